From an optimization exercise on the open Yosys and OpenROAD flow, aimed at small area and a short achievable clock period; shortcuts taken in it are not production practice.
RTL that was checked went through simulation tests only; none was proved equivalent to the original.
The runs stand in the order in which they began. Some may have run side by side, so a run need not build on the results above it, and the first need not be the original design.
Some runs may be left out. An edit can pass the tests and still lose a function that they never use.
No functional check of the RTL was part of runs 1 to 10, 14, 16 and 18 to 21.
Power figures rest on the tool's default switching activity, not on a simulated workload.

$ cat flow/config.mk
export PLATFORM = sky130hd
export DESIGN_NAME = b16_core
export DESIGN_NICKNAME = b16_core
export VERILOG_FILES = /design/flow/design.v
export SDC_FILE = /design/flow/constraint.sdc
export NUM_CORES = 4
export LEC_CHECK = 0
export CAP_MARGIN = 20
export CORE_MARGIN = 2
export CORE_UTILIZATION = 40
export SLEW_MARGIN = 20
$ cat flow/constraint.sdc
create_clock -name core_clock -period 14.0 [get_ports {clk}]
set_input_delay 2.8000 -clock core_clock [delete_from_list [all_inputs] [get_ports {clk}]]
set_output_delay 2.8000 -clock core_clock [all_outputs]
set_load 0.01 [all_outputs]
$ cat flow/design.v
module alu(res, carry, zero, T, N, c, inst);
   parameter l=16;
   input [l-1:0] T, N;
   input c;
   input [2:0] inst;
   output [l-1:0] res;
   output carry, zero;
   wire prop, andor, selr;
   assign { prop, selr, andor } = inst;
   wire        [l-1:0] r1, r2;
   wire [l:0]  carries;
   assign r1 = T ^ N ^ carries;
   assign r2 = (T & N) | 
               (T & carries[l-1:0]) | 
               (N & carries[l-1:0]);
   assign carries = 
        prop ? { r2[l-1:0], (c | selr) & andor } 
             : { c, {(l){andor}}};
   assign res = (selr & ~prop) ? r2 : r1;
   assign carry = carries[l];
   assign zero = ~|T;
endmodule  
module stack(clk, sp, spdec, push, gwrite, in, out);
   parameter dep=2, l=16;
   input clk, push, gwrite;
   input [dep-1:0] sp, spdec;
   input [l-1:0] in;
   output [l-1:0] out;
   reg [l-1:0] stackmem[0:(1<<dep)-1];
   always @(posedge clk)
      if(push)
         stackmem[spdec] <= in;
  assign out = stackmem[sp];
endmodule  
module cpu(clk, latclk, run, nreset, addr, rd, wr, data, 
           dataout, gwrite
 ,
           dr, dw, daddr, din, dout, bp);
   parameter rstaddr=16'h3FFE, show=0,
             l=16, sdep=4, rdep=4;
   input clk, latclk, run, nreset, gwrite;
   output [l-1:0] addr;
   output rd;
   output [1:0] wr;
   input  [l-1:0] data;
   output [l-1:0] dataout;
      input [2:0] daddr;
      input dr, dw;
      input [l-1:0] din, bp;
      output [l-1:0] dout;
   reg [sdep-1:0] sp;
   reg [rdep-1:0] rp;
   reg [l-1:0] T, I, P, R;
   reg [1:0] state;
   reg c;
   wire [4:0] inst, rwinst;
   reg [l-1:0] jmp;
   assign inst = { 4'b0000, data[15], I[14:0] }
                 >> (5*(3-state[1:0]));
   assign rwinst = { 5'b00000, I[14:0] }
                   >> (5*(3-state[1:0]));
   always @(state or I or P or T or data)
      case(state[1:0])
        2'b00: jmp = { data[14:0], 1'b0 };
        2'b01: jmp = { P[15:11], I[9:0], 1'b0 };
        2'b10: jmp = { P[15:6], I[4:0], 1'b0 };
        2'b11: jmp = { T[15:1], 1'b0 };
      endcase  
   wire [l-1:0] res, toN, toR, N;
   wire carry, zero;
   alu #(l) alu16(.res(res), .carry(carry),
                  .zero(zero),
                  .T(T), .N(N), .c(c),
                  .inst(inst[2:0]));
   wire [l-1:0] incaddr, dataw, datas;
   wire tos2n;
   wire incby, bswap, addrsel, access, rd;
   wire [1:0] wr;
   assign incby = (rwinst[4:2] != 3'b101);
   assign access = (rwinst[4:3]==2'b10);
   assign addrsel = rd ? 
         (access & (rwinst[1:0] != 2'b11)) : |wr;
   assign rd = (state==2'b00) || 
               (access && (rwinst[1:0]!=2'b00));
   assign wr = (access && (rwinst[1:0]==2'b00)) ?
               { ~rwinst[2] | ~T[0], 
                 ~rwinst[2] | T[0] } : 2'b00;
   assign addr = addrsel ? T : P;
   assign incaddr = addr + incby + 1;
   assign tos2n = (!rd | (rwinst[1:0] == 2'b11));
   assign toN = tos2n ? T : dataw;
   assign bswap = ~incby ^ addr[0];
   assign datas = bswap ? { data[7:0], data[l-1:8] }
                        : data;
   assign dataw = incby ? datas
                        : { 8'h00, datas[7:0] }; 
   assign dataout = bswap ? { N[7:0], N[l-1:8] }
                          : N; 
   reg dpush, rpush;
   always @(state or inst or rd or run  
                                       or run or dw or daddr
                                       )
     begin
        rpush = 1'b0;
        dpush = (|state[1:0] & rd) |
                (inst[4] && inst[3] && inst[1]);
        case(inst)
           5'b00001: rpush = |state[1:0] | run;
           5'b11100: rpush = 1'b1;
           default ;
        endcase  
        if(!run && dw) case(daddr)
           3'h0: dpush = 1;
           3'h1: rpush = 1;
           default ;
        endcase
     end
   wire [sdep-1:0] spdec, spinc;
   wire [rdep-1:0] rpdec, rpinc;
   stack #(sdep,l) dstack(.clk(latclk),
                          .sp(sp),
                          .spdec(spdec),
                          .push(dpush),
                          .in(toN),
                          .out(N),
                          .gwrite(gwrite));
   stack #(rdep,l) rstack(.clk(latclk),
                          .sp(rp),
                          .spdec(rpdec),
                          .push(rpush),
                          .in(R),
                          .out(toR),
                          .gwrite(gwrite));
   assign spdec = sp-{{(sdep-1){1'b0}}, 1'b1};
   assign spinc = sp+{{(sdep-1){1'b0}}, 1'b1};
   assign rpdec = rp-{{(rdep-1){1'b0}}, 1'b1};
   assign rpinc = rp+{{(rdep-1){1'b0}}, 1'b1};
   wire [1:0] nextstate;
   assign nextstate = ((~|inst) || (|inst[4:3])) ?
                      state[1:0] + 2'b01 : 2'b00;
   reg [l-1:0] dout;
   always @(daddr or dr or run or P or T or R or I or
            state or sp or rp or c or N or toR or bp)
   if(!dr || run) dout = 'h0;
   else case(daddr)
      3'h0: dout = N;
      3'h1: dout = toR;
      3'h2: dout = bp;
      3'h3: dout = { run, 4'h0, c, state,
                     {4-sdep{1'b0}}, sp,
                     {4-rdep{1'b0}}, rp };
      3'h4: dout = P;
      3'h5: dout = T;
      3'h6: dout = R;
      3'h7: dout = I;
   endcase
   always @(posedge clk or negedge nreset)
      if(!nreset) begin
         state <= 2'b11;
         P <= rstaddr;
         T <= 16'h0000;
         I <= 16'h0000;
         R <= 16'h0000;
         c <= 1'b0;
         sp <= 0;
         rp <= 0;
      end else if(run) begin
         if(~|state || 
            ({ inst[4:3], inst[1:0] } == 4'b1011))
            P <= incaddr;
         if(|state[1:0]) begin 
            if(rd && { inst[4:3], inst[1:0] } != 4'b1010)
               sp <= spdec;
            if(|wr) sp <= spinc;
         end else begin 
            I <= data; 
            if(!data[15]) state[1:0] <= 2'b01;
         end
         state <= nextstate;
         case(inst)
            5'b00001: begin  
               rp <= rpdec;
               R <= { ~|state ? incaddr[15:1] : P[15:1], c };
               P <= jmp;
               c <= 1'b0;
               if(state == 2'b11) { sp, T } <= { spinc, N };
            end  
            5'b00010: begin  
               P <= jmp;
               if(state == 2'b11) { sp, T } <= { spinc, N };
            end
            5'b00011:  
                      { rp, c, P, R } <= 
                      { rpinc, R[0], R[l-1:1], 1'b0, toR };
            5'b00100, 5'b00101, 5'b00110, 5'b00111:
            begin  
               if((inst[1] ? c : zero) ^ inst[0]) 
                  P <= jmp;
               { sp, T } <= { spinc, N };
            end
            5'b01001:  
               { c, T } <= { 1'b1, ~T };
            5'b01110:  
               { T, R, c } <=
               { c ? { carry, res } : { 1'b0, T }, R };
            5'b01111:  
               { c, T, R } <=
               { (c | carry) ? res : T, R, (c | carry) };
            5'b01000, 5'b01010, 5'b01011, 5'b01100, 5'b01101:
               { sp, c, T } <= { spinc, carry, res };
            5'b10000, 5'b10001, 5'b10100, 5'b10101:
            begin         
               if(nextstate != 2'b10) T <= incaddr;
               sp <= rd ? spdec : spinc;
            end
            5'b10010, 5'b10011, 5'b10110, 5'b10111:
               T <= dataw;   
            5'b11000: sp <= spinc;                
            5'b11001: { sp, T } <= { spinc, N };                      
            5'b11010: { sp, T } <= { spdec, N };  
            5'b11011: sp <= spdec;                
            5'b11100: begin                       
               R <= T; rp <= rpdec; { sp, T } <= { spinc, N };
            end  
            5'b11110: begin                       
               { sp, T, R } <= { spdec, R, toR };
               rp <= rpinc;
            end  
            default ;                             
         endcase  
      end else begin  
         if(dw) case(daddr)
            3'h0: { sp, T } <= { spdec, din };
            3'h1: { rp, R } <= { rpdec, din };
            3'h3: { c, state, sp, rp } <= 
                    { din[10:8],
                      din[sdep+3:4], din[rdep-1:0] };
            3'h4: P <= din;
            3'h5: T <= din;
            3'h6: R <= din;
            3'h7: I <= din;
            default ;
         endcase
         if(dr) case(daddr)
            3'h0: sp <= spinc;
            3'h1: rp <= rpinc;
            default ;
         endcase
      end  
endmodule  
module b16_core(clk, nreset, run, addr, rd, wr, data, dataout,
                dr, dw, daddr, din, bp, dout);
   input         clk, nreset, run;
   output [15:0] addr;
   output        rd;
   output [1:0]  wr;
   input  [15:0] data;
   output [15:0] dataout;
   input         dr, dw;
   input  [2:0]  daddr;
   input  [15:0] din, bp;
   output [15:0] dout;
   cpu b16(.clk(clk), .latclk(clk), .run(run), .nreset(nreset),
           .addr(addr), .rd(rd), .wr(wr), .data(data),
           .dataout(dataout), .gwrite(1'b0),
           .dr(dr), .dw(dw), .daddr(daddr), .din(din), .dout(dout),
           .bp(bp));
endmodule
$ cat flow/run.sh
#!/bin/bash
# synth_recipe.tcl (not shown) runs the flow's synth.tcl, then flattens the netlist and writes it again
# the make line also repeats each setting of config.mk as NAME=value (left out here)
make -C /OpenROAD-flow-scripts/flow DESIGN_CONFIG=/design/flow/config.mk WORK_HOME=/design/flow/orfs CLKGATE_MAP_FILE= SYNTH_SCRIPT=/design/flow/synth_recipe.tcl finish
==> flow_summary.ini, run 1 <==
[drt]
drt_pre_antenna_iters = 8
dr_total_vias = 23600
avgRoutedWirePerCell_um = 34.0
detail_route.vias_per_cell = 6.59
count_of_unresolved_drc_violations_after_routing = 0
first_iter_violations = 3257
route.antenna.remaining_nets = 0
postRouteWirelength_mm = 122

[global_route]
wire_length_of_the_first_global_routing_pass_mm = 172
grt_pass1_vias = 22700
pin_count_of_the_biggest_net_entering_global_routing = 78
antenna_violations_before_repair = 2
grt.overflow.total = 0
grt.total_usage_pct = 30.8

[yosys]
synth_top_area_share_pct = 50.4
post_synth_edffs = 512
synth_cell_types = 88
synth_area_leader_cell = sky130_fd_sc_hd__edfxtp_1
synth_top_cells_by_count = sky130_fd_sc_hd__edfxtp_1 (512), sky130_fd_sc_hd__nand2_1 (240), sky130_fd_sc_hd__o21ai_0 (178), sky130_fd_sc_hd__nor2_1 (165), sky130_fd_sc_hd__mux2i_1 (158)
async_flop_share_pct = 12.8
prevailing_post_synth_register_cell = sky130_fd_sc_hd__edfxtp_1
synth.area.top_cells = sky130_fd_sc_hd__edfxtp_1 (50%), sky130_fd_sc_hd__mux4_2 (8.6%), sky130_fd_sc_hd__mux2i_1 (5.2%)
postSynthAreaPerCell_um2 = 12.5
ys_seq_area_share_pct = 56.6
synth.cell_area_mm2 = 0.0305
ys.warnings.count = 2
gate_count_post_synth = 2434
postSynthRegisterBits = 587
yosys.cell_count.top_type = sky130_fd_sc_hd__edfxtp_1

[timing]
slew_headroom_pct = 20.4
hold_viol_final = 0
finalSetupViolCount = 0
worst_slew_pin_slew_ns = 1.19
report.final.slew_viol_count = 0
rsz_0062_raised_after_global_routing = no
fmaxAchievable_ghz = 0.0748
timing.clock.skew_ns = 0.0435
final.setup.worst_slack_ns = 0.628
min_period_over_period_pct = 95.5
fin_crit_ns = 13.37

[layout]
nets = 2640
layout.core_utilization_pct = 46.8
post_route_cells_drive_above_1_share_pct = 18.2
multi_input_area_mm2 = 0.0123
num-fill-cells = 6694
ff_latch_area_mm2 = 0.0173
syn_to_final_growth_pct = 16.1

[critical_path]
required_ns = 14.48
reg2reg_slack_ns = 1.34
cp_num_buf_inv = 2
worstRegToRegCells = 43
cell_seen_most_often_among_critical_path_stages = sky130_fd_sc_hd__fa_2
critical_path_cell_count = 41
crit_path_max_incr_delay_ns = 0.56
cp-end-kind = register
critPathTopFamily = adder cells
worstSetupStartpoint = data[15]
worst-endpoint-arrival_ns = 13.85
setup.worst_path.class = primary input to register
critical_path.reg2reg.startpoint = b16.sp[1]
path_max_fanout = 16
crit_path_end = b16.T[3]
r2r_end = b16.T[3]
startpoint_type = primary input
crit_slowest_cell = sky130_fd_sc_hd__or4bb_4

[place]
number_of_buffer_cells_added_on_primary_ports = 106
post-dp-hpwl_mm = 81.8
routabilityCongestion = 1.03
dpl_worst_slack_ns = -0.664

[outcome]
status = no timing/DRC/antenna violations

[floorplanning]
num_io_pins = 107
floorplan.die.width_um = 280
die-height_um = 280
die_area_mm2 = 0.0785
floorplan.initialDensity_pct = 40.3
core.rowCount = 101
floorplan.core_area_mm2 = 0.0757

[clock_tree]
clk_root_buffer_cell = sky130_fd_sc_hd__clkbuf_16
cts_max_path_buffers = 3
cts_hold_buffers = 0
tritoncts_num_sinks = 587
cts_made_buffers = 68
h-tree-depth = 3
cts_tree = yes
clk-insertion-delay-late_ns = 0.63
clock_pin_slew_on_the_worst_setup_and_hold_paths_ns = 0.07

[flow_run]
max_cap_violations = 0

[hold_path]
holdCritPathClass = register to register
-- through the flow --
step / instance area [µm²] / setup TNS, ns / hold WS, ns / instances
after floorplan: 30600 / 0 / 0.445 / 2434
after global placement: 33100 / -6.91 / 0.527 / 3456
after detailed placement: 33200 / -8.08 / 0.537 / 3458
after CTS: 35300 / 0 / 0.552 / 3578
after global routing: 35400 / 0 / 0.569 / 3579
final: 35400 / 0 / 0.559 / 3580
-- per-layer routing --
layer / global-route usage [%] / routed length [µm] / up-vias
met3: 6.79 / 12700 / 342
li1: - / - / 9715
met1: 43.0 / 49500 / 11900
met4: 15.6 / 7180 / 2
met2: 45.2 / 52200 / 1615
met5: 0 / 13 / -
-- cells in the final DEF, fill, tap and decap left out, drive strengths merged, types with 12 or more instances in the layout --
master / n
o221ai: 19
mux2: 13
xnor2: 26
nand4: 12
a22oi: 41
o21ai: 189
clkbuf: 82
nor4: 17
nand3: 48
clkinv: 35
a221oi: 61
clkdlybuf4s50: 102
o21a: 19
edfxtp: 512
a222oi: 12
nor2: 165
nor3: 30
o211ai: 15
nor2b: 17
nand2: 240
a21oi: 111
inv: 61
o22ai: 34
o31ai: 17
dfrtp: 60
dfstp: 15
mux2i: 158
a31oi: 37
ha: 17
fa: 16
mux4: 116
a211oi: 24
buf: 145
-- timing repair --
item                       in CTS  in global routing
pin swaps                       0                  2
gates cloned                    0                  0
resized for setup               1                 10
setup buffers                   0                  1
setup endpoints to repair       2                 17
-- cells by family after synthesis --
| logic type | Yosys count | share of synthesized area (%) |
|---|---|---|
| multiplexers | 287 | 14.3 |
| AND/OR/NAND/NOR | 574 | 8.32 |
| XOR/XNOR | 34 | 0.977 |
| adder cells (fa/ha/maj) | 33 | 1.75 |
| flip-flops | 587 | 56.6 |
| buffers and inverters | 265 | 3.69 |
| AO/OA/AOI/OAI | 654 | 14.4 |
-- layout make-up --
cell class                      instances  area share [%]
Antenna cell                            1         0.00707
Clock inverter                         38            1.17
Tap cell                              978            3.46
Inverter                               64           0.679
Multi-Input combinational cell       1582            34.9
Sequential cell                       587            48.8
Clock buffer                           82            4.95
Timing Repair Buffer                  248            6.05
-- registers in the layout, indices dropped and copies added (netlist names) --
| register | cells |
|---|---|
| b16.sp | 4 |
| b16.c | 1 |
| b16.P | 16 |
| b16.rp | 4 |
| b16.T | 16 |
| b16.I | 16 |
| b16.rstack.stackmem | 256 |
| b16.R | 16 |
| b16.state | 2 |
| b16.dstack.stackmem | 256 |
-- worst register-to-register path, delay by kind of cell, from the launching register on --
kind	cells	cell delay, ns
compound gates	20	3.92
simple gates	4	1.38
fa+ha+maj	16	5.87
flops	1	0.72
buf+inv	2	0.45
mux	1	0.22
-- worst min-delay path by stage --
stage / startpoint / to / slack [ns] / depth (start not counted)
after floorplan: b16.I[15] / b16.I[15] / 0.44 / 2
after global placement: b16.I[14] / b16.I[14] / 0.53 / 2
after detailed placement: b16.I[14] / b16.I[14] / 0.54 / 2
after CTS: b16.I[14] / b16.I[14] / 0.55 / 2
after global routing: b16.I[14] / b16.I[14] / 0.57 / 2
final: b16.I[14] / b16.I[14] / 0.56 / 2
Power of run 1 is not shown: the default activity estimate is doubtful for this run.
==> run 2, diff against run 1 <==
--- a/flow/design.v
+++ b/flow/design.v
@@ -7,30 +7,35 @@
    output carry, zero;
    wire prop, andor, selr;
    assign { prop, selr, andor } = inst;
-   wire        [l-1:0] r1, r2;
-   wire [l:0]  carries;
-   assign r1 = T ^ N ^ carries;
-   assign r2 = (T & N) | 
-               (T & carries[l-1:0]) | 
-               (N & carries[l-1:0]);
-   assign carries = 
-        prop ? { r2[l-1:0], (c | selr) & andor } 
-             : { c, {(l){andor}}};
-   assign res = (selr & ~prop) ? r2 : r1;
-   assign carry = carries[l];
+   wire cin = andor & (c | selr);
+   wire [l+1:0] s = { 1'b0, T, 1'b1 } + { 1'b0, N, cin };
+   wire [l-1:0] lg = selr ? (andor ? (T | N) : (T & N))
+                     : (andor ? ~(T ^ N) : (T ^ N));
+   assign res = prop ? s[l:1] : lg;
+   assign carry = prop ? s[l+1] : c;
    assign zero = ~|T;
 endmodule  
-module stack(clk, sp, spdec, push, gwrite, in, out);
-   parameter dep=2, l=16;
-   input clk, push, gwrite;
-   input [dep-1:0] sp, spdec;
+module stack(clk, sp, push, in, out);
+   parameter dep=4, l=16;
+   input clk, push;
+   input [dep-1:0] sp;
    input [l-1:0] in;
    output [l-1:0] out;
-   reg [l-1:0] stackmem[0:(1<<dep)-1];
-   always @(posedge clk)
-      if(push)
-         stackmem[spdec] <= in;
-  assign out = stackmem[sp];
+   localparam n = 1 << dep;
+   wire [n-1:0] sel;
+   wire [n-1:0] we;
+   wire [l-1:0] rd [0:n];
+   assign rd[0] = {l{1'b0}};
+   genvar k;
+   generate for(k=0; k<n; k=k+1) begin : e
+      reg [l-1:0] m;
+      assign sel[k] = (sp == k);
+      assign we[k] = push & sel[(k+1) % n];
+      always @(posedge clk)
+         m <= (in & {l{we[k]}}) | (m & {l{~we[k]}});
+      assign rd[k+1] = rd[k] | (m & {l{sel[k]}});
+   end endgenerate
+   assign out = rd[n];
 endmodule  
 module cpu(clk, latclk, run, nreset, addr, rd, wr, data, 
            dataout, gwrite
@@ -119,18 +124,14 @@
    wire [rdep-1:0] rpdec, rpinc;
    stack #(sdep,l) dstack(.clk(latclk),
                           .sp(sp),
-                          .spdec(spdec),
                           .push(dpush),
                           .in(toN),
-                          .out(N),
-                          .gwrite(gwrite));
+                          .out(N));
    stack #(rdep,l) rstack(.clk(latclk),
                           .sp(rp),
-                          .spdec(rpdec),
                           .push(rpush),
                           .in(R),
-                          .out(toR),
-                          .gwrite(gwrite));
+                          .out(toR));
    assign spdec = sp-{{(sdep-1){1'b0}}, 1'b1};
    assign spinc = sp+{{(sdep-1){1'b0}}, 1'b1};
    assign rpdec = rp-{{(rdep-1){1'b0}}, 1'b1};
--- a/flow/config.mk
+++ b/flow/config.mk
@@ -5,6 +5,7 @@
 export SDC_FILE = /design/flow/constraint.sdc
 export NUM_CORES = 4
 export LEC_CHECK = 0
+export ABC_AREA = 1
 export CAP_MARGIN = 20
 export CORE_MARGIN = 2
 export CORE_UTILIZATION = 40
==> flow_summary.ini, run 2 <==
[timing]
slew_headroom_pct = 17.5
worst_slew_pin_slew_ns = 1.23
finalSetupViolCount = 0
min_period_over_period_pct = 61.8
hold_viol_final = 0
total_negative_slack_ns = 0
timing.clock.skew_ns = 0.0697
fmaxAchievable_ghz = 0.116
rsz_0062_raised_after_global_routing = no
fin_crit_ns = 8.65
report.final.slew_viol_count = 0

[global_route]
pin_count_of_the_biggest_net_entering_global_routing = 58
grt_pass1_vias = 24100
grt.total_usage_pct = 31.2
wire_length_of_the_first_global_routing_pass_mm = 175
grt.overflow.total = 0
antenna_violations_before_repair = 6

[place]
post-dp-hpwl_mm = 84.9
cell_area_after_placement_mm2 = 0.0328
placed_cells_incl_taps = 4178
number_of_buffer_cells_added_on_primary_ports = 106
routabilityCongestion = 1.06

[clock_tree]
cts_max_path_buffers = 3
clk_root_buffer_cell = sky130_fd_sc_hd__clkbuf_16
clock_pin_slew_on_the_worst_setup_and_hold_paths_ns = 0.06
tritoncts_num_sinks = 587
cts_setup_buffers = 0
cts_made_buffers = 68
cts_repair_resize_count = 0
cts_tree = yes
h-tree-depth = 3
cts_hold_buffers = 0
clk-insertion-delay-late_ns = 0.65

[floorplanning]
core.rowCount = 100
floorplan.core_area_mm2 = 0.0746
floorplan.die.width_um = 279
die_area_mm2 = 0.0778
die-height_um = 279
num_io_pins = 107
floorplan.initialDensity_pct = 40.5

[layout]
post_route_cells_drive_above_1_share_pct = 10.6
layout.core_utilization_pct = 47.1
mostFrequentLayoutCells = sky130_fd_sc_hd__nand2_1 (704), sky130_fd_sc_hd__edfxtp_1 (512), sky130_fd_sc_hd__inv_1 (267), sky130_fd_sc_hd__nor2_1 (243), sky130_fd_sc_hd__o21ai_0 (208)
post-route-cell-area_mm2 = 0.0351
count_of_placed_standard_cells_in_the_final_layout_fillers_left_out = 4303
nets = 3385
commonest_non_fill_non_tap_cell_in_the_layout = sky130_fd_sc_hd__nand2_1
syn_to_final_growth_pct = 16.1
num-fill-cells = 7033

[drt]
detail_route.vias_per_cell = 6.08
route.antenna.remaining_nets = 0
dr_total_vias = 26200
drt_pre_antenna_iters = 9
avgRoutedWirePerCell_um = 28.6
first_iter_violations = 3974
count_of_unresolved_drc_violations_after_routing = 0
postRouteWirelength_mm = 123

[yosys]
synth.area.top_cells = sky130_fd_sc_hd__edfxtp_1 (51%), sky130_fd_sc_hd__nand2_1 (8.7%), sky130_fd_sc_hd__dfrtp_1 (5.0%)
synth_top_area_share_pct = 50.9
postSynthAreaPerCell_um2 = 9.68
postSynthRegisterBits = 587
yosys.cell_count.top_type = sky130_fd_sc_hd__nand2_1
prevailing_post_synth_register_cell = sky130_fd_sc_hd__edfxtp_1
synth_cell_types = 72
synth_top_cells_by_count = sky130_fd_sc_hd__nand2_1 (704), sky130_fd_sc_hd__edfxtp_1 (512), sky130_fd_sc_hd__inv_1 (267), sky130_fd_sc_hd__nor2_1 (252), sky130_fd_sc_hd__o21ai_0 (213)
synth.cell_area_mm2 = 0.0302
post_synth_edffs = 512
synth_area_leader_cell = sky130_fd_sc_hd__edfxtp_1
async_flop_share_pct = 12.8
ys_seq_area_share_pct = 57.1
ys.warnings.count = 2
gate_count_post_synth = 3122

[critical_path]
required_ns = 11.20
setup.worst_path.class = primary input to output pin
startpoint_type = primary input
cp-end-kind = output pin
worst-endpoint-arrival_ns = 5.85
path_max_fanout = 9

[hold_path]
holdCritPathClass = register to register

[outcome]
status = no timing/DRC/antenna violations

[flow_run]
max_cap_violations = 0
run 2: changes by cell type after synthesis, sizes merged, moves of 42 or more:
cell and delta:
mux2i -158, inv +231, mux4 -116, nor2 +101, nand2 +493, a21oi +65, nand3 +65, a22o +59
o21ai +61, nand4 +71, clkbuf -42
run 2: cell type report:
class                   instances  area (µm²)  share of cell area (%)
clock inverters                40         458                    1.31
flip-flops and latches        587       17300                    49.2
clock buffers                  83        1780                    5.07
repair buffers                214        1860                    5.31
inverters                     305        1160                    3.31
well taps                     969        1210                    3.46
multi-input cells            2103       11300                    32.3
diodes                          2        5.00                  0.0143
run 2: logic make-up (layout without fill, tap and decap cells):
family          count (synthesis)  count (layout)  synth area share (%)
xor+xnor                       14              14                 0.406
compound gates                771             771                  16.3
other cells                     0               2                     0
mux                             1               1                0.0372
buf+inv                       432             642                  5.83
flops                         587             587                  57.1
fa+ha+maj                      50              50                  2.09
simple gates                 1267            1267                  18.2
run 2: critical path, stage by stage:
cell                              delay, ns
sky130_fd_sc_hd__clkdlybuf4s50_1       0.56
sky130_fd_sc_hd__inv_1                 0.12
sky130_fd_sc_hd__nor2_1                0.54
sky130_fd_sc_hd__clkinv_1              0.45
sky130_fd_sc_hd__o221ai_1              0.30
sky130_fd_sc_hd__a211oi_1              0.07
sky130_fd_sc_hd__a221oi_1              0.39
sky130_fd_sc_hd__clkdlybuf4s50_1       0.61
run 2: path summary, 6_finish.rpt:
path	start	endpoint	slack, ns	cells after the start
worst max-delay path	daddr[2]	dout[2]	5.35	8
worst min-delay path	b16.P[3]	b16.P[3]	0.49	2
worst max register to register	b16.sp[0]	b16.T[10]	7.99	27
worst min register to register	b16.P[3]	b16.P[3]	0.49	2
max in group asynchronous	nreset	b16.T[2]	10.70	2
min in group asynchronous	nreset	b16.P[15]	2.02	1
run 2: per-stage QoR:
stage	hold slack (ns)	worst slack (ns)
final	0.492	5.35
after global routing	0.510	5.07
after CTS	0.491	5.37
after detailed placement	0.482	5.38
after global placement	0.478	5.39
after floorplan	0.463	6.96
run 2: metal layers:
| metal | part of all wire [%] | global-route usage [%] | vias to the layer above |
|---|---|---|---|
| li1 | - | - | 11500 |
| met1 | 40 | 42.8 | 12600 |
| met2 | 42 | 45.6 | 1680 |
| met3 | 12 | 8.12 | 369 |
| met4 | 5.9 | 15.7 | 2 |
| met5 | 0.015 | 0 | - |
Power of run 2 is not shown: the default activity estimate is doubtful for this run.
==> run 3, diff against run 2 <==
--- a/flow/config.mk
+++ b/flow/config.mk
@@ -5,7 +5,6 @@
 export SDC_FILE = /design/flow/constraint.sdc
 export NUM_CORES = 4
 export LEC_CHECK = 0
-export ABC_AREA = 1
 export CAP_MARGIN = 20
 export CORE_MARGIN = 2
 export CORE_UTILIZATION = 40
==> flow_summary.ini, run 3 <==
[clock_tree]
cts_setup_buffers = 0
cts_tree = yes
clk-insertion-delay-late_ns = 0.65
cts_max_path_buffers = 3
cts_repair_resize_count = 0
cts_hold_buffers = 0
clock_pin_slew_on_the_worst_setup_and_hold_paths_ns = 0.07
tritoncts_num_sinks = 587
clk_root_buffer_cell = sky130_fd_sc_hd__clkbuf_16
h-tree-depth = 3
cts_made_buffers = 67

[critical_path]
startpoint_type = primary input
worst-endpoint-arrival_ns = 6.63
path_max_fanout = 47
cp-end-kind = output pin
setup.worst_path.class = primary input to output pin
required_ns = 11.20

[drt]
drt_pre_antenna_iters = 7
avgRoutedWirePerCell_um = 36.5
postRouteWirelength_mm = 138
route.antenna.remaining_nets = 0
first_iter_violations = 3839
count_of_unresolved_drc_violations_after_routing = 0
detail_route.vias_per_cell = 6.81
dr_total_vias = 25700

[floorplanning]
core.rowCount = 101
floorplan.die.width_um = 281
floorplan.core_area_mm2 = 0.0758
floorplan.initialDensity_pct = 40.4
die-height_um = 281
die_area_mm2 = 0.0787
num_io_pins = 107

[yosys]
ys.warnings.count = 2
synth_fa_ha_area_share_pct = 2.07
synth_top_cells_by_count = sky130_fd_sc_hd__edfxtp_1 (512), sky130_fd_sc_hd__nand2_1 (255), sky130_fd_sc_hd__o21ai_0 (189), sky130_fd_sc_hd__clkbuf_1 (172), sky130_fd_sc_hd__a22oi_1 (150)
synth_top_area_share_pct = 50.2
synth_cell_types = 101
post_synth_and_or_nand_nor_area_fraction_pct = 10.6
synth_top_family_by_area = compound AO/OA/AOI/OAI gates
async_flop_share_pct = 12.8
ys_seq_area_share_pct = 56.4
post_synth_edffs = 512
synth.cell_area_mm2 = 0.0306
yosys.cell_count.top_type = sky130_fd_sc_hd__edfxtp_1
synth.area.mux_share_pct = 5.37
postSynthRegisterBits = 587
synth_area_leader_cell = sky130_fd_sc_hd__edfxtp_1
synth_xor_area_share_pct = 1.09
synth.area.top_cells = sky130_fd_sc_hd__edfxtp_1 (50%), sky130_fd_sc_hd__dfrtp_1 (4.9%), sky130_fd_sc_hd__a22oi_1 (3.7%)
postSynthAreaPerCell_um2 = 11.4
synth-compound-area-share_pct = 20.5
gate_count_post_synth = 2673
prevailing_post_synth_register_cell = sky130_fd_sc_hd__edfxtp_1

[layout]
syn_to_final_growth_pct = 15.2
num-fill-cells = 6887
commonest_non_fill_non_tap_cell_in_the_layout = sky130_fd_sc_hd__edfxtp_1
mostFrequentLayoutCells = sky130_fd_sc_hd__edfxtp_1 (512), sky130_fd_sc_hd__nand2_1 (254), sky130_fd_sc_hd__o21ai_0 (187), sky130_fd_sc_hd__a22oi_1 (150), sky130_fd_sc_hd__a21oi_1 (138)
nets = 2853
post_route_cells_drive_above_1_share_pct = 13.0
post-route-cell-area_mm2 = 0.0353
layout.core_utilization_pct = 46.5

[place]
cell_area_after_placement_mm2 = 0.0331
number_of_buffer_cells_added_on_primary_ports = 106
dpl_worst_slack_ns = 4.62
post-dp-hpwl_mm = 93.9
routabilityCongestion = 1.02

[timing]
worst_slew_pin_slew_ns = 1.23
fin_crit_ns = 9.43
hold_viol_final = 0
min_period_over_period_pct = 67.4
final.setup.worst_slack_ns = 4.57
slew_headroom_pct = 17.9
fmaxAchievable_ghz = 0.106
rsz_0062_raised_after_global_routing = no
timing.clock.skew_ns = 0.0477
finalSetupViolCount = 0
total_negative_slack_ns = 0
report.final.slew_viol_count = 0

[hold_path]
holdCritPathClass = register to register

[outcome]
status = no timing/DRC/antenna violations

[global_route]
pin_count_of_the_biggest_net_entering_global_routing = 61
grt.total_usage_pct = 34.5
wire_length_of_the_first_global_routing_pass_mm = 191
grt.overflow.total = 0
grt_pass1_vias = 24300
antenna_violations_before_repair = 9

[flow_run]
max_cap_violations = 0
## run 3: cell count changes in the layout (fill, tap and decap cells not counted), sizes merged, moves of 29 or more
cell,before,now
nand2,733,256
o22ai,53,24
mux2i,0,111
nor2b,0,53
inv,293,67
a21oi,176,142
nand3,113,61
a22oi,52,151
a221oi,31,79
o21ai,250,201
nor2,266,128
nand4,83,40
## run 3: per-layer routing
layer  vias up  share of wire [%]  global-route usage [%]
met3       396                 11                    9.09
li1      10600                  -                       -
met2      1760                 43                    51.2
met4         4                5.4                    16.4
met1     13000                 40                    46.9
met5         -              0.020                       0
## run 3: logic make-up after synthesis
kind of cell,after synthesis
AO/OA/AOI/OAI,889
XOR/XNOR,38
adder cells (fa/ha/maj),50
buffers and inverters,291
flip-flops,587
multiplexers,147
AND/OR/NAND/NOR,671
## run 3: final timing paths
kind                            from          end  slack [ns]  cells past startpoint
max                         data[15]  dataout[13]        4.57                     11
min                        b16.I[15]    b16.I[15]        0.59                      2
max reg2reg                b16.sp[0]    b16.T[15]        7.01                     17
min reg2reg                b16.I[15]    b16.I[15]        0.59                      2
max in group asynchronous     nreset    b16.rp[1]       10.69                      2
min in group asynchronous     nreset     b16.I[8]        2.02                      1
## run 3: final cells by class
type / instances / area [µm²] / share of cell area, %
multi-input combinational: 1795 / 12400 / 35.1
inverter: 64 / 240 / 0.681
timing repair buffer: 232 / 2000 / 5.67
tap: 978 / 1220 / 3.47
sequential: 587 / 17300 / 49.0
clock inverter: 32 / 363 / 1.03
antenna: 6 / 15.0 / 0.0426
clock buffer: 84 / 1770 / 5.03
## run 3: worst max-delay path: stages
cell,delay [ns]
sky130_fd_sc_hd__clkdlybuf4s50_1,0.48
sky130_fd_sc_hd__mux2_2,0.32
sky130_fd_sc_hd__mux2i_4,0.13
sky130_fd_sc_hd__buf_4,0.42
sky130_fd_sc_hd__o211ai_4,0.12
sky130_fd_sc_hd__buf_4,0.30
sky130_fd_sc_hd__o21a_1,0.25
sky130_fd_sc_hd__ha_2,0.31
sky130_fd_sc_hd__buf_4,0.58
sky130_fd_sc_hd__mux2i_1,0.27
sky130_fd_sc_hd__clkdlybuf4s50_1,0.57
## run 3: through the flow
stage	hold WS [ns]	std cells
after floorplan	0.445	2673
after global placement	0.575	3655
after detailed placement	0.579	3656
after CTS	0.594	3772
after global routing	0.608	3774
final	0.595	3778
Power of run 3 is not shown: the default activity estimate is doubtful for this run.
==> run 4, diff against run 3 <==
--- a/flow/config.mk
+++ b/flow/config.mk
@@ -8,4 +8,6 @@
 export CAP_MARGIN = 20
 export CORE_MARGIN = 2
 export CORE_UTILIZATION = 40
+export SETUP_SLACK_MARGIN = 5
 export SLEW_MARGIN = 20
+export TNS_END_PERCENT = 100
==> flow_summary.ini, run 4 <==
[yosys]
synth.area.top_cells = sky130_fd_sc_hd__edfxtp_1 (50%), sky130_fd_sc_hd__dfrtp_1 (4.9%), sky130_fd_sc_hd__a22oi_1 (3.7%)
ys_seq_area_share_pct = 56.4
postSynthAreaPerCell_um2 = 11.4
synth_top_area_share_pct = 50.2
postSynthRegisterBits = 587
synth_cell_types = 101
ys.warnings.count = 2
synth.cell_area_mm2 = 0.0306
synth_area_leader_cell = sky130_fd_sc_hd__edfxtp_1
yosys.cell_count.top_type = sky130_fd_sc_hd__edfxtp_1
post_synth_edffs = 512
synth_top_cells_by_count = sky130_fd_sc_hd__edfxtp_1 (512), sky130_fd_sc_hd__nand2_1 (255), sky130_fd_sc_hd__o21ai_0 (189), sky130_fd_sc_hd__clkbuf_1 (172), sky130_fd_sc_hd__a22oi_1 (150)
prevailing_post_synth_register_cell = sky130_fd_sc_hd__edfxtp_1
async_flop_share_pct = 12.8
gate_count_post_synth = 2673

[critical_path]
path_max_fanout = 46
reg2reg_slack_ns = 7.03
worst-endpoint-arrival_ns = 6.03
cp-end-kind = output pin
crit_slowest_cell = sky130_fd_sc_hd__clkdlybuf4s50_1
required_ns = 11.20
crit_path_max_incr_delay_ns = 0.57
critical_path.cell_chain = clkdlybuf4s50_1 -> mux2_2 -> mux2i_4 -> buf_12 -> o211ai_4 -> buf_8 -> o21a_1 -> ha_2 -> buf_12 -> mux2i_1 -> clkdlybuf4s50_1
worstRegToRegCells = 17
setup.worst_path.class = primary input to output pin
startpoint_type = primary input

[layout]
nets = 2854
syn_to_final_growth_pct = 15.4
post_route_cells_drive_above_1_share_pct = 13.0
mostFrequentLayoutCells = sky130_fd_sc_hd__edfxtp_1 (512), sky130_fd_sc_hd__nand2_1 (254), sky130_fd_sc_hd__o21ai_0 (187), sky130_fd_sc_hd__a22oi_1 (150), sky130_fd_sc_hd__a21oi_1 (138)
commonest_non_fill_non_tap_cell_in_the_layout = sky130_fd_sc_hd__edfxtp_1

[place]
routabilityCongestion = 1.02
number_of_buffer_cells_added_on_primary_ports = 106
post-dp-hpwl_mm = 93.9

[timing]
min_period_over_period_pct = 63.1
finalSetupViolCount = 0
worst_hold_slack_after_final_layout_ns = 0.599
fin_crit_ns = 8.83
worst_slew_pin_slew_ns = 1.21
slew_headroom_pct = 18.9
hold_viol_final = 0
rsz_0062_raised_after_global_routing = no
report.final.slew_viol_count = 0
fmaxAchievable_ghz = 0.113
timing.clock.skew_ns = 0.0524
total_negative_slack_ns = 0

[hold_path]
holdCritPathClass = register to register
worst_hold_path.num_cells = 2

[drt]
drt_pre_antenna_iters = 8
avgRoutedWirePerCell_um = 36.6
count_of_unresolved_drc_violations_after_routing = 0
postRouteWirelength_mm = 138
route.antenna.remaining_nets = 0
detail_route.vias_per_cell = 6.83
first_iter_violations = 3912
dr_total_vias = 25800

[floorplanning]
die_area_mm2 = 0.0787
floorplan.die.width_um = 281
core.rowCount = 101
num_io_pins = 107
floorplan.initialDensity_pct = 40.4
floorplan.core_area_mm2 = 0.0758
die-height_um = 281

[clock_tree]
tritoncts_num_sinks = 587
clock_pin_slew_on_the_worst_setup_and_hold_paths_ns = 0.07
cts_tree = yes
cts_made_buffers = 67
clk_root_buffer_cell = sky130_fd_sc_hd__clkbuf_16
cts_hold_buffers = 0
clk-insertion-delay-late_ns = 0.65
cts_max_path_buffers = 3
cts_setup_buffers = 0
h-tree-depth = 3

[global_route]
grt_pass1_vias = 24200
wire_length_of_the_first_global_routing_pass_mm = 191
grt.total_usage_pct = 34.5
pin_count_of_the_biggest_net_entering_global_routing = 61
antenna_violations_before_repair = 7
grt.overflow.total = 0

[outcome]
status = no timing/DRC/antenna violations

[flow_run]
max_cap_violations = 0
[run 4: cell counts after synthesis]
No cell type changed its count.
[run 4: cell type report]
cell class | count | area, µm²
fillers | 6883 | 40500
flip-flops and latches | 587 | 17300
multi-input cells | 1795 | 12400
repair buffers | 233 | 2060
clock buffers | 84 | 1770
well taps | 978 | 1220
clock inverters | 32 | 363
inverters | 64 | 240
diodes | 3 | 7.51
[run 4: cell families (layout without fill, tap and decap cells)]
| kind of cell | count (synthesis) | count (layout) | share of synthesized area (%) |
|---|---|---|---|
| AO/OA/AOI/OAI | 889 | 889 | 20.5 |
| other | 0 | 3 | 0 |
| adder cells (fa/ha/maj) | 50 | 50 | 2.07 |
| AND/OR/NAND/NOR | 671 | 671 | 10.6 |
| XOR/XNOR | 38 | 38 | 1.09 |
| flip-flops | 587 | 587 | 56.4 |
| multiplexers | 147 | 147 | 5.37 |
| buffers and inverters | 291 | 413 | 3.92 |
[run 4: stage by stage]
| stage | setup WS (ns) | cells | util [%] | instance area [µm²] |
|---|---|---|---|---|
| 2_1_floorplan | 5.61 | 2673 | - | 30600 |
| 3_3_place_gp | 4.66 | 3655 | 43.6 | 33000 |
| 3_5_place_dp | 4.62 | 3656 | 43.6 | 33100 |
| 4_1_cts | 5.02 | 3772 | 46.5 | 35200 |
| 5_1_grt | 5.03 | 3774 | 46.6 | 35300 |
| 6_report | 5.17 | 3776 | 46.6 | 35300 |
[run 4: path summary, 6_finish.rpt]
path                                start     endpoint
worst max-delay path             data[15]  dataout[13]
worst min-delay path            b16.I[15]    b16.I[15]
worst max register to register  b16.sp[0]    b16.T[15]
worst min register to register  b16.I[15]    b16.I[15]
max in group asynchronous          nreset    b16.rp[2]
min in group asynchronous          nreset     b16.I[8]
[run 4: per-layer routing]
layer | track usage (%) | up-vias | part of all wire (%)
li1 | - | 10600 | -
met1 | 46.9 | 13000 | 40
met2 | 51.4 | 1819 | 43
met3 | 9.18 | 382 | 12
met4 | 15.9 | 8 | 5.1
met5 | 0 | - | 0.040
[run 4: critical path: cells and delay by family]
kind,cells,cell delay [ns]
mux,3,0.71
compound gates,2,0.33
buf+inv,5,1.75
fa+ha+maj,1,0.40
[run 4: timing repair]
item	4_1_cts	5_1_grt
endpoints found under the setup margin	16	16
cloned	0	1
gates resized for setup	5	4
Power of run 4 is not shown: the default activity estimate is doubtful for this run.
==> run 5, diff against run 4 <==
==> flow/design.v (replaced) <==
module alu(sum, cout, T, N, cin);
   parameter l=16;
   input [l-1:0] T, N;
   input cin;
   output [l-1:0] sum;
   output cout;
   wire [l+1:0] s = { 1'b0, T, 1'b1 } + { 1'b0, N, cin };
   assign sum = s[l:1];
   assign cout = s[l+1];
endmodule  
module stack(clk, sp, push, in, out);
   parameter dep=4, l=16;
   input clk, push;
   input [dep-1:0] sp;
   input [l-1:0] in;
   output [l-1:0] out;
   localparam n = 1 << dep;
   wire [n*l-1:0] all;
   wire [dep-1:0] spdec = sp - 1'b1;
   genvar k;
   generate for(k=0; k<n; k=k+1) begin : e
      reg [l-1:0] m;
      always @(posedge clk)
         if(push && spdec == k) m <= in;
      assign all[k*l +: l] = m;
   end endgenerate
   assign out = all[sp*l +: l];
endmodule  
module cpu(clk, run, nreset, addr, rd, wr, data, dataout,
           dr, dw, daddr, din, dout, bp);
   parameter rstaddr=16'h3FFE, l=16, sdep=4, rdep=4;
   input clk, run, nreset;
   output [l-1:0] addr;
   output rd;
   output [1:0] wr;
   input  [l-1:0] data;
   output [l-1:0] dataout;
   input [2:0] daddr;
   input dr, dw;
   input [l-1:0] din, bp;
   output [l-1:0] dout;
   reg [sdep-1:0] sp;
   reg [rdep-1:0] rp;
   reg [l-1:0] T, I, P, R;
   reg [1:0] state;
   reg c;
   wire s0 = (state == 2'b00);
   wire s1 = (state == 2'b01);
   wire s3 = (state == 2'b11);
   reg [4:0] slot;                       
   always @(state or I)
      case(state)
        2'b00: slot = 5'b00000;
        2'b01: slot = I[14:10];
        2'b10: slot = I[9:5];
        2'b11: slot = I[4:0];
      endcase
   wire fcall = s0 & data[15];           
   wire op_exec = (slot == 5'b00001);
   wire op_call = fcall | op_exec;
   wire op_jmp  = (slot == 5'b00010);
   wire op_ret  = (slot == 5'b00011);
   wire op_cond = (slot[4:2] == 3'b001);
   wire op_com  = (slot == 5'b01001);
   wire op_mul  = (slot == 5'b01110);
   wire op_div  = (slot == 5'b01111);
   wire op_alu  = (slot[4:3] == 2'b01) & ~slot[0] & ~(slot[2] & slot[1])
                | (slot == 5'b01011) | (slot == 5'b01101);
   wire access  = (slot[4:3] == 2'b10);
   wire op_minc = access & ~slot[1];     
   wire op_ld   = access & slot[1];      
   wire op_lit  = access & slot[1] & slot[0];
   wire op_st   = access & ~slot[1] & ~slot[0];
   wire op_nip  = (slot == 5'b11000);
   wire op_drop = (slot == 5'b11001);
   wire op_over = (slot == 5'b11010);
   wire op_dup  = (slot == 5'b11011);
   wire op_tor  = (slot == 5'b11100);
   wire op_rfrom= (slot == 5'b11110);
   wire bop = (slot[4:2] == 3'b101);    
   assign rd = s0 | (access & (slot[1:0] != 2'b00));
   assign wr = op_st ? { ~slot[2] | ~T[0], ~slot[2] | T[0] } : 2'b00;
   wire addrsel = access & (slot[1:0] != 2'b11);
   assign addr = addrsel ? T : P;
   wire bswap = bop ^ addr[0];
   wire [l-1:0] incaddr = addr + { bop ? 2'b01 : 2'b10 };
   wire [l-1:0] dataw = { bop ? 8'h00 : (bswap ? data[7:0] : data[15:8]),
                     bswap ? data[15:8] : data[7:0] };
   wire [l-1:0] N, toR;
   assign dataout = bswap ? { N[7:0], N[l-1:8] } : N;
   wire dbg = ~run;
   wire dw0 = dbg & dw & (daddr == 3'h0);
   wire dw1 = dbg & dw & (daddr == 3'h1);
   wire tos2n = ~rd | (slot[1:0] == 2'b11);
   wire [l-1:0] toN = tos2n ? T : dataw;
   wire dpush = (access & (slot[1:0] != 2'b00)) |
                (slot[4] & slot[3] & slot[1]) | dw0;
   wire rpush = (fcall & run) | op_exec | op_tor | dw1;
   stack #(sdep,l) dstack(.clk(clk), .sp(sp), .push(dpush),
                          .in(toN), .out(N));
   stack #(rdep,l) rstack(.clk(clk), .sp(rp), .push(rpush),
                          .in(R), .out(toR));
   wire [sdep-1:0] spdec = sp - 1'b1;
   wire [sdep-1:0] spinc = sp + 1'b1;
   wire [rdep-1:0] rpdec = rp - 1'b1;
   wire [rdep-1:0] rpinc = rp + 1'b1;
   wire cin = slot[0] & (c | slot[1]);
   wire [l-1:0] sum;
   wire cout;
   alu #(l) alu16(.sum(sum), .cout(cout), .T(T), .N(N), .cin(cin));
   wire [l-1:0] lres = slot[1] ? (slot[0] ? (T | N) : (T & N)) : (T ^ N);
   wire [l-1:0] res = slot[2] ? sum : lres;        
   wire acarry = slot[2] ? cout : c;
   wire zero = ~|T;
   wire cond = (slot[1] ? c : zero) ^ slot[0];
   wire [l:0] msel = c ? { cout, sum } : { 1'b0, T };
   wire dc = c | cout;
   wire [l-1:0] dsel = dc ? sum : T;
   reg [l-1:0] jmp;
   always @(state or I or P or T or data)
      case(state)
        2'b00: jmp = { data[14:0], 1'b0 };
        2'b01: jmp = { P[15:11], I[9:0], 1'b0 };
        2'b10: jmp = { P[15:6], I[4:0], 1'b0 };
        2'b11: jmp = { T[15:1], 1'b0 };
      endcase
   wire [1:0] nextstate = (op_call | op_jmp | op_ret | op_cond) ?
                          2'b00 : state + 2'b01;
   wire drop3 = (op_call | op_jmp) & s3;
   wire dwa = dbg & dw;
   wire dra = dbg & dr;
   wire p_inc = run & ((s0 & ~fcall) | op_lit);
   wire p_jmp = run & (op_call | op_jmp | (op_cond & cond));
   wire p_ret = run & op_ret;
   wire p_din = dwa & (daddr == 3'h4);
   wire p_hold = ~(p_inc | p_jmp | p_ret | p_din);
   wire [l-1:0] P_n = ({l{p_inc}} & incaddr) | ({l{p_jmp}} & jmp) |
                 ({l{p_ret}} & { R[l-1:1], 1'b0 }) |
                 ({l{p_din}} & din) | ({l{p_hold}} & P);
   wire i_data = run & s0;
   wire i_din = dwa & (daddr == 3'h7);
   wire [l-1:0] I_n = i_data ? data : i_din ? din : I;
   wire t_n    = run & (drop3 | op_cond | op_drop | op_over | op_tor);
   wire t_com  = run & op_com;
   wire t_mul  = run & op_mul;
   wire t_div  = run & op_div;
   wire t_res  = run & op_alu;
   wire t_inc  = run & op_minc & ~s1;
   wire t_ld   = run & op_ld;
   wire t_r    = run & op_rfrom;
   wire t_din  = dwa & ((daddr == 3'h0) | (daddr == 3'h5));
   wire t_hold = ~(t_n | t_com | t_mul | t_div | t_res | t_inc | t_ld |
                   t_r | t_din);
   wire [l-1:0] T_n = ({l{t_n}} & N) | ({l{t_com}} & ~T) |
                 ({l{t_mul}} & msel[l:1]) |
                 ({l{t_div}} & { dsel[l-2:0], R[l-1] }) |
                 ({l{t_res}} & res) | ({l{t_inc}} & incaddr) |
                 ({l{t_ld}} & dataw) | ({l{t_r}} & R) |
                 ({l{t_din}} & din) | ({l{t_hold}} & T);
   wire r_call = run & op_call;
   wire r_pop  = run & (op_ret | op_rfrom);
   wire r_mul  = run & op_mul;
   wire r_div  = run & op_div;
   wire r_t    = run & op_tor;
   wire r_din  = dwa & ((daddr == 3'h1) | (daddr == 3'h6));
   wire r_hold = ~(r_call | r_pop | r_mul | r_div | r_t | r_din);
   wire [l-1:0] R_n = ({l{r_call}} & { s0 ? incaddr[l-1:1] : P[l-1:1], c }) |
                 ({l{r_pop}} & toR) |
                 ({l{r_mul}} & { msel[0], R[l-1:1] }) |
                 ({l{r_div}} & { R[l-2:0], dc }) |
                 ({l{r_t}} & T) | ({l{r_din}} & din) |
                 ({l{r_hold}} & R);
   reg c_n;
   always @(*) begin
      c_n = c;
      if(run) begin
         if(op_call) c_n = 1'b0;
         if(op_ret | op_mul) c_n = R[0];
         if(op_com) c_n = 1'b1;
         if(op_div) c_n = dsel[l-1];
         if(op_alu) c_n = acarry;
      end else if(dw && daddr == 3'h3)
         c_n = din[10];
   end
   wire sp_dec = run ? ((access & slot[0]) | op_over | op_dup | op_rfrom)
                     : (dw & (daddr == 3'h0) & ~(dr & (daddr == 3'h0)));
   wire sp_inc = run ? (op_st | drop3 | op_cond | op_alu | op_nip |
                        op_drop | op_tor)
                     : (dr & (daddr == 3'h0));
   wire sp_din = dwa & (daddr == 3'h3);
   reg [sdep-1:0] sp_n;
   always @(*)
      if(sp_din) sp_n = din[sdep+3:4];
      else if(sp_dec) sp_n = spdec;
      else if(sp_inc) sp_n = spinc;
      else sp_n = sp;
   wire rp_dec = run ? (op_call | op_tor)
                     : (dw & (daddr == 3'h1) & ~(dr & (daddr == 3'h1)));
   wire rp_inc = run ? (op_ret | op_rfrom) : (dr & (daddr == 3'h1));
   reg [rdep-1:0] rp_n;
   always @(*)
      if(sp_din) rp_n = din[rdep-1:0];
      else if(rp_dec) rp_n = rpdec;
      else if(rp_inc) rp_n = rpinc;
      else rp_n = rp;
   wire [1:0] state_n = run ? nextstate :
                        (dwa & (daddr == 3'h3)) ? din[9:8] : state;
   wire dsel_en = dr & ~run;
   wire [7:0] da = { 7'b0, dsel_en } << daddr;
   assign dout = ({l{da[0]}} & N) | ({l{da[1]}} & toR) |
                 ({l{da[2]}} & bp) |
                 ({l{da[3]}} & { run, 4'h0, c, state,
                                 {4-sdep{1'b0}}, sp,
                                 {4-rdep{1'b0}}, rp }) |
                 ({l{da[4]}} & P) | ({l{da[5]}} & T) |
                 ({l{da[6]}} & R) | ({l{da[7]}} & I);
   always @(posedge clk or negedge nreset)
      if(!nreset) begin
         state <= 2'b11;
         P <= rstaddr;
         T <= 16'h0000;
         I <= 16'h0000;
         R <= 16'h0000;
         c <= 1'b0;
         sp <= 0;
         rp <= 0;
      end else begin
         state <= state_n;
         P <= P_n;
         T <= T_n;
         I <= I_n;
         R <= R_n;
         c <= c_n;
         sp <= sp_n;
         rp <= rp_n;
      end
endmodule  
module b16_core(clk, nreset, run, addr, rd, wr, data, dataout,
                dr, dw, daddr, din, bp, dout);
   input         clk, nreset, run;
   output [15:0] addr;
   output        rd;
   output [1:0]  wr;
   input  [15:0] data;
   output [15:0] dataout;
   input         dr, dw;
   input  [2:0]  daddr;
   input  [15:0] din, bp;
   output [15:0] dout;
   cpu b16(.clk(clk), .run(run), .nreset(nreset),
           .addr(addr), .rd(rd), .wr(wr), .data(data),
           .dataout(dataout),
           .dr(dr), .dw(dw), .daddr(daddr), .din(din), .dout(dout),
           .bp(bp));
endmodule
--- a/flow/config.mk
+++ b/flow/config.mk
@@ -8,6 +8,4 @@
 export CAP_MARGIN = 20
 export CORE_MARGIN = 2
 export CORE_UTILIZATION = 40
-export SETUP_SLACK_MARGIN = 5
 export SLEW_MARGIN = 20
-export TNS_END_PERCENT = 100
==> flow_summary.ini, run 5 <==
[critical_path]
critPathTopFamily = simple AND/OR/NAND/NOR gates
setup.worst_path.class = register to output pin
cp_num_buf_inv = 3
required_ns = 11.20
startpoint_type = register
cp-end-kind = output pin
worst-endpoint-arrival_ns = 6.20
critical_path.cell_chain = inv_1 -> ha_1 -> a222oi_1 -> buf_4 -> nor3b_2 -> nand2_1 -> o21ai_0 -> ha_2 -> nand2_1 -> o21ai_0 -> clkdlybuf4s50_1
crit_path_max_incr_delay_ns = 0.98
path_max_fanout = 51
crit_slowest_cell = sky130_fd_sc_hd__ha_2

[global_route]
grt.total_usage_pct = 29.5
grt_pass1_vias = 21300
pin_count_of_the_biggest_net_entering_global_routing = 52
use_met1_pct = 41.2
wire_length_of_the_first_global_routing_pass_mm = 161
antenna_violations_before_repair = 4
gr_util_met2_pct = 43.7
top_usage_layer = met2
grtUsageMet3_pct = 8.31
grt.overflow.total = 0

[floorplanning]
core.rowCount = 99
die-height_um = 276
num_io_pins = 107
floorplan.core_area_mm2 = 0.0732
die_area_mm2 = 0.0764
floorplan.die.width_um = 276
floorplan.initialDensity_pct = 40.5

[timing]
fin_crit_ns = 9.00
hold_viol_final = 0
fmaxAchievable_ghz = 0.111
min_period_over_period_pct = 64.3
timing.clock.skew_ns = 0.0440
total_negative_slack_ns = 0
worst_slew_pin_slew_ns = 1.26
report.final.slew_viol_count = 0
rsz_0062_raised_after_global_routing = no
finalSetupViolCount = 0
slew_headroom_pct = 15.6

[yosys]
async_flop_share_pct = 12.8
postSynthAreaPerCell_um2 = 13.1
synth_cell_types = 83
synth.area.top_cells = sky130_fd_sc_hd__edfxtp_1 (52%), sky130_fd_sc_hd__mux4_2 (8.6%), sky130_fd_sc_hd__mux2i_1 (5.2%)
synth.cell_area_mm2 = 0.0297
synth_area_leader_cell = sky130_fd_sc_hd__edfxtp_1
synth_top_cells_by_count = sky130_fd_sc_hd__edfxtp_1 (512), sky130_fd_sc_hd__nand2_1 (199), sky130_fd_sc_hd__o21ai_0 (156), sky130_fd_sc_hd__mux2i_1 (153), sky130_fd_sc_hd__nor2_1 (143)
prevailing_post_synth_register_cell = sky130_fd_sc_hd__edfxtp_1
postSynthRegisterBits = 587
synth_top_area_share_pct = 51.8
post_synth_edffs = 512
gate_count_post_synth = 2266
ys.warnings.count = 2
yosys.cell_count.top_type = sky130_fd_sc_hd__edfxtp_1
ys_seq_area_share_pct = 58.2

[drt]
first_iter_violations = 3533
route.antenna.remaining_nets = 0
count_of_unresolved_drc_violations_after_routing = 0
dr_total_vias = 22200
avgRoutedWirePerCell_um = 33.8
postRouteWirelength_mm = 115
drt_pre_antenna_iters = 7
detail_route.vias_per_cell = 6.54

[layout]
post_route_cells_drive_above_1_share_pct = 17.2
top_regs = b16.dstack.e.m: 256 flops, b16.rstack.e.m: 256 flops
mostFrequentLayoutCells = sky130_fd_sc_hd__edfxtp_1 (512), sky130_fd_sc_hd__nand2_1 (199), sky130_fd_sc_hd__mux2i_1 (153), sky130_fd_sc_hd__o21ai_0 (152), sky130_fd_sc_hd__buf_4 (119)
num-fill-cells = 6489
post-route-cell-area_mm2 = 0.0344
nets = 2495
commonest_non_fill_non_tap_cell_in_the_layout = sky130_fd_sc_hd__edfxtp_1
syn_to_final_growth_pct = 15.8

[flow_run]
max_cap_violations = 0

[clock_tree]
cts_repair_resize_count = 0
cts_made_buffers = 66
cts_hold_buffers = 0
cts_tree = yes
clk-insertion-delay-late_ns = 0.65
clk_root_buffer_cell = sky130_fd_sc_hd__clkbuf_16
clock_pin_slew_on_the_worst_setup_and_hold_paths_ns = 0.06
cts_setup_buffers = 0
tritoncts_num_sinks = 587
h-tree-depth = 3
cts_max_path_buffers = 3

[place]
post-dp-hpwl_mm = 80.0
number_of_buffer_cells_added_on_primary_ports = 106
cell_area_after_placement_mm2 = 0.0323
routabilityCongestion = 1.02

[hold_path]
holdCritPathClass = register to register

[outcome]
status = no timing/DRC/antenna violations
-- run 5: final timing paths --
check	endpoint	startpoint	slack, ns	depth (start not counted)
max	dataout[4]	b16.state[1]	5.00	11
min	b16.state[1]	b16.state[1]	0.53	2
max reg2reg	b16.T[12]	b16.state[1]	7.20	14
min reg2reg	b16.state[1]	b16.state[1]	0.53	2
max in group asynchronous	b16.rp[0]	nreset	10.66	2
min in group asynchronous	b16.I[4]	nreset	2.15	1
-- run 5: layer usage --
layer	part of all wire [%]	wire [µm]
met1	41	47100
met2	43	49900
met3	11	12900
met4	4.2	4800
met5	0.027	31
-- run 5: tightest hold or removal path: stages, from the launching register on --
cell	delay (ns)
sky130_fd_sc_hd__dfstp_2	0.39
sky130_fd_sc_hd__nand2_1	0.05
sky130_fd_sc_hd__o21ai_0	0.07
-- run 5: metrics by stage --
stage / cells / utilization [%] / hold WS (ns) / worst slack (ns)
after floorplan: 2266 / - / 0.484 / 6.48
after global placement: 3277 / 44.1 / 0.506 / 5.03
after detailed placement: 3277 / 44.1 / 0.513 / 4.99
after CTS: 3391 / 46.9 / 0.522 / 4.99
after global routing: 3391 / 46.9 / 0.569 / 4.46
final: 3392 / 46.9 / 0.530 / 5.00
-- run 5: logic make-up (layout without fill, tap and decap cells) --
family | after synthesis | in the layout | share of synthesized area, %
AO/OA/AOI/OAI | 562 | 562 | 13.3
XOR/XNOR | 35 | 35 | 1.03
adder cells (fa/ha/maj) | 53 | 53 | 2.28
buffers and inverters | 246 | 412 | 3.21
flip-flops | 587 | 587 | 58.2
multiplexers | 274 | 274 | 14.0
other | 0 | 1 | 0
AND/OR/NAND/NOR | 509 | 509 | 7.93
-- run 5: final cells by class --
type                            instances  area, µm²  share of cell area, %
Tap cell                              959       1200                   3.49
Antenna cell                            1       2.50                0.00728
Inverter                               74        278                  0.808
Clock inverter                         42        364                   1.06
Clock buffer                           72       1700                   4.93
Multi-Input combinational cell       1433      11600                   33.8
Sequential cell                       587      17300                   50.3
Timing Repair Buffer                  224       1940                   5.64
Power of run 5 is not shown: the default activity estimate is doubtful for this run.
==> run 6, diff against run 5 <==
==> flow/flow/run.sh (new file) <==
#!/bin/bash
cp standard.sh standard_sh.txt
export SETUP_SLACK_MARGIN=7.2
bash standard.sh > standard.log 2>&1
==> flow/standard.sh (new file) <==
#!/bin/bash
# synth_recipe.tcl (not shown) runs the flow's synth.tcl, then flattens the netlist and writes it again
# the make line also repeats each setting of config.mk as NAME=value (left out here)
make -C /OpenROAD-flow-scripts/flow DESIGN_CONFIG=/design/flow/config.mk WORK_HOME=/design/flow/orfs CLKGATE_MAP_FILE= SYNTH_SCRIPT=/design/flow/synth_recipe.tcl "${@:-finish}"
removed: flow/run.sh
==> flow_summary.ini, run 6 <==
[yosys]
async_flop_share_pct = 12.8
synth_top_area_share_pct = 51.8
postSynthRegisterBits = 587
prevailing_post_synth_register_cell = sky130_fd_sc_hd__edfxtp_1
synth_area_leader_cell = sky130_fd_sc_hd__edfxtp_1
post_synth_edffs = 512
postSynthAreaPerCell_um2 = 13.1
synth.area.top_cells = sky130_fd_sc_hd__edfxtp_1 (52%), sky130_fd_sc_hd__mux4_2 (8.6%), sky130_fd_sc_hd__mux2i_1 (5.2%)
ys.warnings.count = 2
yosys.cell_count.top_type = sky130_fd_sc_hd__edfxtp_1
gate_count_post_synth = 2266
synth.cell_area_mm2 = 0.0297
ys_seq_area_share_pct = 58.2
synth_top_cells_by_count = sky130_fd_sc_hd__edfxtp_1 (512), sky130_fd_sc_hd__nand2_1 (199), sky130_fd_sc_hd__o21ai_0 (156), sky130_fd_sc_hd__mux2i_1 (153), sky130_fd_sc_hd__nor2_1 (143)
synth_cell_types = 83

[pwr]
power.leakage_nw = 12.6
power_density_mw_per_mm2 = 250
worst_ir_drop_vdd_mv = 0.140

[floorplanning]
floorplan.core_area_mm2 = 0.0732
floorplan.die.width_um = 276
die_area_mm2 = 0.0764
core.rowCount = 99
floorplan.initialDensity_pct = 40.5
die-height_um = 276
num_io_pins = 107

[global_route]
grt.overflow.total = 0
grt_pass1_vias = 22100
pin_count_of_the_biggest_net_entering_global_routing = 53
antenna_violations_before_repair = 3
grt.total_usage_pct = 29.1
wire_length_of_the_first_global_routing_pass_mm = 161

[hold_path]
hp-start = b16.P[13]
whs_endpoint = b16.P[13]
holdCritPathClass = register to register
worst_hold_path.num_cells = 2

[timing]
slew_headroom_pct = 23.9
min_period_over_period_pct = 50.5
final.setup.worst_slack_ns = 6.93
worst_slew_pin_slew_ns = 1.14
fin_crit_ns = 7.07
timing.clock.skew_ns = 0.0455
hold_viol_final = 0
finalSetupViolCount = 0
rsz_0062_raised_after_global_routing = yes
report.final.slew_viol_count = 0
fmaxAchievable_ghz = 0.141
total_negative_slack_ns = 0

[critical_path]
setup.worst_path.class = primary input to output pin
worst-endpoint-arrival_ns = 4.27
reg2reg_slack_ns = 8.12
path_max_fanout = 5
startpoint_type = primary input
cp-end-kind = output pin
critical_path.reg2reg.startpoint = b16.sp[0]
r2r_end = b16.T[14]
worstRegToRegCells = 12
required_ns = 11.20

[layout]
multi_input_area_mm2 = 0.0123
nets = 2542
ff_latch_area_mm2 = 0.0173
syn_to_final_growth_pct = 20.1
top_regs = b16.dstack.e.m: 256 flops, b16.rstack.e.m: 256 flops
mostFrequentLayoutCells = sky130_fd_sc_hd__edfxtp_1 (512), sky130_fd_sc_hd__nand2_1 (194), sky130_fd_sc_hd__mux2i_1 (147), sky130_fd_sc_hd__buf_4 (137), sky130_fd_sc_hd__o21ai_0 (117)
post_route_cells_drive_above_1_share_pct = 22.3
num-fill-cells = 6282
commonest_non_fill_non_tap_cell_in_the_layout = sky130_fd_sc_hd__edfxtp_1

[place]
number_of_buffer_cells_added_on_primary_ports = 106
post-dp-hpwl_mm = 76.4
dpl_worst_slack_ns = 5.41
routabilityCongestion = 0.977

[clock_tree]
cts_made_buffers = 61
tritoncts_num_sinks = 587
clk-insertion-delay-late_ns = 0.67
cts_max_path_buffers = 3
clk_root_buffer_cell = sky130_fd_sc_hd__clkbuf_16
h-tree-depth = 2
cts_tree = yes
clock_pin_slew_on_the_worst_setup_and_hold_paths_ns = 0.06

[flow_run]
max_cap_violations = 0

[drt]
first_iter_violations = 3350
avgRoutedWirePerCell_um = 32.9
detail_route.vias_per_cell = 6.59
postRouteWirelength_mm = 113
route.antenna.remaining_nets = 0
count_of_unresolved_drc_violations_after_routing = 0
dr_total_vias = 22600
drt_pre_antenna_iters = 9

[outcome]
status = no timing/DRC/antenna violations
[run 6: repair_timing]
item	CTS	global route
cloned	10	0
endpoints found under the setup margin	50	30
setup buffers	48	5
resized for setup	238	36
pin swaps	31	14
hold buffers	0	0
[run 6: cell type report]
class | instances | share of cell area, %
clock buffer | 72 | 4.40
timing repair buffer | 273 | 7.30
tap | 959 | 3.37
antenna | 1 | 0.00702
multi-input combinational | 1436 | 34.5
sequential | 587 | 48.5
clock inverter | 34 | 1.09
inverter | 74 | 0.832
[run 6: how the worst max path moves through the flow]
| stage | from | endpoint | cells past startpoint |
|---|---|---|---|
| finish | daddr[0] | dout[3] | 11 |
| global route | daddr[0] | dout[3] | 11 |
| CTS | daddr[0] | dout[3] | 11 |
| detailed placement | run | dout[0] | 10 |
| global placement | run | dout[0] | 10 |
| floorplan | run | dout[4] | 9 |
[run 6: logic make-up (layout without fill, tap and decap cells)]
kind of cell,Yosys count,in the layout,share of synthesized area [%]
other,0,1,0
AOI/OAI and AO/OA,562,562,13.3
adders and majority gates,53,53,2.28
muxes,274,274,14.0
DFF,587,587,58.2
and+or+nand+nor,509,512,7.93
xor gates and xnor gates,35,35,1.03
buffers and inverters,246,453,3.21
[run 6: critical path, stage by stage]
cell                       delay [ns]
sky130_fd_sc_hd__buf_12          0.10
sky130_fd_sc_hd__buf_12          0.14
sky130_fd_sc_hd__nand2_8         0.06
sky130_fd_sc_hd__nor2_4          0.05
sky130_fd_sc_hd__and3_4          0.23
sky130_fd_sc_hd__buf_6           0.12
sky130_fd_sc_hd__a22oi_2         0.14
sky130_fd_sc_hd__o21ai_2         0.08
sky130_fd_sc_hd__a221oi_2        0.22
sky130_fd_sc_hd__o21ai_2         0.15
sky130_fd_sc_hd__buf_2           0.17
[run 6: report_power, final]
part / internal (mW) / total (mW) / switching, mW
Sequential: 2.37 / 2.75 / 0.373
Clock: 0.897 / 1.61 / 0.710
Combinational: 1.59 / 4.56 / 2.97
[run 6: metrics by stage]
stage | std cells | utilization [%] | instance area, µm² | total power [mW] | hold WS (ns)
after detailed placement | 3266 | 44.2 | 32400 | 7.05 | 0.551
after global placement | 3265 | 44.2 | 32400 | 7.00 | 0.526
after floorplan | 2266 | - | 30000 | 5.22 | 0.484
after global routing | 3435 | 48.7 | 35600 | 9.24 | 0.639
after CTS | 3430 | 48.4 | 35500 | 8.77 | 0.580
final | 3436 | 48.7 | 35700 | 8.91 | 0.593
[run 6: per-layer routing]
layer  global-route usage (%)  vias to the layer above  routed length, µm
li1                         -                     9311                  -
met1                     38.9                    11500              44600
met2                     43.1                     1473              48900
met3                     8.26                      372              12700
met4                     14.9                        4               6740
met5                        0                        -                 26
==> run 7, diff against run 6 <==
--- a/flow/design.v
+++ b/flow/design.v
@@ -47,14 +47,7 @@
    wire s0 = (state == 2'b00);
    wire s1 = (state == 2'b01);
    wire s3 = (state == 2'b11);
-   reg [4:0] slot;                       
-   always @(state or I)
-      case(state)
-        2'b00: slot = 5'b00000;
-        2'b01: slot = I[14:10];
-        2'b10: slot = I[9:5];
-        2'b11: slot = I[4:0];
-      endcase
+   reg [4:0] slot;
    wire fcall = s0 & data[15];           
    wire op_exec = (slot == 5'b00001);
    wire op_call = fcall | op_exec;
@@ -205,6 +198,14 @@
       else rp_n = rp;
    wire [1:0] state_n = run ? nextstate :
                         (dwa & (daddr == 3'h3)) ? din[9:8] : state;
+   reg [4:0] slot_n;
+   always @(state_n or I_n)
+      case(state_n)
+        2'b00: slot_n = 5'b00000;
+        2'b01: slot_n = I_n[14:10];
+        2'b10: slot_n = I_n[9:5];
+        2'b11: slot_n = I_n[4:0];
+      endcase
    wire dsel_en = dr & ~run;
    wire [7:0] da = { 7'b0, dsel_en } << daddr;
    assign dout = ({l{da[0]}} & N) | ({l{da[1]}} & toR) |
@@ -224,6 +225,7 @@
          c <= 1'b0;
          sp <= 0;
          rp <= 0;
+         slot <= 5'b00000;
       end else begin
          state <= state_n;
          P <= P_n;
@@ -233,6 +235,7 @@
          c <= c_n;
          sp <= sp_n;
          rp <= rp_n;
+         slot <= slot_n;
       end
 endmodule  
 module b16_core(clk, nreset, run, addr, rd, wr, data, dataout,
==> flow_summary.ini, run 7 <==
[clock_tree]
cts_max_path_buffers = 3
cts_hold_buffers = 0
h-tree-depth = 2
cts_tree = yes
cts_made_buffers = 61
tritoncts_num_sinks = 592
clock_pin_slew_on_the_worst_setup_and_hold_paths_ns = 0.05
clk-insertion-delay-late_ns = 0.66
clk_root_buffer_cell = sky130_fd_sc_hd__clkbuf_16

[drt]
wl_met3_mm = 10.4
detail_route.vias_per_cell = 6.40
dr.max_layer_used = met5
avgRoutedWirePerCell_um = 32.2
drt_pre_antenna_iters = 10
met2RoutedLength_mm = 48.9
route.antenna.remaining_nets = 0
first_iter_violations = 2562
postRouteWirelength_mm = 112
drt-met1-wl_mm = 46.3
dr_total_vias = 22200
count_of_unresolved_drc_violations_after_routing = 0

[pwr]
switching_power_mw = 3.94
switching_share_pct = 44.7
power.leakage_nw = 12.5
logic_gate_share_of_total_power_pct = 50.1
power_density_mw_per_mm2 = 252
pwr-share-seq_pct = 31.4
worst_ir_drop_vdd_mv = 0.169
p_int_mw = 4.88
clkPwrFrac_pct = 18.5

[layout]
count_of_placed_standard_cells_in_the_final_layout_fillers_left_out = 3467
post_route_cells_drive_above_1_share_pct = 18.7
mostFrequentLayoutCells = sky130_fd_sc_hd__edfxtp_1 (512), sky130_fd_sc_hd__mux2i_1 (231), sky130_fd_sc_hd__nand2_1 (161), sky130_fd_sc_hd__o21ai_0 (130), sky130_fd_sc_hd__nor2_1 (129)
syn_to_final_growth_pct = 17.7
commonest_non_fill_non_tap_cell_in_the_layout = sky130_fd_sc_hd__edfxtp_1
nets = 2552
layout.core_utilization_pct = 47.3
num-fill-cells = 6640
top_regs = b16.dstack.e.m: 256 flops, b16.rstack.e.m: 256 flops

[critical_path]
required_ns = 11.20
crit_slowest_cell = sky130_fd_sc_hd__or3_4
critPathTopFamily = buffers and inverters
path_max_fanout = 11
worstRegToRegCells = 17
critical_path_cell_count = 9
startpoint_type = primary input
cell_seen_most_often_among_critical_path_stages = sky130_fd_sc_hd__buf_6
critical_path.cell_chain = buf_4 -> buf_12 -> or3_4 -> buf_6 -> buf_6 -> o22ai_2 -> a221oi_2 -> o21ai_2 -> buf_2
worst-endpoint-arrival_ns = 4.33
cp_num_buf_inv = 5
crit_path_max_incr_delay_ns = 0.42
cp-end-kind = output pin
setup.worst_path.class = primary input to output pin

[timing]
worst_slew_pin_slew_ns = 1.14
timing.clock.skew_ns = 0.0415
fmaxAchievable_ghz = 0.140
worst_hold_slack_after_final_layout_ns = 0.596
rsz_0062_raised_after_global_routing = yes
fin_crit_ns = 7.13
total_negative_slack_ns = 0
finalSetupViolCount = 0
slew_headroom_pct = 23.0
hold_viol_final = 0
min_period_over_period_pct = 50.9
report.final.slew_viol_count = 0
final.setup.worst_slack_ns = 6.87

[yosys]
synth_top_area_share_pct = 51.6
ys.warnings.count = 2
ys_seq_area_share_pct = 58.4
async_flop_share_pct = 13.5
post_synth_edffs = 512
synth_cell_types = 84
synth.cell_area_mm2 = 0.0298
yosys.cell_count.top_type = sky130_fd_sc_hd__edfxtp_1
synth_top_cells_by_count = sky130_fd_sc_hd__edfxtp_1 (512), sky130_fd_sc_hd__mux2i_1 (231), sky130_fd_sc_hd__nand2_1 (168), sky130_fd_sc_hd__nor2_1 (152), sky130_fd_sc_hd__o21ai_0 (151)
prevailing_post_synth_register_cell = sky130_fd_sc_hd__edfxtp_1
postSynthAreaPerCell_um2 = 13.0
synth_area_leader_cell = sky130_fd_sc_hd__edfxtp_1
synth.area.top_cells = sky130_fd_sc_hd__edfxtp_1 (52%), sky130_fd_sc_hd__mux2i_1 (7.8%), sky130_fd_sc_hd__mux4_2 (5.6%)
postSynthRegisterBits = 592
gate_count_post_synth = 2297

[global_route]
grt_pass1_vias = 21400
pin_count_of_the_biggest_net_entering_global_routing = 55
grt.total_usage_pct = 28.4
wire_length_of_the_first_global_routing_pass_mm = 158
grt.overflow.total = 0
antenna_violations_before_repair = 6

[flow_run]
max_cap_violations = 0

[floorplanning]
floorplan.die.width_um = 277
die_area_mm2 = 0.0767
floorplan.core_area_mm2 = 0.0741
num_io_pins = 107
floorplan.initialDensity_pct = 40.2
die-height_um = 277
core.rowCount = 100

[place]
number_of_buffer_cells_added_on_primary_ports = 106
placed_cells_incl_taps = 3309
routabilityCongestion = 0.961
post-dp-hpwl_mm = 74.9
dpl_worst_slack_ns = 5.31

[outcome]
status = no timing/DRC/antenna violations

[hold_path]
worst_hold_path.num_cells = 2
holdCritPathClass = register to register
==> run 7: changes by cell type after synthesis, moves of 13 or more <==
cell | previous run | this run
sky130_fd_sc_hd__mux4_2 | 113 | 74
sky130_fd_sc_hd__buf_2 | 17 | 37
sky130_fd_sc_hd__nand2_1 | 199 | 168
sky130_fd_sc_hd__mux2i_1 | 153 | 231
sky130_fd_sc_hd__clkbuf_1 | 132 | 104
sky130_fd_sc_hd__nand4_1 | 22 | 6
sky130_fd_sc_hd__o22ai_1 | 5 | 18
sky130_fd_sc_hd__a221oi_1 | 74 | 93
sky130_fd_sc_hd__o211ai_1 | 33 | 15
==> run 7: path summary, 6_finish.rpt <==
| check | from | to | slack [ns] |
|---|---|---|---|
| max | daddr[0] | dout[6] | 6.87 |
| min | b16.P[11] | b16.P[11] | 0.60 |
| max reg2reg | b16.sp[2] | b16.T[8] | 8.31 |
| min reg2reg | b16.P[11] | b16.P[11] | 0.60 |
| max in group asynchronous | nreset | b16.sp[0] | 10.54 |
| min in group asynchronous | nreset | b16.R[12] | 2.10 |
==> run 7: final cells by class <==
| cell class | instances | area, µm² | share of cell area [%] |
|---|---|---|---|
| well taps | 969 | 1210 | 3.46 |
| multi-input cells | 1460 | 11800 | 33.6 |
| repair buffers | 251 | 2360 | 6.73 |
| clock buffers | 78 | 1600 | 4.56 |
| clock inverters | 37 | 400 | 1.14 |
| inverters | 77 | 289 | 0.824 |
| diodes | 3 | 7.51 | 0.0214 |
| flip-flops and latches | 592 | 17400 | 49.7 |
==> run 7: metrics by stage <==
step,area [µm²],total power [mW]
2_1_floorplan,29800,5.25
4_1_cts,34800,8.71
3_5_place_dp,32200,7.03
3_3_place_gp,32200,6.97
6_report,35100,8.82
5_1_grt,35100,9.18
==> run 7: worst min-delay path, stage by stage (launching register included) <==
cell and delay, ns:
sky130_fd_sc_hd__dfstp_2 0.40, sky130_fd_sc_hd__inv_1 0.06, sky130_fd_sc_hd__o221ai_1 0.11
==> run 7: logic make-up after synthesis <==
logic type	share of synthesized area, %
xor gates and xnor gates	1.03
adders and majority gates	2.28
AOI/OAI and AO/OA	13.8
DFF	58.4
muxes	13.8
buffers and inverters	3.49
and+or+nand+nor	7.19
==> run 7: power by group through the flow <==
stage | registers, mW | clock network (mW) | logic, mW
after detailed placement | 2.79 | 0 | 4.24
final | 2.77 | 1.63 | 4.42
after global routing | 2.78 | 1.72 | 4.67
after floorplan | 2.58 | 0 | 2.67
after global placement | 2.79 | 0 | 4.19
after CTS | 2.75 | 1.65 | 4.31
==> run 7: timing repair <==
item / 4_1_cts / 5_1_grt
pin swaps: 19 / 5
resized for setup: 176 / 38
buffers inserted: 24 / 9
cloned: 3 / 3
hold endpoints to repair: 0 / 0
endpoints found under the setup margin: 32 / 32
==> run 7: layer usage <==
metal	vias up	global-route usage, %
met2	1170	42.8
met5	-	0
met4	6	13.2
li1	9338	-
met1	11400	39.1
met3	299	6.51
==> run 8, diff against run 7 <==
==> flow/flow/run.sh (replaced) <==
#!/bin/bash
cp standard.sh standard_sh.txt
export SETUP_SLACK_MARGIN=7.3
export CTS_ARGS="-sink_clustering_enable -repair_clock_nets -dont_use_dummy_load -sink_clustering_size 30 -buf_list {sky130_fd_sc_hd__clkbuf_4 sky130_fd_sc_hd__clkbuf_8}"
bash standard.sh > standard.log 2>&1
==> flow_summary.ini, run 8 <==
[hold_path]
hp-start = b16.P[1]
holdCritPathClass = register to register

[drt]
detail_route.vias_per_cell = 6.48
dr_total_vias = 22300
count_of_unresolved_drc_violations_after_routing = 0
avgRoutedWirePerCell_um = 32.1
postRouteWirelength_mm = 111
route.antenna.remaining_nets = 0
first_iter_violations = 3175
drt_pre_antenna_iters = 9

[pwr]
power.leakage_nw = 12.2
worst_ir_drop_vdd_mv = 0.167
power_density_mw_per_mm2 = 245
p_total_mw = 8.46

[yosys]
synth_area_leader_cell = sky130_fd_sc_hd__edfxtp_1
post_synth_edffs = 512
ys.warnings.count = 2
ys_seq_area_share_pct = 58.4
postSynthRegisterBits = 592
synth_top_cells_by_count = sky130_fd_sc_hd__edfxtp_1 (512), sky130_fd_sc_hd__mux2i_1 (231), sky130_fd_sc_hd__nand2_1 (168), sky130_fd_sc_hd__nor2_1 (152), sky130_fd_sc_hd__o21ai_0 (151)
synth.cell_area_mm2 = 0.0298
prevailing_post_synth_register_cell = sky130_fd_sc_hd__edfxtp_1
yosys.cell_count.top_type = sky130_fd_sc_hd__edfxtp_1
synth_cell_types = 84
postSynthAreaPerCell_um2 = 13.0
async_flop_share_pct = 13.5
synth_top_area_share_pct = 51.6
gate_count_post_synth = 2297
synth.area.top_cells = sky130_fd_sc_hd__edfxtp_1 (52%), sky130_fd_sc_hd__mux2i_1 (7.8%), sky130_fd_sc_hd__mux4_2 (5.6%)

[clock_tree]
tritoncts_num_sinks = 592
cts_max_path_buffers = 3
cts_tree = yes
h-tree-depth = 3
clock_pin_slew_on_the_worst_setup_and_hold_paths_ns = 0.06
cts_made_buffers = 99
clk-insertion-delay-late_ns = 0.71
clk_root_buffer_cell = sky130_fd_sc_hd__clkbuf_8
cts_hold_buffers = 0

[flow_run]
max_cap_violations = 0

[critical_path]
critical_path.cell_chain = buf_12 -> buf_12 -> nand2b_4 -> or3_4 -> buf_6 -> o22ai_4 -> a221oi_2 -> o21ai_1 -> buf_2
reg2reg_slack_ns = 8.71
cell_seen_most_often_among_critical_path_stages = sky130_fd_sc_hd__buf_12
worst-endpoint-arrival_ns = 4.33
cp-end-kind = output pin
worstSetupStartpoint = run
crit_slowest_cell = sky130_fd_sc_hd__or3_4
critical_path.reg2reg.startpoint = b16.sp[1]
cp_num_buf_inv = 4
path_max_fanout = 5
critPathTopFamily = simple AND/OR/NAND/NOR gates
required_ns = 11.20
setup.worst_path.class = primary input to output pin
startpoint_type = primary input
crit_path_max_incr_delay_ns = 0.45

[layout]
syn_to_final_growth_pct = 15.9
mostFrequentLayoutCells = sky130_fd_sc_hd__edfxtp_1 (512), sky130_fd_sc_hd__mux2i_1 (224), sky130_fd_sc_hd__nand2_1 (159), sky130_fd_sc_hd__o21ai_0 (128), sky130_fd_sc_hd__nor2_1 (126)
top_regs = b16.dstack.e.m: 256 flops, b16.rstack.e.m: 256 flops
ff_latch_area_mm2 = 0.0174
post_route_cells_drive_above_1_share_pct = 19.8
nets = 2587
commonest_non_fill_non_tap_cell_in_the_layout = sky130_fd_sc_hd__edfxtp_1
multi_input_area_mm2 = 0.0119
num-fill-cells = 6644

[timing]
slew_headroom_pct = 26.0
fin_crit_ns = 7.13
report.final.slew_viol_count = 0
finalSetupViolCount = 0
timing.clock.skew_ns = 0.0718
total_negative_slack_ns = 0
worst_slew_pin_slew_ns = 1.11
rsz_0062_raised_after_global_routing = yes
hold_viol_final = 0
min_period_over_period_pct = 50.9
fmaxAchievable_ghz = 0.140

[global_route]
antenna_violations_before_repair = 7
grt.overflow.total = 0
grt_pass1_vias = 21600
pin_count_of_the_biggest_net_entering_global_routing = 51
wire_length_of_the_first_global_routing_pass_mm = 158
grt.total_usage_pct = 28.4

[floorplanning]
floorplan.die.width_um = 277
die-height_um = 277
core.rowCount = 100
num_io_pins = 107
floorplan.core_area_mm2 = 0.0741
floorplan.initialDensity_pct = 40.2
die_area_mm2 = 0.0767

[place]
number_of_buffer_cells_added_on_primary_ports = 106
post-dp-hpwl_mm = 74.3
routabilityCongestion = 0.991

[outcome]
status = no timing/DRC/antenna violations
-- run 8: cell types whose count changed in the layout (fill, tap and decap cells not counted), sizes merged, moves of 2 or more --
cell	change
clkinv	-25
clkbuf	+16
bufinv	-6
clkinvlp	-3
inv	-3
diode	+2
dlygate4sd2	+2
-- run 8: final cells by class --
type	instances	share of cell area (%)
Multi-Input combinational cell	1462	34.5
Sequential cell	592	50.4
Timing Repair Buffer	246	6.78
Inverter	77	0.859
Tap cell	969	3.51
Antenna cell	5	0.0362
Clock buffer	99	3.95
-- run 8: routing by layer --
metal | vias to the layer above | GRT usage [%] | wire [µm]
met5 | - | 0 | 35
met4 | 6 | 13.2 | 5870
met3 | 318 | 7.27 | 12400
met2 | 1369 | 41.6 | 47100
met1 | 11300 | 39.6 | 45100
li1 | 9357 | - | -
-- run 8: path summary, 6_finish.rpt --
path,end,cells past startpoint
max,dout[9],9
min,b16.P[1],2
max reg2reg,b16.T[8],17
min reg2reg,b16.P[1],2
max in group asynchronous,b16.rp[0],2
min in group asynchronous,b16.R[11],1
-- run 8: power by group --
group | switching, mW | internal [mW] | total [mW]
combinational | 2.88 | 1.58 | 4.46
clock | 0.629 | 0.619 | 1.25
sequential | 0.343 | 2.40 | 2.75
-- run 8: cells by family after synthesis --
logic type | Yosys count | share of synthesized area, %
xor gates and xnor gates | 35 | 1.03
AOI/OAI and AO/OA | 590 | 13.8
DFF | 592 | 58.4
buffers and inverters | 245 | 3.49
and+or+nand+nor | 465 | 7.19
adders and majority gates | 53 | 2.28
muxes | 317 | 13.8
-- run 8: worst reg2reg max path: stages, from the launching register on --
cell                       delay (ns)
sky130_fd_sc_hd__dfrtp_2         0.37
sky130_fd_sc_hd__buf_12          0.28
sky130_fd_sc_hd__nor2_4          0.20
sky130_fd_sc_hd__buf_4           0.26
sky130_fd_sc_hd__a221oi_1        0.39
sky130_fd_sc_hd__o21ai_0         0.13
sky130_fd_sc_hd__nand2_1         0.56
sky130_fd_sc_hd__inv_1           0.11
sky130_fd_sc_hd__ha_1            0.47
sky130_fd_sc_hd__nand3_1         0.16
sky130_fd_sc_hd__nor4_1          0.48
sky130_fd_sc_hd__a21oi_1         0.16
sky130_fd_sc_hd__a21oi_2         0.48
sky130_fd_sc_hd__nor2_2          0.05
sky130_fd_sc_hd__buf_4           0.25
sky130_fd_sc_hd__mux2i_1         0.19
sky130_fd_sc_hd__nor2_1          0.05
sky130_fd_sc_hd__or4_1           0.53
-- run 8: timing repair --
item                       CTS  global route
pin swaps                   14             4
buffers inserted            22             7
setup endpoints to repair   32            32
gates cloned                 6             0
resized for setup          196            38
-- run 8: stage by stage --
stage / area, µm² / worst slack, ns / utilization [%] / hold WS (ns) / instances
after floorplan: 29800 / 7.21 / - / 0.526 / 2297
after global placement: 32200 / 5.43 / 43.5 / 0.568 / 3311
final: 34500 / 6.87 / 46.6 / 0.598 / 3450
after CTS: 34300 / 6.86 / 46.3 / 0.583 / 3438
after detailed placement: 32200 / 5.34 / 43.5 / 0.574 / 3311
after global routing: 34500 / 6.84 / 46.6 / 0.610 / 3446
==> run 9, diff against run 8 <==
==> flow/flow/run.sh (replaced) <==
#!/bin/bash
cp standard.sh standard_sh.txt
export SETUP_SLACK_MARGIN=7.3
export CTS_ARGS="-sink_clustering_enable -repair_clock_nets -dont_use_dummy_load -sink_clustering_size 30 -buf_list {sky130_fd_sc_hd__clkbuf_4 sky130_fd_sc_hd__clkbuf_8}"
export BUFFER_PORTS_ARGS="-buffer_cell sky130_fd_sc_hd__buf_1"
bash standard.sh > standard.log 2>&1
==> flow_summary.ini, run 9 <==
[critical_path]
cell_seen_most_often_among_critical_path_stages = sky130_fd_sc_hd__buf_12
required_ns = 11.20
crit_slowest_cell = sky130_fd_sc_hd__or3_4
cp-end-kind = output pin
path_max_fanout = 8
startpoint_type = primary input
worst-endpoint-arrival_ns = 4.30
worstSetupStartpoint = run
critical_path.reg2reg.startpoint = b16.sp[2]
setup.worst_path.class = primary input to output pin
critical_path.cell_chain = buf_12 -> buf_12 -> nand2b_4 -> or3_4 -> o22ai_2 -> a221oi_2 -> o21ai_2 -> buf_2
crit_path_max_incr_delay_ns = 0.50

[hold_path]
hp-start = b16.P[12]
holdCritPathClass = register to register

[drt]
route.antenna.remaining_nets = 0
avgRoutedWirePerCell_um = 32.3
drt_pre_antenna_iters = 7
first_iter_violations = 3115
detail_route.vias_per_cell = 6.48
count_of_unresolved_drc_violations_after_routing = 0
postRouteWirelength_mm = 111
dr_total_vias = 22200

[yosys]
postSynthRegisterBits = 592
synth_area_leader_cell = sky130_fd_sc_hd__edfxtp_1
synth_top_area_share_pct = 51.6
gate_count_post_synth = 2297
postSynthAreaPerCell_um2 = 13.0
ys.warnings.count = 2
post_synth_edffs = 512
synth.area.top_cells = sky130_fd_sc_hd__edfxtp_1 (52%), sky130_fd_sc_hd__mux2i_1 (7.8%), sky130_fd_sc_hd__mux4_2 (5.6%)
synth.cell_area_mm2 = 0.0298
prevailing_post_synth_register_cell = sky130_fd_sc_hd__edfxtp_1
ys_seq_area_share_pct = 58.4
yosys.cell_count.top_type = sky130_fd_sc_hd__edfxtp_1
synth_top_cells_by_count = sky130_fd_sc_hd__edfxtp_1 (512), sky130_fd_sc_hd__mux2i_1 (231), sky130_fd_sc_hd__nand2_1 (168), sky130_fd_sc_hd__nor2_1 (152), sky130_fd_sc_hd__o21ai_0 (151)
synth_cell_types = 84
async_flop_share_pct = 13.5

[layout]
num-fill-cells = 6729
top_regs = b16.dstack.e.m: 256 flops, b16.rstack.e.m: 256 flops
mostFrequentLayoutCells = sky130_fd_sc_hd__edfxtp_1 (512), sky130_fd_sc_hd__mux2i_1 (231), sky130_fd_sc_hd__nand2_1 (164), sky130_fd_sc_hd__nor2_1 (132), sky130_fd_sc_hd__o21ai_0 (131)
post_route_cells_drive_above_1_share_pct = 17.9
syn_to_final_growth_pct = 12.5
commonest_non_fill_non_tap_cell_in_the_layout = sky130_fd_sc_hd__edfxtp_1
nets = 2564

[timing]
worst_slew_pin_slew_ns = 1.20
slew_headroom_pct = 19.2
finalSetupViolCount = 0
total_negative_slack_ns = 0
rsz_0062_raised_after_global_routing = yes
hold_viol_final = 0
report.final.slew_viol_count = 0
min_period_over_period_pct = 50.7
fmaxAchievable_ghz = 0.141
timing.clock.skew_ns = 0.0752
fin_crit_ns = 7.10

[place]
routabilityCongestion = 0.999
number_of_buffer_cells_added_on_primary_ports = 106
post-dp-hpwl_mm = 75.4

[clock_tree]
clk_root_buffer_cell = sky130_fd_sc_hd__clkbuf_8
cts_tree = yes
clk-insertion-delay-late_ns = 0.70
tritoncts_num_sinks = 592
cts_max_path_buffers = 3
h-tree-depth = 3
clock_pin_slew_on_the_worst_setup_and_hold_paths_ns = 0.05
cts_hold_buffers = 0
cts_made_buffers = 97

[global_route]
grt_pass1_vias = 21600
wire_length_of_the_first_global_routing_pass_mm = 157
pin_count_of_the_biggest_net_entering_global_routing = 59
grt.overflow.total = 0
antenna_violations_before_repair = 4
grt.total_usage_pct = 28.3

[floorplanning]
floorplan.die.width_um = 277
die-height_um = 277
floorplan.initialDensity_pct = 40.2
die_area_mm2 = 0.0767
num_io_pins = 107
floorplan.core_area_mm2 = 0.0741
core.rowCount = 100

[outcome]
status = no timing/DRC/antenna violations

[flow_run]
max_cap_violations = 0
[run 9: cell counts after synthesis]
No cell type changed its count.
[run 9: worst paths after layout]
check / to / slack [ns] / cells past startpoint
setup / recovery: dout[5] / 6.90 / 8
hold / removal: b16.P[12] / 0.60 / 2
setup reg to reg: b16.T[8] / 8.10 / 17
hold reg to reg: b16.P[12] / 0.60 / 2
max in group asynchronous: b16.sp[0] / 10.52 / 2
min in group asynchronous: b16.R[13] / 2.06 / 1
[run 9: timing repair]
action | 4_1_cts | 5_1_grt
pin swaps | 13 | 11
gates resized for setup | 88 | 22
gates cloned | 4 | 0
setup buffers | 10 | 7
endpoints found under the setup margin | 32 | 25
[run 9: stage by stage]
step,hold slack (ns),setup slack (ns),utilization [%],instances,instance area [µm²]
2_1_floorplan,0.526,7.21,-,2297,29800
3_3_place_gp,0.592,5.89,42.5,3302,31500
3_5_place_dp,0.589,6.14,42.6,3303,31500
4_1_cts,0.597,6.92,45.0,3414,33400
5_1_grt,0.629,6.90,45.2,3423,33500
6_report,0.597,6.90,45.2,3423,33500
[run 9: logic make-up after synthesis]
family / after synthesis / share of synthesized area (%)
AO/OA/AOI/OAI: 590 / 13.8
buffers and inverters: 245 / 3.49
AND/OR/NAND/NOR: 465 / 7.19
XOR/XNOR: 35 / 1.03
multiplexers: 317 / 13.8
adder cells (fa/ha/maj): 53 / 2.28
flip-flops: 592 / 58.4
[run 9: layout make-up]
cell class | count | area (µm²) | share of cell area, %
diodes | 1 | 2.50 | 0.00747
inverters | 77 | 293 | 0.874
clock buffers | 97 | 1340 | 3.98
well taps | 969 | 1210 | 3.62
repair buffers | 226 | 1550 | 4.63
multi-input cells | 1461 | 11700 | 34.9
flip-flops and latches | 592 | 17400 | 51.9
[run 9: worst max-delay path: cells and delay by family]
kind | cells | cell delay [ns]
and+or+nand+nor | 2 | 0.68
buffers and inverters | 3 | 0.41
AOI/OAI and AO/OA | 3 | 0.39
[run 9: routing by layer]
layer  share of wire (%)  wire [µm]  GRT usage [%]  vias up
met2                  43      47800           41.9     1389
met4                 4.6       5120           12.0        6
li1                    -          -              -     9303
met1                  41      45600           39.4    11200
met3                  11      12000           7.28      281
met5               0.032         35              0        -
Power of run 9 is not shown: the default activity estimate is doubtful for this run.
==> run 10, diff against run 9 <==
--- a/flow/design.v
+++ b/flow/design.v
@@ -4,9 +4,25 @@
    input cin;
    output [l-1:0] sum;
    output cout;
-   wire [l+1:0] s = { 1'b0, T, 1'b1 } + { 1'b0, N, cin };
-   assign sum = s[l:1];
-   assign cout = s[l+1];
+   wire [l:0] g0 = { T & N, cin };
+   wire [l:0] p0 = { T ^ N, 1'b0 };
+   reg [l:0] g, p;
+   integer i, d;
+   always @(g0 or p0) begin
+      g = g0; p = p0;
+      for(d = 1; d < l+1; d = d * 2)
+         for(i = 2*d-1; i < l+1; i = i + 2*d) begin
+            g[i] = g[i] | (p[i] & g[i-d]);
+            p[i] = p[i] & p[i-d];
+         end
+      for(d = 8; d >= 1; d = d / 2)
+         for(i = 3*d-1; i < l+1; i = i + 2*d) begin
+            g[i] = g[i] | (p[i] & g[i-d]);
+            p[i] = p[i] & p[i-d];
+         end
+   end
+   assign sum = p0[l:1] ^ g[l-1:0];
+   assign cout = g[l];
 endmodule  
 module stack(clk, sp, push, in, out);
    parameter dep=4, l=16;
@@ -101,14 +117,10 @@
    wire [l-1:0] sum;
    wire cout;
    alu #(l) alu16(.sum(sum), .cout(cout), .T(T), .N(N), .cin(cin));
-   wire [l-1:0] lres = slot[1] ? (slot[0] ? (T | N) : (T & N)) : (T ^ N);
-   wire [l-1:0] res = slot[2] ? sum : lres;        
-   wire acarry = slot[2] ? cout : c;
    wire zero = ~|T;
    wire cond = (slot[1] ? c : zero) ^ slot[0];
-   wire [l:0] msel = c ? { cout, sum } : { 1'b0, T };
-   wire dc = c | cout;
-   wire [l-1:0] dsel = dc ? sum : T;
+   wire k = c | (slot[0] & cout);
+   wire [l-1:0] u = k ? sum : T;
    reg [l-1:0] jmp;
    always @(state or I or P or T or data)
       case(state)
@@ -135,21 +147,34 @@
    wire [l-1:0] I_n = i_data ? data : i_din ? din : I;
    wire t_n    = run & (drop3 | op_cond | op_drop | op_over | op_tor);
    wire t_com  = run & op_com;
+   wire t_xor  = run & (slot == 5'b01000);
+   wire t_and  = run & (slot == 5'b01010);
+   wire t_or   = run & (slot == 5'b01011);
+   wire t_add  = run & (slot[4:1] == 4'b0110);
    wire t_mul  = run & op_mul;
    wire t_div  = run & op_div;
-   wire t_res  = run & op_alu;
    wire t_inc  = run & op_minc & ~s1;
    wire t_ld   = run & op_ld;
    wire t_r    = run & op_rfrom;
    wire t_din  = dwa & ((daddr == 3'h0) | (daddr == 3'h5));
-   wire t_hold = ~(t_n | t_com | t_mul | t_div | t_res | t_inc | t_ld |
-                   t_r | t_din);
-   wire [l-1:0] T_n = ({l{t_n}} & N) | ({l{t_com}} & ~T) |
-                 ({l{t_mul}} & msel[l:1]) |
-                 ({l{t_div}} & { dsel[l-2:0], R[l-1] }) |
-                 ({l{t_res}} & res) | ({l{t_inc}} & incaddr) |
+   wire t_hold = ~(t_n | t_com | t_xor | t_and | t_or | t_add | t_mul |
+                   t_div | t_inc | t_ld | t_r | t_din);
+   wire [3:0] lut = { t_hold | t_n | t_and | t_or,
+                      t_hold | t_xor | t_or,
+                      t_com | t_n | t_xor | t_or,
+                      t_com };
+   reg [l-1:0] tl;
+   integer i;
+   always @(lut or T or N)
+      for(i=0; i<l; i=i+1)
+         tl[i] = T[i] ? (N[i] ? lut[3] : lut[2])
+                      : (N[i] ? lut[1] : lut[0]);
+   wire [l-1:0] T_n = tl | ({l{t_add}} & sum) |
+                 ({l{t_mul}} & { k & cout, u[l-1:1] }) |
+                 ({l{t_div}} & { u[l-2:0], R[l-1] }) |
+                 ({l{t_inc}} & incaddr) |
                  ({l{t_ld}} & dataw) | ({l{t_r}} & R) |
-                 ({l{t_din}} & din) | ({l{t_hold}} & T);
+                 ({l{t_din}} & din);
    wire r_call = run & op_call;
    wire r_pop  = run & (op_ret | op_rfrom);
    wire r_mul  = run & op_mul;
@@ -159,8 +184,8 @@
    wire r_hold = ~(r_call | r_pop | r_mul | r_div | r_t | r_din);
    wire [l-1:0] R_n = ({l{r_call}} & { s0 ? incaddr[l-1:1] : P[l-1:1], c }) |
                  ({l{r_pop}} & toR) |
-                 ({l{r_mul}} & { msel[0], R[l-1:1] }) |
-                 ({l{r_div}} & { R[l-2:0], dc }) |
+                 ({l{r_mul}} & { u[0], R[l-1:1] }) |
+                 ({l{r_div}} & { R[l-2:0], k }) |
                  ({l{r_t}} & T) | ({l{r_din}} & din) |
                  ({l{r_hold}} & R);
    reg c_n;
@@ -170,8 +195,8 @@
          if(op_call) c_n = 1'b0;
          if(op_ret | op_mul) c_n = R[0];
          if(op_com) c_n = 1'b1;
-         if(op_div) c_n = dsel[l-1];
-         if(op_alu) c_n = acarry;
+         if(op_div) c_n = u[l-1];
+         if(op_alu & slot[2]) c_n = cout;
       end else if(dw && daddr == 3'h3)
          c_n = din[10];
    end
==> flow/flow/run.sh (replaced) <==
#!/bin/bash
cp standard.sh standard_sh.txt
export SETUP_SLACK_MARGIN=7.3
export CTS_ARGS="-sink_clustering_enable -repair_clock_nets -dont_use_dummy_load -sink_clustering_size 30 -sink_clustering_max_diameter 120 -buf_list {sky130_fd_sc_hd__clkbuf_8 sky130_fd_sc_hd__clkbuf_16}"
bash standard.sh > standard.log 2>&1
--- a/flow/config.mk
+++ b/flow/config.mk
@@ -7,5 +7,6 @@
 export LEC_CHECK = 0
 export CAP_MARGIN = 20
 export CORE_MARGIN = 2
-export CORE_UTILIZATION = 40
+export CORE_UTILIZATION = 60
+export PLACE_DENSITY = 0.72
 export SLEW_MARGIN = 20
==> flow_summary.ini, run 10 <==
[outcome]
status = no timing/DRC/antenna violations

[global_route]
top_usage_layer = met2
pin_count_of_the_biggest_net_entering_global_routing = 49
grt.overflow.total = 0
gr_util_met2_pct = 57.4
grtUsageMet3_pct = 7.55
antenna_violations_before_repair = 0
grt.total_usage_pct = 38.7
grt_pass1_vias = 19600
use_met1_pct = 54.0
wire_length_of_the_first_global_routing_pass_mm = 137

[layout]
top_regs = b16.dstack.e.m: 256 flops, b16.rstack.e.m: 256 flops
num-fill-cells = 3262
count_of_placed_standard_cells_in_the_final_layout_fillers_left_out = 2738
post_route_cells_drive_above_1_share_pct = 20.5
layout.core_utilization_pct = 67.4
syn_to_final_growth_pct = 11.1
ff_latch_area_mm2 = 0.0174
multi_input_area_mm2 = 0.0111
nets = 2223
mostFrequentLayoutCells = sky130_fd_sc_hd__edfxtp_1 (512), sky130_fd_sc_hd__nand2_1 (191), sky130_fd_sc_hd__mux4_2 (125), sky130_fd_sc_hd__mux2i_1 (120), sky130_fd_sc_hd__buf_4 (94)
post-route-cell-area_mm2 = 0.0320
commonest_non_fill_non_tap_cell_in_the_layout = sky130_fd_sc_hd__edfxtp_1

[yosys]
ys.warnings.count = 3
postSynthAreaPerCell_um2 = 14.2
ys_seq_area_share_pct = 60.4
async_flop_share_pct = 13.5
yosys.cell_count.top_type = sky130_fd_sc_hd__edfxtp_1
postSynthRegisterBits = 592
synth_area_leader_cell = sky130_fd_sc_hd__edfxtp_1
post_synth_edffs = 512
synth_cell_types = 80
synth.area.top_cells = sky130_fd_sc_hd__edfxtp_1 (53%), sky130_fd_sc_hd__mux4_2 (9.8%), sky130_fd_sc_hd__dfrtp_1 (5.6%)
prevailing_post_synth_register_cell = sky130_fd_sc_hd__edfxtp_1
synth_top_area_share_pct = 53.4
gate_count_post_synth = 2029
synth_top_cells_by_count = sky130_fd_sc_hd__edfxtp_1 (512), sky130_fd_sc_hd__nand2_1 (207), sky130_fd_sc_hd__mux4_2 (125), sky130_fd_sc_hd__mux2i_1 (120), sky130_fd_sc_hd__a22oi_1 (103)
synth.cell_area_mm2 = 0.0288

[drt]
detail_route.vias_per_cell = 7.47
first_iter_violations = 3131
postRouteWirelength_mm = 96.3
dr_total_vias = 20400
avgRoutedWirePerCell_um = 35.2
route.antenna.remaining_nets = 0
drt_pre_antenna_iters = 12
count_of_unresolved_drc_violations_after_routing = 0

[floorplanning]
die_area_mm2 = 0.0498
floorplan.die.width_um = 223
floorplan.core_area_mm2 = 0.0475
floorplan.initialDensity_pct = 60.6
die-height_um = 223
num_io_pins = 107
core.rowCount = 80

[critical_path]
critical_path_cell_count = 9
startpoint_type = primary input
path_max_fanout = 7
setup.worst_path.class = primary input to output pin
critical_path.reg2reg.startpoint = b16.sp[2]
crit_slowest_cell = sky130_fd_sc_hd__or3_4
cp_num_buf_inv = 5
reg2reg_slack_ns = 7.69
r2r_end = b16.T[12]
critical_path.cell_chain = buf_12 -> inv_4 -> or3_4 -> buf_6 -> nor2_4 -> clkbuf_16 -> a22oi_2 -> nand4_1 -> buf_2
worstRegToRegCells = 22
critPathTopFamily = simple AND/OR/NAND/NOR gates
crit_path_end = dout[5]
required_ns = 11.20
worstSetupStartpoint = dr
crit_path_max_incr_delay_ns = 0.38
worst-endpoint-arrival_ns = 4.21
cp-end-kind = output pin

[flow_run]
max_cap_violations = 0

[timing]
hold_viol_final = 0
fin_crit_ns = 7.01
min_period_over_period_pct = 50.1
timing.clock.skew_ns = 0.0426
worst_hold_slack_after_final_layout_ns = 0.527
finalSetupViolCount = 0
final.setup.worst_slack_ns = 6.99
report.final.slew_viol_count = 0
worst_slew_pin_slew_ns = 1.16
total_negative_slack_ns = 0
slew_headroom_pct = 22.5
rsz_0062_raised_after_global_routing = yes
fmaxAchievable_ghz = 0.143

[pwr]
switching_share_pct = 44.1
p_int_mw = 4.09
p_total_mw = 7.33
power.leakage_nw = 11.1
power_density_mw_per_mm2 = 229
clkPwrFrac_pct = 11.2
logic_gate_share_of_total_power_pct = 50.3
switching_power_mw = 3.23
worst_ir_drop_vdd_mv = 0.164
pwr-share-seq_pct = 38.5

[clock_tree]
h-tree-depth = 1
clk_root_buffer_cell = sky130_fd_sc_hd__clkbuf_16
clock_pin_slew_on_the_worst_setup_and_hold_paths_ns = 0.07
cts_made_buffers = 24
clk-insertion-delay-late_ns = 0.61
cts_max_path_buffers = 3
cts_tree = yes
tritoncts_num_sinks = 592

[place]
dpl_worst_slack_ns = 5.71
placed_cells_incl_taps = 2671
number_of_buffer_cells_added_on_primary_ports = 106
cell_area_after_placement_mm2 = 0.0307
post-dp-hpwl_mm = 64.9
routabilityCongestion = 1.05

[hold_path]
holdCritPathClass = register to register
[run 10: changes by cell type after synthesis, sizes merged, moves of 25 or more]
cell | previous run | this run
mux4 | 74 | 125
mux2i | 231 | 120
a22oi | 57 | 103
o21ai | 163 | 102
inv | 76 | 26
nand3 | 17 | 42
nor2 | 153 | 95
a21oi | 92 | 42
a221oi | 95 | 57
nand2 | 168 | 207
[run 10: cells by family (layout without fill, tap and decap cells)]
| kind of cell | after synthesis | in the layout | synth area share, % |
|---|---|---|---|
| flops | 592 | 592 | 60.4 |
| simple gates | 467 | 467 | 7.60 |
| compound gates | 460 | 460 | 11.7 |
| mux | 258 | 258 | 14.4 |
| buf+inv | 179 | 272 | 2.83 |
| fa+ha+maj | 43 | 43 | 2.13 |
| xor+xnor | 30 | 30 | 0.938 |
| other cells | 0 | 1 | 0 |
[run 10: layout make-up]
class	count	share of cell area, %
sequential	592	54.4
multi-input combinational	1258	34.6
timing repair buffer	219	6.39
tap	615	2.40
clock buffer	24	1.88
inverter	28	0.352
timing repair inverter	1	0.0234
antenna	1	0.00781
[run 10: worst min-delay path by stage]
stage / start / end / cells past startpoint
6_report: b16.P[1] / b16.P[1] / 2
5_1_grt: b16.P[1] / b16.P[1] / 2
4_1_cts: b16.P[4] / b16.P[4] / 2
3_5_place_dp: b16.P[4] / b16.P[4] / 2
3_3_place_gp: b16.P[4] / b16.P[4] / 2
2_1_floorplan: b16.P[1] / b16.P[1] / 2
[run 10: power by group through the flow]
| stage | combinational, mW | clock [mW] | sequential [mW] |
|---|---|---|---|
| finish | 3.69 | 0.823 | 2.82 |
| global route | 3.86 | 0.875 | 2.83 |
| CTS | 3.54 | 0.827 | 2.79 |
| detailed placement | 3.46 | 0 | 2.84 |
| global placement | 3.40 | 0 | 2.83 |
| floorplan | 2.26 | 0 | 2.57 |
[run 10: timing repair]
action / in CTS / in global routing
setup buffers: 34 / 5
hold buffers: 0 / 0
gates cloned: 1 / 2
resized for setup: 155 / 45
setup endpoints to repair: 52 / 39
pin swaps: 24 / 23
[run 10: routing by layer]
metal | share of wire [%] | up-vias
li1 | - | 8300
met1 | 37 | 10300
met2 | 44 | 1498
met3 | 11 | 359
met4 | 7.3 | 0
met5 | 0 | -
[run 10: worst reg2reg max path, cell delays in order (launching register included)]
cell                       delay (ns)
sky130_fd_sc_hd__dfrtp_1         0.35
sky130_fd_sc_hd__buf_4           0.55
sky130_fd_sc_hd__and2_1          0.24
sky130_fd_sc_hd__buf_6           0.33
sky130_fd_sc_hd__a221oi_1        0.16
sky130_fd_sc_hd__o21ai_0         0.41
sky130_fd_sc_hd__nand2_2         0.29
sky130_fd_sc_hd__fa_1            0.49
sky130_fd_sc_hd__a21o_1          0.18
sky130_fd_sc_hd__a21o_1          0.20
sky130_fd_sc_hd__a21o_1          0.20
sky130_fd_sc_hd__o311a_1         0.31
sky130_fd_sc_hd__a221o_1         0.36
sky130_fd_sc_hd__nand4_1         0.14
sky130_fd_sc_hd__a31o_2          0.19
sky130_fd_sc_hd__fa_1            0.21
sky130_fd_sc_hd__inv_1           0.06
sky130_fd_sc_hd__a21oi_1         0.47
sky130_fd_sc_hd__mux2_2          0.44
sky130_fd_sc_hd__a22oi_1         0.15
sky130_fd_sc_hd__nand3_1         0.12
sky130_fd_sc_hd__a221oi_1        0.21
sky130_fd_sc_hd__o21ai_1         0.11
==> run 11, diff against run 10 <==
--- a/flow/design.v
+++ b/flow/design.v
@@ -31,17 +31,52 @@
    input [l-1:0] in;
    output [l-1:0] out;
    localparam n = 1 << dep;
+   wire [n-1:0] sel = { {n-1{1'b0}}, 1'b1 } << sp;
    wire [n*l-1:0] all;
-   wire [dep-1:0] spdec = sp - 1'b1;
-   genvar k;
+   genvar k, b;
    generate for(k=0; k<n; k=k+1) begin : e
       reg [l-1:0] m;
       always @(posedge clk)
-         if(push && spdec == k) m <= in;
-      assign all[k*l +: l] = m;
+         if(push && sel[(k+1) % n]) m <= in;
+      for(b=0; b<l; b=b+1) begin : t
+         assign all[b*n+k] = m[b];
+      end
+   end endgenerate
+   generate for(b=0; b<l; b=b+1) begin : r
+      mux16oh rm(.d(all[b*n +: n]), .s(sel), .y(out[b]));
    end endgenerate
-   assign out = all[sp*l +: l];
 endmodule  
+module mux16oh(d, s, y);
+   input [15:0] d, s;
+   output y;
+   wire [5:0] t;
+   aoi222 a0(.a1(d[0]), .a2(s[0]), .b1(d[1]), .b2(s[1]), .c1(d[2]), .c2(s[2]), .y(t[0]));
+   aoi222 a1(.a1(d[3]), .a2(s[3]), .b1(d[4]), .b2(s[4]), .c1(d[5]), .c2(s[5]), .y(t[1]));
+   aoi222 a2(.a1(d[6]), .a2(s[6]), .b1(d[7]), .b2(s[7]), .c1(d[8]), .c2(s[8]), .y(t[2]));
+   aoi222 a3(.a1(d[9]), .a2(s[9]), .b1(d[10]), .b2(s[10]), .c1(d[11]), .c2(s[11]), .y(t[3]));
+   aoi222 a4(.a1(d[12]), .a2(s[12]), .b1(d[13]), .b2(s[13]), .c1(d[14]), .c2(s[14]), .y(t[4]));
+   assign t[5] = ~(d[15] & s[15]);
+   nand6 o(.a(t), .y(y));
+endmodule
+module aoi222(a1, a2, b1, b2, c1, c2, y);
+   input a1, a2, b1, b2, c1, c2;
+   output y;
+   assign y = ~(a1 & a2 | b1 & b2 | c1 & c2);
+endmodule
+module nand6(a, y);
+   input [5:0] a;
+   output y;
+   assign y = ~&a;
+endmodule
+module mux8oh(d, s, y);
+   input [7:0] d, s;
+   output y;
+   wire [2:0] t;
+   aoi222 a0(.a1(d[0]), .a2(s[0]), .b1(d[1]), .b2(s[1]), .c1(d[2]), .c2(s[2]), .y(t[0]));
+   aoi222 a1(.a1(d[3]), .a2(s[3]), .b1(d[4]), .b2(s[4]), .c1(d[5]), .c2(s[5]), .y(t[1]));
+   assign t[2] = ~(d[6] & s[6] | d[7] & s[7]);
+   assign y = ~&t;
+endmodule
 module cpu(clk, run, nreset, addr, rd, wr, data, dataout,
            dr, dw, daddr, din, dout, bp);
    parameter rstaddr=16'h3FFE, l=16, sdep=4, rdep=4;
@@ -233,13 +268,13 @@
       endcase
    wire dsel_en = dr & ~run;
    wire [7:0] da = { 7'b0, dsel_en } << daddr;
-   assign dout = ({l{da[0]}} & N) | ({l{da[1]}} & toR) |
-                 ({l{da[2]}} & bp) |
-                 ({l{da[3]}} & { run, 4'h0, c, state,
-                                 {4-sdep{1'b0}}, sp,
-                                 {4-rdep{1'b0}}, rp }) |
-                 ({l{da[4]}} & P) | ({l{da[5]}} & T) |
-                 ({l{da[6]}} & R) | ({l{da[7]}} & I);
+   wire [l-1:0] st = { run, 4'h0, c, state, {4-sdep{1'b0}}, sp,
+                  {4-rdep{1'b0}}, rp };
+   genvar b;
+   generate for(b=0; b<l; b=b+1) begin : dbg_rd
+      mux8oh dm(.d({ I[b], R[b], T[b], P[b], st[b], bp[b], toR[b], N[b] }),
+                .s(da), .y(dout[b]));
+   end endgenerate
    always @(posedge clk or negedge nreset)
       if(!nreset) begin
          state <= 2'b11;
==> flow/flow/run.sh (replaced) <==
#!/bin/bash
cp standard.sh standard_sh.txt
export SETUP_SLACK_MARGIN=7.3
export CTS_ARGS="-sink_clustering_enable -repair_clock_nets -dont_use_dummy_load -sink_clustering_size 30 -sink_clustering_max_diameter 120 -buf_list {sky130_fd_sc_hd__clkbuf_8 sky130_fd_sc_hd__clkbuf_16}"
export BUFFER_PORTS_ARGS="-buffer_cell sky130_fd_sc_hd__buf_1"
bash standard.sh > standard.log 2>&1
--- a/flow/config.mk
+++ b/flow/config.mk
@@ -7,6 +7,6 @@
 export LEC_CHECK = 0
 export CAP_MARGIN = 20
 export CORE_MARGIN = 2
-export CORE_UTILIZATION = 60
-export PLACE_DENSITY = 0.72
+export CORE_UTILIZATION = 40
 export SLEW_MARGIN = 20
+export SYNTH_HIERARCHICAL = 1
==> flow_summary.ini, run 11 <==
[floorplanning]
floorplan.initialDensity_pct = 40.6
core.rowCount = 95
floorplan.core_area_mm2 = 0.0674
num_io_pins = 107
die_area_mm2 = 0.0704
floorplan.die.width_um = 265
die-height_um = 265

[yosys]
prevailing_post_synth_register_cell = sky130_fd_sc_hd__edfxtp_1
yosys.cell_count.top_type = sky130_fd_sc_hd__edfxtp_1
synth_top_cells_by_count = sky130_fd_sc_hd__edfxtp_1 (512), sky130_fd_sc_hd__a222oi_1 (229), sky130_fd_sc_hd__nand2_1 (153), sky130_fd_sc_hd__nor2_1 (110), sky130_fd_sc_hd__nand3_1 (76)
ys_seq_area_share_pct = 63.6
ys.warnings.count = 9
synth.cell_area_mm2 = 0.0273
synth_area_leader_cell = sky130_fd_sc_hd__edfxtp_1
postSynthAreaPerCell_um2 = 13.5
postSynthRegisterBits = 592
async_flop_share_pct = 13.5
synth_cell_types = 88
synth.area.top_cells = sky130_fd_sc_hd__edfxtp_1 (56%), sky130_fd_sc_hd__a222oi_1 (8.4%), sky130_fd_sc_hd__dfrtp_1 (6.0%)
synth_top_area_share_pct = 56.3
post_synth_edffs = 512
gate_count_post_synth = 2023

[timing]
total_negative_slack_ns = 0
worst_slew_pin_slew_ns = 1.16
finalSetupViolCount = 0
fmaxAchievable_ghz = 0.139
report.final.slew_viol_count = 0
rsz_0062_raised_after_global_routing = yes
slew_headroom_pct = 22.2
hold_viol_final = 0
fin_crit_ns = 7.20
min_period_over_period_pct = 51.4
timing.clock.skew_ns = 0.0466

[place]
post-dp-hpwl_mm = 71.2
placed_cells_incl_taps = 3015
number_of_buffer_cells_added_on_primary_ports = 106
routabilityCongestion = 0.994

[critical_path]
setup.worst_path.class = primary input to output pin
startpoint_type = primary input
reg2reg_slack_ns = 7.68
path_max_fanout = 5
cp-end-kind = output pin
worst-endpoint-arrival_ns = 4.40
required_ns = 11.20

[flow_run]
max_cap_violations = 0

[global_route]
pin_count_of_the_biggest_net_entering_global_routing = 51
grt.overflow.total = 0
antenna_violations_before_repair = 1
grt.total_usage_pct = 29.2
grt_pass1_vias = 20200
wire_length_of_the_first_global_routing_pass_mm = 149

[layout]
num-fill-cells = 6011
count_of_placed_standard_cells_in_the_final_layout_fillers_left_out = 3080
nets = 2300
commonest_non_fill_non_tap_cell_in_the_layout = sky130_fd_sc_hd__edfxtp_1
multi_input_area_mm2 = 0.00957
top_regs = b16.dstack.e.m: 256 flops, b16.rstack.e.m: 256 flops
ff_latch_area_mm2 = 0.0174
syn_to_final_growth_pct = 12.3
post_route_cells_drive_above_1_share_pct = 14.0
mostFrequentLayoutCells = sky130_fd_sc_hd__edfxtp_1 (512), sky130_fd_sc_hd__a222oi_1 (229), sky130_fd_sc_hd__nand2_1 (152), sky130_fd_sc_hd__buf_4 (127), sky130_fd_sc_hd__nor2_1 (98)

[drt]
route.antenna.remaining_nets = 0
dr_total_vias = 21200
count_of_unresolved_drc_violations_after_routing = 0
detail_route.vias_per_cell = 6.89
avgRoutedWirePerCell_um = 34.3
drt_pre_antenna_iters = 10
postRouteWirelength_mm = 106
first_iter_violations = 3870

[pwr]
worst_ir_drop_vdd_mv = 0.175
power.leakage_nw = 10.2
power_density_mw_per_mm2 = 235

[outcome]
status = no timing/DRC/antenna violations

[clock_tree]
clk_root_buffer_cell = sky130_fd_sc_hd__clkbuf_16
clk-insertion-delay-late_ns = 0.62
clock_pin_slew_on_the_worst_setup_and_hold_paths_ns = 0.07
cts_made_buffers = 25
cts_max_path_buffers = 3
tritoncts_num_sinks = 592
cts_tree = yes
h-tree-depth = 1

[hold_path]
holdCritPathClass = register to register
==> run 11: cell types whose count changed in the layout (fill, tap and decap cells not counted), moves of 38 or more <==
cell | before | now
sky130_fd_sc_hd__mux4_2 | 125 | 0
sky130_fd_sc_hd__nand2_1 | 191 | 152
sky130_fd_sc_hd__a221oi_1 | 53 | 4
sky130_fd_sc_hd__a222oi_1 | 42 | 229
sky130_fd_sc_hd__clkdlybuf4s50_1 | 84 | 0
sky130_fd_sc_hd__buf_1 | 0 | 85
sky130_fd_sc_hd__inv_1 | 24 | 62
sky130_fd_sc_hd__mux2i_1 | 120 | 65
==> run 11: per-module statistics from Yosys, one instance, submodules excluded, a selection <==
| module | cell area [µm²] | flip-flops and latches |
|---|---|---|
| mux8oh | 12.5 | 0 |
| nand6 | 13.8 | 0 |
| mux16oh | 3.75 | 0 |
| aoi222 | 10.0 | 0 |
| cpu | 8100 | 80 |
==> run 11: layer usage <==
metal	vias to the layer above	global-route usage, %	routed length, µm	share of wire, %
met5	-	0	0	0
met4	0	12.4	5470	5.2
met3	265	7.21	12500	12
met2	1458	43.3	45700	43
met1	10700	40.9	42100	40
li1	8789	-	-	-
==> run 11: worst max-delay path, stage by stage <==
cell,delay [ns]
sky130_fd_sc_hd__buf_8,0.10
sky130_fd_sc_hd__buf_12,0.12
sky130_fd_sc_hd__or3b_4,0.42
sky130_fd_sc_hd__buf_12,0.15
sky130_fd_sc_hd__nor2_4,0.12
sky130_fd_sc_hd__buf_4,0.15
sky130_fd_sc_hd__buf_6,0.12
sky130_fd_sc_hd__a222oi_1,0.06
sky130_fd_sc_hd__nand3_1,0.18
sky130_fd_sc_hd__buf_2,0.16
==> run 11: path summary, 6_finish.rpt <==
| check | startpoint | endpoint | depth (start not counted) |
|---|---|---|---|
| max | run | dout[2] | 10 |
| min | b16.P[1] | b16.P[1] | 2 |
| max reg2reg | b16.sp[2] | b16.T[8] | 20 |
| min reg2reg | b16.P[1] | b16.P[1] | 2 |
| max in group asynchronous | nreset | b16.I[7] | 2 |
| min in group asynchronous | nreset | b16.R[8] | 1 |
==> run 11: kinds of logic after synthesis <==
| family | after synthesis | share of synthesized area [%] |
|---|---|---|
| AOI/OAI and AO/OA | 592 | 17.9 |
| DFF | 592 | 63.6 |
| and+or+nand+nor | 520 | 9.69 |
| buffers and inverters | 165 | 2.51 |
| muxes | 89 | 3.37 |
| adders and majority gates | 37 | 2.02 |
| xor gates and xnor gates | 27 | 0.865 |
| other | 1 | 0.0137 |
==> run 11: where the power goes <==
group / leakage [nW] / internal [mW] / switching (mW)
Sequential: 5.62 / 2.41 / 0.298
Clock: 0.308 / 0.321 / 0.522
Combinational: 4.23 / 1.06 / 2.61
Total: 10.2 / 3.79 / 3.43
==> run 11: metrics by stage <==
stage / hold slack [ns] / utilization, % / area [µm²] / worst slack [ns] / total power [mW]
finish: 0.563 / 45.6 / 30700 / 6.80 / 7.22
global route: 0.577 / 45.5 / 30700 / 6.83 / 7.47
CTS: 0.559 / 45.3 / 30500 / 6.87 / 7.06
detailed placement: 0.547 / 43.6 / 29400 / 5.88 / 6.21
global placement: 0.547 / 43.6 / 29400 / 6.01 / 6.17
floorplan: 0.506 / - / 27400 / 6.94 / 4.60
==> run 11: what timing repair did <==
action                     4_1_cts  5_1_grt
pin swaps                       19       15
gates cloned                     2        1
setup endpoints to repair       32       33
resized for setup               49       21
hold buffers                     0        0
setup buffers                   30        5
hold endpoints to repair         0        0
==> run 11: area by class of cell <==
class	instances	area share, %
Sequential cell	592	56.7
Multi-Input combinational cell	1269	31.2
Timing Repair Buffer	255	5.75
Tap cell	873	3.56
Clock buffer	25	2.04
Inverter	64	0.795
Antenna cell	2	0.0163
==> run 12, diff against run 11 <==
==> flow/flow/run.sh (replaced) <==
#!/bin/bash
cp standard.sh standard_sh.txt
export SETUP_SLACK_MARGIN=7.3
export CTS_ARGS="-sink_clustering_enable -repair_clock_nets -dont_use_dummy_load -sink_clustering_size 20 -sink_clustering_max_diameter 100 -buf_list {sky130_fd_sc_hd__clkbuf_8 sky130_fd_sc_hd__clkbuf_16}"
export BUFFER_PORTS_ARGS="-buffer_cell sky130_fd_sc_hd__buf_1"
bash standard.sh > standard.log 2>&1
--- a/flow/config.mk
+++ b/flow/config.mk
@@ -7,6 +7,7 @@
 export LEC_CHECK = 0
 export CAP_MARGIN = 20
 export CORE_MARGIN = 2
-export CORE_UTILIZATION = 40
+export CORE_UTILIZATION = 60
+export PLACE_DENSITY = 0.72
 export SLEW_MARGIN = 20
 export SYNTH_HIERARCHICAL = 1
==> flow_summary.ini, run 12 <==
[outcome]
status = no timing/DRC/antenna violations

[clock_tree]
clk-insertion-delay-late_ns = 0.60
tritoncts_num_sinks = 592
clk_root_buffer_cell = sky130_fd_sc_hd__clkbuf_16
cts_tree = yes
h-tree-depth = 2
clock_pin_slew_on_the_worst_setup_and_hold_paths_ns = 0.10
cts_made_buffers = 36
cts_max_path_buffers = 3

[drt]
detail_route.vias_per_cell = 7.78
count_of_unresolved_drc_violations_after_routing = 0
avgRoutedWirePerCell_um = 35.8
dr_total_vias = 21800
first_iter_violations = 4802
postRouteWirelength_mm = 100
route.antenna.remaining_nets = 0
drt_pre_antenna_iters = 14

[yosys]
synth.cell_area_mm2 = 0.0273
ys_seq_area_share_pct = 63.6
ys.warnings.count = 9
postSynthRegisterBits = 592
prevailing_post_synth_register_cell = sky130_fd_sc_hd__edfxtp_1
gate_count_post_synth = 2023
post_synth_edffs = 512
postSynthAreaPerCell_um2 = 13.5
synth_cell_types = 88
synth_top_cells_by_count = sky130_fd_sc_hd__edfxtp_1 (512), sky130_fd_sc_hd__a222oi_1 (229), sky130_fd_sc_hd__nand2_1 (153), sky130_fd_sc_hd__nor2_1 (110), sky130_fd_sc_hd__nand3_1 (76)
synth_top_area_share_pct = 56.3
synth.area.top_cells = sky130_fd_sc_hd__edfxtp_1 (56%), sky130_fd_sc_hd__a222oi_1 (8.4%), sky130_fd_sc_hd__dfrtp_1 (6.0%)
synth_area_leader_cell = sky130_fd_sc_hd__edfxtp_1
yosys.cell_count.top_type = sky130_fd_sc_hd__edfxtp_1
async_flop_share_pct = 13.5

[global_route]
grt.total_usage_pct = 42.0
wire_length_of_the_first_global_routing_pass_mm = 142
pin_count_of_the_biggest_net_entering_global_routing = 53
grt_pass1_vias = 20500
grt.overflow.total = 0
antenna_violations_before_repair = 8

[floorplanning]
die-height_um = 217
floorplan.core_area_mm2 = 0.0452
num_io_pins = 107
floorplan.die.width_um = 217
core.rowCount = 78
die_area_mm2 = 0.0473
floorplan.initialDensity_pct = 60.5

[timing]
fin_crit_ns = 7.20
slew_headroom_pct = 22.2
worst_slew_pin_slew_ns = 1.15
hold_viol_final = 0
total_negative_slack_ns = 0
final.setup.worst_slack_ns = 6.80
finalSetupViolCount = 0
min_period_over_period_pct = 51.4
timing.clock.skew_ns = 0.0611
rsz_0062_raised_after_global_routing = yes
report.final.slew_viol_count = 0
fmaxAchievable_ghz = 0.139

[layout]
post_route_cells_drive_above_1_share_pct = 13.3
syn_to_final_growth_pct = 11.0
mostFrequentLayoutCells = sky130_fd_sc_hd__edfxtp_1 (512), sky130_fd_sc_hd__a222oi_1 (229), sky130_fd_sc_hd__nand2_1 (153), sky130_fd_sc_hd__buf_4 (111), sky130_fd_sc_hd__nor2_1 (95)
layout.core_utilization_pct = 67.1
top_regs = b16.dstack.e.m: 256 flops, b16.rstack.e.m: 256 flops
commonest_non_fill_non_tap_cell_in_the_layout = sky130_fd_sc_hd__edfxtp_1
nets = 2287
num-fill-cells = 3194

[flow_run]
max_cap_violations = 0

[critical_path]
reg2reg_slack_ns = 7.76
required_ns = 11.20
startpoint_type = primary input
cp-end-kind = output pin
r2r_end = b16.T[8]
path_max_fanout = 6
setup.worst_path.class = primary input to output pin
worst-endpoint-arrival_ns = 4.40
critical_path.reg2reg.startpoint = b16.sp[2]
critical_path.cell_chain = buf_8 -> buf_12 -> or3b_4 -> nor3_4 -> buf_6 -> buf_16 -> a222oi_1 -> nand3_1 -> buf_2
crit_path_max_incr_delay_ns = 0.39
crit_slowest_cell = sky130_fd_sc_hd__or3b_4
worstRegToRegCells = 20

[hold_path]
whs_endpoint = b16.P[1]
holdCritPathClass = register to register
worst_hold_path.num_cells = 2
hp-start = b16.P[1]

[pwr]
worst_ir_drop_vdd_mv = 0.189
power.leakage_nw = 10.1
power_density_mw_per_mm2 = 240

[place]
number_of_buffer_cells_added_on_primary_ports = 106
post-dp-hpwl_mm = 66.3
dpl_worst_slack_ns = 6.17
routabilityCongestion = 1.05
==> run 12: cell counts after synthesis <==
Identical to the previous run, type by type.
==> run 12: worst max-delay path by stage <==
stage,slack (ns),start,to,cells past startpoint
floorplan,6.94,run,dout[10],7
global placement,6.20,run,dout[2],7
detailed placement,6.17,run,dout[1],7
CTS,6.82,run,dout[5],9
global route,6.78,run,dout[8],9
finish,6.80,run,dout[8],9
==> run 12: metrics by stage <==
step	hold slack [ns]	total power, mW	instance area (µm²)	std cells
final	0.587	7.29	30300	2795
after global routing	0.599	7.51	30300	2795
after CTS	0.576	7.08	30300	2792
after detailed placement	0.564	6.08	29000	2731
after global placement	0.555	6.01	28900	2730
after floorplan	0.506	4.60	27400	2026
==> run 12: cell type report <==
type	instances	area [µm²]	share of cell area (%)
Tap cell	600	751	2.48
Antenna cell	3	7.51	0.0248
Clock buffer	36	901	2.97
Multi-Input combinational cell	1269	9500	31.3
Timing Repair Buffer	231	1520	5.03
Inverter	64	244	0.805
Sequential cell	592	17400	57.4
==> run 12: per-layer routing <==
metal	track usage (%)	vias to the layer above	wire length (µm)
met3	16.3	381	15800
met5	0.729	-	26
met1	56.5	10700	35500
li1	-	8786	-
met4	20.1	4	5720
met2	60.1	1882	43000
==> run 12: cell families (layout without fill, tap and decap cells) <==
kind of cell / after synthesis / count (layout) / synth area share [%]
adders and majority gates: 37 / 37 / 2.02
xor gates and xnor gates: 27 / 27 / 0.865
other: 1 / 7 / 0.0137
DFF: 592 / 592 / 63.6
and+or+nand+nor: 520 / 520 / 9.69
muxes: 89 / 89 / 3.37
buffers and inverters: 165 / 331 / 2.51
AOI/OAI and AO/OA: 592 / 592 / 17.9
==> run 12: power by group <==
group | internal [mW] | switching (mW)
Combinational | 1.02 | 2.42
Sequential | 2.41 | 0.423
Clock | 0.458 | 0.553
Total | 3.89 | 3.40
==> run 12: critical path: cells and delay by family <==
| family | cells | cell delay (ns) |
|---|---|---|
| and+or+nand+nor | 3 | 0.78 |
| AOI/OAI and AO/OA | 1 | 0.10 |
| buffers and inverters | 5 | 0.73 |
==> run 12: Yosys stat by module, one instance, submodules excluded, a selection <==
module	flops+latches	cells inside
nand6	0	2
mux16oh	0	1
cpu	80	1010
aoi222	0	1
mux8oh	0	2
==> run 12: what timing repair did <==
item | CTS | global route
hold buffers | 0 | 0
resized for setup | 39 | 6
endpoints found under the setup margin | 29 | 31
gates cloned | 2 | 0
setup buffers | 23 | 0
pin swaps | 25 | 8
==> run 13, diff against run 12 <==
--- a/flow/design.v
+++ b/flow/design.v
@@ -36,8 +36,14 @@
    genvar k, b;
    generate for(k=0; k<n; k=k+1) begin : e
       reg [l-1:0] m;
+      wire we = push & sel[(k+1) % n];
+      wire [l-1:0] d;
+      wire hw = ~we;
+      for(b=0; b<l; b=b+4) begin : h
+         keep4 h(.in(in[b +: 4]), .q(m[b +: 4]), .we(we), .hw(hw), .y(d[b +: 4]));
+      end
       always @(posedge clk)
-         if(push && sel[(k+1) % n]) m <= in;
+         m <= d;
       for(b=0; b<l; b=b+1) begin : t
          assign all[b*n+k] = m[b];
       end
@@ -46,6 +52,12 @@
       mux16oh rm(.d(all[b*n +: n]), .s(sel), .y(out[b]));
    end endgenerate
 endmodule  
+module keep4(in, q, we, hw, y);
+   input [3:0] in, q;
+   input we, hw;
+   output [3:0] y;
+   assign y = in & {4{we}} | q & {4{hw}};
+endmodule
 module mux16oh(d, s, y);
    input [15:0] d, s;
    output y;
@@ -68,7 +80,7 @@
    output y;
    assign y = ~&a;
 endmodule
-module mux8oh(d, s, y);
+module ao8(d, s, y);
    input [7:0] d, s;
    output y;
    wire [2:0] t;
@@ -77,6 +89,49 @@
    assign t[2] = ~(d[6] & s[6] | d[7] & s[7]);
    assign y = ~&t;
 endmodule
+module ao7(d, s, y);
+   input [6:0] d, s;
+   output y;
+   wire [2:0] t;
+   aoi222 a0(.a1(d[0]), .a2(s[0]), .b1(d[1]), .b2(s[1]), .c1(d[2]), .c2(s[2]), .y(t[0]));
+   aoi222 a1(.a1(d[3]), .a2(s[3]), .b1(d[4]), .b2(s[4]), .c1(d[5]), .c2(s[5]), .y(t[1]));
+   assign t[2] = ~(d[6] & s[6]);
+   assign y = ~&t;
+endmodule
+module ao7p1(d, s, xn, y);
+   input [6:0] d, s;
+   input xn;
+   output y;
+   wire [3:0] t;
+   aoi222 a0(.a1(d[0]), .a2(s[0]), .b1(d[1]), .b2(s[1]), .c1(d[2]), .c2(s[2]), .y(t[0]));
+   aoi222 a1(.a1(d[3]), .a2(s[3]), .b1(d[4]), .b2(s[4]), .c1(d[5]), .c2(s[5]), .y(t[1]));
+   assign t[2] = ~(d[6] & s[6]);
+   assign t[3] = xn;
+   assign y = ~&t;
+endmodule
+module ao3(d, s, y);
+   input [2:0] d, s;
+   output y;
+   wire t;
+   aoi222 a0(.a1(d[0]), .a2(s[0]), .b1(d[1]), .b2(s[1]), .c1(d[2]), .c2(s[2]), .y(t));
+   assign y = ~t;
+endmodule
+module ao8g(d, s, en_n, y);
+   input [7:0] d, s;
+   input en_n;
+   output y;
+   wire [2:0] t;
+   aoi222 a0(.a1(d[0]), .a2(s[0]), .b1(d[1]), .b2(s[1]), .c1(d[2]), .c2(s[2]), .y(t[0]));
+   aoi222 a1(.a1(d[3]), .a2(s[3]), .b1(d[4]), .b2(s[4]), .c1(d[5]), .c2(s[5]), .y(t[1]));
+   assign t[2] = ~(d[6] & s[6] | d[7] & s[7]);
+   assign y = ~(&t | en_n);
+endmodule
+module lut4(t, n, l, y);
+   input t, n;
+   input [3:0] l;
+   output y;
+   assign y = t ? (n ? l[3] : l[2]) : (n ? l[1] : l[0]);
+endmodule
 module cpu(clk, run, nreset, addr, rd, wr, data, dataout,
            dr, dw, daddr, din, dout, bp);
    parameter rstaddr=16'h3FFE, l=16, sdep=4, rdep=4;
@@ -174,12 +229,29 @@
    wire p_ret = run & op_ret;
    wire p_din = dwa & (daddr == 3'h4);
    wire p_hold = ~(p_inc | p_jmp | p_ret | p_din);
-   wire [l-1:0] P_n = ({l{p_inc}} & incaddr) | ({l{p_jmp}} & jmp) |
-                 ({l{p_ret}} & { R[l-1:1], 1'b0 }) |
-                 ({l{p_din}} & din) | ({l{p_hold}} & P);
+   wire pj0 = p_jmp & s0;
+   wire pj3 = p_jmp & s3;
+   wire [l-1:0] P_n;
+   genvar b;
+   generate for(b=0; b<l; b=b+1) begin : pn
+      if(b == 0) begin : z
+         ao3 g(.d({ din[0], P[0], incaddr[0] }),
+               .s({ p_din, p_hold, p_inc }), .y(P_n[0]));
+      end else begin : nz
+         wire selp = p_hold | (p_jmp & ((b >= 11) & s1 | (b >= 6) & ~s0 & ~s1 & ~s3));
+         wire seli = p_jmp & ((b <= 10) & s1 | (b <= 5) & ~s0 & ~s1 & ~s3);
+         ao7 g(.d({ din[b], R[b], I[b-1], P[b], T[b], data[b-1], incaddr[b] }),
+               .s({ p_din, p_ret, seli, selp, pj3, pj0, p_inc }), .y(P_n[b]));
+      end
+   end endgenerate
    wire i_data = run & s0;
    wire i_din = dwa & (daddr == 3'h7);
-   wire [l-1:0] I_n = i_data ? data : i_din ? din : I;
+   wire i_hold = ~(i_data | i_din);
+   wire [l-1:0] I_n;
+   generate for(b=0; b<l; b=b+1) begin : in_
+      ao3 g(.d({ I[b], din[b], data[b] }), .s({ i_hold, i_din, i_data }),
+            .y(I_n[b]));
+   end endgenerate
    wire t_n    = run & (drop3 | op_cond | op_drop | op_over | op_tor);
    wire t_com  = run & op_com;
    wire t_xor  = run & (slot == 5'b01000);
@@ -198,18 +270,16 @@
                       t_hold | t_xor | t_or,
                       t_com | t_n | t_xor | t_or,
                       t_com };
-   reg [l-1:0] tl;
-   integer i;
-   always @(lut or T or N)
-      for(i=0; i<l; i=i+1)
-         tl[i] = T[i] ? (N[i] ? lut[3] : lut[2])
-                      : (N[i] ? lut[1] : lut[0]);
-   wire [l-1:0] T_n = tl | ({l{t_add}} & sum) |
-                 ({l{t_mul}} & { k & cout, u[l-1:1] }) |
-                 ({l{t_div}} & { u[l-2:0], R[l-1] }) |
-                 ({l{t_inc}} & incaddr) |
-                 ({l{t_ld}} & dataw) | ({l{t_r}} & R) |
-                 ({l{t_din}} & din);
+   wire [l-1:0] T_n;
+   generate for(b=0; b<l; b=b+1) begin : tn
+      wire tln;
+      lut4 f(.t(T[b]), .n(N[b]), .l(~lut), .y(tln));
+      wire mu = (b == l-1) ? k & cout : u[(b+1) % l];
+      wire dv = (b == 0) ? R[l-1] : u[(b+l-1) % l];
+      ao7p1 g(.d({ din[b], R[b], dataw[b], incaddr[b], dv, mu, sum[b] }),
+              .s({ t_din, t_r, t_ld, t_inc, t_div, t_mul, t_add }),
+              .xn(tln), .y(T_n[b]));
+   end endgenerate
    wire r_call = run & op_call;
    wire r_pop  = run & (op_ret | op_rfrom);
    wire r_mul  = run & op_mul;
@@ -217,12 +287,21 @@
    wire r_t    = run & op_tor;
    wire r_din  = dwa & ((daddr == 3'h1) | (daddr == 3'h6));
    wire r_hold = ~(r_call | r_pop | r_mul | r_div | r_t | r_din);
-   wire [l-1:0] R_n = ({l{r_call}} & { s0 ? incaddr[l-1:1] : P[l-1:1], c }) |
-                 ({l{r_pop}} & toR) |
-                 ({l{r_mul}} & { u[0], R[l-1:1] }) |
-                 ({l{r_div}} & { R[l-2:0], k }) |
-                 ({l{r_t}} & T) | ({l{r_din}} & din) |
-                 ({l{r_hold}} & R);
+   wire rc0 = r_call & s0;
+   wire rc1 = r_call & ~s0;
+   wire [l-1:0] R_n;
+   generate for(b=0; b<l; b=b+1) begin : rn
+      if(b == 0) begin : z
+         ao7 g(.d({ R[0], din[0], T[0], k, R[1], toR[0], c }),
+               .s({ r_hold, r_din, r_t, r_div, r_mul, r_pop, r_call }),
+               .y(R_n[0]));
+      end else begin : nz
+         wire mr = (b == l-1) ? u[0] : R[(b+1) % l];
+         ao8 g(.d({ R[b], din[b], T[b], R[b-1], mr, toR[b], P[b], incaddr[b] }),
+               .s({ r_hold, r_din, r_t, r_div, r_mul, r_pop, rc1, rc0 }),
+               .y(R_n[b]));
+      end
+   end endgenerate
    reg c_n;
    always @(*) begin
       c_n = c;
@@ -266,14 +345,13 @@
         2'b10: slot_n = I_n[9:5];
         2'b11: slot_n = I_n[4:0];
       endcase
-   wire dsel_en = dr & ~run;
-   wire [7:0] da = { 7'b0, dsel_en } << daddr;
+   wire dsel_n = ~dr | run;
+   wire [7:0] da = 8'b1 << daddr;
    wire [l-1:0] st = { run, 4'h0, c, state, {4-sdep{1'b0}}, sp,
                   {4-rdep{1'b0}}, rp };
-   genvar b;
    generate for(b=0; b<l; b=b+1) begin : dbg_rd
-      mux8oh dm(.d({ I[b], R[b], T[b], P[b], st[b], bp[b], toR[b], N[b] }),
-                .s(da), .y(dout[b]));
+      ao8g dm(.d({ I[b], R[b], T[b], P[b], st[b], bp[b], toR[b], N[b] }),
+                .s(da), .en_n(dsel_n), .y(dout[b]));
    end endgenerate
    always @(posedge clk or negedge nreset)
       if(!nreset) begin
==> flow/flow/run.sh (replaced) <==
#!/bin/bash
cp standard.sh standard_sh.txt
export SETUP_SLACK_MARGIN=7.5
export CTS_ARGS="-sink_clustering_enable -repair_clock_nets -dont_use_dummy_load -sink_clustering_size 25 -sink_clustering_max_diameter 110 -buf_list {sky130_fd_sc_hd__clkbuf_8 sky130_fd_sc_hd__clkbuf_16}"
export BUFFER_PORTS_ARGS="-buffer_cell sky130_fd_sc_hd__buf_1"
bash standard.sh > standard.log 2>&1
--- a/flow/config.mk
+++ b/flow/config.mk
@@ -6,8 +6,8 @@
 export NUM_CORES = 4
 export LEC_CHECK = 0
 export CAP_MARGIN = 20
+export CELL_PAD_IN_SITES_DETAIL_PLACEMENT = 1
 export CORE_MARGIN = 2
-export CORE_UTILIZATION = 60
-export PLACE_DENSITY = 0.72
+export CORE_UTILIZATION = 45
 export SLEW_MARGIN = 20
 export SYNTH_HIERARCHICAL = 1
==> flow_summary.ini, run 13 <==
[hold_path]
hp-start = b16.dstack.e[14].m[7]
holdCritPathClass = register to register
worst_hold_path.num_cells = 1
whs_endpoint = b16.dstack.e[14].m[7]

[layout]
num-fill-cells = 6070
post-route-cell-area_mm2 = 0.0291
syn_to_final_growth_pct = 12.6
nets = 2631
commonest_non_fill_non_tap_cell_in_the_layout = sky130_fd_sc_hd__a22o_1
mostFrequentLayoutCells = sky130_fd_sc_hd__a22o_1 (514), sky130_fd_sc_hd__dfxtp_1 (512), sky130_fd_sc_hd__a222oi_1 (304), sky130_fd_sc_hd__nand2_1 (149), sky130_fd_sc_hd__buf_4 (102)
layout.core_utilization_pct = 51.4
top_regs = b16.dstack.e.m: 256 flops, b16.rstack.e.m: 256 flops
post_route_cells_drive_above_1_share_pct = 13.6

[drt]
dr_total_vias = 24900
postRouteWirelength_mm = 114
avgRoutedWirePerCell_um = 34.4
first_iter_violations = 4390
detail_route.vias_per_cell = 7.56
drt_pre_antenna_iters = 17
route.antenna.remaining_nets = 0
count_of_unresolved_drc_violations_after_routing = 0

[floorplanning]
floorplan.core_area_mm2 = 0.0566
floorplan.die.width_um = 244
die_area_mm2 = 0.0594
floorplan.initialDensity_pct = 45.7
die-height_um = 244
core.rowCount = 87
num_io_pins = 107

[timing]
min_period_over_period_pct = 48.5
worst_slew_pin_slew_ns = 1.23
slew_headroom_pct = 17.5
total_negative_slack_ns = 0
finalSetupViolCount = 0
hold_viol_final = 0
fmaxAchievable_ghz = 0.147
timing.clock.skew_ns = 0.0537
rsz_0062_raised_after_global_routing = yes
report.final.slew_viol_count = 0
fin_crit_ns = 6.79

[yosys]
ys.warnings.count = 9
synth_top_area_share_pct = 39.7
synth_area_leader_cell = sky130_fd_sc_hd__dfxtp_1
postSynthAreaPerCell_um2 = 11.1
async_flop_share_pct = 13.5
synth_cell_types = 74
post_synth_edffs = 0
postSynthRegisterBits = 592
synth_top_cells_by_count = sky130_fd_sc_hd__a22o_1 (514), sky130_fd_sc_hd__dfxtp_1 (512), sky130_fd_sc_hd__a222oi_1 (304), sky130_fd_sc_hd__nand2_1 (152), sky130_fd_sc_hd__nor2_1 (100)
prevailing_post_synth_register_cell = sky130_fd_sc_hd__dfxtp_1
gate_count_post_synth = 2322
synth.area.top_cells = sky130_fd_sc_hd__dfxtp_1 (40%), sky130_fd_sc_hd__a22o_1 (17%), sky130_fd_sc_hd__a222oi_1 (12%)
yosys.cell_count.top_type = sky130_fd_sc_hd__a22o_1
ys_seq_area_share_pct = 47.5
synth.cell_area_mm2 = 0.0258

[global_route]
grt_pass1_vias = 25000
antenna_violations_before_repair = 3
wire_length_of_the_first_global_routing_pass_mm = 169
pin_count_of_the_biggest_net_entering_global_routing = 49
grt.total_usage_pct = 37.0
grt.overflow.total = 0

[clock_tree]
clk_root_buffer_cell = sky130_fd_sc_hd__clkbuf_16
clk-insertion-delay-late_ns = 0.65
tritoncts_num_sinks = 592
cts_made_buffers = 28
h-tree-depth = 1
cts_tree = yes
cts_max_path_buffers = 3
clock_pin_slew_on_the_worst_setup_and_hold_paths_ns = 0.09

[critical_path]
cp-end-kind = output pin
critical_path.reg2reg.startpoint = b16.sp[2]
r2r_end = b16.T[2]
setup.worst_path.class = primary input to output pin
path_max_fanout = 17
reg2reg_slack_ns = 7.96
required_ns = 11.20
startpoint_type = primary input
worst-endpoint-arrival_ns = 3.99
worstRegToRegCells = 17

[pwr]
power_density_mw_per_mm2 = 239
worst_ir_drop_vdd_mv = 0.147
p_total_mw = 6.96
power.leakage_nw = 11.3

[place]
cell_area_after_placement_mm2 = 0.0278
number_of_buffer_cells_added_on_primary_ports = 106
post-dp-hpwl_mm = 77.2
routabilityCongestion = 1.01

[outcome]
status = no timing/DRC/antenna violations

[flow_run]
max_cap_violations = 0
run 13: changes by cell type in the layout (fill, tap and decap cells not counted), moves of 16 or more:
| cell | change |
|---|---|
| sky130_fd_sc_hd__a21oi_1 | -26 |
| sky130_fd_sc_hd__a222oi_1 | +75 |
| sky130_fd_sc_hd__a22o_1 | +507 |
| sky130_fd_sc_hd__a22oi_1 | -21 |
| sky130_fd_sc_hd__dfxtp_1 | +512 |
| sky130_fd_sc_hd__edfxtp_1 | -512 |
| sky130_fd_sc_hd__mux2_2 | +34 |
| sky130_fd_sc_hd__mux2i_1 | -42 |
| sky130_fd_sc_hd__mux4_2 | +16 |
| sky130_fd_sc_hd__o21ai_0 | -51 |
| sky130_fd_sc_hd__o311ai_0 | -17 |
run 13: area by class of cell:
class | instances | area (µm²) | area share, %
inverter | 58 | 218 | 0.748
antenna | 4 | 10.0 | 0.0344
multi-input combinational | 1643 | 13600 | 46.6
timing repair buffer | 216 | 1370 | 4.72
tap | 756 | 946 | 3.25
sequential | 592 | 12300 | 42.2
clock buffer | 28 | 701 | 2.41
run 13: how the worst max path moves through the flow:
| stage | startpoint | endpoint | slack, ns | depth (start not counted) |
|---|---|---|---|---|
| floorplan | daddr[1] | dout[0] | 7.42 | 4 |
| global placement | daddr[1] | dout[0] | 6.50 | 5 |
| detailed placement | daddr[1] | dout[14] | 6.42 | 5 |
| CTS | daddr[0] | dout[8] | 7.25 | 6 |
| global route | daddr[0] | dout[6] | 7.22 | 7 |
| finish | daddr[0] | dout[6] | 7.21 | 7 |
run 13: timing repair:
item,CTS,global route
gates cloned,4,0
hold buffers,0,0
setup endpoints to repair,45,32
buffers inserted,15,7
pin swaps,16,32
gates resized for setup,77,24
hold endpoints to repair,0,0
run 13: per-stage QoR:
step	std cells	worst slack, ns	hold slack, ns
6_report	3297	7.21	0.477
5_1_grt	3293	7.22	0.492
4_1_cts	3285	7.25	0.482
3_5_place_dp	3238	6.42	0.452
3_3_place_gp	3238	6.50	0.451
2_1_floorplan	2330	7.42	0.439
run 13: power by group:
part / leakage (nW) / internal [mW] / switching (mW) / total (mW)
sequential: 5.15 / 2.36 / 0.585 / 2.94
clock: 0.345 / 0.357 / 0.554 / 0.911
combinational: 5.77 / 1.09 / 2.01 / 3.10
total: 11.3 / 3.80 / 3.15 / 6.96
run 13: per-module statistics from Yosys (local to each module, per instance), a selection:
module / flip-flops and latches / cell area, µm² / cells inside / copies in the design
nand6: 0 / 13.8 / 2 / 32
cpu: 80 / 4950 / 511 / 1
ao8g: 0 / 13.8 / 2 / 16
keep4: 0 / 35.0 / 4 / 128
ao3: 0 / 3.75 / 1 / 17
lut4: 0 / 22.5 / 1 / 16
ao8: 0 / 12.5 / 2 / 15
ao7: 0 / 8.76 / 2 / 16
mux16oh: 0 / 3.75 / 1 / 32
aoi222: 0 / 10.0 / 1 / 303
ao7p1: 0 / 10.0 / 2 / 16
run 13: cells by family after synthesis:
family                   Yosys count  share of synthesized area (%)
AO/OA/AOI/OAI                    968                           33.2
XOR/XNOR                          24                          0.813
adder cells (fa/ha/maj)           36                           2.09
buffers and inverters             99                           1.68
flip-flops                       592                           47.5
multiplexers                      97                           4.81
other                              1                         0.0145
AND/OR/NAND/NOR                  505                           9.94
run 13: per-layer routing:
metal	GRT usage, %	up-vias	part of all wire, %
met5	0	-	0.022
met3	8.52	385	11
met2	54.2	1529	42
met4	18.4	2	6.2
met1	51.2	12700	41
li1	-	10300	-
run 13: critical path, cell delays in order:
cell                       delay, ns
sky130_fd_sc_hd__buf_12         0.11
sky130_fd_sc_hd__buf_12         0.13
sky130_fd_sc_hd__nor3_4         0.20
sky130_fd_sc_hd__buf_12         0.18
sky130_fd_sc_hd__a222oi_1       0.12
sky130_fd_sc_hd__a31oi_1        0.26
sky130_fd_sc_hd__buf_2          0.18
==> run 14, diff against run 13 <==
--- a/flow/design.v
+++ b/flow/design.v
@@ -120,10 +120,11 @@
    input [7:0] d, s;
    input en_n;
    output y;
-   wire [2:0] t;
-   aoi222 a0(.a1(d[0]), .a2(s[0]), .b1(d[1]), .b2(s[1]), .c1(d[2]), .c2(s[2]), .y(t[0]));
-   aoi222 a1(.a1(d[3]), .a2(s[3]), .b1(d[4]), .b2(s[4]), .c1(d[5]), .c2(s[5]), .y(t[1]));
-   assign t[2] = ~(d[6] & s[6] | d[7] & s[7]);
+   wire [3:0] t;
+   assign t[0] = ~(d[0] & s[0] | d[1] & s[1]);
+   assign t[1] = ~(d[2] & s[2] | d[3] & s[3]);
+   assign t[2] = ~(d[4] & s[4] | d[5] & s[5]);
+   assign t[3] = ~(d[6] & s[6] | d[7] & s[7]);
    assign y = ~(&t | en_n);
 endmodule
 module lut4(t, n, l, y);
@@ -176,10 +177,9 @@
    wire op_dup  = (slot == 5'b11011);
    wire op_tor  = (slot == 5'b11100);
    wire op_rfrom= (slot == 5'b11110);
-   wire bop = (slot[4:2] == 3'b101);    
    assign rd = s0 | (access & (slot[1:0] != 2'b00));
    assign wr = op_st ? { ~slot[2] | ~T[0], ~slot[2] | T[0] } : 2'b00;
-   wire addrsel = access & (slot[1:0] != 2'b11);
+   reg addrsel, bop;
    assign addr = addrsel ? T : P;
    wire bswap = bop ^ addr[0];
    wire [l-1:0] incaddr = addr + { bop ? 2'b01 : 2'b10 };
@@ -345,6 +345,8 @@
         2'b10: slot_n = I_n[9:5];
         2'b11: slot_n = I_n[4:0];
       endcase
+   wire addrsel_n = (slot_n[4:3] == 2'b10) & (slot_n[1:0] != 2'b11);
+   wire bop_n = (slot_n[4:2] == 3'b101);
    wire dsel_n = ~dr | run;
    wire [7:0] da = 8'b1 << daddr;
    wire [l-1:0] st = { run, 4'h0, c, state, {4-sdep{1'b0}}, sp,
@@ -364,6 +366,8 @@
          sp <= 0;
          rp <= 0;
          slot <= 5'b00000;
+         addrsel <= 1'b0;
+         bop <= 1'b0;
       end else begin
          state <= state_n;
          P <= P_n;
@@ -374,6 +378,8 @@
          sp <= sp_n;
          rp <= rp_n;
          slot <= slot_n;
+         addrsel <= addrsel_n;
+         bop <= bop_n;
       end
 endmodule  
 module b16_core(clk, nreset, run, addr, rd, wr, data, dataout,
==> flow_summary.ini, run 14 <==
[pwr]
worst_ir_drop_vdd_mv = 0.138
p_total_mw = 6.90
power_density_mw_per_mm2 = 234
power.leakage_nw = 11.4

[place]
post-dp-hpwl_mm = 76.9
number_of_buffer_cells_added_on_primary_ports = 106
placed_cells_incl_taps = 3252
routabilityCongestion = 0.983

[drt]
drt_pre_antenna_iters = 15
avgRoutedWirePerCell_um = 34.7
route.antenna.remaining_nets = 0
count_of_unresolved_drc_violations_after_routing = 0
detail_route.vias_per_cell = 7.53
dr_total_vias = 25000
postRouteWirelength_mm = 115
first_iter_violations = 4589

[floorplanning]
floorplan.die.width_um = 244
floorplan.core_area_mm2 = 0.0574
die_area_mm2 = 0.0596
die-height_um = 244
floorplan.initialDensity_pct = 45.2
num_io_pins = 107
core.rowCount = 88

[layout]
multi_input_area_mm2 = 0.0137
mostFrequentLayoutCells = sky130_fd_sc_hd__a22o_1 (512), sky130_fd_sc_hd__dfxtp_1 (512), sky130_fd_sc_hd__a222oi_1 (271), sky130_fd_sc_hd__nand2_1 (127), sky130_fd_sc_hd__buf_4 (113)
syn_to_final_growth_pct = 13.9
layout.core_utilization_pct = 51.5
nets = 2645
top_regs = b16.dstack.e.m: 256 flops, b16.rstack.e.m: 256 flops
post_route_cells_drive_above_1_share_pct = 14.8
ff_latch_area_mm2 = 0.0123
count_of_placed_standard_cells_in_the_final_layout_fillers_left_out = 3317
num-fill-cells = 6083

[global_route]
grt_pass1_vias = 25000
pin_count_of_the_biggest_net_entering_global_routing = 64
grt.total_usage_pct = 37.4
grt.overflow.total = 0
antenna_violations_before_repair = 4
wire_length_of_the_first_global_routing_pass_mm = 170

[timing]
fmaxAchievable_ghz = 0.143
hold_viol_final = 0
min_period_over_period_pct = 49.9
rsz_0062_raised_after_global_routing = yes
total_negative_slack_ns = 0
timing.clock.skew_ns = 0.0323
finalSetupViolCount = 0
report.final.slew_viol_count = 0
worst_slew_pin_slew_ns = 1.21
fin_crit_ns = 6.99
slew_headroom_pct = 19.6

[hold_path]
holdCritPathClass = register to register

[clock_tree]
cts_tree = yes
cts_hold_buffers = 0
clk_root_buffer_cell = sky130_fd_sc_hd__clkbuf_16
clock_pin_slew_on_the_worst_setup_and_hold_paths_ns = 0.10
cts_made_buffers = 28
h-tree-depth = 1
tritoncts_num_sinks = 594
cts_max_path_buffers = 3
clk-insertion-delay-late_ns = 0.63

[yosys]
synth_top_area_share_pct = 39.5
ys_seq_area_share_pct = 47.5
postSynthRegisterBits = 594
synth_top_cells_by_count = sky130_fd_sc_hd__a22o_1 (512), sky130_fd_sc_hd__dfxtp_1 (512), sky130_fd_sc_hd__a222oi_1 (271), sky130_fd_sc_hd__nand2_1 (129), sky130_fd_sc_hd__nor2_1 (100)
gate_count_post_synth = 2321
synth.area.top_cells = sky130_fd_sc_hd__dfxtp_1 (39%), sky130_fd_sc_hd__a22o_1 (17%), sky130_fd_sc_hd__a222oi_1 (10%)
synth_cell_types = 74
async_flop_share_pct = 13.8
prevailing_post_synth_register_cell = sky130_fd_sc_hd__dfxtp_1
post_synth_edffs = 0
ys.warnings.count = 9
synth.cell_area_mm2 = 0.0260
synth_area_leader_cell = sky130_fd_sc_hd__dfxtp_1
postSynthAreaPerCell_um2 = 11.2

[critical_path]
required_ns = 11.20
path_max_fanout = 6
worst-endpoint-arrival_ns = 4.19
setup.worst_path.class = primary input to output pin
cp-end-kind = output pin
startpoint_type = primary input

[outcome]
status = no timing/DRC/antenna violations

[flow_run]
max_cap_violations = 0
## run 14: cell types whose count changed after synthesis, moves of 6 or more
cell                       change
sky130_fd_sc_hd__a41oi_1      +15
sky130_fd_sc_hd__a22oi_1      +48
sky130_fd_sc_hd__a222oi_1     -33
sky130_fd_sc_hd__inv_1         +9
sky130_fd_sc_hd__nand2_1      -23
sky130_fd_sc_hd__mux2_2        +7
sky130_fd_sc_hd__a31oi_1      -14
sky130_fd_sc_hd__xnor2_1       +6
sky130_fd_sc_hd__nand3_1       -6
## run 14: routing by layer
layer  vias up  global-route usage (%)  part of all wire, %
li1      10300                       -                    -
met1     12700                    51.6                   40
met2      1716                    55.0                   42
met3       345                    9.28                   12
met4         2                    17.4                  5.5
met5         -                       0               0.0096
## run 14: stage by stage
step	worst slack (ns)	area (µm²)	hold WS (ns)
floorplan	7.28	26200	0.439
finish	7.01	29600	0.479
detailed placement	5.89	28100	0.454
global placement	6.04	28100	0.451
CTS	7.15	29400	0.481
global route	7.00	29600	0.491
## run 14: critical path, stage by stage
cell	delay, ns
sky130_fd_sc_hd__buf_12	0.10
sky130_fd_sc_hd__clkinvlp_4	0.16
sky130_fd_sc_hd__buf_6	0.17
sky130_fd_sc_hd__nor2_4	0.15
sky130_fd_sc_hd__buf_12	0.17
sky130_fd_sc_hd__a22oi_2	0.07
sky130_fd_sc_hd__a41oi_2	0.37
sky130_fd_sc_hd__buf_2	0.19
## run 14: layout make-up
type / count / share of cell area (%)
sequential: 594 / 41.7
antenna: 1 / 0.00847
tap: 765 / 3.24
timing repair buffer: 237 / 5.54
clock buffer: 28 / 2.37
inverter: 67 / 0.876
multi-input combinational: 1625 / 46.3
## run 14: final timing paths
check,from,to,slack [ns],cells after the start
min reg2reg,b16.rstack.e[14].m[4],b16.rstack.e[14].m[4],0.48,1
min in group asynchronous,nreset,b16.slot[0],2.08,1
max reg2reg,b16.sp[3],b16.T[12],7.76,18
max,daddr[1],dout[9],7.01,8
max in group asynchronous,nreset,b16.R[10],10.69,2
min,b16.rstack.e[14].m[4],b16.rstack.e[14].m[4],0.48,1
## run 14: per-module statistics from Yosys, one instance, submodules excluded, excerpt
module	cells	cell area (µm²)
ao3	1	3.75
ao7	2	8.76
ao7p1	2	10.0
ao8	2	12.5
ao8g	5	38.8
aoi222	1	10.0
cpu	492	4980
keep4	4	35.0
lut4	1	22.5
mux16oh	1	3.75
nand6	2	13.8
## run 14: kinds of logic (layout without fill, tap and decap cells)
kind of cell	count (synthesis)	after routing	synth area share, %
buffers and inverters	111	332	1.86
xor gates and xnor gates	26	26	0.877
AOI/OAI and AO/OA	979	979	33.3
DFF	594	594	47.5
other	1	10	0.0144
and+or+nand+nor	467	468	9.22
adders and majority gates	36	36	2.08
muxes	107	107	5.21
## run 14: where the power goes
group	internal, mW	switching [mW]
Clock	0.357	0.558
Combinational	1.09	1.94
Sequential	2.35	0.604
Total	3.80	3.10
## run 14: what timing repair did
action                                  4_1_cts  5_1_grt
buffers inserted                             26        7
pin swaps                                    17       21
cloned                                        2        1
endpoints found under the hold margin         0        0
endpoints found under the setup margin       38       25
resized for setup                            73       19
==> run 15, diff against run 14 <==
--- a/flow/design.v
+++ b/flow/design.v
@@ -120,11 +120,10 @@
    input [7:0] d, s;
    input en_n;
    output y;
-   wire [3:0] t;
-   assign t[0] = ~(d[0] & s[0] | d[1] & s[1]);
-   assign t[1] = ~(d[2] & s[2] | d[3] & s[3]);
-   assign t[2] = ~(d[4] & s[4] | d[5] & s[5]);
-   assign t[3] = ~(d[6] & s[6] | d[7] & s[7]);
+   wire [2:0] t;
+   aoi222 a0(.a1(d[0]), .a2(s[0]), .b1(d[1]), .b2(s[1]), .c1(d[2]), .c2(s[2]), .y(t[0]));
+   aoi222 a1(.a1(d[3]), .a2(s[3]), .b1(d[4]), .b2(s[4]), .c1(d[5]), .c2(s[5]), .y(t[1]));
+   assign t[2] = ~(d[6] & s[6] | d[7] & s[7]);
    assign y = ~(&t | en_n);
 endmodule
 module lut4(t, n, l, y);
@@ -177,9 +176,10 @@
    wire op_dup  = (slot == 5'b11011);
    wire op_tor  = (slot == 5'b11100);
    wire op_rfrom= (slot == 5'b11110);
+   wire bop = (slot[4:2] == 3'b101);    
    assign rd = s0 | (access & (slot[1:0] != 2'b00));
    assign wr = op_st ? { ~slot[2] | ~T[0], ~slot[2] | T[0] } : 2'b00;
-   reg addrsel, bop;
+   wire addrsel = access & (slot[1:0] != 2'b11);
    assign addr = addrsel ? T : P;
    wire bswap = bop ^ addr[0];
    wire [l-1:0] incaddr = addr + { bop ? 2'b01 : 2'b10 };
@@ -345,8 +345,6 @@
         2'b10: slot_n = I_n[9:5];
         2'b11: slot_n = I_n[4:0];
       endcase
-   wire addrsel_n = (slot_n[4:3] == 2'b10) & (slot_n[1:0] != 2'b11);
-   wire bop_n = (slot_n[4:2] == 3'b101);
    wire dsel_n = ~dr | run;
    wire [7:0] da = 8'b1 << daddr;
    wire [l-1:0] st = { run, 4'h0, c, state, {4-sdep{1'b0}}, sp,
@@ -366,8 +364,6 @@
          sp <= 0;
          rp <= 0;
          slot <= 5'b00000;
-         addrsel <= 1'b0;
-         bop <= 1'b0;
       end else begin
          state <= state_n;
          P <= P_n;
@@ -378,8 +374,6 @@
          sp <= sp_n;
          rp <= rp_n;
          slot <= slot_n;
-         addrsel <= addrsel_n;
-         bop <= bop_n;
       end
 endmodule  
 module b16_core(clk, nreset, run, addr, rd, wr, data, dataout,
==> flow/flow/run.sh (replaced) <==
#!/bin/bash
cp standard.sh standard_sh.txt
export SETUP_SLACK_MARGIN=7.3
export CTS_ARGS="-sink_clustering_enable -repair_clock_nets -dont_use_dummy_load -sink_clustering_size 20 -sink_clustering_max_diameter 100 -buf_list {sky130_fd_sc_hd__clkbuf_8 sky130_fd_sc_hd__clkbuf_16}"
export BUFFER_PORTS_ARGS="-buffer_cell sky130_fd_sc_hd__buf_1"
bash standard.sh > standard.log 2>&1
--- a/flow/config.mk
+++ b/flow/config.mk
@@ -6,7 +6,6 @@
 export NUM_CORES = 4
 export LEC_CHECK = 0
 export CAP_MARGIN = 20
-export CELL_PAD_IN_SITES_DETAIL_PLACEMENT = 1
 export CORE_MARGIN = 2
 export CORE_UTILIZATION = 45
 export SLEW_MARGIN = 20
==> flow_summary.ini, run 15 <==
[outcome]
status = no timing/DRC/antenna violations

[timing]
slew_headroom_pct = 16.7
worst_slew_pin_slew_ns = 1.25
worst_hold_slack_after_final_layout_ns = 0.476
report.final.slew_viol_count = 0
fmaxAchievable_ghz = 0.148
timing.clock.skew_ns = 0.0546
hold_viol_final = 0
finalSetupViolCount = 0
final.setup.worst_slack_ns = 7.24
min_period_over_period_pct = 48.3
fin_crit_ns = 6.76
rsz_0062_raised_after_global_routing = yes
total_negative_slack_ns = 0

[clock_tree]
clock_pin_slew_on_the_worst_setup_and_hold_paths_ns = 0.08
h-tree-depth = 2
cts_tree = yes
clk_root_buffer_cell = sky130_fd_sc_hd__clkbuf_16
clk-insertion-delay-late_ns = 0.60
cts_hold_buffers = 0
cts_max_path_buffers = 3
cts_made_buffers = 38
tritoncts_num_sinks = 592

[pwr]
worst_ir_drop_vdd_mv = 0.126
switching_share_pct = 44.3
logic_gate_share_of_total_power_pct = 43.1
p_int_mw = 3.92
power_density_mw_per_mm2 = 240
power.leakage_nw = 11.4
clkPwrFrac_pct = 15.2
switching_power_mw = 3.12
pwr-share-seq_pct = 41.7

[yosys]
synth.area.top_cells = sky130_fd_sc_hd__dfxtp_1 (40%), sky130_fd_sc_hd__a22o_1 (17%), sky130_fd_sc_hd__a222oi_1 (12%)
synth_area_leader_cell = sky130_fd_sc_hd__dfxtp_1
postSynthAreaPerCell_um2 = 11.1
synth_top_cells_by_count = sky130_fd_sc_hd__a22o_1 (514), sky130_fd_sc_hd__dfxtp_1 (512), sky130_fd_sc_hd__a222oi_1 (304), sky130_fd_sc_hd__nand2_1 (152), sky130_fd_sc_hd__nor2_1 (100)
synth_top_area_share_pct = 39.7
post_synth_edffs = 0
synth.cell_area_mm2 = 0.0258
postSynthRegisterBits = 592
synth_cell_types = 74
yosys.cell_count.top_type = sky130_fd_sc_hd__a22o_1
ys_seq_area_share_pct = 47.5
gate_count_post_synth = 2322
ys.warnings.count = 9
async_flop_share_pct = 13.5
prevailing_post_synth_register_cell = sky130_fd_sc_hd__dfxtp_1

[place]
routabilityCongestion = 1.00
number_of_buffer_cells_added_on_primary_ports = 106
dpl_worst_slack_ns = 6.39
post-dp-hpwl_mm = 73.4

[critical_path]
critical_path.cell_chain = buf_12 -> nor2b_4 -> and2_4 -> a222oi_1 -> a31oi_1 -> clkbuf_2
cp-end-kind = output pin
path_max_fanout = 8
worstRegToRegCells = 17
setup.worst_path.class = primary input to output pin
crit_slowest_cell = sky130_fd_sc_hd__a222oi_1
critPathTopFamily = compound AO/OA/AOI/OAI gates
worst-endpoint-arrival_ns = 3.96
cp_num_buf_inv = 2
required_ns = 11.20
startpoint_type = primary input
critical_path_cell_count = 6
crit_path_max_incr_delay_ns = 0.37

[drt]
drt_pre_antenna_iters = 17
postRouteWirelength_mm = 110
avgRoutedWirePerCell_um = 33.3
dr_total_vias = 24700
first_iter_violations = 4756
route.antenna.remaining_nets = 0
count_of_unresolved_drc_violations_after_routing = 0
detail_route.vias_per_cell = 7.46

[layout]
post_route_cells_drive_above_1_share_pct = 12.8
nets = 2645
antenna_cells = 0
top_regs = b16.dstack.e.m: 256 flops, b16.rstack.e.m: 256 flops
num-fill-cells = 5103
syn_to_final_growth_pct = 13.2
commonest_non_fill_non_tap_cell_in_the_layout = sky130_fd_sc_hd__a22o_1
mostFrequentLayoutCells = sky130_fd_sc_hd__a22o_1 (514), sky130_fd_sc_hd__dfxtp_1 (512), sky130_fd_sc_hd__a222oi_1 (304), sky130_fd_sc_hd__nand2_1 (148), sky130_fd_sc_hd__buf_4 (110)
layout.core_utilization_pct = 51.7

[global_route]
grt.total_usage_pct = 35.8
pin_count_of_the_biggest_net_entering_global_routing = 64
grt.overflow.total = 0
wire_length_of_the_first_global_routing_pass_mm = 160
grt_pass1_vias = 22900
antenna_violations_before_repair = 2

[floorplanning]
floorplan.core_area_mm2 = 0.0566
die_area_mm2 = 0.0594
num_io_pins = 107
die-height_um = 244
floorplan.initialDensity_pct = 45.7
floorplan.die.width_um = 244
core.rowCount = 87

[flow_run]
max_cap_violations = 0

[hold_path]
worst_hold_path.num_cells = 1
holdCritPathClass = register to register
[run 15: final cells by class]
cell class              count  area [µm²]  share of cell area [%]
inverters                  58         218                   0.744
well taps                 756         946                    3.23
clock buffers              38         951                    3.25
multi-input cells        1642       13500                    46.0
flip-flops and latches    592       12300                    42.0
repair buffers            221        1390                    4.76
[run 15: kinds of logic (layout without fill, tap and decap cells)]
logic type	count (synthesis)	in the layout	synth area share [%]
flops	592	592	47.5
other cells	1	9	0.0145
xor+xnor	24	24	0.813
mux	97	97	4.81
simple gates	505	508	9.94
fa+ha+maj	36	36	2.09
buf+inv	99	317	1.68
compound gates	968	968	33.2
[run 15: stage by stage]
stage	std cells	cell area [µm²]	total power, mW
floorplan	2330	25900	4.54
global placement	3248	27800	5.74
detailed placement	3249	27900	5.80
CTS	3301	29100	6.88
global route	3307	29200	7.29
finish	3307	29200	7.03
[run 15: per-module statistics from Yosys, one instance, submodules excluded, excerpt]
module   copies in the design  area (µm²)  flip-flops and latches  cells
ao7p1                      16        10.0                       0      2
ao8g                       16        13.8                       0      2
nand6                      32        13.8                       0      2
lut4                       16        22.5                       0      1
mux16oh                    32        3.75                       0      1
ao7                        16        8.76                       0      2
ao8                        15        12.5                       0      2
cpu                         1        4950                      80    511
keep4                     128        35.0                       0      4
aoi222                    303        10.0                       0      1
ao3                        17        3.75                       0      1
[run 15: per-layer routing]
| layer | wire length (µm) | global-route usage (%) | vias up |
|---|---|---|---|
| met5 | 16 | 0 | - |
| met4 | 5360 | 15.8 | 4 |
| met3 | 13300 | 7.66 | 303 |
| met2 | 46300 | 51.6 | 1789 |
| met1 | 45000 | 51.3 | 12300 |
| li1 | - | - | 10300 |
[run 15: final timing paths]
| check | startpoint | to | slack [ns] |
|---|---|---|---|
| setup / recovery | daddr[0] | dout[8] | 7.24 |
| hold / removal | b16.rstack.e[3].m[15] | b16.rstack.e[3].m[15] | 0.48 |
| setup reg to reg | b16.sp[2] | b16.T[13] | 8.05 |
| hold reg to reg | b16.rstack.e[3].m[15] | b16.rstack.e[3].m[15] | 0.48 |
| max in group asynchronous | nreset | b16.rp[1] | 10.54 |
| min in group asynchronous | nreset | b16.c | 2.12 |
[run 15: repair_timing]
item / CTS / global route
setup endpoints to repair: 32 / 32
buffers inserted: 11 / 6
resized for setup: 39 / 35
pin swaps: 12 / 26
gates cloned: 3 / 0
[run 15: power by group through the flow]
stage,clock network (mW),registers [mW],logic [mW]
after global placement,0,2.91,2.83
after detailed placement,0,2.92,2.88
after floorplan,0,2.77,1.77
after global routing,1.14,2.99,3.16
after CTS,1.08,2.90,2.90
final,1.07,2.93,3.03
==> run 16, diff against run 15 <==
--- a/flow/design.v
+++ b/flow/design.v
@@ -126,6 +126,14 @@
    assign t[2] = ~(d[6] & s[6] | d[7] & s[7]);
    assign y = ~(&t | en_n);
 endmodule
+module dec8(a, dr, run, y, en_n);
+   input [2:0] a;
+   input dr, run;
+   output [7:0] y;
+   output en_n;
+   assign y = 8'b1 << a;
+   assign en_n = ~dr | run;
+endmodule
 module lut4(t, n, l, y);
    input t, n;
    input [3:0] l;
@@ -345,13 +353,15 @@
         2'b10: slot_n = I_n[9:5];
         2'b11: slot_n = I_n[4:0];
       endcase
-   wire dsel_n = ~dr | run;
-   wire [7:0] da = 8'b1 << daddr;
+   wire [1:0] dsel_n;
+   wire [7:0] da [0:1];
+   dec8 dd0(.a(daddr), .dr(dr), .run(run), .y(da[0]), .en_n(dsel_n[0]));
+   dec8 dd1(.a(daddr), .dr(dr), .run(run), .y(da[1]), .en_n(dsel_n[1]));
    wire [l-1:0] st = { run, 4'h0, c, state, {4-sdep{1'b0}}, sp,
                   {4-rdep{1'b0}}, rp };
    generate for(b=0; b<l; b=b+1) begin : dbg_rd
       ao8g dm(.d({ I[b], R[b], T[b], P[b], st[b], bp[b], toR[b], N[b] }),
-                .s(da), .en_n(dsel_n), .y(dout[b]));
+                .s(da[b/8]), .en_n(dsel_n[b/8]), .y(dout[b]));
    end endgenerate
    always @(posedge clk or negedge nreset)
       if(!nreset) begin
==> flow/flow/run.sh (replaced) <==
#!/bin/bash
cp standard.sh standard_sh.txt
export SETUP_SLACK_MARGIN=7.5
export CTS_ARGS="-sink_clustering_enable -repair_clock_nets -dont_use_dummy_load -sink_clustering_size 22 -sink_clustering_max_diameter 105 -buf_list {sky130_fd_sc_hd__clkbuf_8 sky130_fd_sc_hd__clkbuf_16}"
export BUFFER_PORTS_ARGS="-buffer_cell sky130_fd_sc_hd__buf_1"
bash standard.sh > standard.log 2>&1
--- a/flow/config.mk
+++ b/flow/config.mk
@@ -5,8 +5,9 @@
 export SDC_FILE = /design/flow/constraint.sdc
 export NUM_CORES = 4
 export LEC_CHECK = 0
-export CAP_MARGIN = 20
+export CAP_MARGIN = 10
+export CELL_PAD_IN_SITES_DETAIL_PLACEMENT = 1
 export CORE_MARGIN = 2
 export CORE_UTILIZATION = 45
-export SLEW_MARGIN = 20
+export SLEW_MARGIN = 10
 export SYNTH_HIERARCHICAL = 1
==> flow_summary.ini, run 16 <==
[outcome]
status = no timing/DRC/antenna violations

[floorplanning]
die-height_um = 244
floorplan.initialDensity_pct = 45.2
core.rowCount = 88
floorplan.die.width_um = 244
num_io_pins = 107
die_area_mm2 = 0.0596
floorplan.core_area_mm2 = 0.0574

[timing]
min_period_over_period_pct = 49.4
hold_viol_final = 0
fin_crit_ns = 6.92
total_negative_slack_ns = 0
report.final.slew_viol_count = 0
final.setup.worst_slack_ns = 7.08
rsz_0062_raised_after_global_routing = yes
timing.clock.skew_ns = 0.0270
worst_slew_pin_slew_ns = 1.31
fmaxAchievable_ghz = 0.145
worst_hold_slack_after_final_layout_ns = 0.478
slew_headroom_pct = 12.4
finalSetupViolCount = 0

[place]
cell_area_after_placement_mm2 = 0.0279
number_of_buffer_cells_added_on_primary_ports = 106
dpl_worst_slack_ns = 6.27
post-dp-hpwl_mm = 79.5
routabilityCongestion = 1.02

[pwr]
power.leakage_nw = 11.4
p_total_mw = 6.98
worst_ir_drop_vdd_mv = 0.147
power_density_mw_per_mm2 = 237

[yosys]
synth_top_area_share_pct = 39.5
gate_count_post_synth = 2322
synth_top_cells_by_count = sky130_fd_sc_hd__a22o_1 (514), sky130_fd_sc_hd__dfxtp_1 (512), sky130_fd_sc_hd__a222oi_1 (304), sky130_fd_sc_hd__nand2_1 (135), sky130_fd_sc_hd__nor2_1 (100)
synth_area_leader_cell = sky130_fd_sc_hd__dfxtp_1
ys.warnings.count = 9
yosys.cell_count.top_type = sky130_fd_sc_hd__a22o_1
synth.area.top_cells = sky130_fd_sc_hd__dfxtp_1 (39%), sky130_fd_sc_hd__a22o_1 (17%), sky130_fd_sc_hd__a222oi_1 (12%)
postSynthAreaPerCell_um2 = 11.2
async_flop_share_pct = 13.5
postSynthRegisterBits = 592
ys_seq_area_share_pct = 47.3
post_synth_edffs = 0
synth_cell_types = 75
synth.cell_area_mm2 = 0.0260
prevailing_post_synth_register_cell = sky130_fd_sc_hd__dfxtp_1

[drt]
route.antenna.remaining_nets = 0
postRouteWirelength_mm = 117
dr_total_vias = 25100
count_of_unresolved_drc_violations_after_routing = 0
detail_route.vias_per_cell = 7.59
avgRoutedWirePerCell_um = 35.3
drt_pre_antenna_iters = 14
first_iter_violations = 4435

[global_route]
wire_length_of_the_first_global_routing_pass_mm = 172
antenna_violations_before_repair = 2
grt_pass1_vias = 24700
pin_count_of_the_biggest_net_entering_global_routing = 59
grt.total_usage_pct = 38.1
grt.overflow.total = 0

[hold_path]
holdCritPathClass = register to register

[layout]
nets = 2640
syn_to_final_growth_pct = 13.5
commonest_non_fill_non_tap_cell_in_the_layout = sky130_fd_sc_hd__a22o_1
mostFrequentLayoutCells = sky130_fd_sc_hd__a22o_1 (514), sky130_fd_sc_hd__dfxtp_1 (512), sky130_fd_sc_hd__a222oi_1 (304), sky130_fd_sc_hd__nand2_1 (134), sky130_fd_sc_hd__buf_4 (98)
post-route-cell-area_mm2 = 0.0295
num-fill-cells = 6122
top_regs = b16.dstack.e.m: 256 flops, b16.rstack.e.m: 256 flops
post_route_cells_drive_above_1_share_pct = 13.6

[clock_tree]
tritoncts_num_sinks = 592
clk_root_buffer_cell = sky130_fd_sc_hd__clkbuf_16
cts_hold_buffers = 0
clock_pin_slew_on_the_worst_setup_and_hold_paths_ns = 0.09
clk-insertion-delay-late_ns = 0.63
cts_made_buffers = 31
h-tree-depth = 1
cts_tree = yes
cts_max_path_buffers = 3

[critical_path]
worst-endpoint-arrival_ns = 4.12
setup.worst_path.class = primary input to output pin
required_ns = 11.20
crit_slowest_cell = sky130_fd_sc_hd__a222oi_1
startpoint_type = primary input
path_max_fanout = 8
crit_path_max_incr_delay_ns = 0.49
critical_path.cell_chain = buf_16 -> and3b_2 -> a222oi_1 -> a31oi_1 -> buf_2
cp-end-kind = output pin

[flow_run]
max_cap_violations = 0
[run 16: changes by cell type after synthesis, sizes merged, moves of 5 or more]
cell | before | now
a211oi | 1 | 6
and3b | 5 | 10
mux2 | 58 | 64
nand2 | 152 | 135
nand3 | 87 | 81
nor3b | 8 | 16
[run 16: final timing paths]
path | depth (start not counted) | slack, ns | start | endpoint
max | 5 | 7.08 | daddr[1] | dout[3]
max in group asynchronous | 2 | 10.63 | nreset | b16.rp[1]
min reg2reg | 1 | 0.48 | b16.dstack.e[1].m[9] | b16.dstack.e[1].m[9]
max reg2reg | 18 | 8.10 | b16.sp[2] | b16.c
min | 1 | 0.48 | b16.dstack.e[1].m[9] | b16.dstack.e[1].m[9]
min in group asynchronous | 1 | 2.08 | nreset | b16.I[3]
[run 16: logic make-up (layout without fill, tap and decap cells)]
kind of cell / Yosys count / count (layout) / share of synthesized area [%]
AO/OA/AOI/OAI: 968 / 968 / 33.1
XOR/XNOR: 26 / 26 / 0.877
adder cells (fa/ha/maj): 36 / 36 / 2.08
buffers and inverters: 96 / 312 / 1.60
flip-flops: 592 / 592 / 47.3
multiplexers: 103 / 103 / 5.05
other: 1 / 10 / 0.0144
AND/OR/NAND/NOR: 500 / 500 / 10.0
[run 16: metrics by stage]
stage               std cells  util [%]
floorplan                2330         -
global placement         3254      48.7
detailed placement       3254      48.7
CTS                      3303      51.0
global route             3311      51.3
finish                   3312      51.3
[run 16: worst max-delay path, delay by kind of cell]
family	cells	cell delay, ns
AO/OA/AOI/OAI	2	0.72
buffers and inverters	2	0.32
AND/OR/NAND/NOR	1	0.26
[run 16: timing repair]
item / 4_1_cts / 5_1_grt
endpoints found under the setup margin: 46 / 32
buffers inserted: 13 / 5
gates cloned: 5 / 1
pin swaps: 22 / 30
resized for setup: 71 / 38
[run 16: metal layers]
| metal | up-vias | part of all wire, % | global-route usage, % |
|---|---|---|---|
| li1 | 10300 | - | - |
| met1 | 12900 | 40 | 51.5 |
| met2 | 1579 | 44 | 57.5 |
| met3 | 310 | 12 | 10.5 |
| met4 | 2 | 4.7 | 15.5 |
| met5 | - | 0.017 | 0 |
[run 16: cell type report]
| type | count | area, µm² | share of cell area (%) |
|---|---|---|---|
| diodes | 1 | 2.50 | 0.00850 |
| inverters | 58 | 218 | 0.739 |
| flip-flops and latches | 592 | 12300 | 41.7 |
| well taps | 765 | 957 | 3.25 |
| repair buffers | 223 | 1590 | 5.40 |
| clock buffers | 31 | 776 | 2.63 |
| multi-input cells | 1642 | 13600 | 46.3 |
[run 16: Yosys stat by module, one instance, submodules excluded, a selection]
module,area (µm²),cells inside
ao8g,13.8,2
ao8,12.5,2
ao3,3.75,1
lut4,22.5,1
ao7,8.76,2
ao7p1,10.0,2
keep4,35.0,4
cpu,4920,493
mux16oh,3.75,1
aoi222,10.0,1
nand6,13.8,2
dec8,71.3,9
[run 16: where the power goes]
| group | switching, mW | leakage (nW) | internal, mW |
|---|---|---|---|
| clock network | 0.557 | 0.382 | 0.393 |
| logic | 2.03 | 5.90 | 1.10 |
| registers | 0.591 | 5.14 | 2.31 |
==> run 17, diff against run 16 <==
--- a/flow/design.v
+++ b/flow/design.v
@@ -126,14 +126,6 @@
    assign t[2] = ~(d[6] & s[6] | d[7] & s[7]);
    assign y = ~(&t | en_n);
 endmodule
-module dec8(a, dr, run, y, en_n);
-   input [2:0] a;
-   input dr, run;
-   output [7:0] y;
-   output en_n;
-   assign y = 8'b1 << a;
-   assign en_n = ~dr | run;
-endmodule
 module lut4(t, n, l, y);
    input t, n;
    input [3:0] l;
@@ -353,15 +345,13 @@
         2'b10: slot_n = I_n[9:5];
         2'b11: slot_n = I_n[4:0];
       endcase
-   wire [1:0] dsel_n;
-   wire [7:0] da [0:1];
-   dec8 dd0(.a(daddr), .dr(dr), .run(run), .y(da[0]), .en_n(dsel_n[0]));
-   dec8 dd1(.a(daddr), .dr(dr), .run(run), .y(da[1]), .en_n(dsel_n[1]));
+   wire dsel_n = ~dr | run;
+   wire [7:0] da = 8'b1 << daddr;
    wire [l-1:0] st = { run, 4'h0, c, state, {4-sdep{1'b0}}, sp,
                   {4-rdep{1'b0}}, rp };
    generate for(b=0; b<l; b=b+1) begin : dbg_rd
       ao8g dm(.d({ I[b], R[b], T[b], P[b], st[b], bp[b], toR[b], N[b] }),
-                .s(da[b/8]), .en_n(dsel_n[b/8]), .y(dout[b]));
+                .s(da), .en_n(dsel_n), .y(dout[b]));
    end endgenerate
    always @(posedge clk or negedge nreset)
       if(!nreset) begin
==> flow/flow/run.sh (replaced) <==
#!/bin/bash
cp standard.sh standard_sh.txt
export SETUP_SLACK_MARGIN=7.6
export CTS_ARGS="-sink_clustering_enable -repair_clock_nets -dont_use_dummy_load -sink_clustering_size 22 -sink_clustering_max_diameter 105 -buf_list {sky130_fd_sc_hd__clkbuf_8 sky130_fd_sc_hd__clkbuf_16}"
export BUFFER_PORTS_ARGS="-buffer_cell sky130_fd_sc_hd__buf_1"
bash standard.sh > standard.log 2>&1
--- a/flow/config.mk
+++ b/flow/config.mk
@@ -5,9 +5,9 @@
 export SDC_FILE = /design/flow/constraint.sdc
 export NUM_CORES = 4
 export LEC_CHECK = 0
-export CAP_MARGIN = 10
+export CAP_MARGIN = 20
 export CELL_PAD_IN_SITES_DETAIL_PLACEMENT = 1
 export CORE_MARGIN = 2
 export CORE_UTILIZATION = 45
-export SLEW_MARGIN = 10
+export SLEW_MARGIN = 20
 export SYNTH_HIERARCHICAL = 1
==> flow_summary.ini, run 17 <==
[layout]
syn_to_final_growth_pct = 13.0
ff_latch_area_mm2 = 0.0123
nets = 2635
multi_input_area_mm2 = 0.0136
num-fill-cells = 6082
mostFrequentLayoutCells = sky130_fd_sc_hd__a22o_1 (514), sky130_fd_sc_hd__dfxtp_1 (512), sky130_fd_sc_hd__a222oi_1 (304), sky130_fd_sc_hd__nand2_1 (149), sky130_fd_sc_hd__buf_4 (103)
post_route_cells_drive_above_1_share_pct = 13.8
top_regs = b16.dstack.e.m: 256 flops, b16.rstack.e.m: 256 flops
post-route-cell-area_mm2 = 0.0292
commonest_non_fill_non_tap_cell_in_the_layout = sky130_fd_sc_hd__a22o_1
count_of_placed_standard_cells_in_the_final_layout_fillers_left_out = 3300

[yosys]
synth_top_cells_by_count = sky130_fd_sc_hd__a22o_1 (514), sky130_fd_sc_hd__dfxtp_1 (512), sky130_fd_sc_hd__a222oi_1 (304), sky130_fd_sc_hd__nand2_1 (152), sky130_fd_sc_hd__nor2_1 (100)
synth_top_family_by_area = compound AO/OA/AOI/OAI gates
synth-compound-area-share_pct = 33.2
postSynthAreaPerCell_um2 = 11.1
post_synth_and_or_nand_nor_area_fraction_pct = 9.94
synth_cell_types = 74
synth_xor_area_share_pct = 0.813
prevailing_post_synth_register_cell = sky130_fd_sc_hd__dfxtp_1
async_flop_share_pct = 13.5
gate_count_post_synth = 2322
synth.cell_area_mm2 = 0.0258
synth_fa_ha_area_share_pct = 2.09
ys.warnings.count = 9
post_synth_edffs = 0
yosys.cell_count.top_type = sky130_fd_sc_hd__a22o_1
synth_area_leader_cell = sky130_fd_sc_hd__dfxtp_1
synth.area.top_cells = sky130_fd_sc_hd__dfxtp_1 (40%), sky130_fd_sc_hd__a22o_1 (17%), sky130_fd_sc_hd__a222oi_1 (12%)
synth_top_area_share_pct = 39.7
postSynthRegisterBits = 592
synth.area.mux_share_pct = 4.81
ys_seq_area_share_pct = 47.5

[drt]
dr_total_vias = 25100
detail_route.vias_per_cell = 7.61
count_of_unresolved_drc_violations_after_routing = 0
route.antenna.remaining_nets = 0
first_iter_violations = 4409
drt_pre_antenna_iters = 13
avgRoutedWirePerCell_um = 34.5
postRouteWirelength_mm = 114

[outcome]
status = no timing/DRC/antenna violations

[clock_tree]
clk-insertion-delay-late_ns = 0.63
cts_tree = yes
cts_made_buffers = 31
tritoncts_num_sinks = 592
clock_pin_slew_on_the_worst_setup_and_hold_paths_ns = 0.09
clk_root_buffer_cell = sky130_fd_sc_hd__clkbuf_16
cts_max_path_buffers = 3
h-tree-depth = 1

[timing]
report.final.slew_viol_count = 0
final.setup.worst_slack_ns = 7.21
hold_viol_final = 0
total_negative_slack_ns = 0
slew_headroom_pct = 16.3
finalSetupViolCount = 0
rsz_0062_raised_after_global_routing = yes
worst_hold_slack_after_final_layout_ns = 0.478
timing.clock.skew_ns = 0.0296
fin_crit_ns = 6.79
min_period_over_period_pct = 48.5
worst_slew_pin_slew_ns = 1.25
fmaxAchievable_ghz = 0.147

[global_route]
wire_length_of_the_first_global_routing_pass_mm = 169
grt_pass1_vias = 24900
grt.overflow.total = 0
antenna_violations_before_repair = 4
pin_count_of_the_biggest_net_entering_global_routing = 49
grt.total_usage_pct = 37.1

[hold_path]
holdCritPathClass = register to register
hp-start = b16.rstack.e[3].m[13]

[critical_path]
critical_path.reg2reg.startpoint = b16.sp[3]
worstSetupStartpoint = daddr[2]
setup.worst_path.class = primary input to output pin
crit_slowest_cell = sky130_fd_sc_hd__and2_4
required_ns = 11.20
critical_path.cell_chain = buf_8 -> nor2b_4 -> and2_4 -> a222oi_1 -> a31oi_1 -> buf_2
crit_path_max_incr_delay_ns = 0.27
path_max_fanout = 9
cp-end-kind = output pin
worst-endpoint-arrival_ns = 3.99
startpoint_type = primary input

[floorplanning]
floorplan.initialDensity_pct = 45.7
die_area_mm2 = 0.0594
core.rowCount = 87
num_io_pins = 107
floorplan.core_area_mm2 = 0.0566
die-height_um = 244
floorplan.die.width_um = 244

[pwr]
power.leakage_nw = 11.3
power_density_mw_per_mm2 = 240
worst_ir_drop_vdd_mv = 0.161

[place]
placed_cells_incl_taps = 3238
cell_area_after_placement_mm2 = 0.0278
dpl_worst_slack_ns = 6.42
number_of_buffer_cells_added_on_primary_ports = 106
routabilityCongestion = 1.01
post-dp-hpwl_mm = 77.2

[flow_run]
max_cap_violations = 0
==> run 17: cells by family (layout without fill, tap and decap cells) <==
group	count (synthesis)	in the layout
other	1	12
XOR/XNOR	24	24
multiplexers	97	97
adder cells (fa/ha/maj)	36	36
flip-flops	592	592
buffers and inverters	99	306
AND/OR/NAND/NOR	505	509
AO/OA/AOI/OAI	968	968
==> run 17: cell type report <==
type,count,share of cell area (%)
multi-input cells,1643,46.5
flip-flops and latches,592,42.1
repair buffers,217,4.73
well taps,756,3.24
clock buffers,31,2.66
inverters,58,0.745
diodes,3,0.0257
==> run 17: path summary, 6_finish.rpt <==
path	end	slack [ns]	cells past startpoint
max	dout[6]	7.21	6
min	b16.rstack.e[3].m[13]	0.48	1
max reg2reg	b16.T[14]	8.04	15
min reg2reg	b16.rstack.e[3].m[13]	0.48	1
max in group asynchronous	b16.rp[0]	10.61	2
min in group asynchronous	b16.I[5]	2.16	1
==> run 17: metal layers <==
| layer | track usage [%] | share of wire [%] | wire length [µm] | vias up |
|---|---|---|---|---|
| li1 | - | - | - | 10300 |
| met1 | 51.5 | 40 | 46000 | 12800 |
| met2 | 54.6 | 43 | 48500 | 1654 |
| met3 | 8.15 | 11 | 12600 | 360 |
| met4 | 18.2 | 5.9 | 6710 | 4 |
| met5 | 0 | 0.025 | 28 | - |
==> run 17: Yosys stat by module, one instance, submodules excluded, a selection <==
module / flip-flops and latches / area (µm²) / cells inside / copies in the design
ao3: 0 / 3.75 / 1 / 17
ao7: 0 / 8.76 / 2 / 16
ao8g: 0 / 13.8 / 2 / 16
aoi222: 0 / 10.0 / 1 / 303
cpu: 80 / 4950 / 511 / 1
mux16oh: 0 / 3.75 / 1 / 32
nand6: 0 / 13.8 / 2 / 32
==> run 17: repair_timing <==
action                     in CTS  in global routing
setup endpoints to repair      49                 32
gates resized for setup        85                 22
pin swaps                      18                 31
hold buffers                    0                  0
setup buffers                  15                  7
cloned                          4                  0
==> run 17: per-stage QoR <==
stage | power [mW] | utilization (%)
final | 7.01 | 51.6
after CTS | 6.86 | 51.3
after global placement | 5.72 | 49.0
after global routing | 7.27 | 51.6
after detailed placement | 5.86 | 49.1
after floorplan | 4.54 | -
==> run 17: critical path, delay by kind of cell <==
family,cells,cell delay [ns]
simple gates,2,0.49
compound gates,2,0.37
buf+inv,2,0.32
==> run 17: power breakdown <==
| part | total (mW) | leakage (nW) | switching (mW) | internal [mW] |
|---|---|---|---|---|
| sequential | 2.94 | 5.15 | 0.578 | 2.36 |
| clock | 0.954 | 0.382 | 0.561 | 0.393 |
| combinational | 3.12 | 5.77 | 2.03 | 1.09 |
| total | 7.01 | 11.3 | 3.17 | 3.84 |
==> run 18, diff against run 17 <==
--- a/flow/design.v
+++ b/flow/design.v
@@ -126,6 +126,12 @@
    assign t[2] = ~(d[6] & s[6] | d[7] & s[7]);
    assign y = ~(&t | en_n);
 endmodule
+module deceq(a, y);
+   parameter K = 0;
+   input [2:0] a;
+   output y;
+   assign y = (a == K);
+endmodule
 module lut4(t, n, l, y);
    input t, n;
    input [3:0] l;
@@ -346,7 +352,10 @@
         2'b11: slot_n = I_n[4:0];
       endcase
    wire dsel_n = ~dr | run;
-   wire [7:0] da = 8'b1 << daddr;
+   wire [7:0] da;
+   generate for(b=0; b<8; b=b+1) begin : dsel
+      deceq #(b) d(.a(daddr), .y(da[b]));
+   end endgenerate
    wire [l-1:0] st = { run, 4'h0, c, state, {4-sdep{1'b0}}, sp,
                   {4-rdep{1'b0}}, rp };
    generate for(b=0; b<l; b=b+1) begin : dbg_rd
==> flow_summary.ini, run 18 <==
[yosys]
synth_area_leader_cell = sky130_fd_sc_hd__dfxtp_1
postSynthRegisterBits = 592
post_synth_edffs = 0
synth.area.mux_share_pct = 4.92
gate_count_post_synth = 2318
synth_xor_area_share_pct = 0.809
synth_top_cells_by_count = sky130_fd_sc_hd__a22o_1 (515), sky130_fd_sc_hd__dfxtp_1 (512), sky130_fd_sc_hd__a222oi_1 (305), sky130_fd_sc_hd__nand2_1 (128), sky130_fd_sc_hd__nor2_1 (101)
synth_fa_ha_area_share_pct = 2.08
synth.cell_area_mm2 = 0.0260
yosys.cell_count.top_type = sky130_fd_sc_hd__a22o_1
synth-compound-area-share_pct = 33.2
postSynthAreaPerCell_um2 = 11.2
prevailing_post_synth_register_cell = sky130_fd_sc_hd__dfxtp_1
synth_cell_types = 83
ys.warnings.count = 9
async_flop_share_pct = 13.5
post_synth_and_or_nand_nor_area_fraction_pct = 9.96
ys_seq_area_share_pct = 47.2
synth.area.top_cells = sky130_fd_sc_hd__dfxtp_1 (39%), sky130_fd_sc_hd__a22o_1 (17%), sky130_fd_sc_hd__a222oi_1 (12%)
synth_top_family_by_area = compound AO/OA/AOI/OAI gates
synth_top_area_share_pct = 39.4

[place]
dpl_worst_slack_ns = 6.15
post-dp-hpwl_mm = 79.6
routabilityCongestion = 1.00
number_of_buffer_cells_added_on_primary_ports = 106

[clock_tree]
tritoncts_num_sinks = 592
h-tree-depth = 2
cts_max_path_buffers = 3
clock_pin_slew_on_the_worst_setup_and_hold_paths_ns = 0.08
cts_made_buffers = 34
cts_tree = yes
clk_root_buffer_cell = sky130_fd_sc_hd__clkbuf_16
clk-insertion-delay-late_ns = 0.60

[critical_path]
path_max_fanout = 7
startpoint_type = primary input
worst-endpoint-arrival_ns = 4.00
setup.worst_path.class = primary input to output pin
required_ns = 11.20
cp-end-kind = output pin

[drt]
count_of_unresolved_drc_violations_after_routing = 0
route.antenna.remaining_nets = 0
postRouteWirelength_mm = 118
first_iter_violations = 4403
detail_route.vias_per_cell = 7.64
drt_pre_antenna_iters = 17
avgRoutedWirePerCell_um = 35.6
dr_total_vias = 25300

[floorplanning]
floorplan.die.width_um = 244
die_area_mm2 = 0.0597
die-height_um = 244
floorplan.core_area_mm2 = 0.0574
core.rowCount = 88
floorplan.initialDensity_pct = 45.3
num_io_pins = 107

[layout]
top_regs = b16.dstack.e.m: 256 flops, b16.rstack.e.m: 256 flops
post_route_cells_drive_above_1_share_pct = 15.0
syn_to_final_growth_pct = 14.0
mostFrequentLayoutCells = sky130_fd_sc_hd__a22o_1 (515), sky130_fd_sc_hd__dfxtp_1 (512), sky130_fd_sc_hd__a222oi_1 (305), sky130_fd_sc_hd__nand2_1 (126), sky130_fd_sc_hd__buf_4 (110)
commonest_non_fill_non_tap_cell_in_the_layout = sky130_fd_sc_hd__a22o_1
nets = 2641

[timing]
fmaxAchievable_ghz = 0.147
fin_crit_ns = 6.80
report.final.slew_viol_count = 0
worst_slew_pin_slew_ns = 1.27
rsz_0062_raised_after_global_routing = yes
timing.clock.skew_ns = 0.0427
slew_headroom_pct = 14.6
total_negative_slack_ns = 0
hold_viol_final = 0
final.setup.worst_slack_ns = 7.20
finalSetupViolCount = 0
min_period_over_period_pct = 48.6

[global_route]
wire_length_of_the_first_global_routing_pass_mm = 173
grt.overflow.total = 0
pin_count_of_the_biggest_net_entering_global_routing = 63
grt_pass1_vias = 24900
grt.total_usage_pct = 38.5
antenna_violations_before_repair = 5

[flow_run]
max_cap_violations = 0

[hold_path]
holdCritPathClass = register to register

[pwr]
worst_ir_drop_vdd_mv = 0.153
power_density_mw_per_mm2 = 235
power.leakage_nw = 11.3

[outcome]
status = no timing/DRC/antenna violations
[run 18: cell types whose count changed after synthesis, sizes merged, moves of 7 or more]
cell and change:
nand2 -24, a21oi -7, mux2i -8, mux2 +10
[run 18: Yosys stat by module (local to each module, per instance), excerpt]
module	area, µm²	flip-flops and latches	times used
cpu	5020	80	1
nand6	13.8	0	32
ao8g	13.8	0	16
ao8	12.5	0	15
aoi222	10.0	0	303
ao7	8.76	0	16
[run 18: worst paths after layout]
| check | depth (start not counted) | end | slack, ns | startpoint |
|---|---|---|---|---|
| setup / recovery | 5 | dout[10] | 7.20 | daddr[2] |
| hold / removal | 1 | b16.dstack.e[13].m[5] | 0.47 | b16.dstack.e[13].m[5] |
| setup reg to reg | 18 | b16.T[1] | 7.88 | b16.sp[0] |
| hold reg to reg | 1 | b16.dstack.e[13].m[5] | 0.47 | b16.dstack.e[13].m[5] |
| max in group asynchronous | 2 | b16.rp[1] | 10.59 | nreset |
| min in group asynchronous | 1 | b16.sp[1] | 2.14 | nreset |
[run 18: per-layer routing]
| layer | track usage [%] | wire length [µm] | up-vias |
|---|---|---|---|
| met2 | 56.5 | 50100 | 1783 |
| met3 | 11.6 | 14700 | 404 |
| li1 | - | - | 10300 |
| met5 | 0 | 7 | - |
| met4 | 18.5 | 6570 | 2 |
| met1 | 51.5 | 46700 | 12800 |
[run 18: layout make-up]
class,instances,area [µm²]
antenna,5,12.5
clock buffer,34,851
fill,6122,27700
inverter,60,225
multi-input combinational,1635,13700
sequential,592,12300
tap,765,957
timing repair buffer,226,1550
[run 18: kinds of logic (layout without fill, tap and decap cells)]
| kind of cell | after synthesis | after routing |
|---|---|---|
| buf+inv | 103 | 320 |
| other cells | 1 | 14 |
| mux | 99 | 99 |
| fa+ha+maj | 36 | 36 |
| xor+xnor | 24 | 24 |
| flops | 592 | 592 |
| simple gates | 494 | 498 |
| compound gates | 969 | 969 |
[run 18: critical path, cell delays in order]
cell and delay (ns):
sky130_fd_sc_hd__buf_16 0.11, sky130_fd_sc_hd__and3b_4 0.26, sky130_fd_sc_hd__a222oi_1 0.49, sky130_fd_sc_hd__a31oi_2 0.17, sky130_fd_sc_hd__buf_2 0.17
[run 18: per-stage QoR]
stage | instances | util (%) | total power, mW | instance area, µm² | hold slack, ns
floorplan | 2326 | - | 4.42 | 26200 | 0.439
detailed placement | 3242 | 48.9 | 5.73 | 28000 | 0.453
finish | 3317 | 51.6 | 6.97 | 29600 | 0.475
global placement | 3237 | 48.8 | 5.60 | 28000 | 0.452
global route | 3313 | 51.6 | 7.20 | 29600 | 0.490
CTS | 3295 | 51.2 | 6.77 | 29400 | 0.477
[run 18: what timing repair did]
item                                    4_1_cts  5_1_grt
resized for setup                            72       21
endpoints found under the hold margin         0        0
gates cloned                                  7        2
buffers inserted                             12       13
hold buffers                                  0        0
endpoints found under the setup margin       38       32
pin swaps                                    20       27
[run 18: report_power, final]
| group | leakage, nW | internal, mW | total, mW | switching [mW] |
|---|---|---|---|---|
| Combinational | 5.79 | 1.09 | 3.06 | 1.98 |
| Clock | 0.419 | 0.436 | 1.02 | 0.581 |
| Sequential | 5.14 | 2.30 | 2.89 | 0.593 |
| Total | 11.3 | 3.82 | 6.97 | 3.15 |
==> run 19, diff against run 18 <==
--- a/flow/design.v
+++ b/flow/design.v
@@ -182,10 +182,9 @@
    wire op_dup  = (slot == 5'b11011);
    wire op_tor  = (slot == 5'b11100);
    wire op_rfrom= (slot == 5'b11110);
-   wire bop = (slot[4:2] == 3'b101);    
    assign rd = s0 | (access & (slot[1:0] != 2'b00));
    assign wr = op_st ? { ~slot[2] | ~T[0], ~slot[2] | T[0] } : 2'b00;
-   wire addrsel = access & (slot[1:0] != 2'b11);
+   reg addrsel, bop;
    assign addr = addrsel ? T : P;
    wire bswap = bop ^ addr[0];
    wire [l-1:0] incaddr = addr + { bop ? 2'b01 : 2'b10 };
@@ -351,6 +350,8 @@
         2'b10: slot_n = I_n[9:5];
         2'b11: slot_n = I_n[4:0];
       endcase
+   wire addrsel_n = (slot_n[4:3] == 2'b10) & (slot_n[1:0] != 2'b11);
+   wire bop_n = (slot_n[4:2] == 3'b101);
    wire dsel_n = ~dr | run;
    wire [7:0] da;
    generate for(b=0; b<8; b=b+1) begin : dsel
@@ -373,6 +374,8 @@
          sp <= 0;
          rp <= 0;
          slot <= 5'b00000;
+         addrsel <= 1'b0;
+         bop <= 1'b0;
       end else begin
          state <= state_n;
          P <= P_n;
@@ -383,6 +386,8 @@
          sp <= sp_n;
          rp <= rp_n;
          slot <= slot_n;
+         addrsel <= addrsel_n;
+         bop <= bop_n;
       end
 endmodule  
 module b16_core(clk, nreset, run, addr, rd, wr, data, dataout,
==> flow_summary.ini, run 19 <==
[outcome]
status = no timing/DRC/antenna violations

[pwr]
logic_gate_share_of_total_power_pct = 43.7
worst_ir_drop_vdd_mv = 0.125
power.leakage_nw = 11.3
switching_power_mw = 3.25
power_density_mw_per_mm2 = 245
switching_share_pct = 44.9
pwr-share-seq_pct = 42.4
p_int_mw = 4.00
clkPwrFrac_pct = 13.9

[clock_tree]
cts_tree = yes
cts_made_buffers = 34
clk_root_buffer_cell = sky130_fd_sc_hd__clkbuf_16
clock_pin_slew_on_the_worst_setup_and_hold_paths_ns = 0.08
clk-insertion-delay-late_ns = 0.61
h-tree-depth = 2
cts_max_path_buffers = 3
tritoncts_num_sinks = 594

[timing]
slew_headroom_pct = 17.8
min_period_over_period_pct = 49.0
rsz_0062_raised_after_global_routing = yes
hold_viol_final = 0
worst_hold_slack_after_final_layout_ns = 0.476
fmaxAchievable_ghz = 0.146
worst_slew_pin_slew_ns = 1.23
final.setup.worst_slack_ns = 7.14
timing.clock.skew_ns = 0.0832
total_negative_slack_ns = 0
fin_crit_ns = 6.86
finalSetupViolCount = 0
report.final.slew_viol_count = 0

[place]
post-dp-hpwl_mm = 76.2
cell_area_after_placement_mm2 = 0.0279
number_of_buffer_cells_added_on_primary_ports = 106
routabilityCongestion = 1.04
dpl_worst_slack_ns = 6.07

[yosys]
synth.cell_area_mm2 = 0.0258
synth_area_leader_cell = sky130_fd_sc_hd__dfxtp_1
synth_cell_types = 81
post_synth_edffs = 0
ys.warnings.count = 9
postSynthAreaPerCell_um2 = 11.3
prevailing_post_synth_register_cell = sky130_fd_sc_hd__dfxtp_1
gate_count_post_synth = 2286
ys_seq_area_share_pct = 47.7
synth.area.top_cells = sky130_fd_sc_hd__dfxtp_1 (40%), sky130_fd_sc_hd__a22o_1 (17%), sky130_fd_sc_hd__a222oi_1 (12%)
postSynthRegisterBits = 594
synth_top_area_share_pct = 39.7
async_flop_share_pct = 13.8
synth_top_cells_by_count = sky130_fd_sc_hd__a22o_1 (512), sky130_fd_sc_hd__dfxtp_1 (512), sky130_fd_sc_hd__a222oi_1 (303), sky130_fd_sc_hd__nand2_1 (129), sky130_fd_sc_hd__nor2_1 (96)

[floorplanning]
num_io_pins = 107
die_area_mm2 = 0.0594
floorplan.core_area_mm2 = 0.0566
die-height_um = 244
floorplan.initialDensity_pct = 45.7
floorplan.die.width_um = 244
core.rowCount = 87

[layout]
mostFrequentLayoutCells = sky130_fd_sc_hd__a22o_1 (512), sky130_fd_sc_hd__dfxtp_1 (512), sky130_fd_sc_hd__a222oi_1 (303), sky130_fd_sc_hd__nand2_1 (128), sky130_fd_sc_hd__buf_4 (104)
layout.core_utilization_pct = 52.2
num-fill-cells = 6023
post-route-cell-area_mm2 = 0.0295
top_regs = b16.dstack.e.m: 256 flops, b16.rstack.e.m: 256 flops
syn_to_final_growth_pct = 14.3
post_route_cells_drive_above_1_share_pct = 14.4
nets = 2615

[critical_path]
worst-endpoint-arrival_ns = 4.06
required_ns = 11.20
setup.worst_path.class = primary input to output pin
crit_path_max_incr_delay_ns = 0.41
cp-end-kind = output pin
critical_path.reg2reg.startpoint = b16.sp[2]
path_max_fanout = 13
crit_slowest_cell = sky130_fd_sc_hd__a222oi_1
critical_path.cell_chain = buf_12 -> nor3b_4 -> buf_12 -> buf_4 -> a222oi_1 -> a31oi_2 -> clkbuf_2
cell_seen_most_often_among_critical_path_stages = sky130_fd_sc_hd__buf_12
r2r_end = b16.T[0]
worstRegToRegCells = 16
startpoint_type = primary input
reg2reg_slack_ns = 7.88

[drt]
dr_total_vias = 24900
postRouteWirelength_mm = 114
drt_pre_antenna_iters = 12
first_iter_violations = 4418
avgRoutedWirePerCell_um = 34.8
detail_route.vias_per_cell = 7.58
route.antenna.remaining_nets = 0
count_of_unresolved_drc_violations_after_routing = 0

[hold_path]
worst_hold_path.num_cells = 1
holdCritPathClass = register to register
whs_endpoint = b16.rstack.e[15].m[15]
hp-start = b16.rstack.e[15].m[15]

[global_route]
wire_length_of_the_first_global_routing_pass_mm = 168
pin_count_of_the_biggest_net_entering_global_routing = 57
grt.total_usage_pct = 37.2
grt.overflow.total = 0
antenna_violations_before_repair = 4
grt_pass1_vias = 24400

[flow_run]
max_cap_violations = 0
## run 19: changes by cell type in the layout (fill, tap and decap cells not counted), moves of 4 or more
cell	change
sky130_fd_sc_hd__buf_12	+5
sky130_fd_sc_hd__nand2b_1	-7
sky130_fd_sc_hd__nor3_2	-4
sky130_fd_sc_hd__buf_6	+10
sky130_fd_sc_hd__nand3_1	-11
sky130_fd_sc_hd__nor2b_1	+9
sky130_fd_sc_hd__nand4_1	-4
sky130_fd_sc_hd__dfrtp_2	-6
sky130_fd_sc_hd__a31oi_2	-6
sky130_fd_sc_hd__a31oi_4	+6
sky130_fd_sc_hd__and2_1	-5
sky130_fd_sc_hd__buf_4	-6
sky130_fd_sc_hd__mux2i_1	+7
sky130_fd_sc_hd__dfrtp_1	+8
## run 19: power groups by stage
stage	combinational (mW)	clock [mW]	sequential, mW
final	3.17	1.01	3.07
after detailed placement	2.95	0	3.07
after global routing	3.30	1.08	3.14
after CTS	3.01	1.01	3.05
after floorplan	1.87	0	2.83
after global placement	2.84	0	3.04
## run 19: worst max-delay path: cells and delay by family
family,cells,cell delay [ns]
buf+inv,4,0.55
compound gates,2,0.55
simple gates,1,0.15
## run 19: modules after synthesis (local to each module, per instance), excerpt
module	times used	cells	cell area, µm²
keep4	128	4	35.0
cpu	1	467	4880
ao3	17	1	3.75
lut4	16	1	22.5
ao8	15	2	12.5
ao7p1	16	2	10.0
aoi222	303	1	10.0
nand6	32	2	13.8
ao8g	16	2	13.8
mux16oh	32	1	3.75
ao7	16	2	8.76
## run 19: worst max-delay path by stage
stage	endpoint	start	cells past startpoint
2_1_floorplan	dout[10]	daddr[0]	3
3_3_place_gp	dout[13]	daddr[0]	5
3_5_place_dp	dout[12]	daddr[0]	5
4_1_cts	dout[12]	daddr[1]	6
5_1_grt	dout[8]	daddr[1]	6
6_report	dout[0]	daddr[1]	7
## run 19: logic make-up after synthesis
family                   after synthesis  share of synthesized area [%]
other                                  1                         0.0145
AND/OR/NAND/NOR                      473                           9.63
flip-flops                           594                           47.7
XOR/XNOR                              26                          0.881
adder cells (fa/ha/maj)               36                           2.09
AO/OA/AOI/OAI                        957                           33.1
multiplexers                         102                           5.03
buffers and inverters                 97                           1.59
## run 19: layout make-up
cell class,instances,area [µm²],share of cell area [%]
multi-input cells,1605,13600,46.0
flip-flops and latches,594,12300,41.8
clock buffers,34,851,2.88
diodes,4,10.0,0.0339
inverters,59,221,0.750
well taps,756,946,3.20
repair buffers,229,1600,5.42
## run 19: routing by layer
metal	global-route usage [%]	vias up	part of all wire [%]
met1	50.7	12600	41
met4	18.1	4	5.7
met5	0	-	0.016
met3	10.6	363	11
li1	-	10200	-
met2	53.9	1619	42
## run 19: through the flow
step / power, mW / std cells
3_3_place_gp: 5.88 / 3200
4_1_cts: 7.07 / 3271
2_1_floorplan: 4.70 / 2294
5_1_grt: 7.51 / 3277
3_5_place_dp: 6.02 / 3200
6_report: 7.25 / 3281
## run 19: repair_timing
item,in CTS,in global routing
hold buffers,0,0
gates resized for setup,70,14
setup endpoints to repair,50,32
setup buffers,32,5
pin swaps,28,18
cloned,5,0
==> run 20, diff against run 19 <==
--- a/flow/design.v
+++ b/flow/design.v
@@ -116,21 +116,22 @@
    aoi222 a0(.a1(d[0]), .a2(s[0]), .b1(d[1]), .b2(s[1]), .c1(d[2]), .c2(s[2]), .y(t));
    assign y = ~t;
 endmodule
-module ao8g(d, s, en_n, y);
+module ao8n(d, s, y);
    input [7:0] d, s;
-   input en_n;
    output y;
-   wire [2:0] t;
-   aoi222 a0(.a1(d[0]), .a2(s[0]), .b1(d[1]), .b2(s[1]), .c1(d[2]), .c2(s[2]), .y(t[0]));
-   aoi222 a1(.a1(d[3]), .a2(s[3]), .b1(d[4]), .b2(s[4]), .c1(d[5]), .c2(s[5]), .y(t[1]));
-   assign t[2] = ~(d[6] & s[6] | d[7] & s[7]);
-   assign y = ~(&t | en_n);
+   wire [3:0] t;
+   assign t[0] = ~(d[0] & s[0] | d[1] & s[1]);
+   assign t[1] = ~(d[2] & s[2] | d[3] & s[3]);
+   assign t[2] = ~(d[4] & s[4] | d[5] & s[5]);
+   assign t[3] = ~(d[6] & s[6] | d[7] & s[7]);
+   assign y = ~&t;
 endmodule
-module deceq(a, y);
+module deceq(a, en, y);
    parameter K = 0;
    input [2:0] a;
+   input en;
    output y;
-   assign y = (a == K);
+   assign y = en & (a == K);
 endmodule
 module lut4(t, n, l, y);
    input t, n;
@@ -182,9 +183,10 @@
    wire op_dup  = (slot == 5'b11011);
    wire op_tor  = (slot == 5'b11100);
    wire op_rfrom= (slot == 5'b11110);
+   wire bop = (slot[4:2] == 3'b101);    
    assign rd = s0 | (access & (slot[1:0] != 2'b00));
    assign wr = op_st ? { ~slot[2] | ~T[0], ~slot[2] | T[0] } : 2'b00;
-   reg addrsel, bop;
+   wire addrsel = access & (slot[1:0] != 2'b11);
    assign addr = addrsel ? T : P;
    wire bswap = bop ^ addr[0];
    wire [l-1:0] incaddr = addr + { bop ? 2'b01 : 2'b10 };
@@ -350,18 +352,16 @@
         2'b10: slot_n = I_n[9:5];
         2'b11: slot_n = I_n[4:0];
       endcase
-   wire addrsel_n = (slot_n[4:3] == 2'b10) & (slot_n[1:0] != 2'b11);
-   wire bop_n = (slot_n[4:2] == 3'b101);
-   wire dsel_n = ~dr | run;
+   wire dren = dr & ~run;
    wire [7:0] da;
    generate for(b=0; b<8; b=b+1) begin : dsel
-      deceq #(b) d(.a(daddr), .y(da[b]));
+      deceq #(b) d(.a(daddr), .en(dren), .y(da[b]));
    end endgenerate
    wire [l-1:0] st = { run, 4'h0, c, state, {4-sdep{1'b0}}, sp,
                   {4-rdep{1'b0}}, rp };
    generate for(b=0; b<l; b=b+1) begin : dbg_rd
-      ao8g dm(.d({ I[b], R[b], T[b], P[b], st[b], bp[b], toR[b], N[b] }),
-                .s(da), .en_n(dsel_n), .y(dout[b]));
+      ao8n dm(.d({ I[b], R[b], T[b], P[b], st[b], bp[b], toR[b], N[b] }),
+                .s(da), .y(dout[b]));
    end endgenerate
    always @(posedge clk or negedge nreset)
       if(!nreset) begin
@@ -374,8 +374,6 @@
          sp <= 0;
          rp <= 0;
          slot <= 5'b00000;
-         addrsel <= 1'b0;
-         bop <= 1'b0;
       end else begin
          state <= state_n;
          P <= P_n;
@@ -386,8 +384,6 @@
          sp <= sp_n;
          rp <= rp_n;
          slot <= slot_n;
-         addrsel <= addrsel_n;
-         bop <= bop_n;
       end
 endmodule  
 module b16_core(clk, nreset, run, addr, rd, wr, data, dataout,
==> flow_summary.ini, run 20 <==
[yosys]
synth_area_leader_cell = sky130_fd_sc_hd__dfxtp_1
synth_top_family_by_area = compound AO/OA/AOI/OAI gates
ys.warnings.count = 9
synth-compound-area-share_pct = 32.9
ys_seq_area_share_pct = 47.2
synth_cell_types = 79
postSynthAreaPerCell_um2 = 11.1
synth_top_cells_by_count = sky130_fd_sc_hd__a22o_1 (514), sky130_fd_sc_hd__dfxtp_1 (512), sky130_fd_sc_hd__a222oi_1 (272), sky130_fd_sc_hd__nand2_1 (136), sky130_fd_sc_hd__nor2_1 (95)
post_synth_edffs = 0
synth.area.mux_share_pct = 4.85
synth_xor_area_share_pct = 0.910
yosys.cell_count.top_type = sky130_fd_sc_hd__a22o_1
async_flop_share_pct = 13.5
synth.cell_area_mm2 = 0.0260
synth_top_area_share_pct = 39.4
gate_count_post_synth = 2335
prevailing_post_synth_register_cell = sky130_fd_sc_hd__dfxtp_1
synth_fa_ha_area_share_pct = 2.08
synth.area.top_cells = sky130_fd_sc_hd__dfxtp_1 (39%), sky130_fd_sc_hd__a22o_1 (17%), sky130_fd_sc_hd__a222oi_1 (10%)
postSynthRegisterBits = 592
post_synth_and_or_nand_nor_area_fraction_pct = 10.3

[drt]
postRouteWirelength_mm = 120
route.antenna.remaining_nets = 0
first_iter_violations = 4461
detail_route.vias_per_cell = 7.65
count_of_unresolved_drc_violations_after_routing = 0
dr_total_vias = 25500
drt_pre_antenna_iters = 15
avgRoutedWirePerCell_um = 36.0

[critical_path]
crit_slowest_cell = sky130_fd_sc_hd__nand4_1
critical_path.cell_chain = buf_8 -> buf_12 -> inv_12 -> nand2_8 -> inv_8 -> buf_6 -> and4bb_4 -> buf_12 -> a22oi_2 -> nand4_1 -> buf_2
startpoint_type = primary input
cp_num_buf_inv = 7
setup.worst_path.class = primary input to output pin
critical_path.reg2reg.startpoint = b16.sp[2]
cell_seen_most_often_among_critical_path_stages = sky130_fd_sc_hd__buf_12
required_ns = 11.20
r2r_end = b16.c
reg2reg_slack_ns = 8.21
worst-endpoint-arrival_ns = 4.35
cp-end-kind = output pin
worstRegToRegCells = 20
crit_path_max_incr_delay_ns = 0.30
critPathTopFamily = buffers and inverters
path_max_fanout = 7

[timing]
rsz_0062_raised_after_global_routing = yes
slew_headroom_pct = 22.7
min_period_over_period_pct = 51.0
hold_viol_final = 0
report.final.slew_viol_count = 0
timing.clock.skew_ns = 0.0398
worst_slew_pin_slew_ns = 1.16
fin_crit_ns = 7.15
finalSetupViolCount = 0
final.setup.worst_slack_ns = 6.85
total_negative_slack_ns = 0
fmaxAchievable_ghz = 0.140

[floorplanning]
num_io_pins = 107
floorplan.die.width_um = 244
core.rowCount = 88
die_area_mm2 = 0.0597
die-height_um = 244
floorplan.initialDensity_pct = 45.3
floorplan.core_area_mm2 = 0.0574

[global_route]
top_usage_layer = met2
antenna_violations_before_repair = 4
grt.total_usage_pct = 39.0
use_met1_pct = 53.5
grtUsageMet3_pct = 9.24
wire_length_of_the_first_global_routing_pass_mm = 175
grt.overflow.total = 0
gr_util_met2_pct = 57.6
grt_pass1_vias = 25100
pin_count_of_the_biggest_net_entering_global_routing = 47

[layout]
nets = 2670
syn_to_final_growth_pct = 14.4
multi_input_area_mm2 = 0.0138
top_regs = b16.dstack.e.m: 256 flops, b16.rstack.e.m: 256 flops
commonest_non_fill_non_tap_cell_in_the_layout = sky130_fd_sc_hd__a22o_1
post_route_cells_drive_above_1_share_pct = 15.6
num-fill-cells = 6161
mostFrequentLayoutCells = sky130_fd_sc_hd__a22o_1 (514), sky130_fd_sc_hd__dfxtp_1 (512), sky130_fd_sc_hd__a222oi_1 (272), sky130_fd_sc_hd__nand2_1 (133), sky130_fd_sc_hd__buf_4 (119)
ff_latch_area_mm2 = 0.0123
antenna_cells = 0

[outcome]
status = no timing/DRC/antenna violations

[clock_tree]
cts_max_path_buffers = 3
clock_pin_slew_on_the_worst_setup_and_hold_paths_ns = 0.09
h-tree-depth = 1
cts_made_buffers = 31
cts_tree = yes
cts_hold_buffers = 0
clk_root_buffer_cell = sky130_fd_sc_hd__clkbuf_16
tritoncts_num_sinks = 592
clk-insertion-delay-late_ns = 0.63

[pwr]
pwr-share-seq_pct = 41.5
p_int_mw = 3.83
worst_ir_drop_vdd_mv = 0.144
logic_gate_share_of_total_power_pct = 45.0
power.leakage_nw = 11.6
switching_share_pct = 45.8
switching_power_mw = 3.24
power_density_mw_per_mm2 = 238
p_total_mw = 7.06
clkPwrFrac_pct = 13.4

[place]
post-dp-hpwl_mm = 79.6
number_of_buffer_cells_added_on_primary_ports = 106
routabilityCongestion = 1.04
dpl_worst_slack_ns = 6.24

[hold_path]
hp-start = b16.rstack.e[1].m[1]
worst_hold_path.num_cells = 1
holdCritPathClass = register to register
whs_endpoint = b16.rstack.e[1].m[1]

[flow_run]
max_cap_violations = 0
run 20: changes by cell type after synthesis, sizes merged, moves of 10 or more:
cell | previous run | this run
a22oi | 31 | 80
nor3 | 18 | 28
nor2b | 23 | 12
a31oi | 23 | 8
nand4 | 18 | 39
a222oi | 303 | 272
run 20: cell families (layout without fill, tap and decap cells):
group	count (synthesis)	count (layout)
compound gates	972	972
mux	98	98
other cells	1	9
buf+inv	103	336
flops	592	592
fa+ha+maj	36	36
xor+xnor	27	27
simple gates	506	506
run 20: worst register-to-register path, cell delays in order (launching register included):
cell,delay [ns]
sky130_fd_sc_hd__dfrtp_4,0.59
sky130_fd_sc_hd__nand2b_2,0.34
sky130_fd_sc_hd__nor2_2,0.66
sky130_fd_sc_hd__a222oi_1,0.18
sky130_fd_sc_hd__and4_1,0.29
sky130_fd_sc_hd__nand3_4,0.25
sky130_fd_sc_hd__inv_1,0.12
sky130_fd_sc_hd__fa_1,0.47
sky130_fd_sc_hd__nand2b_1,0.19
sky130_fd_sc_hd__a21oi_2,0.19
sky130_fd_sc_hd__o21ai_2,0.12
sky130_fd_sc_hd__a32o_1,0.26
sky130_fd_sc_hd__fa_1,0.37
sky130_fd_sc_hd__inv_1,0.12
sky130_fd_sc_hd__a21oi_1,0.09
sky130_fd_sc_hd__buf_4,0.24
sky130_fd_sc_hd__mux2_2,0.34
sky130_fd_sc_hd__or3_1,0.32
sky130_fd_sc_hd__a31oi_1,0.18
sky130_fd_sc_hd__a21oi_1,0.08
sky130_fd_sc_hd__mux2_2,0.27
run 20: routing by layer:
metal | routed length [µm] | part of all wire [%] | vias to the layer above
met5 | 13 | 0.011 | -
met2 | 50600 | 42 | 1807
met1 | 47700 | 40 | 12900
li1 | - | - | 10400
met3 | 14200 | 12 | 434
met4 | 7680 | 6.4 | 2
run 20: layout make-up:
class / count / area share, %
Multi-Input combinational cell: 1648 / 46.4
Sequential cell: 592 / 41.3
Timing Repair Buffer: 241 / 5.55
Tap cell: 765 / 3.22
Clock buffer: 31 / 2.61
Inverter: 64 / 0.880
run 20: worst max-delay path by stage:
stage,start,end,slack (ns),cells after the start
2_1_floorplan,run,dout[0],7.26,7
3_3_place_gp,run,dout[11],6.31,9
3_5_place_dp,run,dout[12],6.24,9
4_1_cts,run,dout[14],6.94,11
5_1_grt,run,dout[10],6.85,11
6_report,run,dout[10],6.85,11
run 20: per-stage QoR:
stage | area [µm²] | std cells | hold slack [ns] | util [%]
final | 29700 | 3341 | 0.478 | 51.8
after global placement | 28000 | 3269 | 0.451 | 48.8
after global routing | 29700 | 3341 | 0.494 | 51.8
after floorplan | 26100 | 2343 | 0.439 | -
after CTS | 29500 | 3327 | 0.480 | 51.4
after detailed placement | 28000 | 3269 | 0.454 | 48.8
run 20: repair_timing:
item,CTS,global route
gates resized for setup,108,26
setup endpoints to repair,33,32
setup buffers,24,12
cloned,3,0
pin swaps,35,22
run 20: power by group through the flow:
stage	Clock, mW	Combinational, mW	Sequential, mW
after floorplan	0	1.79	2.72
after global placement	0	2.83	2.89
after detailed placement	0	2.93	2.92
after CTS	0.949	3.00	2.90
after global routing	1.01	3.30	2.99
final	0.948	3.18	2.93
run 20: per-module statistics from Yosys (local to each module, per instance), a selection:
module | copies in the design | cells inside
cpu | 1 | 498
ao8n | 16 | 5
nand6 | 32 | 2
lut4 | 16 | 1
ao7p1 | 16 | 2
aoi222 | 271 | 1
ao8 | 15 | 2
mux16oh | 32 | 1
ao3 | 17 | 1
ao7 | 16 | 2
keep4 | 128 | 4
==> run 21, diff against run 20 <==
--- a/flow/design.v
+++ b/flow/design.v
@@ -116,22 +116,22 @@
    aoi222 a0(.a1(d[0]), .a2(s[0]), .b1(d[1]), .b2(s[1]), .c1(d[2]), .c2(s[2]), .y(t));
    assign y = ~t;
 endmodule
-module ao8n(d, s, y);
+module ao8g(d, s, en_n, y);
    input [7:0] d, s;
+   input en_n;
    output y;
    wire [3:0] t;
    assign t[0] = ~(d[0] & s[0] | d[1] & s[1]);
    assign t[1] = ~(d[2] & s[2] | d[3] & s[3]);
    assign t[2] = ~(d[4] & s[4] | d[5] & s[5]);
    assign t[3] = ~(d[6] & s[6] | d[7] & s[7]);
-   assign y = ~&t;
+   assign y = ~(&t | en_n);
 endmodule
-module deceq(a, en, y);
+module deceq(a, y);
    parameter K = 0;
    input [2:0] a;
-   input en;
    output y;
-   assign y = en & (a == K);
+   assign y = (a == K);
 endmodule
 module lut4(t, n, l, y);
    input t, n;
@@ -352,16 +352,16 @@
         2'b10: slot_n = I_n[9:5];
         2'b11: slot_n = I_n[4:0];
       endcase
-   wire dren = dr & ~run;
+   wire dsel_n = ~dr | run;
    wire [7:0] da;
    generate for(b=0; b<8; b=b+1) begin : dsel
-      deceq #(b) d(.a(daddr), .en(dren), .y(da[b]));
+      deceq #(b) d(.a(daddr), .y(da[b]));
    end endgenerate
    wire [l-1:0] st = { run, 4'h0, c, state, {4-sdep{1'b0}}, sp,
                   {4-rdep{1'b0}}, rp };
    generate for(b=0; b<l; b=b+1) begin : dbg_rd
-      ao8n dm(.d({ I[b], R[b], T[b], P[b], st[b], bp[b], toR[b], N[b] }),
-                .s(da), .y(dout[b]));
+      ao8g dm(.d({ I[b], R[b], T[b], P[b], st[b], bp[b], toR[b], N[b] }),
+                .s(da), .en_n(dsel_n), .y(dout[b]));
    end endgenerate
    always @(posedge clk or negedge nreset)
       if(!nreset) begin
==> flow/flow/run.sh (replaced) <==
#!/bin/bash
cp standard.sh standard_sh.txt
export SETUP_SLACK_MARGIN=7.3
export CTS_ARGS="-sink_clustering_enable -repair_clock_nets -dont_use_dummy_load -sink_clustering_size 20 -sink_clustering_max_diameter 100 -buf_list {sky130_fd_sc_hd__clkbuf_8 sky130_fd_sc_hd__clkbuf_16}"
export BUFFER_PORTS_ARGS="-buffer_cell sky130_fd_sc_hd__buf_1"
bash standard.sh > standard.log 2>&1
--- a/flow/config.mk
+++ b/flow/config.mk
@@ -6,7 +6,6 @@
 export NUM_CORES = 4
 export LEC_CHECK = 0
 export CAP_MARGIN = 20
-export CELL_PAD_IN_SITES_DETAIL_PLACEMENT = 1
 export CORE_MARGIN = 2
 export CORE_UTILIZATION = 45
 export SLEW_MARGIN = 20
==> flow_summary.ini, run 21 <==
[drt]
first_iter_violations = 4675
detail_route.vias_per_cell = 7.44
drt-met1-wl_mm = 45.6
wl_met3_mm = 14.3
met2RoutedLength_mm = 45.8
dr.max_layer_used = met5
route.antenna.remaining_nets = 0
drt_pre_antenna_iters = 15
postRouteWirelength_mm = 112
avgRoutedWirePerCell_um = 33.4
dr_total_vias = 25000
count_of_unresolved_drc_violations_after_routing = 0

[critical_path]
setup.worst_path.class = primary input to output pin
critical_path.reg2reg.startpoint = b16.sp[3]
r2r_end = b16.T[11]
path_max_fanout = 10
worstRegToRegCells = 17
required_ns = 11.20
startpoint_type = primary input
reg2reg_slack_ns = 7.90
cp-end-kind = output pin
worst-endpoint-arrival_ns = 4.09

[timing]
finalSetupViolCount = 0
worst_hold_slack_after_final_layout_ns = 0.474
hold_viol_final = 0
fmaxAchievable_ghz = 0.145
worst_slew_pin_slew_ns = 1.22
final.setup.worst_slack_ns = 7.11
slew_headroom_pct = 17.8
min_period_over_period_pct = 49.2
report.final.slew_viol_count = 0
fin_crit_ns = 6.89
rsz_0062_raised_after_global_routing = yes
total_negative_slack_ns = 0
timing.clock.skew_ns = 0.0498

[yosys]
ys_seq_area_share_pct = 47.2
postSynthAreaPerCell_um2 = 11.1
async_flop_share_pct = 13.5
synth.area.top_cells = sky130_fd_sc_hd__dfxtp_1 (39%), sky130_fd_sc_hd__a22o_1 (17%), sky130_fd_sc_hd__a222oi_1 (11%)
synth_xor_area_share_pct = 0.944
post_synth_and_or_nand_nor_area_fraction_pct = 9.87
synth_cell_types = 71
prevailing_post_synth_register_cell = sky130_fd_sc_hd__dfxtp_1
synth.cell_area_mm2 = 0.0260
synth_top_cells_by_count = sky130_fd_sc_hd__a22o_1 (513), sky130_fd_sc_hd__dfxtp_1 (512), sky130_fd_sc_hd__a222oi_1 (273), sky130_fd_sc_hd__nand2_1 (147), sky130_fd_sc_hd__nor2_1 (99)
synth_area_leader_cell = sky130_fd_sc_hd__dfxtp_1
yosys.cell_count.top_type = sky130_fd_sc_hd__a22o_1
synth_top_area_share_pct = 39.4
synth_fa_ha_area_share_pct = 2.08
ys.warnings.count = 9
synth.area.mux_share_pct = 4.91
gate_count_post_synth = 2344
postSynthRegisterBits = 592
synth-compound-area-share_pct = 33.2
post_synth_edffs = 0
synth_top_family_by_area = compound AO/OA/AOI/OAI gates

[place]
dpl_worst_slack_ns = 6.17
post-dp-hpwl_mm = 73.2
routabilityCongestion = 1.00
number_of_buffer_cells_added_on_primary_ports = 106

[pwr]
p_total_mw = 7.16
worst_ir_drop_vdd_mv = 0.149
power_density_mw_per_mm2 = 240
power.leakage_nw = 11.5

[clock_tree]
clk_root_buffer_cell = sky130_fd_sc_hd__clkbuf_16
cts_max_path_buffers = 3
clk-insertion-delay-late_ns = 0.59
cts_tree = yes
clock_pin_slew_on_the_worst_setup_and_hold_paths_ns = 0.08
h-tree-depth = 2
cts_made_buffers = 37
tritoncts_num_sinks = 592

[layout]
layout.core_utilization_pct = 52.1
top_regs = b16.dstack.e.m: 256 flops, b16.rstack.e.m: 256 flops
syn_to_final_growth_pct = 15.0
num-fill-cells = 5155
post_route_cells_drive_above_1_share_pct = 14.9
mostFrequentLayoutCells = sky130_fd_sc_hd__a22o_1 (513), sky130_fd_sc_hd__dfxtp_1 (512), sky130_fd_sc_hd__a222oi_1 (273), sky130_fd_sc_hd__nand2_1 (145), sky130_fd_sc_hd__buf_4 (111)
commonest_non_fill_non_tap_cell_in_the_layout = sky130_fd_sc_hd__a22o_1
nets = 2683
ff_latch_area_mm2 = 0.0123
multi_input_area_mm2 = 0.0138

[flow_run]
max_cap_violations = 0

[floorplanning]
die-height_um = 244
floorplan.die.width_um = 244
floorplan.initialDensity_pct = 45.3
num_io_pins = 107
floorplan.core_area_mm2 = 0.0574
die_area_mm2 = 0.0597
core.rowCount = 88

[hold_path]
hp-start = b16.dstack.e[14].m[5]
whs_endpoint = b16.dstack.e[14].m[5]
holdCritPathClass = register to register
worst_hold_path.num_cells = 1

[global_route]
grt.total_usage_pct = 36.2
pin_count_of_the_biggest_net_entering_global_routing = 52
wire_length_of_the_first_global_routing_pass_mm = 163
grt.overflow.total = 0
antenna_violations_before_repair = 3
grt_pass1_vias = 23600

[outcome]
status = no timing/DRC/antenna violations
==> run 21: final cells by class <==
| class | count | share of cell area [%] |
|---|---|---|
| tap | 765 | 3.20 |
| sequential | 592 | 41.1 |
| inverter | 69 | 0.879 |
| antenna | 3 | 0.0251 |
| timing repair buffer | 238 | 5.65 |
| clock buffer | 37 | 3.10 |
| multi-input combinational | 1653 | 46.1 |
==> run 21: cells by family (layout without fill, tap and decap cells) <==
group / Yosys count / after routing
xor+xnor: 28 / 28
simple gates: 499 / 500
mux: 100 / 100
fa+ha+maj: 36 / 36
flops: 592 / 592
compound gates: 980 / 980
other cells: 1 / 12
buf+inv: 108 / 344
==> run 21: repair_timing <==
item,4_1_cts,5_1_grt
buffers inserted,27,11
gates cloned,5,1
hold buffers,0,0
pin swaps,22,9
setup endpoints to repair,32,32
gates resized for setup,114,17
==> run 21: routing by layer <==
layer  GRT usage, %  vias to the layer above
met5              0                        -
met4           18.7                        4
met3           9.49                      330
met2           50.0                     1907
met1           51.7                    12300
li1               -                    10400
==> run 21: worst max-delay path by stage <==
stage          startpoint        to  slack (ns)  cells after the start
6_report         daddr[2]  dout[14]        7.11                      6
5_1_grt          daddr[0]  dout[14]        7.11                      6
4_1_cts          daddr[0]  dout[13]        7.14                      6
3_5_place_dp     daddr[0]   dout[7]        6.17                      5
3_3_place_gp     daddr[2]   dout[7]        6.26                      5
2_1_floorplan    daddr[1]   dout[0]        7.33                      3
==> run 21: Yosys stat by module, one instance, submodules excluded, a selection <==
module  flops+latches  copies in the design  cell area (µm²)
ao8                 0                    15             12.5
keep4               0                   128             35.0
ao8g                0                    16             38.8
nand6               0                    32             13.8
lut4                0                    16             22.5
cpu                80                     1             4930
==> run 21: metrics by stage <==
stage | cell area [µm²] | std cells
5_1_grt | 29900 | 3354
6_report | 29900 | 3357
4_1_cts | 29700 | 3342
2_1_floorplan | 26000 | 2352
3_3_place_gp | 27900 | 3270
3_5_place_dp | 27900 | 3273
==> run 21: report_power, final <==
| part | leakage, nW | switching (mW) | internal, mW |
|---|---|---|---|
| clock | 0.456 | 0.582 | 0.472 |
| combinational | 5.88 | 1.93 | 1.11 |
| sequential | 5.16 | 0.683 | 2.38 |
==> run 21: critical path, stage by stage <==
cell	delay (ns)
sky130_fd_sc_hd__buf_12	0.11
sky130_fd_sc_hd__nor3b_4	0.31
sky130_fd_sc_hd__buf_6	0.24
sky130_fd_sc_hd__a22oi_2	0.11
sky130_fd_sc_hd__a41oi_2	0.32
sky130_fd_sc_hd__buf_2	0.20

[port drivers added, routing unchanged]
The flow's constraints put no driver on any port. The routed layouts listed below were extracted and timed again, unchanged, in two steps.
Step 1 (the two cells are an assumption about what drives the block):
set clk [get_ports {clk}]
set_driving_cell -lib_cell sky130_fd_sc_hd__clkbuf_16 $clk
set_driving_cell -lib_cell sky130_fd_sc_hd__buf_2 [delete_from_list [all_inputs] $clk]
Step 2 times the ports against the registers' clock, not the clock port: input delays grow and output delays shrink by t, the midpoint of the rising clock arrivals with the driver on.
Three values: ideal ports, drivers, drivers and shift; two values: the first two.
run	shift t [ns]	setup WS [ns]	hold WS [ns]
run 1	0.683	0.628 / 0.676 / -0.008	0.559 / 0.559 / 0.559
run 2	0.681	5.351 / 5.311 / 5.311	0.492 / 0.492 / 0.492
run 3	0.695	4.569 / 4.547 / 4.547	0.595 / 0.595 / 0.595
run 4	0.695	5.168 / 5.145 / 5.145	0.599 / 0.599 / 0.599
run 5	0.696	5.003 / 4.937 / 5.148	0.530 / 0.530 / 0.530
run 6	0.718	6.928 / 6.845 / 6.845	0.593 / 0.593 / 0.593
run 7	0.701	6.872 / 6.789 / 6.789	0.596 / 0.596 / 0.596
run 8	0.728	6.869 / 6.809 / 6.809	0.598 / 0.598 / 0.598
run 9	0.719	6.903 / 6.855 / 6.855	0.597 / 0.597 / 0.597
run 10	0.649	6.987 / 6.907 / 6.907	0.527 / 0.527 / 0.527
run 11	0.654	6.804 / 6.762 / 6.762	0.563 / 0.563 / 0.563
run 12	0.637	6.799 / 6.743 / 6.743	0.587 / 0.587 / 0.587
run 13	0.683	7.213 / 7.154 / 7.154	0.477 / 0.477 / 0.477
run 14	0.675	7.008 / 6.929 / 6.929	0.479 / 0.479 / 0.479
run 15	0.635	7.235 / 7.189 / 7.189	0.476 / 0.476 / 0.476
run 16	0.683	7.082 / 6.877 / 6.877	0.478 / 0.478 / 0.478
run 17	0.683	7.208 / 7.153 / 7.153	0.478 / 0.478 / 0.478
run 18	0.639	7.197 / 6.994 / 6.994	0.475 / 0.475 / 0.475
run 19	0.633	7.136 / 7.020 / 7.020	0.476 / 0.476 / 0.476
run 20	0.680	6.854 / 6.793 / 6.793	0.478 / 0.478 / 0.478
run 21	0.633	7.107 / 7.009 / 7.009	0.474 / 0.474 / 0.474
With both steps, setup timing fails in run 1, where it was met with ideal ports. The setup slack of run 1, which loses most, moves by +0.048 ns with the drivers and by -0.636 ns with both steps.
